This is an optimization exercise on Yosys and OpenROAD, whose aim is small area and a short achievable clock period, not a production implementation.
At most, simulation tests tie the RTL to the original design; equivalence was not proved.
The runs stand in the order in which they began. Some may have run side by side, so a run need not build on the results above it, and the first need not be the original design.
Some runs may be left out. An edit can pass the tests and still lose a function that they never use.
Only the layout flow was run in runs 2, 3 and 13; the RTL was not checked for function there.
Power figures rest on the tool's default switching activity, not on a simulated workload.

### flow/config.mk
export PLATFORM = sky130hd
export DESIGN_NAME = fp_pipeline
export DESIGN_NICKNAME = fp_pipeline
export VERILOG_FILES = /design/flow/design.v
export SDC_FILE = /design/flow/constraint.sdc
export NUM_CORES = 4
export LEC_CHECK = 0
export CAP_MARGIN = 20
export CORE_MARGIN = 2
export CORE_UTILIZATION = 40
export SLEW_MARGIN = 20
### flow/constraint.sdc
create_clock -name core_clock -period 7.0 [get_ports {clk}]
set_input_delay 1.4000 -clock core_clock [delete_from_list [all_inputs] [get_ports {clk}]]
set_output_delay 1.4000 -clock core_clock [all_outputs]
set_load 0.01 [all_outputs]
### flow/run.sh
#!/bin/bash
# synth_recipe.tcl (not shown) runs the flow's synth.tcl, then flattens the netlist and writes it again
# the make line also repeats each setting of config.mk as NAME=value (left out here)
make -C /OpenROAD-flow-scripts/flow DESIGN_CONFIG=/design/flow/config.mk WORK_HOME=/design/flow/orfs CLKGATE_MAP_FILE= SYNTH_SCRIPT=/design/flow/synth_recipe.tcl finish
### flow/design.v
module b16fpmul_pipe (          
    input [15:0] oprA, oprB,
    input clk,
    input rst,
    input pipe_en,
    output reg [15:0] Result
);    
    reg SA, SB, SR;                  
    reg [5:0] ExpZ; 
    reg [4:0] ExpA, ExpB, ExpR;      
    reg [9:0] FracA, FracB, FracR;   
    reg [21:0] FracZ;                
    reg [21:0] FracZ_reg;
    reg [5:0] ExpR_reg;
    reg SRreg; 
    always @(*) begin
        SA = oprA[15];
        SB = oprB[15];
        ExpA = oprA[14:10];
        ExpB = oprB[14:10];
        FracA = oprA[9:0];
        FracB = oprB[9:0]; 
        SR = SA ^ SB;
        FracZ = {1'b1, FracA} * {1'b1, FracB};
        ExpZ = ExpA + ExpB;
        ExpZ = ExpZ - 15;
    end
    always @(posedge clk) begin
        if (rst) begin
            FracZ_reg <= 0;
            ExpR_reg <= 0;
            SRreg <= 0;
        end else if (pipe_en) begin
            FracZ_reg <= FracZ;
            ExpR_reg <= ExpZ[5:0];
            SRreg <= SR;
        end
    end
    reg [4:0] ExpR_out;
    always @(*) begin
        ExpR_out = FracZ_reg[21] ? ExpR_reg[4:0] + 1 : ExpR_reg[4:0];
        FracR = FracZ_reg[21] ? FracZ_reg[20:11] : FracZ_reg[19:10];
        if (ExpR_reg[5] == 1) begin
            Result = 16'b0;
        end else begin
            Result = {SRreg, ExpR_out[4:0], FracR};
        end
    end
endmodule
module b16fpadd_pipe (oprA, oprB, clk, reset, pipe_en, Result);         
    input [15:0] oprA, oprB;
    input clk, reset, pipe_en;
    output reg [15:0] Result;
    reg SA, SB, SR;                  
    reg [4:0] ExpA, ExpB, ExpR;      
    reg [9:0] FracA, FracB, FracR;   
    reg [11:0] FracA_ext, FracB_ext;  
    reg [12:0] FracZ;
    reg [4:0] ExpDiff;
    integer i;
    reg [3:0] shift_amt;
    always @(*) begin
        SA = oprA[15];
        SB = oprB[15];
        ExpA = oprA[14:10];
        ExpB = oprB[14:10];
        FracA = oprA[9:0];
        FracB = oprB[9:0];
        FracA_ext = (ExpA == 0) ? {1'b0, FracA, 1'b0} : {1'b1, FracA, 1'b0};   
        FracB_ext = (ExpB == 0) ? {1'b0, FracB, 1'b0} : {1'b1, FracB, 1'b0};   
        if (ExpA > ExpB) begin
            ExpDiff = ExpA - ExpB;
            FracB_ext = FracB_ext >> ExpDiff;
            ExpR = ExpA;
        end else begin
            ExpDiff = ExpB - ExpA;
            FracA_ext = FracA_ext >> ExpDiff;
            ExpR = ExpB;
        end
        if (SA == SB) begin
            FracZ = FracA_ext + FracB_ext;
            SR = SA;
        end else begin
            if (FracA_ext >= FracB_ext) begin
                FracZ = FracA_ext - FracB_ext;
                SR = SA;
            end else begin
                FracZ = FracB_ext - FracA_ext;
                SR = SB;
            end
        end
    end 
    reg [4:0] ExpR_reg;
    reg [12:0] FracZ_reg;
    reg SR_reg;
    always @(posedge clk) begin
        if (reset) begin
            ExpR_reg <= 0;
            FracZ_reg <= 0;
            SR_reg <= 0;
        end else if (pipe_en) begin
            ExpR_reg <= ExpR;
            FracZ_reg <= FracZ;
            SR_reg <= SR;
        end
    end
    reg [4:0] ExpR_norm;
    reg [9:0] FracR_norm;
    reg [12:0] FracZ_norm;
    reg SR_norm;
    always @(*) begin
        shift_amt = 0;
        FracZ_norm = 0;
        if (FracZ_reg == 0) begin
            ExpR_norm = 0;
            FracR_norm = 0;
            SR_norm = 0;
        end else begin
            casex (FracZ_reg)
                13'b1xxxxxxxxxxxx: shift_amt = 0;
                13'b01xxxxxxxxxxx: shift_amt = 1;
                13'b001xxxxxxxxxx: shift_amt = 2;
                13'b0001xxxxxxxxx: shift_amt = 3;
                13'b00001xxxxxxxx: shift_amt = 4;
                13'b000001xxxxxxx: shift_amt = 5;
                13'b0000001xxxxxx: shift_amt = 6;
                13'b00000001xxxxx: shift_amt = 7;
                13'b000000001xxxx: shift_amt = 8;
                13'b0000000001xxx: shift_amt = 9;
                13'b00000000001xx: shift_amt = 10;
                13'b000000000001x: shift_amt = 11;
                13'b0000000000001: shift_amt = 12;
                default: shift_amt = 13;
            endcase
            FracZ_norm = FracZ_reg << shift_amt;
            ExpR_norm = ExpR_reg - shift_amt + 1;
            FracR_norm = FracZ_norm[11:2];
            SR_norm = SR_reg;
        end
        Result = {SR_norm, ExpR_norm, FracR_norm};
    end
endmodule
module fp_pipeline (
    input wire clk,
    input wire reset,
    input wire pipe_en,
    input wire [15:0] in_scalar,
    input wire [15:0] in_batch,
    input wire [8:0] in_waddr,
    input wire in_wen,
    input wire in_valid,
    output wire out_we,
    output wire [8:0] out_waddr,
    output wire [15:0] out_data
);
reg [42:0] ID_MUL_reg;
reg [26:0] MUL_ACC_reg;
reg [26:0] ACC_MEM_reg;
reg proc_en;
always @(posedge clk) begin
    if (reset) begin
        proc_en <= 1'b0;
    end else begin
        proc_en <= pipe_en;
    end
end
always @(posedge clk) begin
    if (reset) begin
        ID_MUL_reg[41] <= 1'b0;
        ID_MUL_reg[42] <= 1'b0;
    end else if (proc_en) begin
        ID_MUL_reg[15:0] <= in_scalar;
        ID_MUL_reg[31:16] <= in_batch;
        ID_MUL_reg[40:32] <= in_waddr;
        ID_MUL_reg[41] <= in_wen;
        ID_MUL_reg[42] <= in_valid;
    end
end
wire [15:0] fp0data_MUL;
wire [15:0] fp1data_MUL;
wire [15:0] fpmul;
wire [8:0] waddr_MUL;
wire wEn_MUL;
wire valid_MUL;
assign fp0data_MUL = ID_MUL_reg[15:0];
assign fp1data_MUL = ID_MUL_reg[31:16];
assign waddr_MUL = ID_MUL_reg[40:32];
assign wEn_MUL = ID_MUL_reg[41];
assign valid_MUL = ID_MUL_reg[42];
b16fpmul_pipe fpmult_pipe (
    .clk(clk),
    .rst(reset),
    .pipe_en(proc_en),
    .oprA(fp0data_MUL),
    .oprB(fp1data_MUL),
    .Result(fpmul)
);
reg [8:0] waddr_MUL_reg;         
reg wEn_MUL_reg;
reg valid_MUL_reg;
always @(posedge clk) begin
    if (reset) begin
        waddr_MUL_reg <= 9'b0;
        wEn_MUL_reg <= 1'b0;
        valid_MUL_reg <= 1'b0;
    end else if (proc_en) begin
        waddr_MUL_reg <= waddr_MUL;
        wEn_MUL_reg <= wEn_MUL;
        valid_MUL_reg <= valid_MUL;
    end
end
always @(posedge clk) begin
    if (reset) begin
        MUL_ACC_reg <= 27'b0;
    end else if (proc_en) begin
        MUL_ACC_reg[15:0] <= fpmul;
        MUL_ACC_reg[24:16] <= waddr_MUL_reg;
        MUL_ACC_reg[25] <= wEn_MUL_reg;
        MUL_ACC_reg[26] <= valid_MUL_reg;
    end
end
wire [15:0] fp2data_ACC;
wire [15:0] fp3data_ACC;
wire [15:0] fpaccum;
wire [8:0] waddr_ACC;
wire wEn_ACC;
wire valid_ACC;
assign valid_ACC = MUL_ACC_reg[26];
assign fp2data_ACC = valid_ACC ? MUL_ACC_reg[15:0] : 16'b0;
assign waddr_ACC = MUL_ACC_reg[24:16];
assign wEn_ACC = MUL_ACC_reg[25];
b16fpadd_pipe fpacc(
    .oprA(fp2data_ACC),
    .oprB(fp3data_ACC),
    .clk(clk),
    .reset(reset),
    .pipe_en(proc_en),
    .Result(fpaccum)
);
reg [8:0] waddr_ACC_reg;         
reg wEn_ACC_reg;
reg valid_ACC_reg;
always @(posedge clk) begin
    if (reset) begin
        waddr_ACC_reg <= 9'b0;
        wEn_ACC_reg <= 1'b0;
        valid_ACC_reg <= 1'b0;
    end else if (proc_en) begin
        waddr_ACC_reg <= waddr_ACC;
        wEn_ACC_reg <= wEn_ACC;
        valid_ACC_reg <= valid_ACC;
    end
end
always @(posedge clk) begin
    if (reset) begin
        ACC_MEM_reg[25] <= 1'b0;
    end else if (proc_en) begin
        ACC_MEM_reg[15:0] <= fpaccum;
        ACC_MEM_reg[24:16] <= waddr_ACC_reg;
        ACC_MEM_reg[25] <= wEn_ACC_reg;
        ACC_MEM_reg[26] <= valid_ACC_reg;
    end
end
wire [15:0] fpmulacc;
wire [8:0] waddr_MEM;
wire wEn_MEM;
wire valid_MEM;
assign fpmulacc = ACC_MEM_reg[15:0];
assign valid_MEM = ACC_MEM_reg[26];
assign fp3data_ACC = (wEn_MEM||!valid_MEM) ? 16'b0 : fpmulacc;
assign waddr_MEM = ACC_MEM_reg[24:16];
assign wEn_MEM = ACC_MEM_reg[25];
assign out_we = wEn_MEM;
assign out_waddr = waddr_MEM;
assign out_data = fpmulacc;
endmodule
==> load_flow_metrics.sql, run 1 <==
INSERT INTO impl_metrics (metric_group, metric, value, unit) VALUES
('worst_hold_path', 'hold_path_depth', '0', ''),
('critical_path', 'worstRegToRegCells', '23', ''),
('power_and_ir_drop', 'combinationalPowerShare', '0.339', ''),
('floorplanning', 'fp.dieW', '187', 'µm'),
('global_routing', 'grt_start_max_net_pins', '72', ''),
('place', 'placement.cell_area', '14400', 'µm²'),
('power_and_ir_drop', 'internal_power', '0.00198', 'W'),
('floorplanning', 'floorplan.die_area', '35000', 'µm²'),
('critical_path', 'critPathSlowestCell', 'sky130_fd_sc_hd__or3_2', ''),
('timing', 'maxSlewViolCount', '0', ''),
('power_and_ir_drop', 'power_switching', '0.00108', 'W'),
('yosys', 'synth.top_cells.by_count', 'sky130_fd_sc_hd__inv_1 (179), sky130_fd_sc_hd__nor2_1 (162), sky130_fd_sc_hd__nand2_1 (124), sky130_fd_sc_hd__ha_1 (117), sky130_fd_sc_hd__dfxtp_1 (91)', ''),
('global_routing', 'grt_util_all_layers', '0.186', ''),
('power_and_ir_drop', 'power.density_cell_area', '204', 'nW/µm²'),
('critical_path', 'path_cells', 'and2b_2 > nand2_1 > inv_1 > ha_1 > inv_1 > fa_1 > a21o_1 > a211o_1 > a21oi_2 > o22ai_2 > nor2_1 > nand3_1 > a21boi_0 > ha_1 > or3_2 > nor3b_1 > a211oi_2 > nor4b_4 > buf_4 > or4_1 > o221ai_1 > mux2_1 > a21oi_1', ''),
('final_layout', 'design.final.nets', '1735', ''),
('final_layout', 'multi_input_comb_area', '8540', 'µm²'),
('place', 'port_buffers', '71', ''),
('yosys', 'synthDominantCellAreaShare', '0.150', ''),
('routing', 'dr_total_vias', '10247', ''),
('routing', 'wirelength', '31300', 'µm'),
('final_layout', 'final_layout_size_suffix_gt1_frac', '0.0707', ''),
('routing', 'drt_iter0_markers', '753', ''),
('worst_hold_path', 'worst_hold_startpoint', 'waddr_ACC_reg[4]$_SDFFE_PP0P_', ''),
('worst_hold_path', 'timing.hold.worst_endpoint', 'ACC_MEM_reg[20]$_DFFE_PP_', ''),
('yosys', 'yosysMostFrequentCell', 'sky130_fd_sc_hd__inv_1', ''),
('place', 'gp_congestion', '0.847', ''),
('yosys', 'yosys_register_bits', '158', ''),
('timing', 'max_freq', '155', 'MHz'),
('clock_tree', 'cts_htree_levels', '4', ''),
('floorplanning', 'initial_utilization', '0.403', ''),
('timing', 'timing.final.setup_violations', '0', ''),
('routing', 'wl_per_cell', '16.1', 'µm'),
('place', 'dp_hpwl', '23400', 'µm'),
('routing', 'drt_first_pass_iters', '7', ''),
('routing', 'ant_nets', '0', ''),
('floorplanning', 'die_y', '187', 'µm'),
('routing', 'viasPerCell', '5.26', ''),
('clock_tree', 'tritoncts_num_sinks', '158', ''),
('timing', 'slew_headroom', '0.344', ''),
('yosys', 'synth.cell_area', '13400', 'µm²'),
('routing', 'remaining_drc_errors', '0', ''),
('global_routing', 'first_global_vias', '10287', ''),
('clock_tree', 'cts_buffer_depth', '2', ''),
('critical_path', 'worst_ep_arrival_time', '6.84', 'ns'),
('status', 'status', 'finished clean', ''),
('timing', 'final.min_clock_period', '6.45', 'ns'),
('power_and_ir_drop', 'clockPowerShare', '0.305', ''),
('power_and_ir_drop', 'seqPwrFrac', '0.356', ''),
('yosys', 'synthesis.area_per_instance', '9.20', 'µm²'),
('final_layout', 'largest_register_ffs', '43', ''),
('yosys', 'async_flop_share', '0', ''),
('critical_path', 'r2r_start', 'ACC_MEM_reg[25]$_SDFFE_PP0P_', ''),
('global_routing', 'grt_overflow', '0', ''),
('place', 'dp_slack', '0.471', 'ns'),
('critical_path', 'timing.critical_path.max_delay_family', 'simple AND/OR/NAND/NOR gates', ''),
('timing', 'final_hold_violating_endpoints', '0', ''),
('yosys', 'synth.lib_cells_used.distinct', '83', ''),
('yosys', 'seq_area_frac_synth', '0.286', ''),
('critical_path', 'end_kind', 'flop', ''),
('floorplanning', 'core_area', '33300', 'µm²'),
('timing', 'grt_setup_unrepaired', 'false', ''),
('clock_tree', 'worst_setup_hold_path_clk_slew', '0.08', 'ns'),
('final_layout', 'n_fill_cell', '3238', ''),
('yosys', 'top_flip_flop_cell_by_instance_count_after_synthesis', 'sky130_fd_sc_hd__dfxtp_1', ''),
('critical_path', 'cp_num_cells', '23', ''),
('critical_path', 'critical_path.startpoint_type', 'flop', ''),
('clock_tree', 'cts_buffers', '17', ''),
('final_layout', 'area_growth', '11.8', '%'),
('final_layout', 'area.sequential', '3840', 'µm²'),
('yosys', 'synth_edf_count', '67', '');
how the worst max path moves through the flow:
| stage | from | to | slack [ns] |
|---|---|---|---|
| 4_1_cts | ACC_MEM_reg[25]$_SDFFE_PP0P_ | fpacc.FracZ_reg[4]$_SDFFE_PP0P_ | 0.45 |
| 6_report | ACC_MEM_reg[25]$_SDFFE_PP0P_ | fpacc.FracZ_reg[7]$_SDFFE_PP0P_ | 0.55 |
| 2_1_floorplan | ACC_MEM_reg[25]$_SDFFE_PP0P_ | fpacc.FracZ_reg[7]$_SDFFE_PP0P_ | 0.85 |
| 3_5_place_dp | ACC_MEM_reg[25]$_SDFFE_PP0P_ | fpacc.FracZ_reg[4]$_SDFFE_PP0P_ | 0.47 |
| 5_1_grt | ACC_MEM_reg[25]$_SDFFE_PP0P_ | fpacc.FracZ_reg[7]$_SDFFE_PP0P_ | 0.07 |
| 3_3_place_gp | ACC_MEM_reg[25]$_SDFFE_PP0P_ | fpacc.FracZ_reg[4]$_SDFFE_PP0P_ | 0.58 |
power groups by stage:
| stage | clock (W) | combinational, W | sequential [W] |
|---|---|---|---|
| 2_1_floorplan | 0 | 0.000837 | 0.00108 |
| 3_3_place_gp | 0 | 0.00103 | 0.00111 |
| 3_5_place_dp | 0 | 0.00104 | 0.00111 |
| 4_1_cts | 0.000956 | 0.00105 | 0.00109 |
| 5_1_grt | 0.000996 | 0.00121 | 0.00110 |
| 6_report | 0.000932 | 0.00104 | 0.00109 |
layer usage:
metal	up-vias	wire, µm	GRT usage
met2	232	14500	0.305
met1	4956	14800	0.251
met4	0	656	0.0672
met5	-	0	0
li1	5022	-	-
met3	37	1320	0.0268
placed cells by master, fill, tap and decap left out, drive strengths merged, types with 6 or more instances in the layout:
| master | instances |
|---|---|
| a211oi | 23 |
| a21o | 13 |
| a21oi | 71 |
| a22o | 13 |
| a22oi | 18 |
| a311oi | 6 |
| a31oi | 11 |
| and2 | 45 |
| buf | 10 |
| clkbuf | 17 |
| clkdlybuf4s50 | 70 |
| dfxtp | 91 |
| edfxtp | 67 |
| fa | 86 |
| ha | 117 |
| inv | 195 |
| mux2 | 25 |
| mux2i | 74 |
| nand2 | 126 |
| nand2b | 10 |
| nand3 | 23 |
| nor2 | 163 |
| nor2b | 10 |
| nor3 | 19 |
| o211ai | 12 |
| o21a | 9 |
| o21ai | 36 |
| o21bai | 12 |
| o22ai | 7 |
| o31ai | 9 |
| or3 | 8 |
| xnor2 | 24 |
| xor2 | 10 |
through the flow:
stage / util / std cells / power [W] / hold WS (ns)
global route: 0.450 / 1947 / 0.00331 / 0.436
detailed placement: 0.432 / 1914 / 0.00215 / 0.415
global placement: 0.432 / 1914 / 0.00214 / 0.418
finish: 0.450 / 1947 / 0.00306 / 0.427
CTS: 0.450 / 1946 / 0.00309 / 0.429
floorplan: - / 1457 / 0.00192 / 0.408
area by class of cell:
| class | instances | area share |
|---|---|---|
| Multi-Input combinational cell | 1045 | 0.570 |
| Tap cell | 448 | 0.0374 |
| Timing Repair Buffer | 80 | 0.0518 |
| Inverter | 184 | 0.0461 |
| Sequential cell | 158 | 0.256 |
| Clock inverter | 15 | 0.0107 |
| Clock buffer | 17 | 0.0284 |
what timing repair did:
action | in CTS | in global routing
resized for setup | 0 | 1
endpoints found under the setup margin | 0 | 4
hold buffers | 0 | 0
buffers inserted | 0 | 1
logic make-up (layout without fill, tap and decap cells):
logic type / after synthesis / after routing / share of synthesized area
simple gates: 430 / 430 / 0.150
xor+xnor: 34 / 34 / 0.0236
mux: 102 / 102 / 0.0822
buf+inv: 254 / 296 / 0.0789
compound gates: 276 / 276 / 0.142
flops: 158 / 158 / 0.286
fa+ha+maj: 203 / 203 / 0.238
==> inputs of run 2 (changes only) <==
==> flow/design.v (replaced) <==
module fpmul_exp (
    input  [4:0] ea, eb,
    input        valid,
    output [4:0] e5,
    output       z
);
    wire [5:0] ez = {1'b0, ea} + {1'b0, eb} - 6'd15;
    assign e5 = ez[4:0];
    assign z  = ez[5] | ~valid;
endmodule
module fpmul_frac (
    input  [9:0]  fa, fb,
    output [11:0] ph
);
    wire [21:0] p = {1'b1, fa} * {1'b1, fb};
    assign ph = p[21:10];
endmodule
module fpmul_norm (
    input  [11:0] ph,
    input  [4:0]  e5,
    input         z,
    input         s,
    output [15:0] r
);
    wire [4:0] e = e5 + {4'b0, ph[11]};
    wire [9:0] f = ph[11] ? ph[10:1] : ph[9:0];
    assign r = z ? 16'b0 : {s, e, f};
endmodule
module fpadd_align (
    input  [15:0] a, b,
    output reg [12:0] fz,
    output reg [4:0]  er,
    output reg        sr
);
    wire       sa = a[15], sb = b[15];
    wire [4:0] ea = a[14:10], eb = b[14:10];
    wire [11:0] xa = {|ea, a[9:0], 1'b0};
    wire [11:0] xb = {|eb, b[9:0], 1'b0};
    wire        agt = ea > eb;
    wire [4:0]  dab = ea - eb;
    wire [4:0]  dba = eb - ea;
    wire [11:0] big   = agt ? xa : xb;
    wire [11:0] sml = agt ? (xb >> dab) : (xa >> dba);
    wire        eq = (ea == eb);
    wire        alt = xa < xb;   
    always @(*) begin
        er = agt ? ea : eb;
        if (sa == sb) begin
            fz = {1'b0, big} + {1'b0, sml};
            sr = sa;
        end else if (eq) begin
            fz = alt ? {1'b0, xb} - {1'b0, xa} : {1'b0, xa} - {1'b0, xb};
            sr = alt ? sb : sa;
        end else begin
            fz = {1'b0, big} - {1'b0, sml};
            sr = agt ? sa : sb;
        end
    end
endmodule
module fpadd_norm (
    input  [12:0] fz,
    input  [4:0]  er,
    input         sr,
    output reg [15:0] r
);
    reg [3:0] lz;
    reg [12:0] n;
    integer i;
    always @(*) begin
        lz = 4'd12;
        for (i = 0; i <= 12; i = i + 1)
            if (fz[i]) lz = 12 - i;
        n = fz << lz;
        if (fz == 13'b0)
            r = 16'b0;
        else
            r = {sr, er - {1'b0, lz} + 5'd1, n[11:2]};
    end
endmodule
module fp_pipeline (
    input wire clk,
    input wire reset,
    input wire pipe_en,
    input wire [15:0] in_scalar,
    input wire [15:0] in_batch,
    input wire [8:0] in_waddr,
    input wire in_wen,
    input wire in_valid,
    output wire out_we,
    output wire [8:0] out_waddr,
    output wire [15:0] out_data
);
reg proc_en;
always @(posedge clk) begin
    if (reset) proc_en <= 1'b0;
    else       proc_en <= pipe_en;
end
wire [4:0] e5_in;
wire       z_in;
fpmul_exp u_exp (.ea(in_scalar[14:10]), .eb(in_batch[14:10]), .valid(in_valid),
                 .e5(e5_in), .z(z_in));
reg [9:0] s1_fa, s1_fb;
reg [4:0] s1_e5;
reg       s1_s;
reg [8:0] s1_waddr;
reg       s1_z, s1_wen, s1_vw;
always @(posedge clk) begin
    if (proc_en) begin
        s1_fa    <= in_scalar[9:0];
        s1_fb    <= in_batch[9:0];
        s1_e5    <= e5_in;
        s1_s     <= in_scalar[15] ^ in_batch[15];
        s1_waddr <= in_waddr;
    end
end
always @(posedge clk) begin
    if (reset) begin
        s1_z <= 1'b1; s1_wen <= 1'b0; s1_vw <= 1'b0;
    end else if (proc_en) begin
        s1_z <= z_in; s1_wen <= in_wen; s1_vw <= in_valid | in_wen;
    end
end
wire [11:0] ph;
fpmul_frac u_mul (.fa(s1_fa), .fb(s1_fb), .ph(ph));
reg [11:0] s2_ph;
reg [4:0]  s2_e5;
reg        s2_s;
reg [8:0]  s2_waddr;
reg        s2_z, s2_wen, s2_vw;
always @(posedge clk) begin
    if (proc_en) begin
        s2_ph    <= ph;
        s2_e5    <= s1_e5;
        s2_s     <= s1_s;
        s2_waddr <= s1_waddr;
    end
end
always @(posedge clk) begin
    if (reset) begin
        s2_z <= 1'b1; s2_wen <= 1'b0; s2_vw <= 1'b0;
    end else if (proc_en) begin
        s2_z <= s1_z; s2_wen <= s1_wen; s2_vw <= s1_vw;
    end
end
wire [15:0] prod;
fpmul_norm u_mnorm (.ph(s2_ph), .e5(s2_e5), .z(s2_z), .s(s2_s), .r(prod));
reg [15:0] s3_p;
reg [8:0]  s3_waddr;
reg        s3_wen, s3_vw;
always @(posedge clk) begin
    if (proc_en) begin
        s3_p     <= prod;
        s3_waddr <= s2_waddr;
        s3_vw    <= s2_vw;
    end
end
always @(posedge clk) begin
    if (reset)        s3_wen <= 1'b0;
    else if (proc_en) s3_wen <= s2_wen;
end
reg  [15:0] s5_sum;
reg         s5_wen;
wire        use_c = s3_vw & ~s5_wen;
wire [15:0] c = {s5_sum[15], use_c ? s5_sum[14:0] : 15'b0};
wire [12:0] fz;
wire [4:0]  er;
wire        sr;
fpadd_align u_align (.a(s3_p), .b(c), .fz(fz), .er(er), .sr(sr));
reg [12:0] s4_fz;
reg [4:0]  s4_er;
reg        s4_sr;
reg [8:0]  s4_waddr;
reg        s4_wen;
always @(posedge clk) begin
    if (proc_en) begin
        s4_fz    <= fz;
        s4_er    <= er;
        s4_sr    <= sr;
        s4_waddr <= s3_waddr;
    end
end
always @(posedge clk) begin
    if (reset)        s4_wen <= 1'b0;
    else if (proc_en) s4_wen <= s3_wen;
end
wire [15:0] sum;
fpadd_norm u_anorm (.fz(s4_fz), .er(s4_er), .sr(s4_sr), .r(sum));
reg [8:0] s5_waddr;
always @(posedge clk) begin
    if (proc_en) begin
        s5_sum   <= sum;
        s5_waddr <= s4_waddr;
    end
end
always @(posedge clk) begin
    if (reset)        s5_wen <= 1'b0;
    else if (proc_en) s5_wen <= s4_wen;
end
assign out_we    = s5_wen;
assign out_waddr = s5_waddr;
assign out_data  = s5_sum;
endmodule
--- a/flow/config.mk
+++ b/flow/config.mk
@@ -5,7 +5,9 @@
 export SDC_FILE = /design/flow/constraint.sdc
 export NUM_CORES = 4
 export LEC_CHECK = 0
+export ABC_CLOCK_PERIOD_IN_PS = 3000
 export CAP_MARGIN = 20
 export CORE_MARGIN = 2
 export CORE_UTILIZATION = 40
+export SETUP_SLACK_MARGIN = 3.5
 export SLEW_MARGIN = 20
==> run 2 against run 1 <==
Highest routed layer unchanged; via count is 3.2% lower; synthesized cell count shrank 9.5%; non-clock buffer count increased by 104; sequential cell count decreased by 7; critical endpoint is now s2_ph[10]$_DFFE_PP_; largest power group is now combinational cells; clock-buffer cell count unchanged.
==> load_flow_metrics.sql, run 2 <==
INSERT INTO impl_metrics (metric_group, metric, value, unit) VALUES
('global_routing', 'grt_pass1_wl', '50100', 'µm'),
('routing', 'drt_iter0_markers', '423', ''),
('final_layout', 'design.final.nets', '1731', ''),
('global_routing', 'antenna_found_initial', '0', ''),
('yosys', 'post_synthesis_cell_count', '1319', ''),
('timing', 'worstMarginPinSlew', '0.822', 'ns'),
('global_routing', 'grt_overflow', '0', ''),
('yosys', 'async_flop_share', '0', ''),
('floorplanning', 'fp.dieW', '185', 'µm'),
('global_routing', 'grtUsageMet1', '0.227', ''),
('timing', 'finalSetupTns', '0', 'ns'),
('floorplanning', 'core_area', '32500', 'µm²'),
('critical_path', 'end_kind', 'flop', ''),
('critical_path', 'critical_path.startpoint_type', 'flop', ''),
('final_layout', 'final_layout_size_suffix_gt1_frac', '0.205', ''),
('timing', 'timing.final.setup_violations', '0', ''),
('clock_tree', 'hold_buffers', '0', ''),
('critical_path', 'worstPathMaxFanout', '4', ''),
('clock_tree', 'cts_buffer_depth', '2', ''),
('clock_tree', 'cts_htree_levels', '4', ''),
('final_layout', 'antenna_cells_inserted', '0', ''),
('place', 'dp_hpwl', '22600', 'µm'),
('timing', 'maxSlewViolCount', '0', ''),
('timing', 'share_of_the_cycle_needed_by_the_critical_path_after_routing', '0.753', ''),
('yosys', 'synthesis.area_per_instance', '9.97', 'µm²'),
('routing', 'viasPerCell', '5.15', ''),
('yosys', 'yosysMostFrequentCell', 'sky130_fd_sc_hd__inv_1', ''),
('final_layout', 'n_fill_cell', '2923', ''),
('floorplanning', 'core.rowCount', '66', ''),
('timing', 'max_freq', '190', 'MHz'),
('yosys', 'synth_top_area_cell', 'sky130_fd_sc_hd__edfxtp_1', ''),
('global_routing', 'first_global_vias', '10079', ''),
('final_layout', 'layout.cells.most_common_list', 'sky130_fd_sc_hd__inv_1 (168), sky130_fd_sc_hd__edfxtp_1 (141), sky130_fd_sc_hd__nand2_1 (132), sky130_fd_sc_hd__ha_1 (105), sky130_fd_sc_hd__buf_4 (90)', ''),
('yosys', 'seq_area_frac_synth', '0.337', ''),
('power_and_ir_drop', 'power_switching', '0.00157', 'W'),
('routing', 'dr_total_vias', '9923', ''),
('critical_path', 'worstRegToRegCells', '20', ''),
('timing', 'final_hold_violating_endpoints', '0', ''),
('power_and_ir_drop', 'netSwitchingFraction', '0.374', ''),
('timing', 'grt_setup_unrepaired', 'true', ''),
('timing', 'slew_headroom', '0.452', ''),
('timing', 'final.min_clock_period', '5.27', 'ns'),
('power_and_ir_drop', 'clockPowerShare', '0.220', ''),
('global_routing', 'grt_util_met2', '0.324', ''),
('routing', 'remaining_drc_errors', '0', ''),
('yosys', 'yosys_register_bits', '151', ''),
('worst_hold_path', 'timing.hold.worst_endpoint', 's4_waddr[7]$_DFFE_PP_', ''),
('power_and_ir_drop', 'seqPwrFrac', '0.290', ''),
('timing', 'fin_skew', '0.0121', 'ns'),
('power_and_ir_drop', 'max-vdd-ir-drop', '0.000210', 'V'),
('yosys', 'top_flip_flop_cell_by_instance_count_after_synthesis', 'sky130_fd_sc_hd__edfxtp_1', ''),
('clock_tree', 'cts_tree', 'yes', ''),
('routing', 'ant_nets', '0', ''),
('global_routing', 'use_met3', '0.0319', ''),
('yosys', 'synth.lib_cells_used.distinct', '73', ''),
('place', 'dp_slack', '1.44', 'ns'),
('global_routing', 'global_route.peak_usage_layer', 'met2', ''),
('routing', 'drt_first_pass_iters', '5', ''),
('yosys', 'synthDominantCellAreaShare', '0.322', ''),
('power_and_ir_drop', 'internal_power', '0.00263', 'W'),
('yosys', 'postSynthNetCount', '1579', ''),
('clock_tree', 'tritoncts_num_sinks', '151', ''),
('power_and_ir_drop', 'power.density_cell_area', '255', 'nW/µm²'),
('yosys', 'synth_edf_count', '141', ''),
('clock_tree', 'cts_buffers', '17', ''),
('floorplanning', 'initial_utilization', '0.405', ''),
('critical_path', 'reg2reg_setup_slack', '1.73', 'ns'),
('power_and_ir_drop', 'combinationalPowerShare', '0.490', ''),
('status', 'status', 'finished clean', ''),
('worst_hold_path', 'worst_hold_startpoint', 's3_waddr[7]$_DFFE_PP_', ''),
('yosys', 'synth-warning-count', '3', ''),
('yosys', 'synth.cell_area', '13100', 'µm²'),
('place', 'port_buffers', '71', ''),
('clock_tree', 'root_buffer', 'sky130_fd_sc_hd__clkbuf_16', ''),
('power_and_ir_drop', 'cellLeakagePower', '7.01', 'nW'),
('critical_path', 'worst_ep_required_time', '7.18', 'ns'),
('yosys', 'synth.top_cells.by_count', 'sky130_fd_sc_hd__inv_1 (182), sky130_fd_sc_hd__nand2_1 (144), sky130_fd_sc_hd__edfxtp_1 (141), sky130_fd_sc_hd__ha_1 (127), sky130_fd_sc_hd__fa_1 (87)', ''),
('global_routing', 'grt_util_all_layers', '0.186', ''),
('routing', 'wirelength', '31000', 'µm'),
('floorplanning', 'floorplan.die_area', '34300', 'µm²'),
('clock_tree', 'worst_setup_hold_path_clk_slew', '0.08', 'ns'),
('final_layout', 'layout.cells.most_common', 'sky130_fd_sc_hd__inv_1', ''),
('clock_tree', 'clock_insertion_delay_worst_skew', '0.43', 'ns'),
('floorplanning', 'die_y', '185', 'µm'),
('final_layout', 'area_growth', '25.4', '%'),
('yosys', 'post_synth_main_area_contributors', 'sky130_fd_sc_hd__edfxtp_1 (32%), sky130_fd_sc_hd__fa_1 (13%), sky130_fd_sc_hd__ha_1 (12%)', ''),
('critical_path', 'timing.setup.critical_path_class', 'flop to flop', ''),
('worst_hold_path', 'hold_path_depth', '0', ''),
('worst_hold_path', 'min_path_type', 'flop to flop', ''),
('timing', 'finalWorstSetupSlack', '1.73', 'ns'),
('place', 'gp_congestion', '0.861', ''),
('critical_path', 'worst_ep_arrival_time', '5.45', 'ns'),
('flow_run', 'drv_cap', '0', ''),
('global_routing', 'grt_start_max_net_pins', '67', ''),
('critical_path', 'r2r_start', 's1_fb[4]$_DFFE_PP_', ''),
('routing', 'wl_per_cell', '16.1', 'µm'),
('floorplanning', 'pin_count', '72', ''),
('critical_path', 'critical_path.reg2reg.endpoint', 's2_ph[10]$_DFFE_PP_', '');
run 2: cell count changes in the layout (fill, tap and decap cells not counted), moves of 16 or more:
cell | previous run | this run
sky130_fd_sc_hd__mux2_2 | 23 | 7
sky130_fd_sc_hd__nor2_1 | 162 | 77
sky130_fd_sc_hd__a22oi_1 | 18 | 2
sky130_fd_sc_hd__a21oi_1 | 69 | 47
sky130_fd_sc_hd__ha_4 | 0 | 16
sky130_fd_sc_hd__dfxtp_1 | 90 | 8
sky130_fd_sc_hd__edfxtp_1 | 67 | 141
sky130_fd_sc_hd__mux2i_1 | 73 | 43
sky130_fd_sc_hd__buf_6 | 0 | 18
sky130_fd_sc_hd__buf_4 | 10 | 90
run 2: final cells by class:
type	instances	area, µm²	share of cell area
multi-input combinational	934	8510	0.516
tap	442	553	0.0336
timing repair buffer	184	1680	0.102
inverter	183	694	0.0421
clock buffer	17	425	0.0258
clock inverter	15	176	0.0107
sequential	151	4440	0.270
run 2: per-stage QoR:
| step | instance area [µm²] | std cells | hold slack (ns) | util | total power [W] |
|---|---|---|---|---|---|
| after floorplan | 13500 | 1319 | 0.400 | - | 0.00254 |
| after global placement | 14400 | 1786 | 0.401 | 0.445 | 0.00289 |
| after detailed placement | 14400 | 1786 | 0.405 | 0.445 | 0.00293 |
| after CTS | 15900 | 1896 | 0.420 | 0.491 | 0.00410 |
| after global routing | 16500 | 1926 | 0.426 | 0.508 | 0.00452 |
| final | 16500 | 1926 | 0.415 | 0.508 | 0.00420 |
run 2: cell families (layout without fill, tap and decap cells):
group           count (synthesis)  in the layout  synth area share
compound gates                254            254             0.127
xor+xnor                       37             37            0.0258
fa+ha+maj                     214            214             0.253
buf+inv                       235            399            0.0690
flops                         151            151             0.337
mux                            66             66            0.0586
simple gates                  362            363             0.129
run 2: power by group through the flow:
stage | logic [W] | clock network, W | registers (W)
after floorplan | 0.00133 | 0 | 0.00122
after global placement | 0.00165 | 0 | 0.00124
after detailed placement | 0.00168 | 0 | 0.00124
after CTS | 0.00194 | 0.000945 | 0.00122
after global routing | 0.00231 | 0.000986 | 0.00123
final | 0.00206 | 0.000924 | 0.00122
run 2: critical path: stages, from the launching register on:
cell and delay (ns):
sky130_fd_sc_hd__edfxtp_1 0.45, sky130_fd_sc_hd__buf_6 0.15, sky130_fd_sc_hd__buf_8 0.12, sky130_fd_sc_hd__nand2_4 0.06, sky130_fd_sc_hd__fa_1 0.43, sky130_fd_sc_hd__fa_2 0.54
sky130_fd_sc_hd__inv_2 0.04, sky130_fd_sc_hd__ha_4 0.23, sky130_fd_sc_hd__fa_1 0.46, sky130_fd_sc_hd__fa_1 0.61, sky130_fd_sc_hd__ha_4 0.23, sky130_fd_sc_hd__a211oi_2 0.24
sky130_fd_sc_hd__o211ai_1 0.18, sky130_fd_sc_hd__a211oi_2 0.27, sky130_fd_sc_hd__o211ai_1 0.17, sky130_fd_sc_hd__nand2_1 0.12, sky130_fd_sc_hd__a211o_1 0.12, sky130_fd_sc_hd__and4b_1 0.22
sky130_fd_sc_hd__o21bai_2 0.09, sky130_fd_sc_hd__buf_4 0.14, sky130_fd_sc_hd__xor2_2 0.13
run 2: routing by layer:
metal	vias up	routed length (µm)	part of all wire
li1	4842	-	-
met1	4768	13200	0.43
met2	249	15400	0.50
met3	64	1260	0.041
met4	0	1100	0.035
met5	-	0	0
run 2: worst max path at each step:
stage	from	endpoint	slack (ns)
2_1_floorplan	s1_fb[8]$_DFFE_PP_	s2_ph[11]$_DFFE_PP_	2.00
3_3_place_gp	s1_fb[2]$_DFFE_PP_	s2_ph[11]$_DFFE_PP_	1.52
3_5_place_dp	s1_fa[5]$_DFFE_PP_	s2_ph[11]$_DFFE_PP_	1.44
4_1_cts	s1_fb[3]$_DFFE_PP_	s2_ph[11]$_DFFE_PP_	1.75
5_1_grt	s1_fb[4]$_DFFE_PP_	s2_ph[10]$_DFFE_PP_	1.52
6_report	s1_fb[4]$_DFFE_PP_	s2_ph[10]$_DFFE_PP_	1.73
run 2: timing repair:
| item | 4_1_cts | 5_1_grt |
|---|---|---|
| gates resized for setup | 60 | 77 |
| pin swaps | 58 | 57 |
| setup endpoints to repair | 26 | 25 |
| setup buffers | 77 | 30 |
| gates cloned | 1 | 0 |
==> inputs of run 3 (changes only) <==
--- a/flow/config.mk
+++ b/flow/config.mk
@@ -5,9 +5,7 @@
 export SDC_FILE = /design/flow/constraint.sdc
 export NUM_CORES = 4
 export LEC_CHECK = 0
-export ABC_CLOCK_PERIOD_IN_PS = 3000
 export CAP_MARGIN = 20
 export CORE_MARGIN = 2
 export CORE_UTILIZATION = 40
-export SETUP_SLACK_MARGIN = 3.5
 export SLEW_MARGIN = 20
==> run 3 against run 2 <==
Area after synthesis stayed put; core utilization is 5.0 points lower; maximum frequency is 11% lower; setup slack worse by 0.63 ns; clock skew is 0.0010 ns higher; final area is 9.9% lower; via count is 4.6% lower; highest routed layer is now met5.
==> load_flow_metrics.sql, run 3 <==
INSERT INTO impl_metrics (metric_group, metric, value, unit) VALUES
('status', 'status', 'finished clean', ''),
('final_layout', 'final_layout_size_suffix_gt1_frac', '0.0494', ''),
('timing', 'max_freq', '169', 'MHz'),
('place', 'gp_congestion', '0.910', ''),
('clock_tree', 'cts_buffers', '17', ''),
('floorplanning', 'core.rowCount', '66', ''),
('clock_tree', 'cts_buffer_depth', '2', ''),
('yosys', 'async_flop_share', '0', ''),
('floorplanning', 'pin_count', '72', ''),
('yosys', 'seq_area_frac_synth', '0.337', ''),
('routing', 'wl_per_cell', '16.3', 'µm'),
('clock_tree', 'worst_setup_hold_path_clk_slew', '0.06', 'ns'),
('critical_path', 'worstSetupStartpoint', 's3_vw$_DFFE_PP_', ''),
('timing', 'worstMarginPinSlew', '1.08', 'ns'),
('yosys', 'synthDominantCellAreaShare', '0.322', ''),
('final_layout', 'layout.cells.most_common', 'sky130_fd_sc_hd__inv_1', ''),
('global_routing', 'first_global_vias', '9483', ''),
('clock_tree', 'clock_insertion_delay_worst_skew', '0.44', 'ns'),
('yosys', 'yosysMostFrequentCell', 'sky130_fd_sc_hd__inv_1', ''),
('power_and_ir_drop', 'seqPwrFrac', '0.325', ''),
('yosys', 'yosys_register_bits', '151', ''),
('floorplanning', 'core_area', '32500', 'µm²'),
('critical_path', 'worst_ep_arrival_time', '6.08', 'ns'),
('yosys', 'post_synthesis_cell_count', '1319', ''),
('clock_tree', 'cts-resized-gates', '0', ''),
('place', 'dp_slack', '1.18', 'ns'),
('routing', 'ant_nets', '0', ''),
('critical_path', 'critical_path.startpoint_type', 'flop', ''),
('final_layout', 'area_growth', '13.0', '%'),
('timing', 'finalWorstSetupSlack', '1.10', 'ns'),
('floorplanning', 'die_y', '185', 'µm'),
('yosys', 'synth-warning-count', '3', ''),
('critical_path', 'critPathSlowestCell', 'sky130_fd_sc_hd__fa_1', ''),
('final_layout', 'antenna_cells_inserted', '0', ''),
('routing', 'wirelength', '29700', 'µm'),
('yosys', 'top_flip_flop_cell_by_instance_count_after_synthesis', 'sky130_fd_sc_hd__edfxtp_1', ''),
('global_routing', 'grt_util_all_layers', '0.184', ''),
('critical_path', 'path_cells', 'nor2b_1 > buf_4 > nand2_1 > ha_1 > fa_1 > mux2i_1 > mux2i_1 > mux2i_1 > o22a_1 > o21ai_0 > ha_1 > fa_1 > a21o_1 > a21o_1 > a21o_1 > a21oi_1 > o21bai_1 > a21oi_1 > nor2_1 > a211oi_1 > o22ai_1 > o21bai_1', ''),
('timing', 'maxSlewViolCount', '0', ''),
('critical_path', 'r2r_start', 's3_vw$_DFFE_PP_', ''),
('critical_path', 'timing.setup.critical_path_class', 'flop to flop', ''),
('yosys', 'synth.top_cells.by_count', 'sky130_fd_sc_hd__inv_1 (182), sky130_fd_sc_hd__nand2_1 (144), sky130_fd_sc_hd__edfxtp_1 (141), sky130_fd_sc_hd__ha_1 (127), sky130_fd_sc_hd__fa_1 (87)', ''),
('yosys', 'synth.cell_area', '13100', 'µm²'),
('clock_tree', 'tritoncts_num_sinks', '151', ''),
('worst_hold_path', 'min_path_type', 'flop to flop', ''),
('routing', 'dr_total_vias', '9471', ''),
('timing', 'final.min_clock_period', '5.90', 'ns'),
('floorplanning', 'fp.dieW', '185', 'µm'),
('power_and_ir_drop', 'combinationalPowerShare', '0.420', ''),
('timing', 'finalSetupTns', '0', 'ns'),
('critical_path', 'end_kind', 'flop', ''),
('yosys', 'post_synth_main_area_contributors', 'sky130_fd_sc_hd__edfxtp_1 (32%), sky130_fd_sc_hd__fa_1 (13%), sky130_fd_sc_hd__ha_1 (12%)', ''),
('yosys', 'synth.lib_cells_used.distinct', '73', ''),
('power_and_ir_drop', 'netSwitchingFraction', '0.352', ''),
('timing', 'slew_headroom', '0.283', ''),
('flow_run', 'drv_cap', '0', ''),
('final_layout', 'area.sequential', '4440', 'µm²'),
('global_routing', 'grt_pass1_wl', '49100', 'µm'),
('critical_path', 'worstPathMaxFanout', '19', ''),
('global_routing', 'grt_overflow', '0', ''),
('clock_tree', 'hold_buffers', '0', ''),
('power_and_ir_drop', 'internal_power', '0.00246', 'W'),
('timing', 'fin_skew', '0.0132', 'ns'),
('routing', 'drt_first_pass_iters', '6', ''),
('yosys', 'synth_top_area_cell', 'sky130_fd_sc_hd__edfxtp_1', ''),
('floorplanning', 'initial_utilization', '0.405', ''),
('yosys', 'synthesis.area_per_instance', '9.97', 'µm²'),
('routing', 'viasPerCell', '5.21', ''),
('clock_tree', 'cts_tree', 'yes', ''),
('final_layout', 'design.final.nets', '1624', ''),
('power_and_ir_drop', 'clockPowerShare', '0.255', ''),
('yosys', 'postSynthNetCount', '1579', ''),
('clock_tree', 'cts_htree_levels', '4', ''),
('timing', 'share_of_the_cycle_needed_by_the_critical_path_after_routing', '0.843', ''),
('final_layout', 'n_fill_cell', '3083', ''),
('clock_tree', 'cts_setup_buffers', '0', ''),
('place', 'dp_hpwl', '23400', 'µm'),
('yosys', 'synth_edf_count', '141', ''),
('timing', 'final_hold_violating_endpoints', '0', ''),
('global_routing', 'antenna_found_initial', '1', ''),
('critical_path', 'worst_path_largest_cell_delay', '0.94', 'ns'),
('power_and_ir_drop', 'power_switching', '0.00134', 'W'),
('power_and_ir_drop', 'max-vdd-ir-drop', '0.000160', 'V'),
('global_routing', 'grt_start_max_net_pins', '85', ''),
('critical_path', 'worst_ep_required_time', '7.18', 'ns'),
('power_and_ir_drop', 'cellLeakagePower', '6.38', 'nW'),
('critical_path', 'timing.critical_path.max_delay_family', 'compound AO/OA/AOI/OAI gates', ''),
('floorplanning', 'floorplan.die_area', '34300', 'µm²'),
('worst_hold_path', 'worst_hold_startpoint', 's1_waddr[5]$_DFFE_PP_', ''),
('timing', 'timing.final.setup_violations', '0', ''),
('final_layout', 'multi_input_comb_area', '7800', 'µm²'),
('final_layout', 'layout.cells.most_common_list', 'sky130_fd_sc_hd__inv_1 (182), sky130_fd_sc_hd__nand2_1 (144), sky130_fd_sc_hd__edfxtp_1 (141), sky130_fd_sc_hd__ha_1 (127), sky130_fd_sc_hd__fa_1 (87)', ''),
('routing', 'drt_iter0_markers', '721', ''),
('power_and_ir_drop', 'power.density_cell_area', '256', 'nW/µm²'),
('place', 'port_buffers', '71', ''),
('routing', 'remaining_drc_errors', '0', ''),
('power_and_ir_drop', 'power.total', '0.00380', 'W'),
('clock_tree', 'root_buffer', 'sky130_fd_sc_hd__clkbuf_16', ''),
('critical_path', 'worst-path-buf-inv', '1', ''),
('timing', 'grt_setup_unrepaired', 'false', '');
-- run 3: cell counts after synthesis --
Identical to the previous run, type by type.
-- run 3: metal layers --
metal,wire length (µm),share of wire,up-vias,global-route usage
met2,14700,0.49,227,0.316
li1,-,-,4621,-
met5,13,0.00044,-,0
met4,763,0.026,2,0.0635
met1,13000,0.44,4575,0.234
met3,1210,0.041,46,0.0326
-- run 3: final timing paths --
kind | endpoint | slack, ns | cells after the start
worst max-delay path | s4_fz[9]$_DFFE_PP_ | 1.10 | 22
worst min-delay path | s2_waddr[5]$_DFFE_PP_ | 0.42 | 0
worst max register to register | s4_fz[9]$_DFFE_PP_ | 1.10 | 22
worst min register to register | s2_waddr[5]$_DFFE_PP_ | 0.42 | 0
-- run 3: cell families (layout without fill, tap and decap cells) --
family / count (synthesis) / in the layout / synth area share
xor+xnor: 37 / 37 / 0.0258
buf+inv: 235 / 293 / 0.0690
mux: 66 / 66 / 0.0586
simple gates: 362 / 362 / 0.129
compound gates: 254 / 254 / 0.127
flops: 151 / 151 / 0.337
fa+ha+maj: 214 / 214 / 0.253
-- run 3: per-stage QoR --
stage,instances,utilization,area [µm²],hold slack [ns]
floorplan,1319,-,13100,0.400
global placement,1787,0.439,14200,0.401
detailed placement,1787,0.439,14200,0.405
CTS,1819,0.458,14900,0.420
global route,1819,0.458,14900,0.424
finish,1819,0.458,14900,0.417
-- run 3: power by group through the flow --
stage / Sequential (W) / Clock [W] / Combinational (W)
floorplan: 0.00122 / 0 / 0.00125
global placement: 0.00125 / 0 / 0.00157
detailed placement: 0.00125 / 0 / 0.00159
CTS: 0.00124 / 0.000998 / 0.00160
global route: 0.00125 / 0.00104 / 0.00182
finish: 0.00123 / 0.000967 / 0.00159
-- run 3: cell type report --
type                    count  share of cell area
flip-flops and latches    151               0.299
inverters                 183              0.0462
clock inverters            13              0.0120
clock buffers              19              0.0291
repair buffers             78              0.0514
multi-input cells         933               0.525
well taps                 442              0.0372
-- run 3: worst reg2reg max path, cell delays in order, from the launching register on --
cell and delay, ns:
sky130_fd_sc_hd__edfxtp_1 0.33, sky130_fd_sc_hd__nor2b_1 0.29, sky130_fd_sc_hd__buf_4 0.29, sky130_fd_sc_hd__nand2_1 0.12, sky130_fd_sc_hd__ha_1 0.21, sky130_fd_sc_hd__fa_1 0.94
sky130_fd_sc_hd__mux2i_1 0.33, sky130_fd_sc_hd__mux2i_1 0.14, sky130_fd_sc_hd__mux2i_1 0.17, sky130_fd_sc_hd__o22a_1 0.20, sky130_fd_sc_hd__o21ai_0 0.18, sky130_fd_sc_hd__ha_1 0.29
sky130_fd_sc_hd__fa_1 0.42, sky130_fd_sc_hd__a21o_1 0.18, sky130_fd_sc_hd__a21o_1 0.20, sky130_fd_sc_hd__a21o_1 0.19, sky130_fd_sc_hd__a21oi_1 0.23, sky130_fd_sc_hd__o21bai_1 0.09
sky130_fd_sc_hd__a21oi_1 0.30, sky130_fd_sc_hd__nor2_1 0.07, sky130_fd_sc_hd__a211oi_1 0.22, sky130_fd_sc_hd__o22ai_1 0.09, sky130_fd_sc_hd__o21bai_1 0.17
==> inputs of run 4 (changes only) <==
==> flow/design.v (replaced) <==
module fpmul_exp (
    input  [4:0] ea, eb,
    input        valid,
    output [4:0] e5,
    output       z
);
    wire [5:0] ez = {1'b0, ea} + {1'b0, eb} - 6'd15;
    assign e5 = ez[4:0];
    assign z  = ez[5] | ~valid;
endmodule
module fpmul_norm (
    input  [21:0] r0, r1,
    input  [4:0]  e5,
    input         z,
    input         s,
    output [15:0] r,
    output        hidden     
);
    wire [21:0] p = r0 + r1;
    wire [4:0] e = p[21] ? e5 + 5'd1 : e5;
    wire [9:0] f = p[21] ? p[20:11] : p[19:10];
    assign r = z ? 16'b0 : {s, e, f};
    assign hidden = ~z & (|e);
endmodule
module fpmul_tree (
    input  [9:0]  fa, fb,
    output [21:0] r0, r1
);
    wire t1, t2;
    assign t1 = (fa[0]&fb[9]) ^ (fa[1]&fb[8]);
    assign t2 = (fa[0]&fb[9]) & (fa[1]&fb[8]);
    wire t3, t4;
    assign t3 = (fa[1]&fb[9]) ^ (fa[2]&fb[8]) ^ (fa[3]&fb[7]);
    assign t4 = ((fa[1]&fb[9]) & (fa[2]&fb[8])) | ((fa[1]&fb[9]) & (fa[3]&fb[7])) | ((fa[2]&fb[8]) & (fa[3]&fb[7]));
    wire t5, t6;
    assign t5 = (fa[4]&fb[6]) ^ (fa[5]&fb[5]);
    assign t6 = (fa[4]&fb[6]) & (fa[5]&fb[5]);
    wire t7, t8;
    assign t7 = (fa[2]&fb[9]) ^ (fa[3]&fb[8]) ^ (fa[4]&fb[7]);
    assign t8 = ((fa[2]&fb[9]) & (fa[3]&fb[8])) | ((fa[2]&fb[9]) & (fa[4]&fb[7])) | ((fa[3]&fb[8]) & (fa[4]&fb[7]));
    wire t9, t10;
    assign t9 = (fa[5]&fb[6]) ^ (fa[6]&fb[5]);
    assign t10 = (fa[5]&fb[6]) & (fa[6]&fb[5]);
    wire t11, t12;
    assign t11 = (fa[3]&fb[9]) ^ (fa[4]&fb[8]) ^ (fa[5]&fb[7]);
    assign t12 = ((fa[3]&fb[9]) & (fa[4]&fb[8])) | ((fa[3]&fb[9]) & (fa[5]&fb[7])) | ((fa[4]&fb[8]) & (fa[5]&fb[7]));
    wire t13, t14;
    assign t13 = (fa[0]&fb[6]) ^ (fa[1]&fb[5]);
    assign t14 = (fa[0]&fb[6]) & (fa[1]&fb[5]);
    wire t15, t16;
    assign t15 = (fa[0]&fb[7]) ^ (fa[1]&fb[6]) ^ (fa[2]&fb[5]);
    assign t16 = ((fa[0]&fb[7]) & (fa[1]&fb[6])) | ((fa[0]&fb[7]) & (fa[2]&fb[5])) | ((fa[1]&fb[6]) & (fa[2]&fb[5]));
    wire t17, t18;
    assign t17 = (fa[3]&fb[4]) ^ (fa[4]&fb[3]);
    assign t18 = (fa[3]&fb[4]) & (fa[4]&fb[3]);
    wire t19, t20;
    assign t19 = (fa[0]&fb[8]) ^ (fa[1]&fb[7]) ^ (fa[2]&fb[6]);
    assign t20 = ((fa[0]&fb[8]) & (fa[1]&fb[7])) | ((fa[0]&fb[8]) & (fa[2]&fb[6])) | ((fa[1]&fb[7]) & (fa[2]&fb[6]));
    wire t21, t22;
    assign t21 = (fa[3]&fb[5]) ^ (fa[4]&fb[4]) ^ (fa[5]&fb[3]);
    assign t22 = ((fa[3]&fb[5]) & (fa[4]&fb[4])) | ((fa[3]&fb[5]) & (fa[5]&fb[3])) | ((fa[4]&fb[4]) & (fa[5]&fb[3]));
    wire t23, t24;
    assign t23 = (fa[6]&fb[2]) ^ (fa[7]&fb[1]);
    assign t24 = (fa[6]&fb[2]) & (fa[7]&fb[1]);
    wire t25, t26;
    assign t25 = t1 ^ (fa[2]&fb[7]) ^ (fa[3]&fb[6]);
    assign t26 = (t1 & (fa[2]&fb[7])) | (t1 & (fa[3]&fb[6])) | ((fa[2]&fb[7]) & (fa[3]&fb[6]));
    wire t27, t28;
    assign t27 = (fa[4]&fb[5]) ^ (fa[5]&fb[4]) ^ (fa[6]&fb[3]);
    assign t28 = ((fa[4]&fb[5]) & (fa[5]&fb[4])) | ((fa[4]&fb[5]) & (fa[6]&fb[3])) | ((fa[5]&fb[4]) & (fa[6]&fb[3]));
    wire t29, t30;
    assign t29 = (fa[7]&fb[2]) ^ (fa[8]&fb[1]) ^ (fa[9]&fb[0]);
    assign t30 = ((fa[7]&fb[2]) & (fa[8]&fb[1])) | ((fa[7]&fb[2]) & (fa[9]&fb[0])) | ((fa[8]&fb[1]) & (fa[9]&fb[0]));
    wire t31, t32;
    assign t31 = t2 ^ t3 ^ t5;
    assign t32 = (t2 & t3) | (t2 & t5) | (t3 & t5);
    wire t33, t34;
    assign t33 = (fa[6]&fb[4]) ^ (fa[7]&fb[3]) ^ (fa[8]&fb[2]);
    assign t34 = ((fa[6]&fb[4]) & (fa[7]&fb[3])) | ((fa[6]&fb[4]) & (fa[8]&fb[2])) | ((fa[7]&fb[3]) & (fa[8]&fb[2]));
    wire t35, t36;
    assign t35 = (fa[9]&fb[1]) ^ fa[0] ^ fb[0];
    assign t36 = ((fa[9]&fb[1]) & fa[0]) | ((fa[9]&fb[1]) & fb[0]) | (fa[0] & fb[0]);
    wire t37, t38;
    assign t37 = t4 ^ t6 ^ t7;
    assign t38 = (t4 & t6) | (t4 & t7) | (t6 & t7);
    wire t39, t40;
    assign t39 = t9 ^ (fa[7]&fb[4]) ^ (fa[8]&fb[3]);
    assign t40 = (t9 & (fa[7]&fb[4])) | (t9 & (fa[8]&fb[3])) | ((fa[7]&fb[4]) & (fa[8]&fb[3]));
    wire t41, t42;
    assign t41 = (fa[9]&fb[2]) ^ fa[1] ^ fb[1];
    assign t42 = ((fa[9]&fb[2]) & fa[1]) | ((fa[9]&fb[2]) & fb[1]) | (fa[1] & fb[1]);
    wire t43, t44;
    assign t43 = t8 ^ t10 ^ t11;
    assign t44 = (t8 & t10) | (t8 & t11) | (t10 & t11);
    wire t45, t46;
    assign t45 = (fa[6]&fb[6]) ^ (fa[7]&fb[5]) ^ (fa[8]&fb[4]);
    assign t46 = ((fa[6]&fb[6]) & (fa[7]&fb[5])) | ((fa[6]&fb[6]) & (fa[8]&fb[4])) | ((fa[7]&fb[5]) & (fa[8]&fb[4]));
    wire t47, t48;
    assign t47 = (fa[9]&fb[3]) ^ fa[2] ^ fb[2];
    assign t48 = ((fa[9]&fb[3]) & fa[2]) | ((fa[9]&fb[3]) & fb[2]) | (fa[2] & fb[2]);
    wire t49, t50;
    assign t49 = t12 ^ (fa[4]&fb[9]) ^ (fa[5]&fb[8]);
    assign t50 = (t12 & (fa[4]&fb[9])) | (t12 & (fa[5]&fb[8])) | ((fa[4]&fb[9]) & (fa[5]&fb[8]));
    wire t51, t52;
    assign t51 = (fa[6]&fb[7]) ^ (fa[7]&fb[6]) ^ (fa[8]&fb[5]);
    assign t52 = ((fa[6]&fb[7]) & (fa[7]&fb[6])) | ((fa[6]&fb[7]) & (fa[8]&fb[5])) | ((fa[7]&fb[6]) & (fa[8]&fb[5]));
    wire t53, t54;
    assign t53 = (fa[9]&fb[4]) ^ fa[3] ^ fb[3];
    assign t54 = ((fa[9]&fb[4]) & fa[3]) | ((fa[9]&fb[4]) & fb[3]) | (fa[3] & fb[3]);
    wire t55, t56;
    assign t55 = (fa[5]&fb[9]) ^ (fa[6]&fb[8]) ^ (fa[7]&fb[7]);
    assign t56 = ((fa[5]&fb[9]) & (fa[6]&fb[8])) | ((fa[5]&fb[9]) & (fa[7]&fb[7])) | ((fa[6]&fb[8]) & (fa[7]&fb[7]));
    wire t57, t58;
    assign t57 = (fa[8]&fb[6]) ^ (fa[9]&fb[5]) ^ fa[4];
    assign t58 = ((fa[8]&fb[6]) & (fa[9]&fb[5])) | ((fa[8]&fb[6]) & fa[4]) | ((fa[9]&fb[5]) & fa[4]);
    wire t59, t60;
    assign t59 = (fa[6]&fb[9]) ^ (fa[7]&fb[8]) ^ (fa[8]&fb[7]);
    assign t60 = ((fa[6]&fb[9]) & (fa[7]&fb[8])) | ((fa[6]&fb[9]) & (fa[8]&fb[7])) | ((fa[7]&fb[8]) & (fa[8]&fb[7]));
    wire t61, t62;
    assign t61 = (fa[0]&fb[4]) ^ (fa[1]&fb[3]);
    assign t62 = (fa[0]&fb[4]) & (fa[1]&fb[3]);
    wire t63, t64;
    assign t63 = (fa[0]&fb[5]) ^ (fa[1]&fb[4]) ^ (fa[2]&fb[3]);
    assign t64 = ((fa[0]&fb[5]) & (fa[1]&fb[4])) | ((fa[0]&fb[5]) & (fa[2]&fb[3])) | ((fa[1]&fb[4]) & (fa[2]&fb[3]));
    wire t65, t66;
    assign t65 = (fa[3]&fb[2]) ^ (fa[4]&fb[1]);
    assign t66 = (fa[3]&fb[2]) & (fa[4]&fb[1]);
    wire t67, t68;
    assign t67 = t13 ^ (fa[2]&fb[4]) ^ (fa[3]&fb[3]);
    assign t68 = (t13 & (fa[2]&fb[4])) | (t13 & (fa[3]&fb[3])) | ((fa[2]&fb[4]) & (fa[3]&fb[3]));
    wire t69, t70;
    assign t69 = (fa[4]&fb[2]) ^ (fa[5]&fb[1]) ^ (fa[6]&fb[0]);
    assign t70 = ((fa[4]&fb[2]) & (fa[5]&fb[1])) | ((fa[4]&fb[2]) & (fa[6]&fb[0])) | ((fa[5]&fb[1]) & (fa[6]&fb[0]));
    wire t71, t72;
    assign t71 = t14 ^ t15 ^ t17;
    assign t72 = (t14 & t15) | (t14 & t17) | (t15 & t17);
    wire t73, t74;
    assign t73 = (fa[5]&fb[2]) ^ (fa[6]&fb[1]) ^ (fa[7]&fb[0]);
    assign t74 = ((fa[5]&fb[2]) & (fa[6]&fb[1])) | ((fa[5]&fb[2]) & (fa[7]&fb[0])) | ((fa[6]&fb[1]) & (fa[7]&fb[0]));
    wire t75, t76;
    assign t75 = t16 ^ t18 ^ t19;
    assign t76 = (t16 & t18) | (t16 & t19) | (t18 & t19);
    wire t77, t78;
    assign t77 = t21 ^ t23 ^ (fa[8]&fb[0]);
    assign t78 = (t21 & t23) | (t21 & (fa[8]&fb[0])) | (t23 & (fa[8]&fb[0]));
    wire t79, t80;
    assign t79 = t20 ^ t22 ^ t24;
    assign t80 = (t20 & t22) | (t20 & t24) | (t22 & t24);
    wire t81, t82;
    assign t81 = t25 ^ t27 ^ t29;
    assign t82 = (t25 & t27) | (t25 & t29) | (t27 & t29);
    wire t83, t84;
    assign t83 = t26 ^ t28 ^ t30;
    assign t84 = (t26 & t28) | (t26 & t30) | (t28 & t30);
    wire t85, t86;
    assign t85 = t31 ^ t33 ^ t35;
    assign t86 = (t31 & t33) | (t31 & t35) | (t33 & t35);
    wire t87, t88;
    assign t87 = t32 ^ t34 ^ t36;
    assign t88 = (t32 & t34) | (t32 & t36) | (t34 & t36);
    wire t89, t90;
    assign t89 = t37 ^ t39 ^ t41;
    assign t90 = (t37 & t39) | (t37 & t41) | (t39 & t41);
    wire t91, t92;
    assign t91 = t38 ^ t40 ^ t42;
    assign t92 = (t38 & t40) | (t38 & t42) | (t40 & t42);
    wire t93, t94;
    assign t93 = t43 ^ t45 ^ t47;
    assign t94 = (t43 & t45) | (t43 & t47) | (t45 & t47);
    wire t95, t96;
    assign t95 = t44 ^ t46 ^ t48;
    assign t96 = (t44 & t46) | (t44 & t48) | (t46 & t48);
    wire t97, t98;
    assign t97 = t49 ^ t51 ^ t53;
    assign t98 = (t49 & t51) | (t49 & t53) | (t51 & t53);
    wire t99, t100;
    assign t99 = t50 ^ t52 ^ t54;
    assign t100 = (t50 & t52) | (t50 & t54) | (t52 & t54);
    wire t101, t102;
    assign t101 = t55 ^ t57 ^ fb[4];
    assign t102 = (t55 & t57) | (t55 & fb[4]) | (t57 & fb[4]);
    wire t103, t104;
    assign t103 = t56 ^ t58 ^ t59;
    assign t104 = (t56 & t58) | (t56 & t59) | (t58 & t59);
    wire t105, t106;
    assign t105 = (fa[9]&fb[6]) ^ fa[5] ^ fb[5];
    assign t106 = ((fa[9]&fb[6]) & fa[5]) | ((fa[9]&fb[6]) & fb[5]) | (fa[5] & fb[5]);
    wire t107, t108;
    assign t107 = t60 ^ (fa[7]&fb[9]) ^ (fa[8]&fb[8]);
    assign t108 = (t60 & (fa[7]&fb[9])) | (t60 & (fa[8]&fb[8])) | ((fa[7]&fb[9]) & (fa[8]&fb[8]));
    wire t109, t110;
    assign t109 = (fa[9]&fb[7]) ^ fa[6] ^ fb[6];
    assign t110 = ((fa[9]&fb[7]) & fa[6]) | ((fa[9]&fb[7]) & fb[6]) | (fa[6] & fb[6]);
    wire t111, t112;
    assign t111 = (fa[8]&fb[9]) ^ (fa[9]&fb[8]) ^ fa[7];
    assign t112 = ((fa[8]&fb[9]) & (fa[9]&fb[8])) | ((fa[8]&fb[9]) & fa[7]) | ((fa[9]&fb[8]) & fa[7]);
    wire t113, t114;
    assign t113 = (fa[0]&fb[3]) ^ (fa[1]&fb[2]);
    assign t114 = (fa[0]&fb[3]) & (fa[1]&fb[2]);
    wire t115, t116;
    assign t115 = t61 ^ (fa[2]&fb[2]) ^ (fa[3]&fb[1]);
    assign t116 = (t61 & (fa[2]&fb[2])) | (t61 & (fa[3]&fb[1])) | ((fa[2]&fb[2]) & (fa[3]&fb[1]));
    wire t117, t118;
    assign t117 = t62 ^ t63 ^ t65;
    assign t118 = (t62 & t63) | (t62 & t65) | (t63 & t65);
    wire t119, t120;
    assign t119 = t64 ^ t66 ^ t67;
    assign t120 = (t64 & t66) | (t64 & t67) | (t66 & t67);
    wire t121, t122;
    assign t121 = t68 ^ t70 ^ t71;
    assign t122 = (t68 & t70) | (t68 & t71) | (t70 & t71);
    wire t123, t124;
    assign t123 = t72 ^ t74 ^ t75;
    assign t124 = (t72 & t74) | (t72 & t75) | (t74 & t75);
    wire t125, t126;
    assign t125 = t76 ^ t78 ^ t79;
    assign t126 = (t76 & t78) | (t76 & t79) | (t78 & t79);
    wire t127, t128;
    assign t127 = t80 ^ t82 ^ t83;
    assign t128 = (t80 & t82) | (t80 & t83) | (t82 & t83);
    wire t129, t130;
    assign t129 = t84 ^ t86 ^ t87;
    assign t130 = (t84 & t86) | (t84 & t87) | (t86 & t87);
    wire t131, t132;
    assign t131 = t88 ^ t90 ^ t91;
    assign t132 = (t88 & t90) | (t88 & t91) | (t90 & t91);
    wire t133, t134;
    assign t133 = t92 ^ t94 ^ t95;
    assign t134 = (t92 & t94) | (t92 & t95) | (t94 & t95);
    wire t135, t136;
    assign t135 = t96 ^ t98 ^ t99;
    assign t136 = (t96 & t98) | (t96 & t99) | (t98 & t99);
    wire t137, t138;
    assign t137 = t100 ^ t102 ^ t103;
    assign t138 = (t100 & t102) | (t100 & t103) | (t102 & t103);
    wire t139, t140;
    assign t139 = t104 ^ t106 ^ t107;
    assign t140 = (t104 & t106) | (t104 & t107) | (t106 & t107);
    wire t141, t142;
    assign t141 = t108 ^ t110 ^ t111;
    assign t142 = (t108 & t110) | (t108 & t111) | (t110 & t111);
    wire t143, t144;
    assign t143 = t112 ^ (fa[9]&fb[9]) ^ fa[8];
    assign t144 = (t112 & (fa[9]&fb[9])) | (t112 & fa[8]) | ((fa[9]&fb[9]) & fa[8]);
    wire t145, t146;
    assign t145 = (fa[0]&fb[2]) ^ (fa[1]&fb[1]);
    assign t146 = (fa[0]&fb[2]) & (fa[1]&fb[1]);
    wire t147, t148;
    assign t147 = t113 ^ (fa[2]&fb[1]) ^ (fa[3]&fb[0]);
    assign t148 = (t113 & (fa[2]&fb[1])) | (t113 & (fa[3]&fb[0])) | ((fa[2]&fb[1]) & (fa[3]&fb[0]));
    wire t149, t150;
    assign t149 = t114 ^ t115 ^ (fa[4]&fb[0]);
    assign t150 = (t114 & t115) | (t114 & (fa[4]&fb[0])) | (t115 & (fa[4]&fb[0]));
    wire t151, t152;
    assign t151 = t116 ^ t117 ^ (fa[5]&fb[0]);
    assign t152 = (t116 & t117) | (t116 & (fa[5]&fb[0])) | (t117 & (fa[5]&fb[0]));
    wire t153, t154;
    assign t153 = t118 ^ t119 ^ t69;
    assign t154 = (t118 & t119) | (t118 & t69) | (t119 & t69);
    wire t155, t156;
    assign t155 = t120 ^ t121 ^ t73;
    assign t156 = (t120 & t121) | (t120 & t73) | (t121 & t73);
    wire t157, t158;
    assign t157 = t122 ^ t123 ^ t77;
    assign t158 = (t122 & t123) | (t122 & t77) | (t123 & t77);
    wire t159, t160;
    assign t159 = t124 ^ t125 ^ t81;
    assign t160 = (t124 & t125) | (t124 & t81) | (t125 & t81);
    wire t161, t162;
    assign t161 = t126 ^ t127 ^ t85;
    assign t162 = (t126 & t127) | (t126 & t85) | (t127 & t85);
    wire t163, t164;
    assign t163 = t128 ^ t129 ^ t89;
    assign t164 = (t128 & t129) | (t128 & t89) | (t129 & t89);
    wire t165, t166;
    assign t165 = t130 ^ t131 ^ t93;
    assign t166 = (t130 & t131) | (t130 & t93) | (t131 & t93);
    wire t167, t168;
    assign t167 = t132 ^ t133 ^ t97;
    assign t168 = (t132 & t133) | (t132 & t97) | (t133 & t97);
    wire t169, t170;
    assign t169 = t134 ^ t135 ^ t101;
    assign t170 = (t134 & t135) | (t134 & t101) | (t135 & t101);
    wire t171, t172;
    assign t171 = t136 ^ t137 ^ t105;
    assign t172 = (t136 & t137) | (t136 & t105) | (t137 & t105);
    wire t173, t174;
    assign t173 = t138 ^ t139 ^ t109;
    assign t174 = (t138 & t139) | (t138 & t109) | (t139 & t109);
    wire t175, t176;
    assign t175 = t140 ^ t141 ^ fb[7];
    assign t176 = (t140 & t141) | (t140 & fb[7]) | (t141 & fb[7]);
    wire t177, t178;
    assign t177 = t142 ^ t143 ^ fb[8];
    assign t178 = (t142 & t143) | (t142 & fb[8]) | (t143 & fb[8]);
    wire t179, t180;
    assign t179 = t144 ^ fa[9] ^ fb[9];
    assign t180 = (t144 & fa[9]) | (t144 & fb[9]) | (fa[9] & fb[9]);
    assign r0 = {1'b0, t180, t178, t176, t174, t172, t170, t168, t166, t164, t162, t160, t158, t156, t154, t152, t150, t148, t146, t145, (fa[0]&fb[1]), (fa[0]&fb[0])};
    assign r1 = {1'b0, 1'b1, t179, t177, t175, t173, t171, t169, t167, t165, t163, t161, t159, t157, t155, t153, t151, t149, t147, (fa[2]&fb[0]), (fa[1]&fb[0]), 1'b0};
endmodule
module fpadd_norm (
    input  [12:0] fz,
    input  [4:0]  er,
    input         sr,
    output reg [15:0] r,
    output reg        hidden    
);
    reg [3:0] lz;
    reg [12:0] n;
    reg [4:0] e;
    integer i;
    always @(*) begin
        lz = 4'd12;
        for (i = 0; i <= 12; i = i + 1)
            if (fz[i]) lz = 12 - i;
        n = fz << lz;
        e = er - {1'b0, lz} + 5'd1;
        if (fz == 13'b0) begin
            r = 16'b0;
            hidden = 1'b0;
        end else begin
            r = {sr, e, n[11:2]};
            hidden = |e;
        end
    end
endmodule
module fpadd_order (
    input  [14:0] a, b,
    output        a_big,
    output [3:0]  d,
    output        dz
);
    wire [4:0] ea = a[14:10], eb = b[14:10];
    wire [5:0] dab = {1'b0, ea} - {1'b0, eb};
    wire [4:0] dba = eb - ea;
    wire       b_egt = dab[5];
    wire       eeq = (ea == eb);
    wire       fge = a[9:0] >= b[9:0];
    assign a_big = ~b_egt & (~eeq | fge);
    wire [4:0] dd = b_egt ? dba : dab[4:0];
    assign d  = dd[3:0];
    assign dz = dd[4] | (dd[3] & dd[2]);
endmodule
module fpadd_align (
    input  [15:0] a, b,        
    input         ha, hb,      
    input         a_big,
    input  [3:0]  d,
    input         dz,
    output [12:0] fz,
    output [4:0]  er,
    output        sr
);
    wire [11:0] xa = {ha, a[9:0], 1'b0};
    wire [11:0] xb = {hb, b[9:0], 1'b0};
    wire [11:0] big = a_big ? xa : xb;
    wire [11:0] sml = a_big ? xb : xa;
    wire [11:0] sh  = dz ? 12'b0 : sml >> d;
    wire        sub = a[15] ^ b[15];
    assign fz = {1'b0, big} + ({1'b0, sh} ^ {13{sub}}) + {12'b0, sub};
    assign er = a_big ? a[14:10] : b[14:10];
    assign sr = a_big ? a[15] : b[15];
endmodule
module fp_pipeline (
    input wire clk,
    input wire reset,
    input wire pipe_en,
    input wire [15:0] in_scalar,
    input wire [15:0] in_batch,
    input wire [8:0] in_waddr,
    input wire in_wen,
    input wire in_valid,
    output wire out_we,
    output wire [8:0] out_waddr,
    output wire [15:0] out_data
);
reg proc_en;
always @(posedge clk) begin
    if (reset) proc_en <= 1'b0;
    else       proc_en <= pipe_en;
end
wire [4:0] e5_in;
wire       z_in;
fpmul_exp u_exp (.ea(in_scalar[14:10]), .eb(in_batch[14:10]), .valid(in_valid),
                 .e5(e5_in), .z(z_in));
reg [9:0] s1_fa, s1_fb;
reg [4:0] s1_e5;
reg       s1_s;
reg [8:0] s1_waddr;
reg       s1_z, s1_wen, s1_vw;
always @(posedge clk) begin
    if (proc_en) begin
        s1_fa    <= in_scalar[9:0];
        s1_fb    <= in_batch[9:0];
        s1_e5    <= e5_in;
        s1_s     <= in_scalar[15] ^ in_batch[15];
        s1_waddr <= in_waddr;
    end
end
always @(posedge clk) begin
    if (reset) begin
        s1_z <= 1'b1; s1_wen <= 1'b0; s1_vw <= 1'b0;
    end else if (proc_en) begin
        s1_z <= z_in; s1_wen <= in_wen; s1_vw <= in_valid | in_wen;
    end
end
wire [21:0] r0, r1;
fpmul_tree u_tree (.fa(s1_fa), .fb(s1_fb), .r0(r0), .r1(r1));
reg [20:1] s2_r0;
reg [19:1] s2_r1;
reg [4:0]  s2_e5;
reg        s2_s;
reg [8:0]  s2_waddr;
reg        s2_z, s2_wen, s2_vw;
always @(posedge clk) begin
    if (proc_en) begin
        s2_r0    <= r0[20:1];
        s2_r1    <= r1[19:1];
        s2_e5    <= s1_e5;
        s2_s     <= s1_s;
        s2_waddr <= s1_waddr;
    end
end
always @(posedge clk) begin
    if (reset) begin
        s2_z <= 1'b1; s2_wen <= 1'b0; s2_vw <= 1'b0;
    end else if (proc_en) begin
        s2_z <= s1_z; s2_wen <= s1_wen; s2_vw <= s1_vw;
    end
end
reg  [12:0] s4_fz;
reg  [4:0]  s4_er;
reg         s4_sr;
reg         s4_wen;
wire [15:0] sum;
wire        sum_h;
fpadd_norm u_anorm (.fz(s4_fz), .er(s4_er), .sr(s4_sr), .r(sum), .hidden(sum_h));
wire [15:0] prod;
wire        prod_h;
fpmul_norm u_mnorm (.r0({1'b0, s2_r0, 1'b0}), .r1({2'b01, s2_r1, 1'b0}),
                    .e5(s2_e5), .z(s2_z), .s(s2_s), .r(prod), .hidden(prod_h));
wire        g_next = s2_vw & ~s4_wen;
wire [14:0] c_next = g_next ? sum[14:0] : 15'b0;
wire        a_big;
wire [3:0]  d;
wire        dz;
fpadd_order u_order (.a(prod[14:0]), .b(c_next), .a_big(a_big), .d(d), .dz(dz));
reg [15:0] s3_p;
reg        s3_h, s3_g, s3_abig, s3_dz;
reg [3:0]  s3_d;
reg [8:0]  s3_waddr;
reg        s3_wen;
always @(posedge clk) begin
    if (proc_en) begin
        s3_p     <= prod;
        s3_h     <= prod_h;
        s3_g     <= g_next;
        s3_abig  <= a_big;
        s3_d     <= d;
        s3_dz    <= dz;
        s3_waddr <= s2_waddr;
    end
end
always @(posedge clk) begin
    if (reset)        s3_wen <= 1'b0;
    else if (proc_en) s3_wen <= s2_wen;
end
reg  [15:0] s5_sum;
reg         s5_h;
wire [15:0] c = {s5_sum[15], s3_g ? s5_sum[14:0] : 15'b0};
wire        c_h = s3_g & s5_h;
wire [12:0] fz;
wire [4:0]  er;
wire        sr;
fpadd_align u_align (.a(s3_p), .b(c), .ha(s3_h), .hb(c_h), .a_big(s3_abig),
                     .d(s3_d), .dz(s3_dz), .fz(fz), .er(er), .sr(sr));
reg [8:0] s4_waddr;
always @(posedge clk) begin
    if (proc_en) begin
        s4_fz    <= fz;
        s4_er    <= er;
        s4_sr    <= sr;
        s4_waddr <= s3_waddr;
    end
end
always @(posedge clk) begin
    if (reset)        s4_wen <= 1'b0;
    else if (proc_en) s4_wen <= s3_wen;
end
reg [8:0] s5_waddr;
reg       s5_wen;
always @(posedge clk) begin
    if (proc_en) begin
        s5_sum   <= sum;
        s5_h     <= sum_h;
        s5_waddr <= s4_waddr;
    end
end
always @(posedge clk) begin
    if (reset)        s5_wen <= 1'b0;
    else if (proc_en) s5_wen <= s4_wen;
end
assign out_we    = s5_wen;
assign out_waddr = s5_waddr;
assign out_data  = s5_sum;
endmodule
--- a/flow/config.mk
+++ b/flow/config.mk
@@ -8,4 +8,5 @@
 export CAP_MARGIN = 20
 export CORE_MARGIN = 2
 export CORE_UTILIZATION = 40
+export SETUP_SLACK_MARGIN = 3.5
 export SLEW_MARGIN = 20
==> run 4 against run 3 <==
Final area grew 4.3%; clock power grew 4%; worst hold slack lost 0.0033 ns; first-iteration DRC count shrank 32%; critical path depth shrank 3.
==> load_flow_metrics.sql, run 4 <==
INSERT INTO impl_metrics (metric_group, metric, value, unit) VALUES
('critical_path', 'worstPathMaxFanout', '8', ''),
('timing', 'finalSetupTns', '0', 'ns'),
('final_layout', 'layout.cells.most_common_list', 'sky130_fd_sc_hd__edfxtp_1 (176), sky130_fd_sc_hd__inv_1 (128), sky130_fd_sc_hd__nand2_1 (94), sky130_fd_sc_hd__fa_1 (81), sky130_fd_sc_hd__buf_4 (78)', ''),
('final_layout', 'design.final.nets', '1456', ''),
('floorplanning', 'floorplan.die_area', '32500', 'µm²'),
('final_layout', 'area_growth', '24.4', '%'),
('timing', 'max_freq', '248', 'MHz'),
('floorplanning', 'die_y', '180', 'µm'),
('yosys', 'postSynthNetCount', '1315', ''),
('routing', 'wl_per_cell', '16.5', 'µm'),
('floorplanning', 'core_area', '30600', 'µm²'),
('yosys', 'synthesis.area_per_instance', '11.2', 'µm²'),
('final_layout', 'multi_input_comb_area', '6910', 'µm²'),
('final_layout', 'n_fill_cell', '2746', ''),
('timing', 'slew_headroom', '0.351', ''),
('yosys', 'async_flop_share', '0', ''),
('global_routing', 'antenna_found_initial', '0', ''),
('final_layout', 'finalCoreUtilization', '0.506', ''),
('critical_path', 'end_kind', 'flop', ''),
('power_and_ir_drop', 'power.total', '0.00365', 'W'),
('clock_tree', 'cts_htree_levels', '4', ''),
('timing', 'final.min_clock_period', '4.04', 'ns'),
('final_layout', 'final_layout_size_suffix_gt1_frac', '0.181', ''),
('yosys', 'synth.cell_area', '12400', 'µm²'),
('status', 'status', 'finished clean', ''),
('yosys', 'synth-warning-count', '2', ''),
('timing', 'holdWs', '0.414', 'ns'),
('global_routing', 'first_global_vias', '8532', ''),
('timing', 'final_hold_violating_endpoints', '0', ''),
('timing', 'worstMarginPinSlew', '0.973', 'ns'),
('clock_tree', 'cts_tree', 'yes', ''),
('yosys', 'seq_area_frac_synth', '0.441', ''),
('routing', 'remaining_drc_errors', '0', ''),
('global_routing', 'grt_pass1_wl', '44300', 'µm'),
('critical_path', 'timing.setup.critical_path_class', 'flop to flop', ''),
('yosys', 'synth.top_cells.by_count', 'sky130_fd_sc_hd__edfxtp_1 (176), sky130_fd_sc_hd__inv_1 (131), sky130_fd_sc_hd__nand2_1 (98), sky130_fd_sc_hd__fa_1 (85), sky130_fd_sc_hd__ha_1 (76)', ''),
('global_routing', 'grt_util_all_layers', '0.171', ''),
('yosys', 'post_synth_main_area_contributors', 'sky130_fd_sc_hd__edfxtp_1 (42%), sky130_fd_sc_hd__fa_1 (14%), sky130_fd_sc_hd__ha_1 (7.6%)', ''),
('clock_tree', 'hold_buffers', '0', ''),
('timing', 'maxSlewViolCount', '0', ''),
('timing', 'grt_setup_unrepaired', 'true', ''),
('routing', 'viasPerCell', '5.10', ''),
('timing', 'timing.final.setup_violations', '0', ''),
('timing', 'share_of_the_cycle_needed_by_the_critical_path_after_routing', '0.577', ''),
('place', 'port_buffers', '71', ''),
('timing', 'fin_skew', '0.0101', 'ns'),
('critical_path', 'worst_ep_required_time', '7.21', 'ns'),
('clock_tree', 'cts_buffer_depth', '2', ''),
('yosys', 'yosysMostFrequentCell', 'sky130_fd_sc_hd__edfxtp_1', ''),
('final_layout', 'area.sequential', '5490', 'µm²'),
('floorplanning', 'initial_utilization', '0.407', ''),
('floorplanning', 'core.rowCount', '64', ''),
('clock_tree', 'cts_buffers', '17', ''),
('power_and_ir_drop', 'power.density_cell_area', '235', 'nW/µm²'),
('power_and_ir_drop', 'max-vdd-ir-drop', '0.000191', 'V'),
('yosys', 'synthDominantCellAreaShare', '0.425', ''),
('routing', 'drt_iter0_markers', '491', ''),
('yosys', 'synth.lib_cells_used.distinct', '65', ''),
('flow_run', 'drv_cap', '0', ''),
('place', 'gp_congestion', '0.874', ''),
('final_layout', 'layout.cells.most_common', 'sky130_fd_sc_hd__edfxtp_1', ''),
('routing', 'wirelength', '27300', 'µm'),
('final_layout', 'largest_register_ffs', '20', ''),
('power_and_ir_drop', 'cellLeakagePower', '6.22', 'nW'),
('place', 'dp_hpwl', '18700', 'µm'),
('global_routing', 'grt_overflow', '0', ''),
('worst_hold_path', 'min_path_type', 'flop to flop', ''),
('global_routing', 'grt_start_max_net_pins', '77', ''),
('clock_tree', 'clock_insertion_delay_worst_skew', '0.45', 'ns'),
('routing', 'dr_total_vias', '8463', ''),
('clock_tree', 'root_buffer', 'sky130_fd_sc_hd__clkbuf_16', ''),
('floorplanning', 'pin_count', '72', ''),
('routing', 'ant_nets', '0', ''),
('floorplanning', 'fp.dieW', '180', 'µm'),
('critical_path', 'worst_ep_arrival_time', '4.25', 'ns'),
('final_layout', 'antenna_cells_inserted', '0', ''),
('yosys', 'yosys_register_bits', '186', ''),
('routing', 'drt_first_pass_iters', '7', ''),
('critical_path', 'critical_path.startpoint_type', 'flop', ''),
('clock_tree', 'tritoncts_num_sinks', '186', ''),
('clock_tree', 'worst_setup_hold_path_clk_slew', '0.08', 'ns'),
('yosys', 'synth_edf_count', '176', ''),
('yosys', 'synth_top_area_cell', 'sky130_fd_sc_hd__edfxtp_1', ''),
('yosys', 'post_synthesis_cell_count', '1108', ''),
('yosys', 'top_flip_flop_cell_by_instance_count_after_synthesis', 'sky130_fd_sc_hd__edfxtp_1', '');
==> run 4: stage by stage <==
step	cells	instance area, µm²	setup slack [ns]
floorplan	1108	12600	3.00
global placement	1545	13700	2.22
detailed placement	1545	13700	2.10
CTS	1643	15200	3.02
global route	1658	15500	2.78
finish	1658	15500	2.96
==> run 4: repair_timing <==
action                                  in CTS  in global routing
resized for setup                           66                 39
cloned                                       4                  0
setup buffers                               62                 15
endpoints found under the setup margin      20                 17
pin swaps                                   37                 36
hold endpoints to repair                     0                  0
==> run 4: final timing paths <==
| path | from | to | slack (ns) | cells after the start |
|---|---|---|---|---|
| setup reg to reg | s4_fz[1]$_DFFE_PP_ | s3_abig$_DFFE_PP_ | 2.96 | 19 |
| setup / recovery | s4_fz[1]$_DFFE_PP_ | s3_abig$_DFFE_PP_ | 2.96 | 19 |
| hold / removal | s1_s$_DFFE_PP_ | s2_s$_DFFE_PP_ | 0.41 | 0 |
| hold reg to reg | s1_s$_DFFE_PP_ | s2_s$_DFFE_PP_ | 0.41 | 0 |
==> run 4: cells by family (layout without fill, tap and decap cells) <==
family,after synthesis,after routing,synth area share
buf+inv,172,325,0.0531
xor+xnor,44,44,0.0310
simple gates,329,329,0.130
fa+ha+maj,161,161,0.213
flops,186,186,0.441
compound gates,177,178,0.0967
mux,39,39,0.0350
==> run 4: area by class of cell <==
cell class,count,area share
Clock inverter,15,0.0132
Multi-Input combinational cell,751,0.446
Tap cell,396,0.0320
Clock buffer,17,0.0275
Timing Repair Buffer,157,0.0935
Sequential cell,186,0.354
Inverter,136,0.0333
==> run 4: power by group <==
group	internal (W)	total, W	switching, W
Combinational	0.000571	0.00119	0.000620
Clock	0.000519	0.00101	0.000494
Sequential	0.00136	0.00144	0.0000814
==> run 4: worst max-delay path: stages (launching register included) <==
cell and delay (ns):
sky130_fd_sc_hd__edfxtp_1 0.43, sky130_fd_sc_hd__buf_4 0.18, sky130_fd_sc_hd__nand2b_4 0.05, sky130_fd_sc_hd__a21o_1 0.18, sky130_fd_sc_hd__a21oi_2 0.20, sky130_fd_sc_hd__o31ai_4 0.11, sky130_fd_sc_hd__a21oi_4 0.18, sky130_fd_sc_hd__inv_2 0.08
sky130_fd_sc_hd__ha_2 0.19, sky130_fd_sc_hd__ha_4 0.16, sky130_fd_sc_hd__fa_2 0.35, sky130_fd_sc_hd__xnor2_2 0.17, sky130_fd_sc_hd__or3_4 0.36, sky130_fd_sc_hd__inv_2 0.08, sky130_fd_sc_hd__ha_4 0.22, sky130_fd_sc_hd__a21o_1 0.18
sky130_fd_sc_hd__a21o_1 0.22, sky130_fd_sc_hd__buf_4 0.16, sky130_fd_sc_hd__a21boi_0 0.11, sky130_fd_sc_hd__a41o_1 0.21
==> run 4: metal layers <==
metal	vias up	global-route usage	routed length (µm)	share of wire
met4	0	0.0748	892	0.033
li1	4098	-	-	-
met1	4135	0.218	12200	0.44
met2	174	0.286	13400	0.49
met5	-	0	0	0
met3	56	0.0285	862	0.032
==> inputs of run 5 (changes only) <==
--- a/flow/design.v
+++ b/flow/design.v
@@ -9,16 +9,17 @@
     assign z  = ez[5] | ~valid;
 endmodule
 module fpmul_norm (
-    input  [21:0] r0, r1,
+    input  [11:0] r0, r1,
+    input         c10,
     input  [4:0]  e5,
     input         z,
     input         s,
     output [15:0] r,
     output        hidden     
 );
-    wire [21:0] p = r0 + r1;
-    wire [4:0] e = p[21] ? e5 + 5'd1 : e5;
-    wire [9:0] f = p[21] ? p[20:11] : p[19:10];
+    wire [11:0] p = r0 + r1 + {11'b0, c10};
+    wire [4:0] e = p[11] ? e5 + 5'd1 : e5;
+    wire [9:0] f = p[11] ? p[10:1] : p[9:0];
     assign r = z ? 16'b0 : {s, e, f};
     assign hidden = ~z & (|e);
 endmodule
@@ -407,16 +408,19 @@
 end
 wire [21:0] r0, r1;
 fpmul_tree u_tree (.fa(s1_fa), .fb(s1_fb), .r0(r0), .r1(r1));
-reg [20:1] s2_r0;
-reg [19:1] s2_r1;
-reg [4:0]  s2_e5;
-reg        s2_s;
-reg [8:0]  s2_waddr;
-reg        s2_z, s2_wen, s2_vw;
+wire [9:0]  lo = {1'b0, r0[9:1]} + {1'b0, r1[9:1]};
+reg [20:10] s2_r0;
+reg [19:10] s2_r1;
+reg         s2_c10;
+reg [4:0]   s2_e5;
+reg         s2_s;
+reg [8:0]   s2_waddr;
+reg         s2_z, s2_wen, s2_vw;
 always @(posedge clk) begin
     if (proc_en) begin
-        s2_r0    <= r0[20:1];
-        s2_r1    <= r1[19:1];
+        s2_r0    <= r0[20:10];
+        s2_r1    <= r1[19:10];
+        s2_c10   <= lo[9];
         s2_e5    <= s1_e5;
         s2_s     <= s1_s;
         s2_waddr <= s1_waddr;
@@ -438,7 +442,7 @@
 fpadd_norm u_anorm (.fz(s4_fz), .er(s4_er), .sr(s4_sr), .r(sum), .hidden(sum_h));
 wire [15:0] prod;
 wire        prod_h;
-fpmul_norm u_mnorm (.r0({1'b0, s2_r0, 1'b0}), .r1({2'b01, s2_r1, 1'b0}),
+fpmul_norm u_mnorm (.r0({1'b0, s2_r0}), .r1({2'b01, s2_r1}), .c10(s2_c10),
                     .e5(s2_e5), .z(s2_z), .s(s2_s), .r(prod), .hidden(prod_h));
 wire        g_next = s2_vw & ~s4_wen;
 wire [14:0] c_next = g_next ? sum[14:0] : 15'b0;
--- a/flow/config.mk
+++ b/flow/config.mk
@@ -8,5 +8,5 @@
 export CAP_MARGIN = 20
 export CORE_MARGIN = 2
 export CORE_UTILIZATION = 40
-export SETUP_SLACK_MARGIN = 3.5
+export SETUP_SLACK_MARGIN = 3.0
 export SLEW_MARGIN = 20
==> run 5 against run 4 <==
Clock-buffer cell count stayed put; critical endpoint is now s3_dz$_DFFE_PP_; clock power is 7% lower; global-route usage is 0.74 points lower; routed wire length is 8.0% lower; worst hold slack better by 0.0058 ns; register-to-register slack better by 0.05 ns; critical path depth is 2 lower; sequential power is 9% lower; still clean; largest cell class unchanged; final area is 6.9% lower.
==> load_flow_metrics.sql, run 5 <==
INSERT INTO impl_metrics (metric_group, metric, value, unit) VALUES
('floorplanning', 'initial_utilization', '0.404', ''),
('place', 'gp_congestion', '0.838', ''),
('critical_path', 'worst-path-buf-inv', '3', ''),
('routing', 'wirelength', '25200', 'µm'),
('final_layout', 'layout.cells.most_common', 'sky130_fd_sc_hd__edfxtp_1', ''),
('critical_path', 'end_kind', 'flop', ''),
('power_and_ir_drop', 'seqPwrFrac', '0.394', ''),
('yosys', 'yosys_register_bits', '169', ''),
('floorplanning', 'pin_count', '72', ''),
('timing', 'share_of_the_cycle_needed_by_the_critical_path_after_routing', '0.570', ''),
('clock_tree', 'worst_setup_hold_path_clk_slew', '0.07', 'ns'),
('power_and_ir_drop', 'clockPowerShare', '0.282', ''),
('yosys', 'synth.cell_area', '11900', 'µm²'),
('timing', 'grt_setup_unrepaired', 'true', ''),
('critical_path', 'timing.setup.critical_path_class', 'flop to flop', ''),
('yosys', 'postSynthNetCount', '1263', ''),
('timing', 'maxSlewViolCount', '0', ''),
('timing', 'final_hold_violating_endpoints', '0', ''),
('floorplanning', 'fp.dieW', '177', 'µm'),
('timing', 'max_freq', '251', 'MHz'),
('yosys', 'synth_edf_count', '159', ''),
('timing', 'timing.final.setup_violations', '0', ''),
('yosys', 'post_synth_main_area_contributors', 'sky130_fd_sc_hd__edfxtp_1 (40%), sky130_fd_sc_hd__fa_1 (15%), sky130_fd_sc_hd__ha_1 (7.9%)', ''),
('final_layout', 'final_layout_size_suffix_gt1_frac', '0.146', ''),
('clock_tree', 'cts_buffer_depth', '2', ''),
('routing', 'drt_first_pass_iters', '4', ''),
('yosys', 'synthesis.area_per_instance', '11.3', 'µm²'),
('routing', 'viasPerCell', '4.98', ''),
('power_and_ir_drop', 'netSwitchingFraction', '0.331', ''),
('yosys', 'post_synthesis_cell_count', '1055', ''),
('global_routing', 'antenna_found_initial', '0', ''),
('yosys', 'synth.lib_cells_used.distinct', '67', ''),
('floorplanning', 'core_area', '29500', 'µm²'),
('critical_path', 'critPathSlowestCell', 'sky130_fd_sc_hd__edfxtp_1', ''),
('yosys', 'synthDominantCellAreaShare', '0.401', ''),
('routing', 'wl_per_cell', '15.7', 'µm'),
('flow_run', 'drv_cap', '0', ''),
('status', 'status', 'finished clean', ''),
('routing', 'ant_nets', '0', ''),
('floorplanning', 'floorplan.die_area', '31200', 'µm²'),
('yosys', 'synth_top_area_cell', 'sky130_fd_sc_hd__edfxtp_1', ''),
('power_and_ir_drop', 'internal_power', '0.00223', 'W'),
('yosys', 'seq_area_frac_synth', '0.418', ''),
('routing', 'dr_total_vias', '7972', ''),
('floorplanning', 'core.rowCount', '63', ''),
('power_and_ir_drop', 'power_switching', '0.00110', 'W'),
('yosys', 'synth-warning-count', '2', ''),
('worst_hold_path', 'min_path_type', 'flop to flop', ''),
('yosys', 'top_flip_flop_cell_by_instance_count_after_synthesis', 'sky130_fd_sc_hd__edfxtp_1', ''),
('timing', 'final.min_clock_period', '3.99', 'ns'),
('timing', 'fin_skew', '0.0134', 'ns'),
('yosys', 'yosysMostFrequentCell', 'sky130_fd_sc_hd__edfxtp_1', ''),
('yosys', 'async_flop_share', '0', ''),
('timing', 'worstMarginPinSlew', '1.11', 'ns'),
('clock_tree', 'cts_buffers', '17', ''),
('timing', 'slew_headroom', '0.263', ''),
('critical_path', 'worstPathMaxFanout', '5', ''),
('yosys', 'synth.top_cells.by_count', 'sky130_fd_sc_hd__edfxtp_1 (159), sky130_fd_sc_hd__inv_1 (136), sky130_fd_sc_hd__fa_1 (87), sky130_fd_sc_hd__nand2_1 (81), sky130_fd_sc_hd__ha_1 (75)', ''),
('clock_tree', 'cts_htree_levels', '4', ''),
('clock_tree', 'cts_tree', 'yes', ''),
('critical_path', 'worst_ep_arrival_time', '4.18', 'ns'),
('critical_path', 'path_cells', 'buf_6 > buf_6 > nor3_4 > buf_12 > nand2_4 > ha_4 > ha_4 > a21o_1 > a21oi_2 > xnor2_2 > or3_4 > ha_4 > a21o_1 > a31oi_4 > mux2i_1 > xnor2_1 > a21o_1', ''),
('global_routing', 'first_global_vias', '7910', ''),
('global_routing', 'grt_overflow', '0', ''),
('clock_tree', 'clock_insertion_delay_worst_skew', '0.43', 'ns'),
('global_routing', 'grt_pass1_wl', '40000', 'µm'),
('global_routing', 'grt_util_all_layers', '0.163', ''),
('final_layout', 'n_fill_cell', '2739', ''),
('power_and_ir_drop', 'power.total', '0.00333', 'W'),
('global_routing', 'grt_start_max_net_pins', '66', ''),
('critical_path', 'critical_path.startpoint_type', 'flop', ''),
('final_layout', 'layout.cells.most_common_list', 'sky130_fd_sc_hd__edfxtp_1 (159), sky130_fd_sc_hd__inv_1 (136), sky130_fd_sc_hd__fa_1 (85), sky130_fd_sc_hd__nand2_1 (78)', ''),
('routing', 'drt_iter0_markers', '419', ''),
('place', 'dp_hpwl', '18500', 'µm'),
('timing', 'finalSetupTns', '0', 'ns'),
('clock_tree', 'tritoncts_num_sinks', '169', ''),
('floorplanning', 'die_y', '177', 'µm'),
('critical_path', 'worst_path_largest_cell_delay', '0.47', 'ns'),
('final_layout', 'antenna_cells_inserted', '0', ''),
('power_and_ir_drop', 'cellLeakagePower', '5.96', 'nW'),
('clock_tree', 'root_buffer', 'sky130_fd_sc_hd__clkbuf_16', ''),
('power_and_ir_drop', 'power.density_cell_area', '231', 'nW/µm²'),
('critical_path', 'timing.critical_path.max_delay_family', 'compound AO/OA/AOI/OAI gates', ''),
('routing', 'remaining_drc_errors', '0', ''),
('final_layout', 'area_growth', '21.1', '%'),
('place', 'port_buffers', '71', ''),
('power_and_ir_drop', 'max-vdd-ir-drop', '0.000154', 'V'),
('final_layout', 'design.final.nets', '1405', ''),
('critical_path', 'worst_ep_required_time', '7.19', 'ns'),
('power_and_ir_drop', 'combinationalPowerShare', '0.324', '');
==> run 5: cell count changes in the layout (fill, tap and decap cells not counted), sizes merged, moves of 5 or more <==
cell	change
a21oi	-9
buf	-6
edfxtp	-17
inv	+7
mux2	+9
mux2i	+12
nand2	-17
nand3	-5
o21ai	-6
xnor2	-8
xor2	+8
==> run 5: per-layer routing <==
| metal | vias up | routed length, µm | track usage |
|---|---|---|---|
| met1 | 3905 | 11000 | 0.212 |
| met5 | - | 0 | 0 |
| met2 | 152 | 12700 | 0.282 |
| li1 | 3884 | - | - |
| met3 | 31 | 884 | 0.0241 |
| met4 | 0 | 506 | 0.0496 |
==> run 5: cells by family after synthesis <==
family                   count (synthesis)  synth area share
XOR/XNOR                                44            0.0324
multiplexers                            59            0.0546
AND/OR/NAND/NOR                        306             0.130
flip-flops                             169             0.418
AO/OA/AOI/OAI                          150            0.0847
adder cells (fa/ha/maj)                162             0.225
buffers and inverters                  165            0.0552
==> run 5: metrics by stage <==
stage / area, µm² / util / worst slack [ns] / cells / hold slack [ns]
after CTS: 13900 / 0.470 / 2.93 / 1542 / 0.421
after global routing: 14400 / 0.489 / 2.87 / 1600 / 0.429
final: 14400 / 0.489 / 3.01 / 1600 / 0.419
after detailed placement: 13100 / 0.443 / 2.49 / 1491 / 0.405
after floorplan: 12000 / - / 2.99 / 1055 / 0.400
after global placement: 13100 / 0.443 / 2.57 / 1491 / 0.401
==> run 5: cell type report <==
| type | instances | area (µm²) | area share |
|---|---|---|---|
| Tap cell | 390 | 488 | 0.0339 |
| Sequential cell | 169 | 4980 | 0.345 |
| Inverter | 137 | 514 | 0.0357 |
| Timing Repair Buffer | 151 | 1350 | 0.0933 |
| Clock buffer | 17 | 425 | 0.0295 |
| Clock inverter | 15 | 171 | 0.0119 |
| Multi-Input combinational cell | 721 | 6490 | 0.450 |
==> run 5: worst paths after layout <==
check / from / to / slack, ns / cells after the start
max: s4_fz[9]$_DFFE_PP_ / s3_dz$_DFFE_PP_ / 3.01 / 17
min: s1_e5[3]$_DFFE_PP_ / s2_e5[3]$_DFFE_PP_ / 0.42 / 0
max reg2reg: s4_fz[9]$_DFFE_PP_ / s3_dz$_DFFE_PP_ / 3.01 / 17
min reg2reg: s1_e5[3]$_DFFE_PP_ / s2_e5[3]$_DFFE_PP_ / 0.42 / 0
==> run 5: worst reg2reg max path, delay by kind of cell (launching register included) <==
family | cells | cell delay, ns
XOR/XNOR | 2 | 0.22
flip-flops | 1 | 0.47
adder cells (fa/ha/maj) | 3 | 0.68
buffers and inverters | 3 | 0.44
AND/OR/NAND/NOR | 3 | 0.74
AO/OA/AOI/OAI | 5 | 0.95
multiplexers | 1 | 0.25
==> run 5: power groups by stage <==
stage	Sequential, W	Combinational, W	Clock (W)
detailed placement	0.00135	0.000967	0
floorplan	0.00132	0.000735	0
global placement	0.00135	0.000955	0
finish	0.00131	0.00108	0.000941
CTS	0.00132	0.00102	0.000969
global route	0.00132	0.00122	0.00101
==> run 5: what timing repair did <==
| action | in CTS | in global routing |
|---|---|---|
| buffers inserted | 19 | 58 |
| hold buffers | 0 | 0 |
| setup endpoints to repair | 8 | 10 |
| gates resized for setup | 10 | 28 |
| pin swaps | 4 | 25 |
==> inputs of run 6 (changes only) <==
==> flow/flow/run.sh (new file) <==
#!/bin/bash
# The standard layout (standard.sh, unchanged synthesis and steps),
# except that the buffers it puts on every input and output port are
# sky130_fd_sc_hd__buf_1 cells instead of the flow's default choice.
set -e
cd "$(dirname "$0")/.."
export BUFFER_PORTS_ARGS="-buffer_cell sky130_fd_sc_hd__buf_1"
bash standard.sh > standard.log 2>&1
==> flow/standard.sh (new file) <==
#!/bin/bash
# synth_recipe.tcl (not shown) runs the flow's synth.tcl, then flattens the netlist and writes it again
# the make line also repeats each setting of config.mk as NAME=value (left out here)
make -C /OpenROAD-flow-scripts/flow DESIGN_CONFIG=/design/flow/config.mk WORK_HOME=/design/flow/orfs CLKGATE_MAP_FILE= SYNTH_SCRIPT=/design/flow/synth_recipe.tcl "${@:-finish}"
removed: flow/run.sh
==> run 6 against run 5 <==
Worst hold slack got worse by 0.0017 ns; sequential power about the same; via count decreased by 0.54%; maximum frequency increased by 0.38%; final area decreased by 3.2%; core utilization decreased by 1.6 points; first-iteration DRC count decreased by 1.2%; critical path depth decreased by 2; clock skew about the same; largest power group unchanged; highest routed layer unchanged.
==> load_flow_metrics.sql, run 6 <==
INSERT INTO impl_metrics (metric_group, metric, value, unit) VALUES
('yosys', 'synth_edf_count', '159', ''),
('clock_tree', 'root_buffer', 'sky130_fd_sc_hd__clkbuf_16', ''),
('final_layout', 'finalCoreUtilization', '0.473', ''),
('global_routing', 'antenna_found_initial', '0', ''),
('critical_path', 'reg2reg_setup_slack', '3.03', 'ns'),
('global_routing', 'grt_overflow', '0', ''),
('final_layout', 'layout.cells.most_common_list', 'sky130_fd_sc_hd__edfxtp_1 (159), sky130_fd_sc_hd__inv_1 (136), sky130_fd_sc_hd__fa_1 (85), sky130_fd_sc_hd__nand2_1 (78), sky130_fd_sc_hd__and2_1 (74)', ''),
('routing', 'viasPerCell', '4.99', ''),
('yosys', 'synthDominantCellAreaShare', '0.401', ''),
('critical_path', 'worst_ep_arrival_time', '4.16', 'ns'),
('place', 'placement.cell_area', '12600', 'µm²'),
('floorplanning', 'floorplan.die_area', '31200', 'µm²'),
('critical_path', 'critical_path.startpoint_type', 'flop', ''),
('power_and_ir_drop', 'max-vdd-ir-drop', '0.000128', 'V'),
('routing', 'routedLengthMet1', '11100', 'µm'),
('floorplanning', 'core.rowCount', '63', ''),
('global_routing', 'grt_util_all_layers', '0.160', ''),
('clock_tree', 'cts_htree_levels', '4', ''),
('power_and_ir_drop', 'cellLeakagePower', '5.71', 'nW'),
('worst_hold_path', 'worst_hold_startpoint', 's1_e5[3]$_DFFE_PP_', ''),
('global_routing', 'grt_start_max_net_pins', '63', ''),
('final_layout', 'design.final.nets', '1393', ''),
('critical_path', 'worst_path_largest_cell_delay', '0.46', 'ns'),
('routing', 'wirelength', '24600', 'µm'),
('floorplanning', 'die_y', '177', 'µm'),
('routing', 'wl_per_cell', '15.5', 'µm'),
('clock_tree', 'clock_insertion_delay_worst_skew', '0.43', 'ns'),
('timing', 'holdWs', '0.418', 'ns'),
('clock_tree', 'cts_buffer_depth', '2', ''),
('critical_path', 'path_cells', 'nor4_4 > o31ai_2 > and2_4 > ha_1 > inv_1 > ha_2 > fa_2 > xnor2_2 > or3_4 > inv_1 > ha_2 > a31oi_4 > mux2i_1 > xnor2_1 > a21o_1', ''),
('timing', 'final_hold_violating_endpoints', '0', ''),
('timing', 'maxSlewViolCount', '0', ''),
('place', 'port_buffers', '71', ''),
('floorplanning', 'fp.dieW', '177', 'µm'),
('critical_path', 'r2r_start', 's4_fz[5]$_DFFE_PP_', ''),
('timing', 'max_freq', '252', 'MHz'),
('routing', 'dr_total_vias', '7929', ''),
('critical_path', 'worst-path-buf-inv', '2', ''),
('worst_hold_path', 'timing.hold.worst_endpoint', 's2_e5[3]$_DFFE_PP_', ''),
('critical_path', 'critical_path.reg2reg.endpoint', 's3_dz$_DFFE_PP_', ''),
('routing', 'remaining_drc_errors', '0', ''),
('critical_path', 'worstPathMaxFanout', '5', ''),
('yosys', 'synth.top_cells.by_count', 'sky130_fd_sc_hd__edfxtp_1 (159), sky130_fd_sc_hd__inv_1 (136), sky130_fd_sc_hd__fa_1 (87), sky130_fd_sc_hd__nand2_1 (81), sky130_fd_sc_hd__ha_1 (75)', ''),
('power_and_ir_drop', 'power.density_cell_area', '239', 'nW/µm²'),
('timing', 'worstMarginPinSlew', '0.799', 'ns'),
('critical_path', 'timing.setup.critical_path_class', 'flop to flop', ''),
('final_layout', 'final_layout_size_suffix_gt1_frac', '0.146', ''),
('timing', 'final.min_clock_period', '3.97', 'ns'),
('yosys', 'post_synth_main_area_contributors', 'sky130_fd_sc_hd__edfxtp_1 (40%), sky130_fd_sc_hd__fa_1 (15%), sky130_fd_sc_hd__ha_1 (7.9%)', ''),
('routing', 'routed-wl-met3', '787', 'µm'),
('critical_path', 'timing.critical_path.max_delay_family', 'adder cells', ''),
('floorplanning', 'initial_utilization', '0.404', ''),
('final_layout', 'layout.cells.most_common', 'sky130_fd_sc_hd__edfxtp_1', ''),
('timing', 'share_of_the_cycle_needed_by_the_critical_path_after_routing', '0.568', ''),
('timing', 'timing.final.setup_violations', '0', ''),
('timing', 'grt_setup_unrepaired', 'true', ''),
('yosys', 'synthesis.area_per_instance', '11.3', 'µm²'),
('final_layout', 'area_growth', '17.1', '%'),
('global_routing', 'first_global_vias', '7829', ''),
('yosys', 'synth-warning-count', '2', ''),
('place', 'dp_hpwl', '18100', 'µm'),
('clock_tree', 'cts_buffers', '17', ''),
('yosys', 'seq_area_frac_synth', '0.418', ''),
('place', 'gp_congestion', '0.854', ''),
('global_routing', 'grt_pass1_wl', '39400', 'µm'),
('floorplanning', 'pin_count', '72', ''),
('yosys', 'postSynthNetCount', '1263', ''),
('routing', 'ant_nets', '0', ''),
('status', 'status', 'finished clean', ''),
('final_layout', 'antenna_cells_inserted', '0', ''),
('final_layout', 'n_fill_cell', '2753', ''),
('yosys', 'yosys_register_bits', '169', ''),
('timing', 'finalSetupTns', '0', 'ns'),
('routing', 'drt_first_pass_iters', '7', ''),
('worst_hold_path', 'hold_path_depth', '0', ''),
('timing', 'slew_headroom', '0.467', ''),
('yosys', 'yosysMostFrequentCell', 'sky130_fd_sc_hd__edfxtp_1', ''),
('yosys', 'synth.cell_area', '11900', 'µm²'),
('clock_tree', 'tritoncts_num_sinks', '169', ''),
('critical_path', 'cp_num_cells', '15', ''),
('clock_tree', 'cts_tree', 'yes', ''),
('yosys', 'async_flop_share', '0', ''),
('clock_tree', 'worst_setup_hold_path_clk_slew', '0.07', 'ns'),
('floorplanning', 'core_area', '29500', 'µm²'),
('critical_path', 'worst_ep_required_time', '7.19', 'ns'),
('critical_path', 'critPathSlowestCell', 'sky130_fd_sc_hd__edfxtp_1', ''),
('yosys', 'synth.lib_cells_used.distinct', '67', ''),
('yosys', 'synth_top_area_cell', 'sky130_fd_sc_hd__edfxtp_1', ''),
('routing', 'route.met2.wl', '12300', 'µm'),
('critical_path', 'worstRegToRegCells', '15', ''),
('worst_hold_path', 'min_path_type', 'flop to flop', ''),
('clock_tree', 'hold_buffers', '0', ''),
('timing', 'fin_skew', '0.0129', 'ns'),
('routing', 'drt_iter0_markers', '414', ''),
('critical_path', 'end_kind', 'flop', ''),
('final_layout', 'finished_layout_cell_area', '13900', 'µm²'),
('routing', 'maxUsedRoutingLayer', 'met4', ''),
('yosys', 'top_flip_flop_cell_by_instance_count_after_synthesis', 'sky130_fd_sc_hd__edfxtp_1', ''),
('flow_run', 'drv_cap', '0', ''),
('yosys', 'post_synthesis_cell_count', '1055', '');
==> run 6: changes by cell type in the layout (fill, tap and decap cells not counted), sizes merged <==
cell,change
clkinv,-2
clkinvlp,+1
clkdlybuf4s50,-71
buf,+59
bufinv,+1
==> run 6: worst max path at each step <==
| stage | from | endpoint | slack [ns] |
|---|---|---|---|
| floorplan | s4_fz[11]$_DFFE_PP_ | s3_dz$_DFFE_PP_ | 2.99 |
| global placement | s4_fz[11]$_DFFE_PP_ | s3_dz$_DFFE_PP_ | 2.55 |
| detailed placement | s4_fz[11]$_DFFE_PP_ | s3_dz$_DFFE_PP_ | 2.48 |
| CTS | s2_r0[10]$_DFFE_PP_ | s3_dz$_DFFE_PP_ | 2.97 |
| global route | s4_fz[5]$_DFFE_PP_ | s3_dz$_DFFE_PP_ | 2.89 |
| finish | s4_fz[5]$_DFFE_PP_ | s3_dz$_DFFE_PP_ | 3.03 |
==> run 6: per-layer routing <==
| layer | GRT usage | up-vias |
|---|---|---|
| met5 | 0 | - |
| li1 | - | 3872 |
| met2 | 0.278 | 149 |
| met1 | 0.209 | 3881 |
| met4 | 0.0434 | 0 |
| met3 | 0.0237 | 27 |
==> run 6: logic make-up after synthesis <==
group | synth area share
XOR/XNOR | 0.0324
multiplexers | 0.0546
AND/OR/NAND/NOR | 0.130
adder cells (fa/ha/maj) | 0.225
AO/OA/AOI/OAI | 0.0847
buffers and inverters | 0.0552
flip-flops | 0.418
==> run 6: stage by stage <==
step           total power [W]  cells  setup WS [ns]
2_1_floorplan          0.00205   1055           2.99
3_3_place_gp           0.00227   1491           2.55
3_5_place_dp           0.00230   1491           2.48
4_1_cts                0.00329   1541           2.97
5_1_grt                0.00354   1588           2.89
6_report               0.00333   1588           3.03
==> run 6: area by class of cell <==
class,count,area [µm²],area share
inverter,137,514,0.0369
clock buffer,17,425,0.0305
timing repair buffer,139,811,0.0581
tap,390,488,0.0350
sequential,169,4980,0.357
multi-input combinational,721,6560,0.470
clock inverter,15,171,0.0123
==> run 6: power by group <==
group / internal, W / switching [W] / total [W] / leakage, nW
registers: 0.00124 / 0.0000739 / 0.00131 / 1.59
clock network: 0.000512 / 0.000436 / 0.000948 / 0.292
logic: 0.000487 / 0.000584 / 0.00107 / 3.83
==> run 6: what timing repair did <==
item / 4_1_cts / 5_1_grt
resized for setup: 12 / 39
setup buffers: 18 / 46
gates cloned: 0 / 1
pin swaps: 5 / 25
endpoints found under the setup margin: 6 / 10
==> inputs of run 7 (changes only) <==
--- a/flow/config.mk
+++ b/flow/config.mk
@@ -8,5 +8,6 @@
 export CAP_MARGIN = 20
 export CORE_MARGIN = 2
 export CORE_UTILIZATION = 40
+export CTS_BUF_LIST = sky130_fd_sc_hd__clkbuf_8
 export SETUP_SLACK_MARGIN = 3.0
 export SLEW_MARGIN = 20
==> run 7 against run 6 <==
Sequential share of layout area rose by 0.43 points; largest cell class unchanged; core utilization shrank 0.56 points; via count is 0.21% lower; setup slack worse by 0.075 ns; sequential cell count unchanged; area after synthesis unchanged; routed wire length is essentially flat; register-to-register slack worse by 0.08 ns; largest power group unchanged; combinational power about the same.
==> load_flow_metrics.sql, run 7 <==
INSERT INTO impl_metrics (metric_group, metric, value, unit) VALUES
('global_routing', 'grt_pass1_wl', '39400', 'µm'),
('floorplanning', 'floorplan.die_area', '31200', 'µm²'),
('yosys', 'post_synth_xor_area_fraction', '0.0324', ''),
('timing', 'max_freq', '247', 'MHz'),
('yosys', 'synth.top_cells.by_count', 'sky130_fd_sc_hd__edfxtp_1 (159), sky130_fd_sc_hd__inv_1 (136), sky130_fd_sc_hd__fa_1 (87), sky130_fd_sc_hd__nand2_1 (81), sky130_fd_sc_hd__ha_1 (75)', ''),
('critical_path', 'worst_ep_arrival_time', '4.28', 'ns'),
('timing', 'finalSetupTns', '0', 'ns'),
('power_and_ir_drop', 'power.density_cell_area', '224', 'nW/µm²'),
('clock_tree', 'tritoncts_num_sinks', '169', ''),
('yosys', 'async_flop_share', '0', ''),
('clock_tree', 'cts_buffer_depth', '2', ''),
('yosys', 'top_flip_flop_cell_by_instance_count_after_synthesis', 'sky130_fd_sc_hd__edfxtp_1', ''),
('clock_tree', 'worst_setup_hold_path_clk_slew', '0.10', 'ns'),
('power_and_ir_drop', 'max-vdd-ir-drop', '0.000100', 'V'),
('floorplanning', 'fp.dieW', '177', 'µm'),
('global_routing', 'antenna_found_initial', '0', ''),
('yosys', 'seq_area_frac_synth', '0.418', ''),
('timing', 'grt_setup_unrepaired', 'true', ''),
('timing', 'maxSlewViolCount', '0', ''),
('yosys', 'yosysMostFrequentCell', 'sky130_fd_sc_hd__edfxtp_1', ''),
('clock_tree', 'clock_insertion_delay_worst_skew', '0.47', 'ns'),
('status', 'status', 'finished clean', ''),
('critical_path', 'timing.setup.critical_path_class', 'flop to flop', ''),
('yosys', 'synthDominantCellAreaShare', '0.401', ''),
('routing', 'ant_nets', '0', ''),
('worst_hold_path', 'min_path_type', 'flop to flop', ''),
('yosys', 'post_synth_main_area_contributors', 'sky130_fd_sc_hd__edfxtp_1 (40%), sky130_fd_sc_hd__fa_1 (15%), sky130_fd_sc_hd__ha_1 (7.9%)', ''),
('routing', 'wl_per_cell', '15.5', 'µm'),
('clock_tree', 'cts_tree', 'yes', ''),
('timing', 'holdWs', '0.419', 'ns'),
('floorplanning', 'core.rowCount', '63', ''),
('global_routing', 'grt_start_max_net_pins', '63', ''),
('timing', 'worstMarginPinSlew', '0.800', 'ns'),
('yosys', 'synth_mux_area_frac', '0.0546', ''),
('global_routing', 'grt_util_met2', '0.280', ''),
('floorplanning', 'core_area', '29500', 'µm²'),
('critical_path', 'critical_path.reg2reg.endpoint', 's3_dz$_DFFE_PP_', ''),
('global_routing', 'use_met3', '0.0263', ''),
('floorplanning', 'initial_utilization', '0.404', ''),
('yosys', 'synth-warning-count', '2', ''),
('final_layout', 'antenna_cells_inserted', '0', ''),
('yosys', 'synth_top_area_cell', 'sky130_fd_sc_hd__edfxtp_1', ''),
('timing', 'final_hold_violating_endpoints', '0', ''),
('yosys', 'synthAdderAreaFrac', '0.225', ''),
('power_and_ir_drop', 'cellLeakagePower', '5.63', 'nW'),
('yosys', 'synth_compound_area_frac', '0.0847', ''),
('worst_hold_path', 'hold_path_depth', '0', ''),
('routing', 'dr_total_vias', '7912', ''),
('final_layout', 'layout.cells.most_common', 'sky130_fd_sc_hd__edfxtp_1', ''),
('place', 'dp_hpwl', '18100', 'µm'),
('global_routing', 'global_route.peak_usage_layer', 'met2', ''),
('routing', 'wirelength', '24600', 'µm'),
('timing', 'slew_headroom', '0.466', ''),
('place', 'dp_slack', '2.48', 'ns'),
('timing', 'fin_skew', '0.0216', 'ns'),
('final_layout', 'area.sequential', '4980', 'µm²'),
('yosys', 'synth_simple_gate_area_share', '0.130', ''),
('critical_path', 'r2r_start', 's4_fz[9]$_DFFE_PP_', ''),
('routing', 'drt_iter0_markers', '373', ''),
('floorplanning', 'pin_count', '72', ''),
('yosys', 'post_synthesis_cell_count', '1055', ''),
('yosys', 'yosys_register_bits', '169', ''),
('flow_run', 'drv_cap', '0', ''),
('timing', 'finalWorstSetupSlack', '2.95', 'ns'),
('global_routing', 'first_global_vias', '7864', ''),
('timing', 'share_of_the_cycle_needed_by_the_critical_path_after_routing', '0.578', ''),
('final_layout', 'area_growth', '15.8', '%'),
('routing', 'drt_first_pass_iters', '5', ''),
('critical_path', 'worstSetupStartpoint', 's4_fz[9]$_DFFE_PP_', ''),
('clock_tree', 'cts_buffers', '17', ''),
('timing', 'final.min_clock_period', '4.05', 'ns'),
('yosys', 'synth_edf_count', '159', ''),
('critical_path', 'end_kind', 'flop', ''),
('yosys', 'postSynthNetCount', '1263', ''),
('critical_path', 'worstPathMaxFanout', '5', ''),
('yosys', 'synth.lib_cells_used.distinct', '67', ''),
('global_routing', 'grt_util_all_layers', '0.161', ''),
('final_layout', 'multi_input_comb_area', '6580', 'µm²'),
('yosys', 'synth.cell_area', '11900', 'µm²'),
('critical_path', 'worstRegToRegCells', '16', ''),
('global_routing', 'grt_overflow', '0', ''),
('critical_path', 'critical_path.startpoint_type', 'flop', ''),
('clock_tree', 'root_buffer', 'sky130_fd_sc_hd__clkbuf_8', ''),
('critical_path', 'reg2reg_setup_slack', '2.95', 'ns'),
('yosys', 'synth_top_family_by_area', 'adder cells', ''),
('final_layout', 'layout.cells.most_common_list', 'sky130_fd_sc_hd__edfxtp_1 (159), sky130_fd_sc_hd__inv_1 (134), sky130_fd_sc_hd__fa_1 (85), sky130_fd_sc_hd__nand2_1 (79), sky130_fd_sc_hd__and2_1 (74)', ''),
('yosys', 'synthesis.area_per_instance', '11.3', 'µm²'),
('clock_tree', 'cts_htree_levels', '4', ''),
('timing', 'timing.final.setup_violations', '0', ''),
('place', 'port_buffers', '71', ''),
('critical_path', 'worst_ep_required_time', '7.23', 'ns'),
('routing', 'viasPerCell', '4.99', ''),
('place', 'gp_congestion', '0.854', ''),
('final_layout', 'design.final.nets', '1392', ''),
('final_layout', 'finalCoreUtilization', '0.468', ''),
('worst_hold_path', 'timing.hold.worst_endpoint', 's2_e5[3]$_DFFE_PP_', ''),
('final_layout', 'final_layout_size_suffix_gt1_frac', '0.145', ''),
('worst_hold_path', 'worst_hold_startpoint', 's1_e5[3]$_DFFE_PP_', ''),
('final_layout', 'n_fill_cell', '2786', ''),
('routing', 'remaining_drc_errors', '0', ''),
('floorplanning', 'die_y', '177', 'µm'),
('global_routing', 'grtUsageMet1', '0.206', '');
==> run 7: changes by cell type in the layout (fill, tap and decap cells not counted), sizes merged <==
cell	change
buf	-1
==> run 7: critical path, cell delays in order, from the launching register on <==
cell and delay [ns]:
sky130_fd_sc_hd__edfxtp_1 0.45, sky130_fd_sc_hd__buf_6 0.15, sky130_fd_sc_hd__nor4_4 0.31, sky130_fd_sc_hd__o31ai_2 0.13
sky130_fd_sc_hd__and2_4 0.21, sky130_fd_sc_hd__ha_4 0.26, sky130_fd_sc_hd__inv_2 0.04, sky130_fd_sc_hd__ha_4 0.16
sky130_fd_sc_hd__fa_2 0.40, sky130_fd_sc_hd__xnor2_2 0.15, sky130_fd_sc_hd__or3_4 0.41, sky130_fd_sc_hd__ha_4 0.17
sky130_fd_sc_hd__a21o_1 0.20, sky130_fd_sc_hd__a31oi_4 0.24, sky130_fd_sc_hd__mux2i_1 0.25, sky130_fd_sc_hd__xnor2_1 0.10
sky130_fd_sc_hd__a21o_1 0.19
==> run 7: layout make-up <==
type,instances,share of cell area
inverter,137,0.0373
timing repair buffer,138,0.0592
sequential,169,0.361
clock inverter,15,0.0124
multi-input combinational,721,0.477
clock buffer,17,0.0170
tap,390,0.0354
==> run 7: stage by stage <==
step	area [µm²]	std cells	power [W]
3_5_place_dp	12600	1491	0.00230
5_1_grt	13800	1587	0.00331
3_3_place_gp	12600	1491	0.00227
2_1_floorplan	12000	1055	0.00205
4_1_cts	13200	1542	0.00305
6_report	13800	1587	0.00309
==> run 7: worst max-delay path by stage <==
stage	to	slack [ns]	depth (start not counted)
final	s3_dz$_DFFE_PP_	2.95	16
after global routing	s3_dz$_DFFE_PP_	2.82	16
after CTS	s3_dz$_DFFE_PP_	2.93	16
after detailed placement	s3_dz$_DFFE_PP_	2.48	14
after global placement	s3_dz$_DFFE_PP_	2.55	14
after floorplan	s3_dz$_DFFE_PP_	2.99	17
==> run 7: where the power goes <==
| part | total [W] | internal, W | switching [W] |
|---|---|---|---|
| Combinational | 0.00107 | 0.000487 | 0.000585 |
| Sequential | 0.00131 | 0.00124 | 0.0000729 |
| Clock | 0.000712 | 0.000303 | 0.000409 |
==> run 7: cell families (layout without fill, tap and decap cells) <==
| logic type | after synthesis | in the layout |
|---|---|---|
| compound gates | 150 | 150 |
| fa+ha+maj | 162 | 162 |
| flops | 169 | 169 |
| buf+inv | 165 | 307 |
| xor+xnor | 44 | 44 |
| simple gates | 306 | 306 |
| mux | 59 | 59 |
==> run 7: layer usage <==
layer  routed length (µm)  part of all wire  up-vias
met3                  845             0.034       31
met2                12200              0.50      162
met4                  491             0.020        0
met1                11100              0.45     3859
li1                     -                 -     3860
met5                    0                 0        -
==> run 7: repair_timing <==
item	4_1_cts	5_1_grt
hold buffers	0	0
setup endpoints to repair	6	11
gates cloned	0	1
pin swaps	6	20
resized for setup	12	41
setup buffers	19	44
==> inputs of run 8 (changes only) <==
--- a/flow/config.mk
+++ b/flow/config.mk
@@ -7,7 +7,7 @@
 export LEC_CHECK = 0
 export CAP_MARGIN = 20
 export CORE_MARGIN = 2
-export CORE_UTILIZATION = 40
-export CTS_BUF_LIST = sky130_fd_sc_hd__clkbuf_8
-export SETUP_SLACK_MARGIN = 3.0
+export CORE_UTILIZATION = 60
+export PLACE_DENSITY = 0.8
+export SETUP_SLACK_MARGIN = 3.1
 export SLEW_MARGIN = 20
==> run 8 against run 7 <==
Highest routed layer unchanged; worst hold slack worse by 0.0027 ns; sequential cell count unchanged; largest cell class unchanged; non-clock buffer count down 1; maximum frequency up 3.3%; die area down 33%; critical path depth unchanged; final cell count down 7.9%; register-to-register slack better by 0.13 ns; routed wire length up 1.3%; synthesized cell count unchanged; sequential power about the same; via count up 2.9%.
==> load_flow_metrics.sql, run 8 <==
INSERT INTO impl_metrics (metric_group, metric, value, unit) VALUES
('power_and_ir_drop', 'power_switching', '0.00111', 'W'),
('clock_tree', 'clock_insertion_delay_worst_skew', '0.43', 'ns'),
('critical_path', 'timing.setup.critical_path_class', 'flop to flop', ''),
('clock_tree', 'cts_buffers', '17', ''),
('power_and_ir_drop', 'cellLeakagePower', '5.72', 'nW'),
('clock_tree', 'cts_tree', 'yes', ''),
('status', 'status', 'finished clean', ''),
('global_routing', 'grt_util_all_layers', '0.238', ''),
('power_and_ir_drop', 'max-vdd-ir-drop', '0.000197', 'V'),
('routing', 'remaining_drc_errors', '0', ''),
('power_and_ir_drop', 'netSwitchingFraction', '0.335', ''),
('critical_path', 'cp_num_cells', '16', ''),
('place', 'dp_hpwl', '17100', 'µm'),
('final_layout', 'antenna_cells_inserted', '0', ''),
('critical_path', 'r2r_start', 's4_fz[8]$_DFFE_PP_', ''),
('routing', 'ant_nets', '0', ''),
('critical_path', 'critPathSlowestCell', 'sky130_fd_sc_hd__edfxtp_1', ''),
('routing', 'dr_total_vias', '8144', ''),
('power_and_ir_drop', 'combinationalPowerShare', '0.328', ''),
('timing', 'share_of_the_cycle_needed_by_the_critical_path_after_routing', '0.560', ''),
('timing', 'grt_setup_unrepaired', 'true', ''),
('yosys', 'async_flop_share', '0', ''),
('flow_run', 'drv_cap', '0', ''),
('critical_path', 'end_kind', 'flop', ''),
('yosys', 'synthesis.area_per_instance', '11.3', 'µm²'),
('place', 'port_buffers', '71', ''),
('final_layout', 'n_fill_cell', '1326', ''),
('final_layout', 'layout.cells.most_common_list', 'sky130_fd_sc_hd__edfxtp_1 (159), sky130_fd_sc_hd__inv_1 (134), sky130_fd_sc_hd__fa_1 (84), sky130_fd_sc_hd__nand2_1 (78), sky130_fd_sc_hd__and2_1 (74)', ''),
('yosys', 'post_synthesis_cell_count', '1055', ''),
('critical_path', 'timing.critical_path.max_delay_family', 'simple AND/OR/NAND/NOR gates', ''),
('routing', 'drt_first_pass_iters', '5', ''),
('clock_tree', 'root_buffer', 'sky130_fd_sc_hd__clkbuf_16', ''),
('final_layout', 'finished_layout_cell_area', '13900', 'µm²'),
('final_layout', 'design.final.nets', '1391', ''),
('final_layout', 'final_layout_size_suffix_gt1_frac', '0.152', ''),
('yosys', 'post_synth_main_area_contributors', 'sky130_fd_sc_hd__edfxtp_1 (40%), sky130_fd_sc_hd__fa_1 (15%), sky130_fd_sc_hd__ha_1 (7.9%)', ''),
('place', 'placement.cell_area', '12500', 'µm²'),
('clock_tree', 'hold_buffers', '0', ''),
('floorplanning', 'initial_utilization', '0.612', ''),
('critical_path', 'path_cells', 'or2_4 > nor3_4 > nand2_2 > nand2_4 > ha_4 > ha_4 > a21o_1 > a21oi_2 > xnor2_2 > or3_4 > ha_4 > a21o_1 > a31oi_4 > mux2i_1 > xnor2_1 > a21o_1', ''),
('yosys', 'seq_area_frac_synth', '0.418', ''),
('routing', 'viasPerCell', '5.57', ''),
('timing', 'worstMarginPinSlew', '0.955', 'ns'),
('final_layout', 'area_growth', '16.4', '%'),
('timing', 'finalSetupTns', '0', 'ns'),
('timing', 'timing.final.setup_violations', '0', ''),
('critical_path', 'worstSetupStartpoint', 's4_fz[8]$_DFFE_PP_', ''),
('yosys', 'top_flip_flop_cell_by_instance_count_after_synthesis', 'sky130_fd_sc_hd__edfxtp_1', ''),
('yosys', 'synth.top_cells.by_count', 'sky130_fd_sc_hd__edfxtp_1 (159), sky130_fd_sc_hd__inv_1 (136), sky130_fd_sc_hd__fa_1 (87), sky130_fd_sc_hd__nand2_1 (81), sky130_fd_sc_hd__ha_1 (75)', ''),
('critical_path', 'worstPathMaxFanout', '4', ''),
('critical_path', 'worst_ep_required_time', '7.19', 'ns'),
('critical_path', 'critPathCapture', 's3_dz$_DFFE_PP_', ''),
('floorplanning', 'pin_count', '72', ''),
('floorplanning', 'floorplan.die_area', '21000', 'µm²'),
('yosys', 'synth_edf_count', '159', ''),
('clock_tree', 'worst_setup_hold_path_clk_slew', '0.07', 'ns'),
('critical_path', 'worst-path-buf-inv', '0', ''),
('timing', 'final_hold_violating_endpoints', '0', ''),
('yosys', 'synth.cell_area', '11900', 'µm²'),
('timing', 'fin_skew', '0.0105', 'ns'),
('clock_tree', 'tritoncts_num_sinks', '169', ''),
('worst_hold_path', 'min_path_type', 'flop to flop', ''),
('yosys', 'synth.lib_cells_used.distinct', '67', ''),
('clock_tree', 'cts_buffer_depth', '2', ''),
('global_routing', 'grt_pass1_wl', '38200', 'µm'),
('critical_path', 'reg2reg_setup_slack', '3.08', 'ns'),
('floorplanning', 'core.rowCount', '51', ''),
('critical_path', 'worst_path_largest_cell_delay', '0.42', 'ns'),
('critical_path', 'critical_path.startpoint_type', 'flop', ''),
('floorplanning', 'core_area', '19500', 'µm²'),
('global_routing', 'antenna_found_initial', '0', ''),
('timing', 'max_freq', '255', 'MHz'),
('power_and_ir_drop', 'power.density_cell_area', '240', 'nW/µm²'),
('power_and_ir_drop', 'power.total', '0.00333', 'W'),
('timing', 'final.min_clock_period', '3.92', 'ns'),
('routing', 'drt_iter0_markers', '538', ''),
('place', 'gp_congestion', '0.923', ''),
('yosys', 'synth_top_area_cell', 'sky130_fd_sc_hd__edfxtp_1', ''),
('power_and_ir_drop', 'internal_power', '0.00221', 'W'),
('floorplanning', 'die_y', '145', 'µm'),
('global_routing', 'first_global_vias', '7944', ''),
('floorplanning', 'fp.dieW', '145', 'µm'),
('critical_path', 'worst_ep_arrival_time', '4.11', 'ns'),
('routing', 'wl_per_cell', '17.0', 'µm'),
('yosys', 'synth-warning-count', '2', ''),
('timing', 'maxSlewViolCount', '0', ''),
('critical_path', 'critical_path.reg2reg.endpoint', 's3_dz$_DFFE_PP_', ''),
('global_routing', 'grt_overflow', '0', ''),
('final_layout', 'layout.cells.most_common', 'sky130_fd_sc_hd__edfxtp_1', ''),
('timing', 'slew_headroom', '0.364', ''),
('yosys', 'postSynthNetCount', '1263', ''),
('clock_tree', 'cts_htree_levels', '4', ''),
('critical_path', 'worstRegToRegCells', '16', ''),
('yosys', 'yosysMostFrequentCell', 'sky130_fd_sc_hd__edfxtp_1', ''),
('power_and_ir_drop', 'seqPwrFrac', '0.394', ''),
('timing', 'holdWs', '0.416', 'ns'),
('power_and_ir_drop', 'clockPowerShare', '0.278', ''),
('yosys', 'synthDominantCellAreaShare', '0.401', ''),
('routing', 'wirelength', '24900', 'µm'),
('yosys', 'yosys_register_bits', '169', ''),
('global_routing', 'grt_start_max_net_pins', '87', '');
-- run 8: cell count changes in the layout (fill, tap and decap cells not counted), sizes merged --
cell	before	now
buf	137	136
bufinv	1	0
clkinv	4	6
inv	146	145
-- run 8: cell type report --
cell class	count	area, µm²	area share
well taps	265	332	0.0239
flip-flops and latches	169	4980	0.359
repair buffers	137	837	0.0604
clock inverters	15	173	0.0125
multi-input cells	721	6610	0.476
clock buffers	17	425	0.0307
inverters	137	514	0.0371
-- run 8: cell families (layout without fill, tap and decap cells) --
family                     count (synthesis)  after routing  share of synthesized area
and+or+nand+nor                          306            306                      0.130
muxes                                     59             59                     0.0546
xor gates and xnor gates                  44             44                     0.0324
buffers and inverters                    165            306                     0.0552
DFF                                      169            169                      0.418
AOI/OAI and AO/OA                        150            150                     0.0847
adders and majority gates                162            162                      0.225
-- run 8: metal layers --
layer | vias up | GRT usage | wire [µm]
met5 | - | 0 | 0
met4 | 0 | 0.104 | 877
met3 | 60 | 0.0451 | 1210
met2 | 243 | 0.414 | 12800
met1 | 3974 | 0.291 | 10000
li1 | 3867 | - | -
-- run 8: per-stage QoR --
step / instances / setup slack (ns) / utilization
floorplan: 1055 / 2.99 / -
global placement: 1366 / 2.55 / 0.640
detailed placement: 1366 / 2.46 / 0.640
CTS: 1418 / 3.05 / 0.684
global route: 1461 / 2.96 / 0.712
finish: 1461 / 3.08 / 0.712
-- run 8: power groups by stage --
stage	clock network, W	logic [W]	registers (W)
2_1_floorplan	0	0.000735	0.00132
5_1_grt	0.000978	0.00123	0.00132
6_report	0.000925	0.00109	0.00131
3_5_place_dp	0	0.000935	0.00135
4_1_cts	0.000938	0.000998	0.00132
3_3_place_gp	0	0.000903	0.00134
-- run 8: worst min-delay path by stage --
| stage | start | endpoint | slack [ns] | depth (start not counted) |
|---|---|---|---|---|
| 2_1_floorplan | s1_e5[0]$_DFFE_PP_ | s2_e5[0]$_DFFE_PP_ | 0.40 | 0 |
| 3_3_place_gp | s1_waddr[2]$_DFFE_PP_ | s2_waddr[2]$_DFFE_PP_ | 0.40 | 0 |
| 3_5_place_dp | s2_waddr[8]$_DFFE_PP_ | s3_waddr[8]$_DFFE_PP_ | 0.40 | 0 |
| 4_1_cts | s1_s$_DFFE_PP_ | s2_s$_DFFE_PP_ | 0.42 | 0 |
| 5_1_grt | s1_e5[1]$_DFFE_PP_ | s2_e5[1]$_DFFE_PP_ | 0.43 | 0 |
| 6_report | s4_waddr[1]$_DFFE_PP_ | s5_waddr[1]$_DFFE_PP_ | 0.42 | 0 |
-- run 8: what timing repair did --
item	4_1_cts	5_1_grt
cloned	0	1
pin swaps	8	37
buffers inserted	20	41
endpoints found under the setup margin	8	9
gates resized for setup	18	51
-- run 8: worst reg2reg max path, cell delays in order (launching register included) --
cell	delay [ns]
sky130_fd_sc_hd__edfxtp_1	0.42
sky130_fd_sc_hd__or2_4	0.30
sky130_fd_sc_hd__nor3_4	0.27
sky130_fd_sc_hd__nand2_2	0.13
sky130_fd_sc_hd__nand2_4	0.08
sky130_fd_sc_hd__ha_4	0.20
sky130_fd_sc_hd__ha_4	0.21
sky130_fd_sc_hd__a21o_1	0.19
sky130_fd_sc_hd__a21oi_2	0.19
sky130_fd_sc_hd__xnor2_2	0.11
sky130_fd_sc_hd__or3_4	0.41
sky130_fd_sc_hd__ha_4	0.23
sky130_fd_sc_hd__a21o_1	0.18
sky130_fd_sc_hd__a31oi_4	0.23
sky130_fd_sc_hd__mux2i_1	0.25
sky130_fd_sc_hd__xnor2_1	0.11
sky130_fd_sc_hd__a21o_1	0.18
==> inputs of run 9 (changes only) <==
--- a/flow/design.v
+++ b/flow/design.v
@@ -329,26 +329,24 @@
 module fpadd_order (
     input  [14:0] a, b,
     output        a_big,
-    output [3:0]  d,
-    output        dz
+    output [4:0]  dab, dba,
+    output        b_egt
 );
     wire [4:0] ea = a[14:10], eb = b[14:10];
-    wire [5:0] dab = {1'b0, ea} - {1'b0, eb};
-    wire [4:0] dba = eb - ea;
-    wire       b_egt = dab[5];
+    wire [5:0] d6 = {1'b0, ea} - {1'b0, eb};
+    assign dab   = d6[4:0];
+    assign dba   = eb - ea;
+    assign b_egt = d6[5];
     wire       eeq = (ea == eb);
     wire       fge = a[9:0] >= b[9:0];
     assign a_big = ~b_egt & (~eeq | fge);
-    wire [4:0] dd = b_egt ? dba : dab[4:0];
-    assign d  = dd[3:0];
-    assign dz = dd[4] | (dd[3] & dd[2]);
 endmodule
 module fpadd_align (
     input  [15:0] a, b,        
     input         ha, hb,      
     input         a_big,
-    input  [3:0]  d,
-    input         dz,
+    input  [4:0]  dab, dba,    
+    input         b_egt,       
     output [12:0] fz,
     output [4:0]  er,
     output        sr
@@ -357,7 +355,9 @@
     wire [11:0] xb = {hb, b[9:0], 1'b0};
     wire [11:0] big = a_big ? xa : xb;
     wire [11:0] sml = a_big ? xb : xa;
-    wire [11:0] sh  = dz ? 12'b0 : sml >> d;
+    wire [4:0]  dd  = b_egt ? dba : dab;
+    wire        dz  = dd[4] | (dd[3] & dd[2]);
+    wire [11:0] sh  = dz ? 12'b0 : sml >> dd[3:0];
     wire        sub = a[15] ^ b[15];
     assign fz = {1'b0, big} + ({1'b0, sh} ^ {13{sub}}) + {12'b0, sub};
     assign er = a_big ? a[14:10] : b[14:10];
@@ -446,13 +446,13 @@
                     .e5(s2_e5), .z(s2_z), .s(s2_s), .r(prod), .hidden(prod_h));
 wire        g_next = s2_vw & ~s4_wen;
 wire [14:0] c_next = g_next ? sum[14:0] : 15'b0;
-wire        a_big;
-wire [3:0]  d;
-wire        dz;
-fpadd_order u_order (.a(prod[14:0]), .b(c_next), .a_big(a_big), .d(d), .dz(dz));
+wire        a_big, b_egt;
+wire [4:0]  dab, dba;
+fpadd_order u_order (.a(prod[14:0]), .b(c_next), .a_big(a_big), .dab(dab), .dba(dba),
+                     .b_egt(b_egt));
 reg [15:0] s3_p;
-reg        s3_h, s3_g, s3_abig, s3_dz;
-reg [3:0]  s3_d;
+reg        s3_h, s3_g, s3_abig, s3_begt;
+reg [4:0]  s3_dab, s3_dba;
 reg [8:0]  s3_waddr;
 reg        s3_wen;
 always @(posedge clk) begin
@@ -461,8 +461,9 @@
         s3_h     <= prod_h;
         s3_g     <= g_next;
         s3_abig  <= a_big;
-        s3_d     <= d;
-        s3_dz    <= dz;
+        s3_dab   <= dab;
+        s3_dba   <= dba;
+        s3_begt  <= b_egt;
         s3_waddr <= s2_waddr;
     end
 end
@@ -478,7 +479,7 @@
 wire [4:0]  er;
 wire        sr;
 fpadd_align u_align (.a(s3_p), .b(c), .ha(s3_h), .hb(c_h), .a_big(s3_abig),
-                     .d(s3_d), .dz(s3_dz), .fz(fz), .er(er), .sr(sr));
+                     .dab(s3_dab), .dba(s3_dba), .b_egt(s3_begt), .fz(fz), .er(er), .sr(sr));
 reg [8:0] s4_waddr;
 always @(posedge clk) begin
     if (proc_en) begin
--- a/flow/config.mk
+++ b/flow/config.mk
@@ -9,5 +9,5 @@
 export CORE_MARGIN = 2
 export CORE_UTILIZATION = 60
 export PLACE_DENSITY = 0.8
-export SETUP_SLACK_MARGIN = 3.1
+export SETUP_SLACK_MARGIN = 3.4
 export SLEW_MARGIN = 20
==> run 9 against run 8 <==
Highest routed layer unchanged; sequential share of layout area fell by 0.47 points; via count rose by 6.9%; first-iteration DRC count rose by 2.6%; combinational power barely moved; maximum frequency rose by 2.4%; clock-buffer cell count did not move; largest power group unchanged; die area rose by 3.0%; global-route usage rose by 2.1 points; worst hold slack improved by 0.0025 ns.
==> load_flow_metrics.sql, run 9 <==
INSERT INTO impl_metrics (metric_group, metric, value, unit) VALUES
('floorplanning', 'fp.dieW', '147', 'µm'),
('place', 'port_buffers', '71', ''),
('timing', 'worstMarginPinSlew', '0.936', 'ns'),
('timing', 'finalSetupTns', '0', 'ns'),
('timing', 'grt_setup_unrepaired', 'true', ''),
('yosys', 'top_flip_flop_cell_by_instance_count_after_synthesis', 'sky130_fd_sc_hd__edfxtp_1', ''),
('global_routing', 'antenna_found_initial', '0', ''),
('global_routing', 'grt_start_max_net_pins', '77', ''),
('clock_tree', 'cts_tree', 'yes', ''),
('critical_path', 'worst_ep_arrival_time', '4.00', 'ns'),
('critical_path', 'critPathSlowestCell', 'sky130_fd_sc_hd__or4_4', ''),
('power_and_ir_drop', 'internal_power', '0.00230', 'W'),
('power_and_ir_drop', 'combinationalPowerShare', '0.324', ''),
('global_routing', 'first_global_vias', '8831', ''),
('floorplanning', 'die_y', '147', 'µm'),
('final_layout', 'area_growth', '17.9', '%'),
('critical_path', 'end_kind', 'flop', ''),
('routing', 'wirelength', '27900', 'µm'),
('yosys', 'synth_edf_count', '164', ''),
('clock_tree', 'worst_setup_hold_path_clk_slew', '0.08', 'ns'),
('floorplanning', 'core.rowCount', '52', ''),
('critical_path', 'worst_path_largest_cell_delay', '0.59', 'ns'),
('floorplanning', 'pin_count', '72', ''),
('power_and_ir_drop', 'clockPowerShare', '0.286', ''),
('yosys', 'post_synthesis_cell_count', '1096', ''),
('final_layout', 'multi_input_comb_area', '6870', 'µm²'),
('global_routing', 'grt_overflow', '0', ''),
('power_and_ir_drop', 'power_switching', '0.00116', 'W'),
('final_layout', 'layout.cells.most_common_list', 'sky130_fd_sc_hd__edfxtp_1 (164), sky130_fd_sc_hd__inv_1 (138), sky130_fd_sc_hd__fa_1 (83), sky130_fd_sc_hd__and2_1 (82), sky130_fd_sc_hd__buf_1 (71)', ''),
('timing', 'maxSlewViolCount', '0', ''),
('yosys', 'yosys_register_bits', '174', ''),
('clock_tree', 'cts_buffers', '17', ''),
('yosys', 'seq_area_frac_synth', '0.417', ''),
('global_routing', 'grt_pass1_wl', '43600', 'µm'),
('routing', 'remaining_drc_errors', '0', ''),
('place', 'placed_cells', '1412', ''),
('routing', 'drt_first_pass_iters', '5', ''),
('yosys', 'postSynthNetCount', '1304', ''),
('final_layout', 'final_cell_count_no_fill', '1521', ''),
('yosys', 'synth_top_area_cell', 'sky130_fd_sc_hd__edfxtp_1', ''),
('worst_hold_path', 'min_path_type', 'flop to flop', ''),
('critical_path', 'critical_path.startpoint_type', 'flop', ''),
('yosys', 'async_flop_share', '0', ''),
('clock_tree', 'clock_insertion_delay_worst_skew', '0.44', 'ns'),
('final_layout', 'n_fill_cell', '1395', ''),
('final_layout', 'design.final.nets', '1446', ''),
('place', 'gp_congestion', '0.907', ''),
('routing', 'wl_per_cell', '18.3', 'µm'),
('clock_tree', 'tritoncts_num_sinks', '174', ''),
('yosys', 'synth.lib_cells_used.distinct', '68', ''),
('power_and_ir_drop', 'cellLeakagePower', '5.94', 'nW'),
('final_layout', 'area.sequential', '5130', 'µm²'),
('final_layout', 'antenna_cells_inserted', '0', ''),
('timing', 'final_hold_violating_endpoints', '0', ''),
('timing', 'slew_headroom', '0.376', ''),
('critical_path', 'worst_ep_required_time', '7.17', 'ns'),
('routing', 'ant_nets', '0', ''),
('final_layout', 'layout.cells.most_common', 'sky130_fd_sc_hd__edfxtp_1', ''),
('yosys', 'synth-warning-count', '2', ''),
('routing', 'viasPerCell', '5.73', ''),
('routing', 'drt_iter0_markers', '552', ''),
('power_and_ir_drop', 'netSwitchingFraction', '0.335', ''),
('clock_tree', 'cts_buffer_depth', '2', ''),
('timing', 'share_of_the_cycle_needed_by_the_critical_path_after_routing', '0.547', ''),
('yosys', 'synth.cell_area', '12300', 'µm²'),
('yosys', 'yosysMostFrequentCell', 'sky130_fd_sc_hd__edfxtp_1', ''),
('power_and_ir_drop', 'seqPwrFrac', '0.389', ''),
('critical_path', 'timing.setup.critical_path_class', 'flop to flop', ''),
('yosys', 'synthesis.area_per_instance', '11.2', 'µm²'),
('final_layout', 'final_layout_size_suffix_gt1_frac', '0.182', ''),
('critical_path', 'worstPathMaxFanout', '4', ''),
('yosys', 'synth.top_cells.by_count', 'sky130_fd_sc_hd__edfxtp_1 (164), sky130_fd_sc_hd__inv_1 (144), sky130_fd_sc_hd__fa_1 (87), sky130_fd_sc_hd__and2_1 (84), sky130_fd_sc_hd__ha_1 (75)', ''),
('power_and_ir_drop', 'max-vdd-ir-drop', '0.000244', 'V'),
('global_routing', 'grt_util_all_layers', '0.259', ''),
('yosys', 'post_synth_main_area_contributors', 'sky130_fd_sc_hd__edfxtp_1 (40%), sky130_fd_sc_hd__fa_1 (14%), sky130_fd_sc_hd__ha_1 (7.6%)', ''),
('clock_tree', 'cts_htree_levels', '4', ''),
('yosys', 'synthDominantCellAreaShare', '0.401', ''),
('routing', 'dr_total_vias', '8708', ''),
('floorplanning', 'initial_utilization', '0.609', ''),
('status', 'status', 'finished clean', ''),
('timing', 'final.min_clock_period', '3.83', 'ns'),
('power_and_ir_drop', 'power.density_cell_area', '239', 'nW/µm²'),
('timing', 'fin_skew', '0.0125', 'ns'),
('timing', 'max_freq', '261', 'MHz'),
('critical_path', 'path_cells', 'buf_6 > or4_4 > a21oi_4 > inv_4 > ha_4 > inv_1 > fa_1 > or3_4 > inv_4 > ha_4 > o21ai_4 > a21boi_2 > o21a_1 > nor2_4 > a211oi_2', ''),
('floorplanning', 'core_area', '20200', 'µm²'),
('timing', 'timing.final.setup_violations', '0', ''),
('place', 'dp_hpwl', '19000', 'µm'),
('flow_run', 'drv_cap', '0', ''),
('floorplanning', 'floorplan.die_area', '21600', 'µm²'),
('clock_tree', 'root_buffer', 'sky130_fd_sc_hd__clkbuf_16', '');
run 9: cell types whose count changed after synthesis, sizes merged, moves of 6 or more:
| cell | change |
|---|---|
| clkbuf | +7 |
| xor2 | -6 |
| a21oi | +10 |
| nand2 | -11 |
| nor3 | -7 |
| mux2i | -19 |
| or4 | +6 |
| a211oi | +14 |
| and2 | +9 |
| inv | +12 |
| o21ai | +6 |
run 9: stage by stage:
stage	setup WS [ns]	instance area (µm²)	hold WS [ns]	total power (W)	utilization
6_report	3.17	14500	0.419	0.00346	0.718
5_1_grt	3.07	14500	0.419	0.00365	0.718
4_1_cts	3.28	14200	0.418	0.00342	0.705
3_5_place_dp	2.64	12900	0.405	0.00232	0.637
3_3_place_gp	2.76	12900	0.401	0.00229	0.637
2_1_floorplan	3.27	12400	0.400	0.00208	-
run 9: metal layers:
layer | GRT usage | wire [µm]
met1 | 0.318 | 11000
met2 | 0.452 | 14500
met3 | 0.0422 | 1410
met4 | 0.119 | 944
met5 | 0 | 0
run 9: power by group through the flow:
stage	Sequential (W)	Clock [W]	Combinational, W
finish	0.00135	0.000989	0.00112
CTS	0.00134	0.00101	0.00107
floorplan	0.00135	0	0.000728
global placement	0.00137	0	0.000914
detailed placement	0.00138	0	0.000939
global route	0.00135	0.00103	0.00126
run 9: cell type report:
type,count,area share
repair buffers,153,0.0643
flip-flops and latches,174,0.354
clock inverters,15,0.0145
well taps,270,0.0233
clock buffers,17,0.0294
inverters,148,0.0393
multi-input cells,744,0.475
run 9: timing repair:
action / in CTS / in global routing
endpoints found under the setup margin: 20 / 17
pin swaps: 32 / 15
buffers inserted: 65 / 12
hold buffers: 0 / 0
resized for setup: 62 / 45
hold endpoints to repair: 0 / 0
run 9: path summary, 6_finish.rpt:
| path | start | end | slack, ns | cells past startpoint |
|---|---|---|---|---|
| setup / recovery | s4_fz[9]$_DFFE_PP_ | s3_abig$_DFFE_PP_ | 3.17 | 15 |
| hold / removal | s2_waddr[8]$_DFFE_PP_ | s3_waddr[8]$_DFFE_PP_ | 0.42 | 0 |
| setup reg to reg | s4_fz[9]$_DFFE_PP_ | s3_abig$_DFFE_PP_ | 3.17 | 15 |
| hold reg to reg | s2_waddr[8]$_DFFE_PP_ | s3_waddr[8]$_DFFE_PP_ | 0.42 | 0 |
run 9: worst max-delay path: cells and delay by family, from the launching register on:
kind	cells	cell delay (ns)
AND/OR/NAND/NOR	3	1.17
adder cells (fa/ha/maj)	3	0.98
AO/OA/AOI/OAI	5	0.62
flip-flops	1	0.44
buffers and inverters	4	0.34
run 9: logic make-up after synthesis:
kind of cell,synth area share
adders and majority gates,0.218
buffers and inverters,0.0562
and+or+nand+nor,0.128
DFF,0.417
AOI/OAI and AO/OA,0.105
xor gates and xnor gates,0.0271
muxes,0.0479
==> inputs of run 10 (changes only) <==
==> flow/design.v: back to that of run 5 <==
--- a/flow/config.mk
+++ b/flow/config.mk
@@ -8,6 +8,7 @@
 export CAP_MARGIN = 20
 export CORE_MARGIN = 2
 export CORE_UTILIZATION = 60
+export CTS_BUF_LIST = sky130_fd_sc_hd__clkbuf_8
 export PLACE_DENSITY = 0.8
-export SETUP_SLACK_MARGIN = 3.4
+export SETUP_SLACK_MARGIN = 3.1
 export SLEW_MARGIN = 20
==> run 10 against run 9 <==
First-iteration DRC count decreased by 15%; still clean on timing, DRC and antenna; non-clock buffer count decreased by 20; sequential share of layout area increased by 1.0 points; die area decreased by 2.9%; routed wire length decreased by 13%; sequential cell count decreased by 5; sequential power decreased by 3%.
==> load_flow_metrics.sql, run 10 <==
INSERT INTO impl_metrics (metric_group, metric, value, unit) VALUES
('yosys', 'synth-warning-count', '2', ''),
('routing', 'viasPerCell', '5.55', ''),
('flow_run', 'drv_cap', '0', ''),
('clock_tree', 'hold_buffers', '0', ''),
('yosys', 'yosysMostFrequentCell', 'sky130_fd_sc_hd__edfxtp_1', ''),
('final_layout', 'multi_input_comb_area', '6610', 'µm²'),
('power_and_ir_drop', 'cellLeakagePower', '5.62', 'nW'),
('floorplanning', 'core.rowCount', '51', ''),
('timing', 'maxSlewViolCount', '0', ''),
('floorplanning', 'initial_utilization', '0.612', ''),
('critical_path', 'worst_ep_required_time', '7.23', 'ns'),
('final_layout', 'design.final.nets', '1387', ''),
('timing', 'grt_setup_unrepaired', 'true', ''),
('yosys', 'synth.top_cells.by_count', 'sky130_fd_sc_hd__edfxtp_1 (159), sky130_fd_sc_hd__inv_1 (136), sky130_fd_sc_hd__fa_1 (87), sky130_fd_sc_hd__nand2_1 (81), sky130_fd_sc_hd__ha_1 (75)', ''),
('critical_path', 'worstPathMaxFanout', '4', ''),
('clock_tree', 'cts_tree', 'yes', ''),
('timing', 'timing.final.setup_violations', '0', ''),
('global_routing', 'grt_overflow', '0', ''),
('place', 'port_buffers', '71', ''),
('clock_tree', 'clock_insertion_delay_worst_skew', '0.47', 'ns'),
('routing', 'ant_nets', '0', ''),
('clock_tree', 'cts_htree_levels', '4', ''),
('global_routing', 'antenna_found_initial', '0', ''),
('critical_path', 'worst_ep_arrival_time', '4.19', 'ns'),
('timing', 'final.min_clock_period', '3.96', 'ns'),
('yosys', 'seq_area_frac_synth', '0.418', ''),
('clock_tree', 'cts_buffers', '17', ''),
('routing', 'wirelength', '24100', 'µm'),
('timing', 'finalSetupTns', '0', 'ns'),
('final_layout', 'antenna_cells_inserted', '0', ''),
('place', 'placement.cell_area', '12500', 'µm²'),
('yosys', 'async_flop_share', '0', ''),
('critical_path', 'critical_path.startpoint_type', 'flop', ''),
('yosys', 'synth_edf_count', '159', ''),
('routing', 'wl_per_cell', '16.6', 'µm'),
('final_layout', 'final_layout_size_suffix_gt1_frac', '0.148', ''),
('yosys', 'synth.cell_area', '11900', 'µm²'),
('floorplanning', 'floorplan.die_area', '21000', 'µm²'),
('yosys', 'synth.lib_cells_used.distinct', '67', ''),
('critical_path', 'worst-path-buf-inv', '2', ''),
('place', 'dp_hpwl', '17100', 'µm'),
('worst_hold_path', 'hold_path_depth', '0', ''),
('critical_path', 'r2r_start', 's4_fz[10]$_DFFE_PP_', ''),
('yosys', 'synth_top_area_cell', 'sky130_fd_sc_hd__edfxtp_1', ''),
('critical_path', 'worstRegToRegCells', '16', ''),
('yosys', 'synthDominantCellAreaShare', '0.401', ''),
('routing', 'remaining_drc_errors', '0', ''),
('critical_path', 'critPathSlowestCell', 'sky130_fd_sc_hd__edfxtp_1', ''),
('worst_hold_path', 'timing.hold.worst_endpoint', 's2_s$_DFFE_PP_', ''),
('worst_hold_path', 'worst_hold_startpoint', 's1_s$_DFFE_PP_', ''),
('yosys', 'yosys_register_bits', '169', ''),
('yosys', 'top_flip_flop_cell_by_instance_count_after_synthesis', 'sky130_fd_sc_hd__edfxtp_1', ''),
('yosys', 'post_synth_main_area_contributors', 'sky130_fd_sc_hd__edfxtp_1 (40%), sky130_fd_sc_hd__fa_1 (15%), sky130_fd_sc_hd__ha_1 (7.9%)', ''),
('clock_tree', 'worst_setup_hold_path_clk_slew', '0.11', 'ns'),
('floorplanning', 'fp.dieW', '145', 'µm'),
('final_layout', 'area_growth', '14.6', '%'),
('yosys', 'post_synthesis_cell_count', '1055', ''),
('clock_tree', 'tritoncts_num_sinks', '169', ''),
('critical_path', 'end_kind', 'flop', ''),
('timing', 'worstMarginPinSlew', '0.957', 'ns'),
('final_layout', 'layout.cells.most_common_list', 'sky130_fd_sc_hd__edfxtp_1 (159), sky130_fd_sc_hd__inv_1 (135), sky130_fd_sc_hd__fa_1 (85), sky130_fd_sc_hd__nand2_1 (78), sky130_fd_sc_hd__and2_1 (74)', ''),
('critical_path', 'worst_path_largest_cell_delay', '0.51', 'ns'),
('floorplanning', 'pin_count', '72', ''),
('floorplanning', 'core_area', '19500', 'µm²'),
('critical_path', 'timing.setup.critical_path_class', 'flop to flop', ''),
('final_layout', 'n_fill_cell', '1380', ''),
('global_routing', 'first_global_vias', '7932', ''),
('floorplanning', 'die_y', '145', 'µm'),
('timing', 'max_freq', '252', 'MHz'),
('final_layout', 'finished_layout_cell_area', '13600', 'µm²'),
('timing', 'share_of_the_cycle_needed_by_the_critical_path_after_routing', '0.566', ''),
('clock_tree', 'cts_buffer_depth', '2', ''),
('critical_path', 'timing.critical_path.max_delay_family', 'compound AO/OA/AOI/OAI gates', ''),
('global_routing', 'grt_util_all_layers', '0.232', ''),
('final_layout', 'layout.cells.most_common', 'sky130_fd_sc_hd__edfxtp_1', ''),
('global_routing', 'grt_start_max_net_pins', '87', ''),
('yosys', 'postSynthNetCount', '1263', ''),
('place', 'gp_congestion', '0.923', ''),
('power_and_ir_drop', 'power.density_cell_area', '226', 'nW/µm²'),
('critical_path', 'critical_path.reg2reg.endpoint', 's3_dz$_DFFE_PP_', ''),
('routing', 'drt_first_pass_iters', '5', ''),
('critical_path', 'reg2reg_setup_slack', '3.04', 'ns'),
('status', 'status', 'finished clean', ''),
('timing', 'fin_skew', '0.0198', 'ns'),
('routing', 'dr_total_vias', '8088', ''),
('worst_hold_path', 'min_path_type', 'flop to flop', ''),
('routing', 'drt_iter0_markers', '468', ''),
('final_layout', 'area.sequential', '4980', 'µm²'),
('power_and_ir_drop', 'max-vdd-ir-drop', '0.000143', 'V'),
('clock_tree', 'root_buffer', 'sky130_fd_sc_hd__clkbuf_8', ''),
('timing', 'slew_headroom', '0.362', ''),
('timing', 'final_hold_violating_endpoints', '0', ''),
('yosys', 'synthesis.area_per_instance', '11.3', 'µm²'),
('critical_path', 'path_cells', 'buf_6 > buf_4 > nor3_4 > nand2_4 > ha_4 > ha_4 > a21o_1 > a21oi_2 > xnor2_2 > or3_4 > ha_4 > a21o_1 > a31oi_4 > mux2i_1 > xnor2_1 > a21o_1', ''),
('global_routing', 'grt_pass1_wl', '37600', 'µm');
==> run 10: logic make-up after synthesis <==
logic type / Yosys count / share of synthesized area
xor+xnor: 44 / 0.0324
compound gates: 150 / 0.0847
buf+inv: 165 / 0.0552
fa+ha+maj: 162 / 0.225
mux: 59 / 0.0546
flops: 169 / 0.418
simple gates: 306 / 0.130
==> run 10: layer usage <==
metal,up-vias,wire length (µm),GRT usage
met1,3929,9860,0.287
met3,44,1200,0.0398
met4,0,678,0.0925
met5,-,0,0
met2,254,12400,0.407
li1,3861,-,-
==> run 10: what timing repair did <==
action	CTS	global route
cloned	0	1
endpoints found under the setup margin	8	9
pin swaps	8	28
resized for setup	21	46
setup buffers	22	35
==> run 10: stage by stage <==
stage	cells	hold slack [ns]	worst slack, ns	util	total power, W
3_5_place_dp	1366	0.405	2.46	0.640	0.00228
4_1_cts	1420	0.417	3.06	0.675	0.00301
3_3_place_gp	1366	0.401	2.55	0.640	0.00225
6_report	1457	0.416	3.04	0.701	0.00308
5_1_grt	1457	0.425	2.92	0.701	0.00328
2_1_floorplan	1055	0.400	2.99	-	0.00205
==> run 10: area by class of cell <==
class | instances | share of cell area
Sequential cell | 169 | 0.365
Multi-Input combinational cell | 721 | 0.484
Tap cell | 265 | 0.0243
Timing Repair Buffer | 133 | 0.0591
Clock inverter | 15 | 0.0127
Clock buffer | 17 | 0.0171
Inverter | 137 | 0.0377
==> run 10: worst max path at each step <==
stage                                    from  depth (start not counted)         endpoint
final                     s4_fz[10]$_DFFE_PP_                         16  s3_dz$_DFFE_PP_
after global routing      s4_fz[10]$_DFFE_PP_                         16  s3_dz$_DFFE_PP_
after CTS                 s4_fz[10]$_DFFE_PP_                         16  s3_dz$_DFFE_PP_
after detailed placement  s4_fz[11]$_DFFE_PP_                         14  s3_dz$_DFFE_PP_
after global placement    s4_fz[11]$_DFFE_PP_                         14  s3_dz$_DFFE_PP_
after floorplan           s4_fz[11]$_DFFE_PP_                         17  s3_dz$_DFFE_PP_
==> run 10: report_power, final <==
| group | leakage (nW) | total [W] | switching, W | internal [W] |
|---|---|---|---|---|
| registers | 1.59 | 0.00131 | 0.0000722 | 0.00124 |
| clock network | 0.202 | 0.000687 | 0.000413 | 0.000273 |
| logic | 3.83 | 0.00108 | 0.000595 | 0.000489 |
==> inputs of run 11 (changes only) <==
--- a/flow/config.mk
+++ b/flow/config.mk
@@ -8,7 +8,7 @@
 export CAP_MARGIN = 20
 export CORE_MARGIN = 2
 export CORE_UTILIZATION = 60
-export CTS_BUF_LIST = sky130_fd_sc_hd__clkbuf_8
 export PLACE_DENSITY = 0.8
 export SETUP_SLACK_MARGIN = 3.1
 export SLEW_MARGIN = 20
+export TNS_END_PERCENT = 10
==> run 11 against run 10 <==
Routed wire length fell by 0.73%; via count decreased by 1.3%; worst hold slack improved by 0.00083 ns; final cell count fell by 1.0%; register-to-register slack improved by 0.03 ns; die area unchanged; sequential cell count is the same; sequential power barely moved; maximum frequency increased by 0.81%; sequential share of layout area fell by 0.057 points; final area up 0.16%; clock-buffer cell count did not move; critical endpoint unchanged.
==> load_flow_metrics.sql, run 11 <==
INSERT INTO impl_metrics (metric_group, metric, value, unit) VALUES
('final_layout', 'finished_layout_cell_area', '13700', 'µm²'),
('flow_run', 'drv_cap', '0', ''),
('place', 'port_buffers', '71', ''),
('yosys', 'synth_edf_count', '159', ''),
('clock_tree', 'clock_insertion_delay_worst_skew', '0.44', 'ns'),
('floorplanning', 'core_area', '19500', 'µm²'),
('timing', 'finalSetupTns', '0', 'ns'),
('yosys', 'yosysMostFrequentCell', 'sky130_fd_sc_hd__edfxtp_1', ''),
('routing', 'drt_iter0_markers', '484', ''),
('floorplanning', 'core.rowCount', '51', ''),
('critical_path', 'worstPathMaxFanout', '4', ''),
('power_and_ir_drop', 'max-vdd-ir-drop', '0.000197', 'V'),
('power_and_ir_drop', 'power.density_cell_area', '241', 'nW/µm²'),
('routing', 'dr_total_vias', '7979', ''),
('timing', 'slew_headroom', '0.364', ''),
('yosys', 'synth-warning-count', '2', ''),
('global_routing', 'grt_overflow', '0', ''),
('clock_tree', 'cts_htree_levels', '4', ''),
('critical_path', 'timing.setup.critical_path_class', 'flop to flop', ''),
('yosys', 'async_flop_share', '0', ''),
('global_routing', 'first_global_vias', '7950', ''),
('clock_tree', 'cts_buffers', '17', ''),
('yosys', 'postSynthNetCount', '1263', ''),
('routing', 'wirelength', '24000', 'µm'),
('critical_path', 'reg2reg_setup_slack', '3.07', 'ns'),
('critical_path', 'critPathSlowestCell', 'sky130_fd_sc_hd__edfxtp_1', ''),
('floorplanning', 'floorplan.die_area', '21000', 'µm²'),
('place', 'placed_cells', '1366', ''),
('status', 'status', 'finished clean', ''),
('critical_path', 'critical_path.startpoint_type', 'flop', ''),
('yosys', 'synth.top_cells.by_count', 'sky130_fd_sc_hd__edfxtp_1 (159), sky130_fd_sc_hd__inv_1 (136), sky130_fd_sc_hd__fa_1 (87), sky130_fd_sc_hd__nand2_1 (81), sky130_fd_sc_hd__ha_1 (75)', ''),
('worst_hold_path', 'min_path_type', 'flop to flop', ''),
('clock_tree', 'root_buffer', 'sky130_fd_sc_hd__clkbuf_16', ''),
('clock_tree', 'cts_buffer_depth', '2', ''),
('global_routing', 'grt_start_max_net_pins', '87', ''),
('final_layout', 'layout.cells.most_common', 'sky130_fd_sc_hd__edfxtp_1', ''),
('timing', 'max_freq', '254', 'MHz'),
('floorplanning', 'initial_utilization', '0.612', ''),
('critical_path', 'end_kind', 'flop', ''),
('yosys', 'top_flip_flop_cell_by_instance_count_after_synthesis', 'sky130_fd_sc_hd__edfxtp_1', ''),
('power_and_ir_drop', 'seqPwrFrac', '0.398', ''),
('timing', 'maxSlewViolCount', '0', ''),
('clock_tree', 'tritoncts_num_sinks', '169', ''),
('critical_path', 'worst-path-buf-inv', '0', ''),
('yosys', 'seq_area_frac_synth', '0.418', ''),
('timing', 'share_of_the_cycle_needed_by_the_critical_path_after_routing', '0.562', ''),
('final_layout', 'area_growth', '14.8', '%'),
('yosys', 'synth.lib_cells_used.distinct', '67', ''),
('place', 'placement.cell_area', '12500', 'µm²'),
('timing', 'final.min_clock_period', '3.93', 'ns'),
('global_routing', 'antenna_found_initial', '0', ''),
('timing', 'fin_skew', '0.00957', 'ns'),
('final_layout', 'antenna_cells_inserted', '0', ''),
('routing', 'drt_first_pass_iters', '4', ''),
('critical_path', 'path_cells', 'or2_4 > nor3_4 > nand2_2 > nand2_4 > ha_4 > ha_4 > a21o_1 > a21oi_2 > xnor2_2 > or3_4 > ha_4 > a21o_1 > a31oi_4 > mux2i_1 > xnor2_1 > a21o_1', ''),
('critical_path', 'worst_ep_required_time', '7.19', 'ns'),
('yosys', 'post_synthesis_cell_count', '1055', ''),
('power_and_ir_drop', 'combinationalPowerShare', '0.321', ''),
('critical_path', 'timing.critical_path.max_delay_family', 'simple AND/OR/NAND/NOR gates', ''),
('timing', 'final_hold_violating_endpoints', '0', ''),
('routing', 'viasPerCell', '5.53', ''),
('power_and_ir_drop', 'netSwitchingFraction', '0.334', ''),
('floorplanning', 'pin_count', '72', ''),
('clock_tree', 'cts_tree', 'yes', ''),
('yosys', 'synth.cell_area', '11900', 'µm²'),
('yosys', 'synthesis.area_per_instance', '11.3', 'µm²'),
('global_routing', 'grt_util_all_layers', '0.238', ''),
('final_layout', 'design.final.nets', '1372', ''),
('timing', 'worstMarginPinSlew', '0.954', 'ns'),
('final_layout', 'final_cell_count_no_fill', '1442', ''),
('yosys', 'synthDominantCellAreaShare', '0.401', ''),
('yosys', 'yosys_register_bits', '169', ''),
('timing', 'timing.final.setup_violations', '0', ''),
('floorplanning', 'die_y', '145', 'µm'),
('final_layout', 'final_layout_size_suffix_gt1_frac', '0.137', ''),
('routing', 'wl_per_cell', '16.6', 'µm'),
('clock_tree', 'hold_buffers', '0', ''),
('power_and_ir_drop', 'cellLeakagePower', '5.61', 'nW'),
('critical_path', 'worst_ep_arrival_time', '4.12', 'ns'),
('power_and_ir_drop', 'power_switching', '0.00110', 'W'),
('final_layout', 'layout.cells.most_common_list', 'sky130_fd_sc_hd__edfxtp_1 (159), sky130_fd_sc_hd__inv_1 (134), sky130_fd_sc_hd__fa_1 (84), sky130_fd_sc_hd__nand2_1 (78), sky130_fd_sc_hd__and2_1 (74)', ''),
('timing', 'grt_setup_unrepaired', 'true', ''),
('yosys', 'synth_top_area_cell', 'sky130_fd_sc_hd__edfxtp_1', ''),
('clock_tree', 'worst_setup_hold_path_clk_slew', '0.07', 'ns'),
('routing', 'ant_nets', '0', ''),
('global_routing', 'grt_pass1_wl', '38200', 'µm'),
('place', 'gp_congestion', '0.923', ''),
('place', 'dp_hpwl', '17100', 'µm'),
('routing', 'remaining_drc_errors', '0', ''),
('yosys', 'post_synth_main_area_contributors', 'sky130_fd_sc_hd__edfxtp_1 (40%), sky130_fd_sc_hd__fa_1 (15%), sky130_fd_sc_hd__ha_1 (7.9%)', ''),
('power_and_ir_drop', 'clockPowerShare', '0.280', ''),
('floorplanning', 'fp.dieW', '145', 'µm'),
('critical_path', 'worst_path_largest_cell_delay', '0.42', 'ns'),
('power_and_ir_drop', 'internal_power', '0.00220', 'W');
[run 11: final cells by class]
type,instances,area (µm²)
Tap cell,265,332
Fill cell,1371,5790
Timing Repair Buffer,118,668
Clock inverter,15,173
Clock buffer,17,425
Inverter,137,514
Sequential cell,169,4980
Multi-Input combinational cell,721,6580
[run 11: what timing repair did]
action,in CTS,in global routing
pin swaps,8,30
setup buffers,20,23
resized for setup,17,45
setup endpoints to repair,8,9
gates cloned,0,0
[run 11: path summary, 6_finish.rpt]
path	startpoint	end	cells after the start
hold / removal	s4_waddr[1]$_DFFE_PP_	s5_waddr[1]$_DFFE_PP_	0
setup reg to reg	s4_fz[8]$_DFFE_PP_	s3_dz$_DFFE_PP_	16
hold reg to reg	s4_waddr[1]$_DFFE_PP_	s5_waddr[1]$_DFFE_PP_	0
setup / recovery	s4_fz[8]$_DFFE_PP_	s3_dz$_DFFE_PP_	16
[run 11: logic make-up after synthesis]
kind of cell	count (synthesis)	synth area share
xor+xnor	44	0.0324
mux	59	0.0546
flops	169	0.418
simple gates	306	0.130
compound gates	150	0.0847
buf+inv	165	0.0552
fa+ha+maj	162	0.225
[run 11: worst register-to-register path, delay by kind of cell, from the launching register on]
kind | cells | cell delay [ns]
AO/OA/AOI/OAI | 5 | 0.94
AND/OR/NAND/NOR | 5 | 1.19
flip-flops | 1 | 0.42
adder cells (fa/ha/maj) | 3 | 0.64
XOR/XNOR | 2 | 0.22
multiplexers | 1 | 0.27
[run 11: stage by stage]
stage                     hold WS (ns)  power [W]  worst slack, ns  utilization
after floorplan                  0.400    0.00205             2.99            -
after global placement           0.401    0.00225             2.55        0.640
after detailed placement         0.405    0.00228             2.46        0.640
after CTS                        0.416    0.00325             3.05        0.683
after global routing             0.425    0.00350             2.95        0.702
final                            0.417    0.00330             3.07        0.702
[run 11: per-layer routing]
layer	global-route usage	part of all wire
met4	0.106	0.036
met2	0.413	0.51
met1	0.291	0.41
met5	0	0
met3	0.0451	0.042
[run 11: power groups by stage]
stage               Clock [W]  Sequential, W  Combinational (W)
finish               0.000924        0.00131            0.00106
floorplan                   0        0.00132           0.000735
global route         0.000976        0.00132            0.00120
detailed placement          0        0.00135           0.000935
global placement            0        0.00134           0.000903
CTS                  0.000938        0.00132           0.000997
==> inputs of run 12 (changes only) <==
--- a/flow/config.mk
+++ b/flow/config.mk
@@ -9,6 +9,6 @@
 export CORE_MARGIN = 2
 export CORE_UTILIZATION = 60
 export PLACE_DENSITY = 0.8
-export SETUP_SLACK_MARGIN = 3.1
+export SETUP_SLACK_MARGIN = 3.0
 export SLEW_MARGIN = 20
 export TNS_END_PERCENT = 10
==> run 12 against run 11 <==
Sequential cell count unchanged; largest power group unchanged; critical path depth unchanged; global-route usage down 0.33 points; highest routed layer unchanged; non-clock buffer count down 5; final area down 0.60%; clock power about the same; core utilization down 0.42 points.
==> load_flow_metrics.sql, run 12 <==
INSERT INTO impl_metrics (metric_group, metric, value, unit) VALUES
('status', 'status', 'finished clean', ''),
('worst_hold_path', 'min_path_type', 'flop to flop', ''),
('critical_path', 'worst_path_largest_cell_delay', '0.40', 'ns'),
('timing', 'slew_headroom', '0.351', ''),
('global_routing', 'grt_util_all_layers', '0.235', ''),
('yosys', 'post_synthesis_cell_count', '1055', ''),
('clock_tree', 'cts_tree', 'yes', ''),
('floorplanning', 'core.rowCount', '51', ''),
('clock_tree', 'root_buffer', 'sky130_fd_sc_hd__clkbuf_16', ''),
('final_layout', 'finalCoreUtilization', '0.698', ''),
('clock_tree', 'clock_insertion_delay_worst_skew', '0.43', 'ns'),
('final_layout', 'final_layout_size_suffix_gt1_frac', '0.122', ''),
('floorplanning', 'fp.dieW', '145', 'µm'),
('routing', 'dr_total_vias', '8016', ''),
('floorplanning', 'initial_utilization', '0.612', ''),
('timing', 'max_freq', '250', 'MHz'),
('power_and_ir_drop', 'max-vdd-ir-drop', '0.000196', 'V'),
('power_and_ir_drop', 'clockPowerShare', '0.281', ''),
('timing', 'worstMarginPinSlew', '0.973', 'ns'),
('timing', 'finalSetupTns', '0', 'ns'),
('floorplanning', 'die_y', '145', 'µm'),
('place', 'placed_cells', '1366', ''),
('power_and_ir_drop', 'netSwitchingFraction', '0.333', ''),
('global_routing', 'first_global_vias', '7841', ''),
('flow_run', 'drv_cap', '0', ''),
('routing', 'remaining_drc_errors', '0', ''),
('clock_tree', 'cts_htree_levels', '4', ''),
('critical_path', 'worst_ep_required_time', '7.19', 'ns'),
('floorplanning', 'floorplan.die_area', '21000', 'µm²'),
('yosys', 'postSynthNetCount', '1263', ''),
('global_routing', 'grt_pass1_wl', '37700', 'µm'),
('floorplanning', 'pin_count', '72', ''),
('power_and_ir_drop', 'power.density_cell_area', '242', 'nW/µm²'),
('clock_tree', 'cts_buffers', '17', ''),
('power_and_ir_drop', 'cellLeakagePower', '5.59', 'nW'),
('timing', 'grt_setup_unrepaired', 'true', ''),
('timing', 'final_hold_violating_endpoints', '0', ''),
('yosys', 'synth-warning-count', '2', ''),
('timing', 'fin_skew', '0.00929', 'ns'),
('routing', 'ant_nets', '0', ''),
('critical_path', 'worst-path-buf-inv', '2', ''),
('yosys', 'seq_area_frac_synth', '0.418', ''),
('yosys', 'yosysMostFrequentCell', 'sky130_fd_sc_hd__edfxtp_1', ''),
('clock_tree', 'hold_buffers', '0', ''),
('place', 'dp_hpwl', '17100', 'µm'),
('yosys', 'synth.lib_cells_used.distinct', '67', ''),
('floorplanning', 'core_area', '19500', 'µm²'),
('timing', 'maxSlewViolCount', '0', ''),
('global_routing', 'grt_start_max_net_pins', '87', ''),
('power_and_ir_drop', 'power.total', '0.00328', 'W'),
('routing', 'wl_per_cell', '16.6', 'µm'),
('final_layout', 'layout.cells.most_common_list', 'sky130_fd_sc_hd__edfxtp_1 (159), sky130_fd_sc_hd__inv_1 (135), sky130_fd_sc_hd__fa_1 (85), sky130_fd_sc_hd__nand2_1 (78), sky130_fd_sc_hd__and2_1 (74)', ''),
('final_layout', 'layout.cells.most_common', 'sky130_fd_sc_hd__edfxtp_1', ''),
('timing', 'timing.final.setup_violations', '0', ''),
('critical_path', 'worstPathMaxFanout', '8', ''),
('yosys', 'synthDominantCellAreaShare', '0.401', ''),
('yosys', 'synthesis.area_per_instance', '11.3', 'µm²'),
('clock_tree', 'worst_setup_hold_path_clk_slew', '0.07', 'ns'),
('clock_tree', 'tritoncts_num_sinks', '169', ''),
('critical_path', 'path_cells', 'buf_6 > nor4_4 > o31ai_2 > and2_4 > ha_1 > inv_1 > ha_1 > fa_2 > xnor2_2 > or3_4 > ha_2 > a21o_1 > a31oi_4 > mux2i_1 > xnor2_1 > a21o_1', ''),
('power_and_ir_drop', 'power_switching', '0.00109', 'W'),
('critical_path', 'timing.critical_path.max_delay_family', 'adder cells', ''),
('yosys', 'top_flip_flop_cell_by_instance_count_after_synthesis', 'sky130_fd_sc_hd__edfxtp_1', ''),
('yosys', 'async_flop_share', '0', ''),
('routing', 'wirelength', '23900', 'µm'),
('yosys', 'post_synth_main_area_contributors', 'sky130_fd_sc_hd__edfxtp_1 (40%), sky130_fd_sc_hd__fa_1 (15%), sky130_fd_sc_hd__ha_1 (7.9%)', ''),
('timing', 'final.min_clock_period', '4.01', 'ns'),
('clock_tree', 'cts_buffer_depth', '2', ''),
('final_layout', 'n_fill_cell', '1383', ''),
('final_layout', 'multi_input_comb_area', '6540', 'µm²'),
('place', 'port_buffers', '71', ''),
('routing', 'drt_first_pass_iters', '5', ''),
('yosys', 'synth_edf_count', '159', ''),
('final_layout', 'area_growth', '14.1', '%'),
('final_layout', 'design.final.nets', '1367', ''),
('critical_path', 'worst_ep_arrival_time', '4.20', 'ns'),
('final_layout', 'area.sequential', '4980', 'µm²'),
('critical_path', 'critPathSlowestCell', 'sky130_fd_sc_hd__or3_4', ''),
('critical_path', 'end_kind', 'flop', ''),
('yosys', 'synth_top_area_cell', 'sky130_fd_sc_hd__edfxtp_1', ''),
('global_routing', 'grt_overflow', '0', ''),
('yosys', 'yosys_register_bits', '169', ''),
('yosys', 'synth.top_cells.by_count', 'sky130_fd_sc_hd__edfxtp_1 (159), sky130_fd_sc_hd__inv_1 (136), sky130_fd_sc_hd__fa_1 (87), sky130_fd_sc_hd__nand2_1 (81), sky130_fd_sc_hd__ha_1 (75)', ''),
('routing', 'viasPerCell', '5.58', ''),
('power_and_ir_drop', 'internal_power', '0.00219', 'W'),
('final_layout', 'final_cell_count_no_fill', '1437', ''),
('routing', 'drt_iter0_markers', '498', ''),
('critical_path', 'critical_path.startpoint_type', 'flop', ''),
('critical_path', 'timing.setup.critical_path_class', 'flop to flop', ''),
('global_routing', 'antenna_found_initial', '0', ''),
('timing', 'share_of_the_cycle_needed_by_the_critical_path_after_routing', '0.573', ''),
('power_and_ir_drop', 'combinationalPowerShare', '0.320', ''),
('power_and_ir_drop', 'seqPwrFrac', '0.400', ''),
('final_layout', 'antenna_cells_inserted', '0', ''),
('yosys', 'synth.cell_area', '11900', 'µm²'),
('place', 'gp_congestion', '0.923', '');
==> run 12: power groups by stage <==
stage | combinational [W] | sequential (W) | clock (W)
after floorplan | 0.000735 | 0.00132 | 0
after global placement | 0.000903 | 0.00134 | 0
after detailed placement | 0.000935 | 0.00135 | 0
after CTS | 0.000979 | 0.00132 | 0.000938
after global routing | 0.00119 | 0.00132 | 0.000976
final | 0.00105 | 0.00131 | 0.000922
==> run 12: cell type report <==
cell class,instances,share of cell area
Clock buffer,17,0.0313
Clock inverter,15,0.0127
Inverter,137,0.0378
Multi-Input combinational cell,721,0.481
Sequential cell,169,0.366
Tap cell,265,0.0244
Timing Repair Buffer,113,0.0464
==> run 12: worst register-to-register path, stage by stage, from the launching register on <==
cell and delay, ns:
sky130_fd_sc_hd__edfxtp_1 0.38, sky130_fd_sc_hd__buf_6 0.15, sky130_fd_sc_hd__nor4_4 0.29, sky130_fd_sc_hd__o31ai_2 0.14
sky130_fd_sc_hd__and2_4 0.19, sky130_fd_sc_hd__ha_1 0.26, sky130_fd_sc_hd__inv_1 0.04, sky130_fd_sc_hd__ha_1 0.22
sky130_fd_sc_hd__fa_2 0.37, sky130_fd_sc_hd__xnor2_2 0.17, sky130_fd_sc_hd__or3_4 0.40, sky130_fd_sc_hd__ha_2 0.19
sky130_fd_sc_hd__a21o_1 0.20, sky130_fd_sc_hd__a31oi_4 0.22, sky130_fd_sc_hd__mux2i_1 0.25, sky130_fd_sc_hd__xnor2_1 0.11
sky130_fd_sc_hd__a21o_1 0.19
==> run 12: routing by layer <==
metal,global-route usage,vias to the layer above,share of wire
met1,0.293,3867,0.41
met5,0,-,0
met3,0.0421,61,0.049
li1,-,3829,-
met2,0.404,259,0.51
met4,0.100,0,0.035
==> run 12: timing repair <==
item                       4_1_cts  5_1_grt
setup endpoints to repair        6       10
pin swaps                        4       21
gates cloned                     0        0
resized for setup               11       36
setup buffers                   13       25
==> run 12: per-stage QoR <==
step                instance area [µm²]  hold WS, ns  setup slack [ns]
global route                      13600        0.425              2.92
finish                            13600        0.416              2.99
floorplan                         12000        0.400              2.99
detailed placement                12500        0.405              2.46
global placement                  12500        0.401              2.55
CTS                               13200        0.416              2.95
==> run 12: path summary, 6_finish.rpt <==
path,from,to,slack (ns),cells past startpoint
hold reg to reg,s4_waddr[1]$_DFFE_PP_,s5_waddr[1]$_DFFE_PP_,0.42,0
hold / removal,s4_waddr[1]$_DFFE_PP_,s5_waddr[1]$_DFFE_PP_,0.42,0
setup reg to reg,s4_fz[10]$_DFFE_PP_,s3_dz$_DFFE_PP_,2.99,16
setup / recovery,s4_fz[10]$_DFFE_PP_,s3_dz$_DFFE_PP_,2.99,16
==> run 12: cells by family (layout without fill, tap and decap cells) <==
logic type | Yosys count | after routing | share of synthesized area
buf+inv | 165 | 282 | 0.0552
xor+xnor | 44 | 44 | 0.0324
flops | 169 | 169 | 0.418
compound gates | 150 | 150 | 0.0847
fa+ha+maj | 162 | 162 | 0.225
simple gates | 306 | 306 | 0.130
mux | 59 | 59 | 0.0546
==> inputs of run 13 (changes only) <==
--- a/flow/design.v
+++ b/flow/design.v
@@ -14,14 +14,12 @@
     input  [4:0]  e5,
     input         z,
     input         s,
-    output [15:0] r,
-    output        hidden     
+    output [15:0] r
 );
     wire [11:0] p = r0 + r1 + {11'b0, c10};
     wire [4:0] e = p[11] ? e5 + 5'd1 : e5;
     wire [9:0] f = p[11] ? p[10:1] : p[9:0];
     assign r = z ? 16'b0 : {s, e, f};
-    assign hidden = ~z & (|e);
 endmodule
 module fpmul_tree (
     input  [9:0]  fa, fb,
@@ -304,8 +302,7 @@
     input  [12:0] fz,
     input  [4:0]  er,
     input         sr,
-    output reg [15:0] r,
-    output reg        hidden    
+    output reg [15:0] r
 );
     reg [3:0] lz;
     reg [12:0] n;
@@ -317,13 +314,10 @@
             if (fz[i]) lz = 12 - i;
         n = fz << lz;
         e = er - {1'b0, lz} + 5'd1;
-        if (fz == 13'b0) begin
+        if (fz == 13'b0)
             r = 16'b0;
-            hidden = 1'b0;
-        end else begin
+        else
             r = {sr, e, n[11:2]};
-            hidden = |e;
-        end
     end
 endmodule
 module fpadd_order (
@@ -438,12 +432,10 @@
 reg         s4_sr;
 reg         s4_wen;
 wire [15:0] sum;
-wire        sum_h;
-fpadd_norm u_anorm (.fz(s4_fz), .er(s4_er), .sr(s4_sr), .r(sum), .hidden(sum_h));
+fpadd_norm u_anorm (.fz(s4_fz), .er(s4_er), .sr(s4_sr), .r(sum));
 wire [15:0] prod;
-wire        prod_h;
 fpmul_norm u_mnorm (.r0({1'b0, s2_r0}), .r1({2'b01, s2_r1}), .c10(s2_c10),
-                    .e5(s2_e5), .z(s2_z), .s(s2_s), .r(prod), .hidden(prod_h));
+                    .e5(s2_e5), .z(s2_z), .s(s2_s), .r(prod));
 wire        g_next = s2_vw & ~s4_wen;
 wire [14:0] c_next = g_next ? sum[14:0] : 15'b0;
 wire        a_big;
@@ -451,14 +443,13 @@
 wire        dz;
 fpadd_order u_order (.a(prod[14:0]), .b(c_next), .a_big(a_big), .d(d), .dz(dz));
 reg [15:0] s3_p;
-reg        s3_h, s3_g, s3_abig, s3_dz;
+reg        s3_g, s3_abig, s3_dz;
 reg [3:0]  s3_d;
 reg [8:0]  s3_waddr;
 reg        s3_wen;
 always @(posedge clk) begin
     if (proc_en) begin
         s3_p     <= prod;
-        s3_h     <= prod_h;
         s3_g     <= g_next;
         s3_abig  <= a_big;
         s3_d     <= d;
@@ -471,13 +462,12 @@
     else if (proc_en) s3_wen <= s2_wen;
 end
 reg  [15:0] s5_sum;
-reg         s5_h;
 wire [15:0] c = {s5_sum[15], s3_g ? s5_sum[14:0] : 15'b0};
-wire        c_h = s3_g & s5_h;
+wire        c_h = s3_g & (|s5_sum[14:10]);
 wire [12:0] fz;
 wire [4:0]  er;
 wire        sr;
-fpadd_align u_align (.a(s3_p), .b(c), .ha(s3_h), .hb(c_h), .a_big(s3_abig),
+fpadd_align u_align (.a(s3_p), .b(c), .ha(|s3_p[14:10]), .hb(c_h), .a_big(s3_abig),
                      .d(s3_d), .dz(s3_dz), .fz(fz), .er(er), .sr(sr));
 reg [8:0] s4_waddr;
 always @(posedge clk) begin
@@ -497,7 +487,6 @@
 always @(posedge clk) begin
     if (proc_en) begin
         s5_sum   <= sum;
-        s5_h     <= sum_h;
         s5_waddr <= s4_waddr;
     end
 end
==> run 13 against run 12 <==
Largest power group unchanged; non-clock buffer count fell by 1; maximum frequency is 3.1% lower; worst hold slack better by 0.0040 ns; area after synthesis rose by 2.1%; synthesized cell count grew 2.7%; via count up 6.0%; sequential power about the same; core utilization fell by 0.92 points.
==> load_flow_metrics.sql, run 13 <==
INSERT INTO impl_metrics (metric_group, metric, value, unit) VALUES
('global_routing', 'global_route.peak_usage_layer', 'met2', ''),
('global_routing', 'grtUsageMet1', '0.320', ''),
('place', 'placement.cell_area', '12600', 'µm²'),
('power_and_ir_drop', 'max-vdd-ir-drop', '0.000160', 'V'),
('yosys', 'post_synth_xor_area_fraction', '0.0288', ''),
('routing', 'wirelength', '25800', 'µm'),
('global_routing', 'grt_start_max_net_pins', '88', ''),
('yosys', 'synthAdderAreaFrac', '0.220', ''),
('yosys', 'synthDominantCellAreaShare', '0.388', ''),
('timing', 'finalSetupTns', '0', 'ns'),
('floorplanning', 'die_y', '146', 'µm'),
('clock_tree', 'clock_insertion_delay_worst_skew', '0.43', 'ns'),
('floorplanning', 'pin_count', '72', ''),
('critical_path', 'end_kind', 'flop', ''),
('floorplanning', 'core_area', '20000', 'µm²'),
('routing', 'remaining_drc_errors', '0', ''),
('yosys', 'synth.lib_cells_used.distinct', '74', ''),
('routing', 'viasPerCell', '5.79', ''),
('yosys', 'synth_mux_area_frac', '0.0524', ''),
('critical_path', 'timing.setup.critical_path_class', 'flop to flop', ''),
('global_routing', 'first_global_vias', '8538', ''),
('final_layout', 'antenna_cells_inserted', '0', ''),
('global_routing', 'grt_overflow', '0', ''),
('yosys', 'post_synth_main_area_contributors', 'sky130_fd_sc_hd__edfxtp_1 (39%), sky130_fd_sc_hd__fa_1 (14%), sky130_fd_sc_hd__ha_1 (7.7%)', ''),
('yosys', 'synth.top_cells.by_count', 'sky130_fd_sc_hd__edfxtp_1 (157), sky130_fd_sc_hd__inv_1 (135), sky130_fd_sc_hd__fa_1 (87), sky130_fd_sc_hd__and2_1 (76), sky130_fd_sc_hd__ha_1 (75)', ''),
('routing', 'wl_per_cell', '17.6', 'µm'),
('power_and_ir_drop', 'power.density_cell_area', '244', 'nW/µm²'),
('yosys', 'synth_top_family_by_area', 'adder cells', ''),
('yosys', 'synth_edf_count', '157', ''),
('global_routing', 'grt_pass1_wl', '42200', 'µm'),
('critical_path', 'worst_ep_arrival_time', '4.32', 'ns'),
('routing', 'drt_first_pass_iters', '5', ''),
('floorplanning', 'initial_utilization', '0.607', ''),
('critical_path', 'critPathSlowestCell', 'sky130_fd_sc_hd__edfxtp_1', ''),
('final_layout', 'design.final.nets', '1393', ''),
('final_layout', 'final_cell_count_no_fill', '1468', ''),
('clock_tree', 'root_buffer', 'sky130_fd_sc_hd__clkbuf_16', ''),
('final_layout', 'finished_layout_cell_area', '13800', 'µm²'),
('yosys', 'synth_simple_gate_area_share', '0.139', ''),
('timing', 'final.min_clock_period', '4.14', 'ns'),
('yosys', 'synth.cell_area', '12200', 'µm²'),
('clock_tree', 'cts_tree', 'yes', ''),
('timing', 'final_hold_violating_endpoints', '0', ''),
('clock_tree', 'hold_buffers', '0', ''),
('timing', 'slew_headroom', '0.302', ''),
('yosys', 'synth_compound_area_frac', '0.100', ''),
('global_routing', 'grt_util_met2', '0.426', ''),
('clock_tree', 'cts_buffer_depth', '2', ''),
('clock_tree', 'cts_buffers', '17', ''),
('final_layout', 'layout.cells.most_common_list', 'sky130_fd_sc_hd__edfxtp_1 (157), sky130_fd_sc_hd__inv_1 (131), sky130_fd_sc_hd__fa_1 (85), sky130_fd_sc_hd__and2_1 (76), sky130_fd_sc_hd__buf_1 (71)', ''),
('timing', 'timing.final.setup_violations', '0', ''),
('critical_path', 'path_cells', 'buf_6 > nor4_4 > o31a_1 > nor2_4 > ha_4 > inv_1 > ha_2 > fa_2 > xnor2_1 > or3_4 > inv_2 > ha_4 > o211ai_1 > buf_4 > a211oi_4 > or3_1 > a22o_1', ''),
('timing', 'grt_setup_unrepaired', 'true', ''),
('floorplanning', 'floorplan.die_area', '21400', 'µm²'),
('clock_tree', 'tritoncts_num_sinks', '167', ''),
('yosys', 'seq_area_frac_synth', '0.404', ''),
('routing', 'drt_iter0_markers', '688', ''),
('place', 'dp_hpwl', '18500', 'µm'),
('critical_path', 'critPathMostFrequentCell', 'sky130_fd_sc_hd__ha_4', ''),
('yosys', 'yosysMostFrequentCell', 'sky130_fd_sc_hd__edfxtp_1', ''),
('yosys', 'async_flop_share', '0', ''),
('timing', 'max_freq', '242', 'MHz'),
('yosys', 'top_flip_flop_cell_by_instance_count_after_synthesis', 'sky130_fd_sc_hd__edfxtp_1', ''),
('timing', 'fin_skew', '0.0141', 'ns'),
('place', 'gp_congestion', '0.902', ''),
('floorplanning', 'fp.dieW', '146', 'µm'),
('global_routing', 'antenna_found_initial', '0', ''),
('yosys', 'post_synthesis_cell_count', '1084', ''),
('timing', 'worstMarginPinSlew', '1.05', 'ns'),
('final_layout', 'final_layout_size_suffix_gt1_frac', '0.134', ''),
('yosys', 'synthesis.area_per_instance', '11.2', 'µm²'),
('yosys', 'synth_top_area_cell', 'sky130_fd_sc_hd__edfxtp_1', ''),
('final_layout', 'n_fill_cell', '1491', ''),
('routing', 'dr_total_vias', '8500', ''),
('clock_tree', 'worst_setup_hold_path_clk_slew', '0.07', 'ns'),
('critical_path', 'critical_path.startpoint_type', 'flop', ''),
('yosys', 'yosys_register_bits', '167', ''),
('place', 'port_buffers', '71', ''),
('power_and_ir_drop', 'cellLeakagePower', '5.56', 'nW'),
('global_routing', 'grt_util_all_layers', '0.248', ''),
('status', 'status', 'finished clean', ''),
('place', 'placed_cells', '1398', ''),
('clock_tree', 'cts_htree_levels', '4', ''),
('worst_hold_path', 'min_path_type', 'flop to flop', ''),
('flow_run', 'drv_cap', '0', ''),
('floorplanning', 'core.rowCount', '52', ''),
('critical_path', 'worst_ep_required_time', '7.19', 'ns'),
('timing', 'share_of_the_cycle_needed_by_the_critical_path_after_routing', '0.591', ''),
('routing', 'ant_nets', '0', ''),
('yosys', 'postSynthNetCount', '1292', ''),
('global_routing', 'use_met3', '0.0484', ''),
('critical_path', 'worstPathMaxFanout', '6', ''),
('timing', 'maxSlewViolCount', '0', ''),
('final_layout', 'layout.cells.most_common', 'sky130_fd_sc_hd__edfxtp_1', ''),
('yosys', 'synth-warning-count', '2', ''),
('final_layout', 'area_growth', '13.5', '%'),
('critical_path', 'worst_path_largest_cell_delay', '0.51', 'ns');
-- run 13: cell types whose count changed after synthesis, sizes merged, moves of 9 or more --
cell	before	now
a31oi	13	2
mux2i	42	19
mux4	2	11
and2	75	84
xor2	20	10
nand2	81	66
-- run 13: logic make-up after synthesis --
family	Yosys count
DFF	167
muxes	47
xor gates and xnor gates	40
and+or+nand+nor	321
AOI/OAI and AO/OA	179
adders and majority gates	162
buffers and inverters	168
-- run 13: layout make-up --
class	instances	area [µm²]	area share
Multi-Input combinational cell	749	6830	0.495
Sequential cell	167	4920	0.356
Timing Repair Buffer	112	594	0.0430
Inverter	138	522	0.0378
Clock buffer	17	425	0.0308
Tap cell	270	338	0.0245
Clock inverter	15	179	0.0130
-- run 13: through the flow --
stage	hold slack, ns	power [W]	worst slack [ns]	util
final	0.420	0.00337	2.86	0.689
after global routing	0.418	0.00357	2.73	0.689
after CTS	0.421	0.00331	2.75	0.669
after detailed placement	0.405	0.00235	2.24	0.631
after global placement	0.400	0.00232	2.49	0.631
after floorplan	0.400	0.00210	2.98	-
-- run 13: timing repair --
item / CTS / global route
pin swaps: 3 / 17
setup endpoints to repair: 10 / 13
setup buffers: 11 / 27
resized for setup: 15 / 35
-- run 13: report_power, final --
part | switching, W | total, W | internal, W
sequential | 0.0000954 | 0.00133 | 0.00123
combinational | 0.000611 | 0.00112 | 0.000509
clock | 0.000444 | 0.000925 | 0.000481
-- run 13: path summary, 6_finish.rpt --
kind	from	to	slack (ns)	cells after the start
worst min register to register	s4_waddr[3]$_DFFE_PP_	s5_waddr[3]$_DFFE_PP_	0.42	0
worst min-delay path	s4_waddr[3]$_DFFE_PP_	s5_waddr[3]$_DFFE_PP_	0.42	0
worst max register to register	s4_fz[6]$_DFFE_PP_	s3_dz$_DFFE_PP_	2.86	17
worst max-delay path	s4_fz[6]$_DFFE_PP_	s3_dz$_DFFE_PP_	2.86	17
-- run 13: routing by layer --
metal  vias to the layer above  routed length [µm]
met4                         0                 682
met1                      4132               10800
met3                        67                1350
met5                         -                   0
met2                       304               13000
li1                       3997                   -
-- run 13: worst max-delay path: cells and delay by family (launching register included) --
kind / cells / cell delay (ns)
AO/OA/AOI/OAI: 4 / 0.61
adder cells (fa/ha/maj): 4 / 1.01
AND/OR/NAND/NOR: 4 / 1.12
buffers and inverters: 4 / 0.46
XOR/XNOR: 1 / 0.17
flip-flops: 1 / 0.51
==> inputs of run 14 (changes only) <==
==> flow/design.v: back to that of run 5 <==
--- a/flow/config.mk
+++ b/flow/config.mk
@@ -9,6 +9,6 @@
 export CORE_MARGIN = 2
 export CORE_UTILIZATION = 60
 export PLACE_DENSITY = 0.8
-export SETUP_SLACK_MARGIN = 3.0
+export SETUP_SLACK_MARGIN = 3.2
 export SLEW_MARGIN = 20
 export TNS_END_PERCENT = 10
==> run 14 against run 13 <==
Still clean; sequential cell count up 2; core utilization is 1.3 points higher; first-iteration DRC count decreased by 33%; maximum frequency increased by 5.7%; clock-buffer cell count stayed put; non-clock buffer count grew 9; clock skew down 0.0036 ns; critical path type unchanged; largest cell class unchanged.
==> load_flow_metrics.sql, run 14 <==
INSERT INTO impl_metrics (metric_group, metric, value, unit) VALUES
('yosys', 'seq_area_frac_synth', '0.418', ''),
('clock_tree', 'worst_setup_hold_path_clk_slew', '0.08', 'ns'),
('critical_path', 'critical_path.reg2reg.endpoint', 's3_dz$_DFFE_PP_', ''),
('critical_path', 'r2r_start', 's4_fz[7]$_DFFE_PP_', ''),
('global_routing', 'antenna_found_initial', '0', ''),
('timing', 'fin_skew', '0.0105', 'ns'),
('power_and_ir_drop', 'max-vdd-ir-drop', '0.000196', 'V'),
('routing', 'wirelength', '24200', 'µm'),
('routing', 'dr_total_vias', '8027', ''),
('place', 'gp_congestion', '0.923', ''),
('floorplanning', 'floorplan.die_area', '21000', 'µm²'),
('timing', 'grt_setup_unrepaired', 'true', ''),
('yosys', 'yosysMostFrequentCell', 'sky130_fd_sc_hd__edfxtp_1', ''),
('critical_path', 'worst_ep_arrival_time', '4.10', 'ns'),
('worst_hold_path', 'hold_path_depth', '0', ''),
('timing', 'slew_headroom', '0.361', ''),
('timing', 'max_freq', '255', 'MHz'),
('final_layout', 'final_layout_size_suffix_gt1_frac', '0.134', ''),
('global_routing', 'grt_start_max_net_pins', '87', ''),
('yosys', 'synth.top_cells.by_count', 'sky130_fd_sc_hd__edfxtp_1 (159), sky130_fd_sc_hd__inv_1 (136), sky130_fd_sc_hd__fa_1 (87), sky130_fd_sc_hd__nand2_1 (81), sky130_fd_sc_hd__ha_1 (75)', ''),
('final_layout', 'layout.cells.most_common_list', 'sky130_fd_sc_hd__edfxtp_1 (159), sky130_fd_sc_hd__inv_1 (134), sky130_fd_sc_hd__fa_1 (84), sky130_fd_sc_hd__nand2_1 (78), sky130_fd_sc_hd__and2_1 (74)', ''),
('timing', 'finalSetupTns', '0', 'ns'),
('timing', 'maxSlewViolCount', '0', ''),
('yosys', 'top_flip_flop_cell_by_instance_count_after_synthesis', 'sky130_fd_sc_hd__edfxtp_1', ''),
('clock_tree', 'cts_tree', 'yes', ''),
('yosys', 'yosys_register_bits', '169', ''),
('timing', 'share_of_the_cycle_needed_by_the_critical_path_after_routing', '0.559', ''),
('timing', 'final.min_clock_period', '3.91', 'ns'),
('floorplanning', 'pin_count', '72', ''),
('floorplanning', 'fp.dieW', '145', 'µm'),
('yosys', 'synth_edf_count', '159', ''),
('power_and_ir_drop', 'power.density_cell_area', '241', 'nW/µm²'),
('yosys', 'post_synthesis_cell_count', '1055', ''),
('worst_hold_path', 'worst_hold_startpoint', 's1_s$_DFFE_PP_', ''),
('clock_tree', 'root_buffer', 'sky130_fd_sc_hd__clkbuf_16', ''),
('yosys', 'async_flop_share', '0', ''),
('timing', 'timing.final.setup_violations', '0', ''),
('final_layout', 'final_cell_count_no_fill', '1445', ''),
('critical_path', 'worst_path_largest_cell_delay', '0.42', 'ns'),
('worst_hold_path', 'min_path_type', 'flop to flop', ''),
('routing', 'drt_first_pass_iters', '5', ''),
('critical_path', 'worstSetupStartpoint', 's4_fz[7]$_DFFE_PP_', ''),
('worst_hold_path', 'timing.hold.worst_endpoint', 's2_s$_DFFE_PP_', ''),
('global_routing', 'grt_pass1_wl', '38900', 'µm'),
('critical_path', 'path_cells', 'or2_4 > nor3_4 > buf_4 > nand2_2 > ha_1 > ha_4 > a21oi_2 > xnor2_2 > or3_4 > ha_4 > a21o_1 > a31oi_4 > mux2i_1 > xnor2_1 > a21o_1', ''),
('yosys', 'post_synth_main_area_contributors', 'sky130_fd_sc_hd__edfxtp_1 (40%), sky130_fd_sc_hd__fa_1 (15%), sky130_fd_sc_hd__ha_1 (7.9%)', ''),
('yosys', 'postSynthNetCount', '1263', ''),
('final_layout', 'design.final.nets', '1375', ''),
('critical_path', 'critPathSlowestCell', 'sky130_fd_sc_hd__edfxtp_1', ''),
('floorplanning', 'core.rowCount', '51', ''),
('critical_path', 'worst-path-buf-inv', '1', ''),
('floorplanning', 'core_area', '19500', 'µm²'),
('floorplanning', 'initial_utilization', '0.612', ''),
('critical_path', 'worstPathMaxFanout', '4', ''),
('clock_tree', 'cts_htree_levels', '4', ''),
('final_layout', 'finalCoreUtilization', '0.702', ''),
('place', 'port_buffers', '71', ''),
('yosys', 'synthDominantCellAreaShare', '0.401', ''),
('place', 'placed_cells', '1366', ''),
('timing', 'worstMarginPinSlew', '0.959', 'ns'),
('final_layout', 'layout.cells.most_common', 'sky130_fd_sc_hd__edfxtp_1', ''),
('place', 'dp_hpwl', '17100', 'µm'),
('routing', 'remaining_drc_errors', '0', ''),
('critical_path', 'worst_ep_required_time', '7.19', 'ns'),
('routing', 'ant_nets', '0', ''),
('clock_tree', 'cts_buffer_depth', '2', ''),
('floorplanning', 'die_y', '145', 'µm'),
('critical_path', 'timing.setup.critical_path_class', 'flop to flop', ''),
('routing', 'drt_iter0_markers', '462', ''),
('yosys', 'synth-warning-count', '2', ''),
('power_and_ir_drop', 'cellLeakagePower', '5.62', 'nW'),
('global_routing', 'grt_util_all_layers', '0.243', ''),
('critical_path', 'worstRegToRegCells', '15', ''),
('power_and_ir_drop', 'power.total', '0.00330', 'W'),
('flow_run', 'drv_cap', '0', ''),
('final_layout', 'antenna_cells_inserted', '0', ''),
('yosys', 'synth_top_area_cell', 'sky130_fd_sc_hd__edfxtp_1', ''),
('global_routing', 'grt_overflow', '0', ''),
('status', 'status', 'finished clean', ''),
('critical_path', 'critical_path.startpoint_type', 'flop', ''),
('clock_tree', 'clock_insertion_delay_worst_skew', '0.43', 'ns'),
('routing', 'viasPerCell', '5.56', ''),
('yosys', 'synth.lib_cells_used.distinct', '67', ''),
('timing', 'final_hold_violating_endpoints', '0', ''),
('critical_path', 'timing.critical_path.max_delay_family', 'simple AND/OR/NAND/NOR gates', ''),
('routing', 'wl_per_cell', '16.8', 'µm'),
('yosys', 'synth.cell_area', '11900', 'µm²'),
('clock_tree', 'tritoncts_num_sinks', '169', ''),
('yosys', 'synthesis.area_per_instance', '11.3', 'µm²'),
('global_routing', 'first_global_vias', '8026', ''),
('clock_tree', 'cts_buffers', '17', ''),
('critical_path', 'end_kind', 'flop', ''),
('final_layout', 'area_growth', '14.7', '%'),
('critical_path', 'reg2reg_setup_slack', '3.09', 'ns');
[run 14: cell types whose count changed in the layout (fill, tap and decap cells not counted), moves of 8 or more]
cell	delta
sky130_fd_sc_hd__buf_4	+8
sky130_fd_sc_hd__nand2_1	+13
sky130_fd_sc_hd__o21ai_0	-9
sky130_fd_sc_hd__mux2i_1	+20
sky130_fd_sc_hd__a31oi_1	+8
sky130_fd_sc_hd__xor2_1	+10
[run 14: timing repair]
action,4_1_cts,5_1_grt
gates resized for setup,36,19
pin swaps,21,14
endpoints found under the setup margin,10,11
hold buffers,0,0
setup buffers,29,17
hold endpoints to repair,0,0
[run 14: cells by family after synthesis]
family / synth area share
mux: 0.0546
simple gates: 0.130
fa+ha+maj: 0.225
flops: 0.418
xor+xnor: 0.0324
buf+inv: 0.0552
compound gates: 0.0847
[run 14: cell type report]
class,count,area (µm²)
inverter,137,514
timing repair buffer,121,683
clock inverter,15,173
sequential,169,4980
fill,1374,5810
clock buffer,17,425
multi-input combinational,721,6550
tap,265,332
[run 14: how the worst max path moves through the flow]
stage	endpoint	cells after the start
6_report	s3_dz$_DFFE_PP_	15
5_1_grt	s3_dz$_DFFE_PP_	16
4_1_cts	s3_dz$_DFFE_PP_	14
3_5_place_dp	s3_dz$_DFFE_PP_	14
3_3_place_gp	s3_dz$_DFFE_PP_	14
2_1_floorplan	s3_dz$_DFFE_PP_	17
[run 14: layer usage]
| layer | vias up | routed length, µm | global-route usage |
|---|---|---|---|
| met5 | - | 0 | 0 |
| met4 | 0 | 856 | 0.107 |
| met3 | 53 | 1140 | 0.0448 |
| met2 | 244 | 12400 | 0.424 |
| met1 | 3883 | 9830 | 0.295 |
| li1 | 3847 | - | - |
[run 14: stage by stage]
step	cell area, µm²	hold slack [ns]	worst slack, ns
6_report	13700	0.416	3.09
5_1_grt	13700	0.425	2.95
4_1_cts	13500	0.416	3.18
3_5_place_dp	12500	0.405	2.46
3_3_place_gp	12500	0.401	2.55
2_1_floorplan	12000	0.400	2.99
[run 14: where the power goes]
part           internal (W)  total [W]  switching (W)
clock network      0.000482   0.000924       0.000442
registers           0.00124    0.00131      0.0000729
logic              0.000478    0.00106       0.000585
==> inputs of run 15 (changes only) <==
==> flow/run.sh (new file) <==
#!/bin/bash
# synth_recipe.tcl (not shown) runs the flow's synth.tcl, then flattens the netlist and writes it again
# the make line also repeats each setting of config.mk as NAME=value (left out here)
make -C /OpenROAD-flow-scripts/flow DESIGN_CONFIG=/design/flow/config.mk WORK_HOME=/design/flow/orfs CLKGATE_MAP_FILE= SYNTH_SCRIPT=/design/flow/synth_recipe.tcl finish
removed: flow/flow/run.sh
removed: flow/standard.sh
==> run 15 against run 14 <==
Sequential share of layout area is 2.0 points lower; highest routed layer unchanged; setup slack better by 0.0031 ns; sequential power hardly changed; worst hold slack better by 0.0040 ns.
==> load_flow_metrics.sql, run 15 <==
INSERT INTO impl_metrics (metric_group, metric, value, unit) VALUES
('worst_hold_path', 'timing.hold.worst_endpoint', 's4_waddr[8]$_DFFE_PP_', ''),
('worst_hold_path', 'min_path_type', 'flop to flop', ''),
('yosys', 'synth.lib_cells_used.distinct', '67', ''),
('final_layout', 'antenna_cells_inserted', '0', ''),
('timing', 'max_freq', '256', 'MHz'),
('routing', 'drt_iter0_markers', '509', ''),
('final_layout', 'area_growth', '21.2', '%'),
('clock_tree', 'hold_buffers', '0', ''),
('critical_path', 'critical_path.reg2reg.endpoint', 's3_dz$_DFFE_PP_', ''),
('routing', 'remaining_drc_errors', '0', ''),
('yosys', 'synth-warning-count', '2', ''),
('power_and_ir_drop', 'max-vdd-ir-drop', '0.000204', 'V'),
('global_routing', 'first_global_vias', '7968', ''),
('floorplanning', 'initial_utilization', '0.612', ''),
('timing', 'share_of_the_cycle_needed_by_the_critical_path_after_routing', '0.559', ''),
('yosys', 'synthesis.area_per_instance', '11.3', 'µm²'),
('routing', 'wirelength', '24500', 'µm'),
('routing', 'drt_first_pass_iters', '5', ''),
('timing', 'finalSetupTns', '0', 'ns'),
('status', 'status', 'finished clean', ''),
('yosys', 'synth.cell_area', '11900', 'µm²'),
('routing', 'wl_per_cell', '16.6', 'µm'),
('place', 'dp_slack', '2.45', 'ns'),
('floorplanning', 'core.rowCount', '51', ''),
('timing', 'worstMarginPinSlew', '1.04', 'ns'),
('critical_path', 'critical_path.startpoint_type', 'flop', ''),
('final_layout', 'design.final.nets', '1412', ''),
('final_layout', 'final_cell_count_no_fill', '1482', ''),
('critical_path', 'worst_ep_required_time', '7.18', 'ns'),
('yosys', 'postSynthNetCount', '1263', ''),
('clock_tree', 'cts_tree', 'yes', ''),
('critical_path', 'reg2reg_setup_slack', '3.09', 'ns'),
('timing', 'grt_setup_unrepaired', 'true', ''),
('global_routing', 'grt_overflow', '0', ''),
('critical_path', 'worstRegToRegCells', '17', ''),
('floorplanning', 'die_y', '145', 'µm'),
('yosys', 'synth_edf_count', '159', ''),
('routing', 'ant_nets', '0', ''),
('final_layout', 'layout.cells.most_common', 'sky130_fd_sc_hd__edfxtp_1', ''),
('yosys', 'synth_top_area_cell', 'sky130_fd_sc_hd__edfxtp_1', ''),
('yosys', 'seq_area_frac_synth', '0.418', ''),
('critical_path', 'end_kind', 'flop', ''),
('floorplanning', 'floorplan.die_area', '21000', 'µm²'),
('global_routing', 'grt_start_max_net_pins', '92', ''),
('timing', 'fin_skew', '0.0135', 'ns'),
('routing', 'dr_total_vias', '8195', ''),
('timing', 'holdWs', '0.420', 'ns'),
('global_routing', 'grt_pass1_wl', '38400', 'µm'),
('place', 'port_buffers', '71', ''),
('power_and_ir_drop', 'cellLeakagePower', '6.01', 'nW'),
('critical_path', 'r2r_start', 's4_fz[10]$_DFFE_PP_', ''),
('clock_tree', 'worst_setup_hold_path_clk_slew', '0.07', 'ns'),
('clock_tree', 'root_buffer', 'sky130_fd_sc_hd__clkbuf_16', ''),
('place', 'dp_hpwl', '17600', 'µm'),
('timing', 'slew_headroom', '0.308', ''),
('yosys', 'yosys_register_bits', '169', ''),
('yosys', 'post_synthesis_cell_count', '1055', ''),
('floorplanning', 'core_area', '19500', 'µm²'),
('worst_hold_path', 'hold_path_depth', '0', ''),
('yosys', 'async_flop_share', '0', ''),
('timing', 'timing.final.setup_violations', '0', ''),
('yosys', 'yosysMostFrequentCell', 'sky130_fd_sc_hd__edfxtp_1', ''),
('critical_path', 'path_cells', 'buf_4 > nor4_4 > o31ai_2 > and2_4 > ha_4 > inv_2 > ha_4 > a21o_1 > a21oi_2 > xnor2_2 > or3_4 > ha_4 > a21o_1 > a31oi_4 > mux2i_1 > xnor2_1 > a21o_1', ''),
('floorplanning', 'fp.dieW', '145', 'µm'),
('critical_path', 'critPathSlowestCell', 'sky130_fd_sc_hd__edfxtp_1', ''),
('timing', 'final_hold_violating_endpoints', '0', ''),
('timing', 'final.min_clock_period', '3.91', 'ns'),
('clock_tree', 'cts_htree_levels', '4', ''),
('flow_run', 'drv_cap', '0', ''),
('yosys', 'post_synth_main_area_contributors', 'sky130_fd_sc_hd__edfxtp_1 (40%), sky130_fd_sc_hd__fa_1 (15%), sky130_fd_sc_hd__ha_1 (7.9%)', ''),
('global_routing', 'grt_util_all_layers', '0.240', ''),
('yosys', 'synthDominantCellAreaShare', '0.401', ''),
('clock_tree', 'cts_buffer_depth', '2', ''),
('critical_path', 'worst_path_largest_cell_delay', '0.49', 'ns'),
('yosys', 'synth.top_cells.by_count', 'sky130_fd_sc_hd__edfxtp_1 (159), sky130_fd_sc_hd__inv_1 (136), sky130_fd_sc_hd__fa_1 (87), sky130_fd_sc_hd__nand2_1 (81), sky130_fd_sc_hd__ha_1 (75)', ''),
('critical_path', 'worst_ep_arrival_time', '4.10', 'ns'),
('place', 'placed_cells', '1366', ''),
('clock_tree', 'tritoncts_num_sinks', '169', ''),
('critical_path', 'worstPathMaxFanout', '5', ''),
('timing', 'maxSlewViolCount', '0', ''),
('final_layout', 'final_layout_size_suffix_gt1_frac', '0.163', ''),
('clock_tree', 'clock_insertion_delay_worst_skew', '0.43', 'ns'),
('critical_path', 'timing.setup.critical_path_class', 'flop to flop', ''),
('yosys', 'top_flip_flop_cell_by_instance_count_after_synthesis', 'sky130_fd_sc_hd__edfxtp_1', ''),
('power_and_ir_drop', 'power.density_cell_area', '236', 'nW/µm²'),
('routing', 'viasPerCell', '5.53', ''),
('worst_hold_path', 'worst_hold_startpoint', 's3_waddr[8]$_DFFE_PP_', ''),
('global_routing', 'antenna_found_initial', '0', ''),
('floorplanning', 'pin_count', '72', ''),
('clock_tree', 'cts_buffers', '17', ''),
('timing', 'finalWorstSetupSlack', '3.09', 'ns'),
('place', 'gp_congestion', '0.903', ''),
('final_layout', 'layout.cells.most_common_list', 'sky130_fd_sc_hd__edfxtp_1 (159), sky130_fd_sc_hd__inv_1 (134), sky130_fd_sc_hd__fa_1 (85), sky130_fd_sc_hd__buf_4 (82), sky130_fd_sc_hd__nand2_1 (78)', '');
[run 15: worst max path at each step]
stage                        start               to  slack [ns]  depth (start not counted)
6_report       s4_fz[10]$_DFFE_PP_  s3_dz$_DFFE_PP_        3.09                         17
5_1_grt        s4_fz[10]$_DFFE_PP_  s3_dz$_DFFE_PP_        2.99                         17
4_1_cts         s4_fz[9]$_DFFE_PP_  s3_dz$_DFFE_PP_        3.12                         16
3_5_place_dp   s4_fz[11]$_DFFE_PP_  s3_dz$_DFFE_PP_        2.45                         14
3_3_place_gp   s4_fz[11]$_DFFE_PP_  s3_dz$_DFFE_PP_        2.52                         14
2_1_floorplan  s4_fz[11]$_DFFE_PP_  s3_dz$_DFFE_PP_        2.99                         17
[run 15: worst max-delay path, delay by kind of cell, from the launching register on]
kind | cells | cell delay [ns]
compound gates | 6 | 1.06
simple gates | 3 | 0.74
fa+ha+maj | 3 | 0.66
flops | 1 | 0.49
mux | 1 | 0.26
buf+inv | 2 | 0.23
xor+xnor | 2 | 0.20
[run 15: logic make-up after synthesis]
| kind of cell | synth area share |
|---|---|
| simple gates | 0.130 |
| flops | 0.418 |
| buf+inv | 0.0552 |
| fa+ha+maj | 0.225 |
| compound gates | 0.0847 |
| mux | 0.0546 |
| xor+xnor | 0.0324 |
[run 15: final cells by class]
type / count / area [µm²]
Inverter: 137 / 514
Fill cell: 1300 / 5030
Tap cell: 265 / 332
Timing Repair Buffer: 158 / 1390
Clock inverter: 15 / 200
Clock buffer: 17 / 425
Sequential cell: 169 / 4980
Multi-Input combinational cell: 721 / 6600
[run 15: layer usage]
layer / GRT usage / vias to the layer above / part of all wire
met4: 0.0935 / 0 / 0.038
li1: - / 3908 / -
met1: 0.300 / 3955 / 0.41
met5: 0 / - / 0
met3: 0.0395 / 65 / 0.043
met2: 0.418 / 267 / 0.51
[run 15: per-stage QoR]
| step | power [W] | instance area [µm²] | util |
|---|---|---|---|
| after floorplan | 0.00205 | 12000 | - |
| after CTS | 0.00336 | 14000 | 0.717 |
| after global placement | 0.00228 | 12900 | 0.663 |
| after detailed placement | 0.00231 | 12900 | 0.663 |
| after global routing | 0.00361 | 14400 | 0.741 |
| final | 0.00341 | 14400 | 0.741 |
[run 15: repair_timing]
action / 4_1_cts / 5_1_grt
pin swaps: 23 / 20
resized for setup: 33 / 26
buffers inserted: 37 / 47
setup endpoints to repair: 12 / 9
[run 15: report_power, final]
part           leakage (nW)  switching, W  internal (W)
Combinational          4.12      0.000595      0.000540
Clock                 0.307      0.000445      0.000521
Sequential             1.59     0.0000736       0.00124
==> inputs of run 16 (changes only) <==
==> flow/flow/run.sh (new file) <==
#!/bin/bash
# The standard layout (standard.sh, unchanged synthesis and steps),
# except that the buffers it puts on every input and output port are
# sky130_fd_sc_hd__buf_1 cells instead of the flow's default choice.
set -e
cd "$(dirname "$0")/.."
export BUFFER_PORTS_ARGS="-buffer_cell sky130_fd_sc_hd__buf_1"
bash standard.sh > standard.log 2>&1
==> flow/standard.sh (new file) <==
#!/bin/bash
# synth_recipe.tcl (not shown) runs the flow's synth.tcl, then flattens the netlist and writes it again
# the make line also repeats each setting of config.mk as NAME=value (left out here)
make -C /OpenROAD-flow-scripts/flow DESIGN_CONFIG=/design/flow/config.mk WORK_HOME=/design/flow/orfs CLKGATE_MAP_FILE= SYNTH_SCRIPT=/design/flow/synth_recipe.tcl "${@:-finish}"
--- a/flow/config.mk
+++ b/flow/config.mk
@@ -7,8 +7,8 @@
 export LEC_CHECK = 0
 export CAP_MARGIN = 20
 export CORE_MARGIN = 2
-export CORE_UTILIZATION = 60
-export PLACE_DENSITY = 0.8
+export CORE_UTILIZATION = 65
+export PLACE_DENSITY = 0.85
 export SETUP_SLACK_MARGIN = 3.2
 export SLEW_MARGIN = 20
 export TNS_END_PERCENT = 10
removed: flow/run.sh
==> run 16 against run 15 <==
Clock skew is 0.00058 ns higher; maximum frequency is 3.5% lower; setup slack worse by 0.14 ns; synthesized cell count stayed put; core utilization is 1.5 points higher; routed wire length is 2.6% higher; clock-buffer cell count stayed put.
==> load_flow_metrics.sql, run 16 <==
INSERT INTO impl_metrics (metric_group, metric, value, unit) VALUES
('timing', 'final.min_clock_period', '4.05', 'ns'),
('yosys', 'seq_area_frac_synth', '0.418', ''),
('worst_hold_path', 'min_path_type', 'flop to flop', ''),
('final_layout', 'n_fill_cell', '1121', ''),
('routing', 'viasPerCell', '5.84', ''),
('yosys', 'synth_simple_gate_area_share', '0.130', ''),
('global_routing', 'grt_util_all_layers', '0.266', ''),
('clock_tree', 'cts_tree', 'yes', ''),
('global_routing', 'antenna_found_initial', '0', ''),
('global_routing', 'grt_start_max_net_pins', '92', ''),
('power_and_ir_drop', 'power.density_cell_area', '244', 'nW/µm²'),
('yosys', 'synth_edf_count', '159', ''),
('global_routing', 'grt_pass1_wl', '40300', 'µm'),
('power_and_ir_drop', 'internal_power', '0.00220', 'W'),
('yosys', 'synth_top_family_by_area', 'adder cells', ''),
('clock_tree', 'worst_setup_hold_path_clk_slew', '0.08', 'ns'),
('final_layout', 'layout.cells.most_common_list', 'sky130_fd_sc_hd__edfxtp_1 (159), sky130_fd_sc_hd__inv_1 (132), sky130_fd_sc_hd__fa_1 (85), sky130_fd_sc_hd__nand2_1 (78), sky130_fd_sc_hd__and2_1 (74)', ''),
('final_layout', 'area.sequential', '4980', 'µm²'),
('routing', 'drt_iter0_markers', '596', ''),
('floorplanning', 'core.rowCount', '49', ''),
('place', 'port_buffers', '71', ''),
('yosys', 'yosys_register_bits', '169', ''),
('routing', 'routedLengthMet1', '9710', 'µm'),
('power_and_ir_drop', 'power_switching', '0.00111', 'W'),
('yosys', 'post_synthesis_cell_count', '1055', ''),
('clock_tree', 'root_buffer', 'sky130_fd_sc_hd__clkbuf_16', ''),
('power_and_ir_drop', 'seqPwrFrac', '0.397', ''),
('routing', 'maxUsedRoutingLayer', 'met4', ''),
('yosys', 'synth_top_area_cell', 'sky130_fd_sc_hd__edfxtp_1', ''),
('routing', 'wirelength', '25200', 'µm'),
('floorplanning', 'core_area', '18000', 'µm²'),
('routing', 'wl_per_cell', '17.9', 'µm'),
('yosys', 'top_flip_flop_cell_by_instance_count_after_synthesis', 'sky130_fd_sc_hd__edfxtp_1', ''),
('timing', 'share_of_the_cycle_needed_by_the_critical_path_after_routing', '0.579', ''),
('floorplanning', 'floorplan.die_area', '19400', 'µm²'),
('routing', 'remaining_drc_errors', '0', ''),
('critical_path', 'r2r_start', 's4_fz[9]$_DFFE_PP_', ''),
('clock_tree', 'clock_insertion_delay_worst_skew', '0.44', 'ns'),
('yosys', 'yosysMostFrequentCell', 'sky130_fd_sc_hd__edfxtp_1', ''),
('final_layout', 'area_growth', '14.1', '%'),
('routing', 'ant_nets', '0', ''),
('place', 'gp_congestion', '0.920', ''),
('routing', 'dr_total_vias', '8223', ''),
('critical_path', 'reg2reg_setup_slack', '2.95', 'ns'),
('critical_path', 'timing.setup.critical_path_class', 'flop to flop', ''),
('yosys', 'post_synth_xor_area_fraction', '0.0324', ''),
('yosys', 'synthAdderAreaFrac', '0.225', ''),
('timing', 'fin_skew', '0.0141', 'ns'),
('critical_path', 'critical_path.reg2reg.endpoint', 's3_dz$_DFFE_PP_', ''),
('final_layout', 'finalCoreUtilization', '0.757', ''),
('power_and_ir_drop', 'max-vdd-ir-drop', '0.000203', 'V'),
('timing', 'final_hold_violating_endpoints', '0', ''),
('critical_path', 'worst_ep_required_time', '7.19', 'ns'),
('yosys', 'synth.top_cells.by_count', 'sky130_fd_sc_hd__edfxtp_1 (159), sky130_fd_sc_hd__inv_1 (136), sky130_fd_sc_hd__fa_1 (87), sky130_fd_sc_hd__nand2_1 (81), sky130_fd_sc_hd__ha_1 (75)', ''),
('floorplanning', 'pin_count', '72', ''),
('yosys', 'post_synth_main_area_contributors', 'sky130_fd_sc_hd__edfxtp_1 (40%), sky130_fd_sc_hd__fa_1 (15%), sky130_fd_sc_hd__ha_1 (7.9%)', ''),
('final_layout', 'layout.cells.most_common', 'sky130_fd_sc_hd__edfxtp_1', ''),
('yosys', 'synth_compound_area_frac', '0.0847', ''),
('final_layout', 'multi_input_comb_area', '6570', 'µm²'),
('power_and_ir_drop', 'netSwitchingFraction', '0.336', ''),
('worst_hold_path', 'hold_path_depth', '0', ''),
('global_routing', 'first_global_vias', '8268', ''),
('worst_hold_path', 'timing.hold.worst_endpoint', 's2_waddr[4]$_DFFE_PP_', ''),
('yosys', 'synth.cell_area', '11900', 'µm²'),
('clock_tree', 'cts_buffer_depth', '2', ''),
('timing', 'finalWorstSetupSlack', '2.95', 'ns'),
('floorplanning', 'fp.dieW', '139', 'µm'),
('power_and_ir_drop', 'clockPowerShare', '0.279', ''),
('place', 'dp_slack', '2.43', 'ns'),
('floorplanning', 'die_y', '139', 'µm'),
('yosys', 'async_flop_share', '0', ''),
('critical_path', 'end_kind', 'flop', ''),
('yosys', 'synth-warning-count', '2', ''),
('timing', 'timing.final.setup_violations', '0', ''),
('global_routing', 'grt_overflow', '0', ''),
('place', 'dp_hpwl', '17600', 'µm'),
('timing', 'finalSetupTns', '0', 'ns'),
('floorplanning', 'initial_utilization', '0.663', ''),
('critical_path', 'worstPathMaxFanout', '5', ''),
('final_layout', 'antenna_cells_inserted', '0', ''),
('yosys', 'synthesis.area_per_instance', '11.3', 'µm²'),
('power_and_ir_drop', 'cellLeakagePower', '5.61', 'nW'),
('clock_tree', 'cts_htree_levels', '4', ''),
('routing', 'routed-wl-met3', '1260', 'µm'),
('clock_tree', 'tritoncts_num_sinks', '169', ''),
('critical_path', 'critical_path.startpoint_type', 'flop', ''),
('timing', 'worstMarginPinSlew', '1.04', 'ns'),
('status', 'status', 'finished clean', ''),
('timing', 'grt_setup_unrepaired', 'true', ''),
('critical_path', 'worst_ep_arrival_time', '4.24', 'ns'),
('timing', 'slew_headroom', '0.309', ''),
('timing', 'max_freq', '247', 'MHz'),
('flow_run', 'drv_cap', '0', ''),
('power_and_ir_drop', 'combinationalPowerShare', '0.324', ''),
('clock_tree', 'cts_buffers', '17', ''),
('routing', 'route.met2.wl', '13200', 'µm'),
('critical_path', 'worstRegToRegCells', '17', ''),
('yosys', 'postSynthNetCount', '1263', ''),
('worst_hold_path', 'worst_hold_startpoint', 's1_waddr[4]$_DFFE_PP_', ''),
('yosys', 'synthDominantCellAreaShare', '0.401', ''),
('clock_tree', 'hold_buffers', '0', ''),
('timing', 'maxSlewViolCount', '0', ''),
('routing', 'drt_first_pass_iters', '5', ''),
('yosys', 'synth.lib_cells_used.distinct', '67', ''),
('final_layout', 'design.final.nets', '1373', ''),
('final_layout', 'final_layout_size_suffix_gt1_frac', '0.133', ''),
('yosys', 'synth_mux_area_frac', '0.0546', '');
[run 16: cell counts after synthesis]
No cell type changed its count.
[run 16: final cells by class]
| type | count | share of cell area |
|---|---|---|
| repair buffers | 119 | 0.0474 |
| clock buffers | 17 | 0.0313 |
| inverters | 137 | 0.0378 |
| multi-input cells | 721 | 0.483 |
| well taps | 229 | 0.0211 |
| clock inverters | 15 | 0.0128 |
| flip-flops and latches | 169 | 0.366 |
[run 16: worst max-delay path by stage]
| stage | from | endpoint | slack (ns) |
|---|---|---|---|
| 6_report | s4_fz[9]$_DFFE_PP_ | s3_dz$_DFFE_PP_ | 2.95 |
| 3_5_place_dp | s4_fz[11]$_DFFE_PP_ | s3_dz$_DFFE_PP_ | 2.43 |
| 2_1_floorplan | s4_fz[11]$_DFFE_PP_ | s3_dz$_DFFE_PP_ | 2.99 |
| 4_1_cts | s4_fz[9]$_DFFE_PP_ | s3_dz$_DFFE_PP_ | 3.09 |
| 3_3_place_gp | s4_fz[11]$_DFFE_PP_ | s3_dz$_DFFE_PP_ | 2.52 |
| 5_1_grt | s4_fz[1]$_DFFE_PP_ | s3_dz$_DFFE_PP_ | 2.85 |
[run 16: worst max-delay path, stage by stage, from the launching register on]
cell,delay (ns)
sky130_fd_sc_hd__edfxtp_1,0.45
sky130_fd_sc_hd__buf_4,0.18
sky130_fd_sc_hd__buf_4,0.14
sky130_fd_sc_hd__nor3_4,0.24
sky130_fd_sc_hd__buf_6,0.15
sky130_fd_sc_hd__nand2_4,0.05
sky130_fd_sc_hd__ha_4,0.29
sky130_fd_sc_hd__ha_4,0.19
sky130_fd_sc_hd__a21o_1,0.16
sky130_fd_sc_hd__a21oi_2,0.16
sky130_fd_sc_hd__xnor2_2,0.11
sky130_fd_sc_hd__or3_4,0.40
sky130_fd_sc_hd__ha_4,0.22
sky130_fd_sc_hd__a21o_1,0.20
sky130_fd_sc_hd__a31oi_4,0.25
sky130_fd_sc_hd__mux2i_1,0.27
sky130_fd_sc_hd__xnor2_1,0.14
sky130_fd_sc_hd__a21o_1,0.20
[run 16: routing by layer]
| layer | vias to the layer above | GRT usage |
|---|---|---|
| met5 | - | 0 |
| met4 | 0 | 0.123 |
| met3 | 80 | 0.0413 |
| met2 | 310 | 0.475 |
| met1 | 4009 | 0.318 |
| li1 | 3824 | - |
[run 16: power by group through the flow]
stage	clock, W	combinational [W]	sequential, W
2_1_floorplan	0	0.000735	0.00132
3_3_place_gp	0	0.000894	0.00135
3_5_place_dp	0	0.000935	0.00135
4_1_cts	0.000937	0.00102	0.00131
5_1_grt	0.000978	0.00120	0.00132
6_report	0.000924	0.00107	0.00132
[run 16: cells by family (layout without fill, tap and decap cells)]
family | after synthesis | after routing
buffers and inverters | 165 | 288
flip-flops | 169 | 169
XOR/XNOR | 44 | 44
multiplexers | 59 | 59
adder cells (fa/ha/maj) | 162 | 162
AND/OR/NAND/NOR | 306 | 306
AO/OA/AOI/OAI | 150 | 150
[run 16: per-stage QoR]
stage | power, W | hold slack [ns] | area, µm² | std cells
after floorplan | 0.00205 | 0.400 | 12000 | 1055
after global placement | 0.00224 | 0.400 | 12400 | 1330
after detailed placement | 0.00228 | 0.405 | 12400 | 1330
after CTS | 0.00328 | 0.418 | 13400 | 1393
after global routing | 0.00350 | 0.423 | 13600 | 1407
final | 0.00331 | 0.417 | 13600 | 1407
[run 16: repair_timing]
action | CTS | global route
endpoints found under the setup margin | 12 | 10
buffers inserted | 31 | 14
gates cloned | 0 | 0
pin swaps | 14 | 13
resized for setup | 27 | 26
==> inputs of run 17 (changes only) <==
--- a/flow/design.v
+++ b/flow/design.v
@@ -305,7 +305,9 @@
     input  [4:0]  er,
     input         sr,
     output reg [15:0] r,
-    output reg        hidden    
+    output reg        hidden,   
+    output reg [14:0] m,        
+    output reg        nz        
 );
     reg [3:0] lz;
     reg [12:0] n;
@@ -317,6 +319,8 @@
             if (fz[i]) lz = 12 - i;
         n = fz << lz;
         e = er - {1'b0, lz} + 5'd1;
+        m = {e, n[11:2]};
+        nz = |fz;
         if (fz == 13'b0) begin
             r = 16'b0;
             hidden = 1'b0;
@@ -328,6 +332,7 @@
 endmodule
 module fpadd_order (
     input  [14:0] a, b,
+    input         bu,
     output        a_big,
     output [3:0]  d,
     output        dz
@@ -338,10 +343,10 @@
     wire       b_egt = dab[5];
     wire       eeq = (ea == eb);
     wire       fge = a[9:0] >= b[9:0];
-    assign a_big = ~b_egt & (~eeq | fge);
+    assign a_big = ~bu | (~b_egt & (~eeq | fge));
     wire [4:0] dd = b_egt ? dba : dab[4:0];
     assign d  = dd[3:0];
-    assign dz = dd[4] | (dd[3] & dd[2]);
+    assign dz = ~bu | dd[4] | (dd[3] & dd[2]);
 endmodule
 module fpadd_align (
     input  [15:0] a, b,        
@@ -439,19 +444,22 @@
 reg         s4_wen;
 wire [15:0] sum;
 wire        sum_h;
-fpadd_norm u_anorm (.fz(s4_fz), .er(s4_er), .sr(s4_sr), .r(sum), .hidden(sum_h));
+wire [14:0] sum_m;
+wire        sum_nz;
+fpadd_norm u_anorm (.fz(s4_fz), .er(s4_er), .sr(s4_sr), .r(sum), .hidden(sum_h),
+                    .m(sum_m), .nz(sum_nz));
 wire [15:0] prod;
 wire        prod_h;
 fpmul_norm u_mnorm (.r0({1'b0, s2_r0}), .r1({2'b01, s2_r1}), .c10(s2_c10),
                     .e5(s2_e5), .z(s2_z), .s(s2_s), .r(prod), .hidden(prod_h));
-wire        g_next = s2_vw & ~s4_wen;
-wire [14:0] c_next = g_next ? sum[14:0] : 15'b0;
+wire        bu_next = s2_vw & ~s4_wen & sum_nz;
 wire        a_big;
 wire [3:0]  d;
 wire        dz;
-fpadd_order u_order (.a(prod[14:0]), .b(c_next), .a_big(a_big), .d(d), .dz(dz));
+fpadd_order u_order (.a(prod[14:0]), .b(sum_m), .bu(bu_next), .a_big(a_big), .d(d),
+                     .dz(dz));
 reg [15:0] s3_p;
-reg        s3_h, s3_g, s3_abig, s3_dz;
+reg        s3_h, s3_abig, s3_dz;
 reg [3:0]  s3_d;
 reg [8:0]  s3_waddr;
 reg        s3_wen;
@@ -459,7 +467,6 @@
     if (proc_en) begin
         s3_p     <= prod;
         s3_h     <= prod_h;
-        s3_g     <= g_next;
         s3_abig  <= a_big;
         s3_d     <= d;
         s3_dz    <= dz;
@@ -472,12 +479,10 @@
 end
 reg  [15:0] s5_sum;
 reg         s5_h;
-wire [15:0] c = {s5_sum[15], s3_g ? s5_sum[14:0] : 15'b0};
-wire        c_h = s3_g & s5_h;
 wire [12:0] fz;
 wire [4:0]  er;
 wire        sr;
-fpadd_align u_align (.a(s3_p), .b(c), .ha(s3_h), .hb(c_h), .a_big(s3_abig),
+fpadd_align u_align (.a(s3_p), .b(s5_sum), .ha(s3_h), .hb(s5_h), .a_big(s3_abig),
                      .d(s3_d), .dz(s3_dz), .fz(fz), .er(er), .sr(sr));
 reg [8:0] s4_waddr;
 always @(posedge clk) begin
--- a/flow/config.mk
+++ b/flow/config.mk
@@ -7,8 +7,8 @@
 export LEC_CHECK = 0
 export CAP_MARGIN = 20
 export CORE_MARGIN = 2
-export CORE_UTILIZATION = 65
-export PLACE_DENSITY = 0.85
+export CORE_UTILIZATION = 60
+export PLACE_DENSITY = 0.8
 export SETUP_SLACK_MARGIN = 3.2
 export SLEW_MARGIN = 20
 export TNS_END_PERCENT = 10
==> run 17 against run 16 <==
Clock-buffer cell count unchanged; maximum frequency decreased by 2.9%; synthesized cell count decreased by 4.7%; area after synthesis decreased by 1.8%; sequential share of layout area decreased by 0.090 points; power decreased by 1.9%; setup slack got worse by 0.12 ns; final cell count decreased by 1.1%; final area decreased by 0.36%; via count decreased by 4.1%.
==> load_flow_metrics.sql, run 17 <==
INSERT INTO impl_metrics (metric_group, metric, value, unit) VALUES
('yosys', 'yosys_register_bits', '168', ''),
('critical_path', 'timing.critical_path.max_delay_family', 'adder cells', ''),
('yosys', 'synthDominantCellAreaShare', '0.406', ''),
('yosys', 'synth_top_area_cell', 'sky130_fd_sc_hd__edfxtp_1', ''),
('yosys', 'top_flip_flop_cell_by_instance_count_after_synthesis', 'sky130_fd_sc_hd__edfxtp_1', ''),
('yosys', 'synth.cell_area', '11700', 'µm²'),
('yosys', 'post_synth_main_area_contributors', 'sky130_fd_sc_hd__edfxtp_1 (41%), sky130_fd_sc_hd__fa_1 (15%), sky130_fd_sc_hd__ha_1 (8.0%)', ''),
('yosys', 'postSynthNetCount', '1213', ''),
('global_routing', 'antenna_found_initial', '0', ''),
('routing', 'remaining_drc_errors', '0', ''),
('critical_path', 'worstPathMaxFanout', '7', ''),
('yosys', 'synthesis.area_per_instance', '11.6', 'µm²'),
('final_layout', 'final_layout_size_suffix_gt1_frac', '0.149', ''),
('final_layout', 'area.sequential', '4950', 'µm²'),
('place', 'placement.cell_area', '12300', 'µm²'),
('routing', 'viasPerCell', '5.67', ''),
('timing', 'finalSetupTns', '0', 'ns'),
('routing', 'ant_nets', '0', ''),
('final_layout', 'finished_layout_cell_area', '13500', 'µm²'),
('power_and_ir_drop', 'cellLeakagePower', '5.64', 'nW'),
('timing', 'timing.final.setup_violations', '0', ''),
('global_routing', 'first_global_vias', '8044', ''),
('critical_path', 'critical_path.startpoint_type', 'flop', ''),
('timing', 'slew_headroom', '0.416', ''),
('routing', 'drt_iter0_markers', '547', ''),
('power_and_ir_drop', 'seqPwrFrac', '0.397', ''),
('floorplanning', 'pin_count', '72', ''),
('floorplanning', 'initial_utilization', '0.607', ''),
('power_and_ir_drop', 'internal_power', '0.00216', 'W'),
('power_and_ir_drop', 'power.density_cell_area', '240', 'nW/µm²'),
('worst_hold_path', 'min_path_type', 'flop to flop', ''),
('clock_tree', 'clock_insertion_delay_worst_skew', '0.44', 'ns'),
('final_layout', 'layout.cells.most_common', 'sky130_fd_sc_hd__edfxtp_1', ''),
('yosys', 'synth_simple_gate_area_share', '0.115', ''),
('global_routing', 'grt_pass1_wl', '39200', 'µm'),
('final_layout', 'layout.cells.most_common_list', 'sky130_fd_sc_hd__edfxtp_1 (158), sky130_fd_sc_hd__inv_1 (129), sky130_fd_sc_hd__fa_1 (84), sky130_fd_sc_hd__and2_1 (72), sky130_fd_sc_hd__buf_1 (71)', ''),
('status', 'status', 'finished clean', ''),
('power_and_ir_drop', 'power_switching', '0.00109', 'W'),
('timing', 'final.min_clock_period', '4.17', 'ns'),
('yosys', 'synth.lib_cells_used.distinct', '67', ''),
('yosys', 'synthAdderAreaFrac', '0.229', ''),
('timing', 'holdWs', '0.419', 'ns'),
('timing', 'maxSlewViolCount', '0', ''),
('floorplanning', 'die_y', '144', 'µm'),
('global_routing', 'grt_overflow', '0', ''),
('clock_tree', 'cts_buffers', '17', ''),
('critical_path', 'worst_path_largest_cell_delay', '0.62', 'ns'),
('timing', 'fin_skew', '0.00832', 'ns'),
('critical_path', 'timing.setup.critical_path_class', 'flop to flop', ''),
('critical_path', 'critPathSlowestCell', 'sky130_fd_sc_hd__fa_2', ''),
('yosys', 'synth_edf_count', '158', ''),
('yosys', 'seq_area_frac_synth', '0.423', ''),
('yosys', 'async_flop_share', '0', ''),
('floorplanning', 'fp.dieW', '144', 'µm'),
('power_and_ir_drop', 'netSwitchingFraction', '0.335', ''),
('critical_path', 'end_kind', 'flop', ''),
('routing', 'drt_first_pass_iters', '6', ''),
('place', 'dp_hpwl', '16600', 'µm'),
('timing', 'worstMarginPinSlew', '0.875', 'ns'),
('floorplanning', 'core.rowCount', '51', ''),
('power_and_ir_drop', 'clockPowerShare', '0.300', ''),
('power_and_ir_drop', 'max-vdd-ir-drop', '0.000228', 'V'),
('floorplanning', 'floorplan.die_area', '20600', 'µm²'),
('yosys', 'post_synthesis_cell_count', '1005', ''),
('yosys', 'post_synth_xor_area_fraction', '0.0307', ''),
('floorplanning', 'core_area', '19300', 'µm²'),
('clock_tree', 'cts_tree', 'yes', ''),
('yosys', 'synth.top_cells.by_count', 'sky130_fd_sc_hd__edfxtp_1 (158), sky130_fd_sc_hd__inv_1 (133), sky130_fd_sc_hd__fa_1 (87), sky130_fd_sc_hd__ha_1 (75), sky130_fd_sc_hd__and2_1 (72)', ''),
('yosys', 'synth_top_family_by_area', 'adder cells', ''),
('clock_tree', 'root_buffer', 'sky130_fd_sc_hd__clkbuf_16', ''),
('power_and_ir_drop', 'power.total', '0.00325', 'W'),
('critical_path', 'critPathMostFrequentCell', 'sky130_fd_sc_hd__ha_4', ''),
('global_routing', 'grt_start_max_net_pins', '67', ''),
('final_layout', 'multi_input_comb_area', '6450', 'µm²'),
('yosys', 'synth_compound_area_frac', '0.0832', ''),
('clock_tree', 'tritoncts_num_sinks', '168', ''),
('critical_path', 'worst_ep_arrival_time', '4.34', 'ns'),
('routing', 'wirelength', '24400', 'µm'),
('yosys', 'yosysMostFrequentCell', 'sky130_fd_sc_hd__edfxtp_1', ''),
('routing', 'wl_per_cell', '17.5', 'µm'),
('global_routing', 'grt_util_all_layers', '0.247', ''),
('yosys', 'synth-warning-count', '2', ''),
('timing', 'final_hold_violating_endpoints', '0', ''),
('final_layout', 'area_growth', '15.8', '%'),
('place', 'port_buffers', '71', ''),
('clock_tree', 'worst_setup_hold_path_clk_slew', '0.08', 'ns'),
('clock_tree', 'hold_buffers', '0', ''),
('routing', 'dr_total_vias', '7888', ''),
('critical_path', 'worst-path-buf-inv', '2', ''),
('clock_tree', 'cts_buffer_depth', '2', ''),
('final_layout', 'n_fill_cell', '1359', ''),
('place', 'gp_congestion', '0.924', ''),
('final_layout', 'design.final.nets', '1321', ''),
('yosys', 'synth_mux_area_frac', '0.0649', ''),
('timing', 'grt_setup_unrepaired', 'true', ''),
('critical_path', 'worst_ep_required_time', '7.17', 'ns'),
('clock_tree', 'cts_htree_levels', '4', ''),
('final_layout', 'antenna_cells_inserted', '0', ''),
('timing', 'max_freq', '240', 'MHz'),
('critical_path', 'path_cells', 'or3_4 > o31ai_4 > inv_4 > ha_2 > ha_4 > fa_2 > inv_2 > ha_4 > or2_4 > o221ai_4 > a21oi_4 > mux2i_2 > o211a_1 > xor2_1 > nand3_1', ''),
('power_and_ir_drop', 'combinationalPowerShare', '0.303', ''),
('timing', 'share_of_the_cycle_needed_by_the_critical_path_after_routing', '0.596', ''),
('flow_run', 'drv_cap', '0', '');
-- run 17: cell count changes after synthesis, moves of 5 or more --
cell                       previous run  this run
sky130_fd_sc_hd__nor2b_1             24        12
sky130_fd_sc_hd__o211ai_1             7         1
sky130_fd_sc_hd__a31oi_1             13         4
sky130_fd_sc_hd__xnor2_1             24        17
sky130_fd_sc_hd__clkbuf_1            15        20
sky130_fd_sc_hd__o21ai_0             32        25
sky130_fd_sc_hd__nand2_1             81        56
sky130_fd_sc_hd__mux2_2              14        21
-- run 17: routing by layer --
metal	vias to the layer above	GRT usage	part of all wire
met1	3865	0.314	0.41
met4	0	0.0893	0.023
met2	274	0.422	0.52
met5	-	0	0
li1	3679	-	-
met3	70	0.0506	0.053
-- run 17: repair_timing --
| action | 4_1_cts | 5_1_grt |
|---|---|---|
| setup buffers | 31 | 9 |
| endpoints found under the setup margin | 11 | 14 |
| pin swaps | 23 | 10 |
| cloned | 1 | 0 |
| gates resized for setup | 49 | 12 |
-- run 17: layout make-up --
| type | instances | share of cell area |
|---|---|---|
| clock buffers | 17 | 0.0314 |
| well taps | 265 | 0.0245 |
| inverters | 136 | 0.0381 |
| repair buffers | 117 | 0.0489 |
| flip-flops and latches | 168 | 0.365 |
| clock inverters | 15 | 0.0152 |
| multi-input cells | 673 | 0.477 |
-- run 17: final timing paths --
path / start / to / slack (ns) / cells past startpoint
worst max-delay path: s4_fz[12]$_DFFE_PP_ / s3_dz$_DFFE_PP_ / 2.83 / 15
worst min-delay path: s3_waddr[8]$_DFFE_PP_ / s4_waddr[8]$_DFFE_PP_ / 0.42 / 0
worst max register to register: s4_fz[12]$_DFFE_PP_ / s3_dz$_DFFE_PP_ / 2.83 / 15
worst min register to register: s3_waddr[8]$_DFFE_PP_ / s4_waddr[8]$_DFFE_PP_ / 0.42 / 0
-- run 17: logic make-up after synthesis --
family	count (synthesis)
and+or+nand+nor	263
DFF	168
buffers and inverters	164
adders and majority gates	162
AOI/OAI and AO/OA	140
muxes	67
xor gates and xnor gates	41
-- run 17: through the flow --
stage | cells | setup slack [ns] | util
2_1_floorplan | 1005 | 2.95 | -
3_3_place_gp | 1318 | 2.55 | 0.636
6_report | 1391 | 2.83 | 0.703
5_1_grt | 1391 | 2.70 | 0.703
3_5_place_dp | 1318 | 2.46 | 0.636
4_1_cts | 1382 | 3.12 | 0.696
-- run 17: power by group through the flow --
stage	registers, W	clock network (W)	logic (W)
3_3_place_gp	0.00131	0	0.000807
5_1_grt	0.00130	0.00102	0.00111
4_1_cts	0.00129	0.000987	0.000936
6_report	0.00129	0.000974	0.000986
3_5_place_dp	0.00131	0	0.000840
2_1_floorplan	0.00129	0	0.000660
==> inputs of run 18 (changes only) <==
==> flow/design.v: back to that of run 5 <==
--- a/flow/config.mk
+++ b/flow/config.mk
@@ -8,6 +8,7 @@
 export CAP_MARGIN = 20
 export CORE_MARGIN = 2
 export CORE_UTILIZATION = 60
+export CTS_BUF_LIST = sky130_fd_sc_hd__clkbuf_8
 export PLACE_DENSITY = 0.8
 export SETUP_SLACK_MARGIN = 3.2
 export SLEW_MARGIN = 20
==> run 18 against run 17 <==
Sequential cell count rose by 1; global-route usage is 1.0 points lower; maximum frequency grew 5.3%; final area is 0.38% lower; first-iteration DRC count shrank 6.4%; die area is 1.8% higher; critical path depth up 1.
==> load_flow_metrics.sql, run 18 <==
INSERT INTO impl_metrics (metric_group, metric, value, unit) VALUES
('place', 'dp_hpwl', '17100', 'µm'),
('timing', 'max_freq', '252', 'MHz'),
('final_layout', 'area.sequential', '4980', 'µm²'),
('global_routing', 'antenna_found_initial', '0', ''),
('global_routing', 'grt_overflow', '0', ''),
('place', 'gp_congestion', '0.923', ''),
('final_layout', 'final_layout_size_suffix_gt1_frac', '0.133', ''),
('final_layout', 'n_fill_cell', '1410', ''),
('yosys', 'yosysMostFrequentCell', 'sky130_fd_sc_hd__edfxtp_1', ''),
('final_layout', 'area_growth', '13.3', '%'),
('clock_tree', 'cts_tree', 'yes', ''),
('place', 'placed_cells', '1366', ''),
('yosys', 'synth.cell_area', '11900', 'µm²'),
('status', 'status', 'finished clean', ''),
('floorplanning', 'core_area', '19500', 'µm²'),
('yosys', 'postSynthNetCount', '1263', ''),
('timing', 'grt_setup_unrepaired', 'true', ''),
('place', 'placement.cell_area', '12500', 'µm²'),
('routing', 'dr_total_vias', '8017', ''),
('timing', 'timing.final.setup_violations', '0', ''),
('critical_path', 'worst_path_largest_cell_delay', '0.52', 'ns'),
('routing', 'ant_nets', '0', ''),
('timing', 'finalSetupTns', '0', 'ns'),
('worst_hold_path', 'min_path_type', 'flop to flop', ''),
('global_routing', 'first_global_vias', '8090', ''),
('floorplanning', 'initial_utilization', '0.612', ''),
('power_and_ir_drop', 'power.density_cell_area', '227', 'nW/µm²'),
('global_routing', 'grt_pass1_wl', '38400', 'µm'),
('yosys', 'async_flop_share', '0', ''),
('global_routing', 'grt_util_all_layers', '0.237', ''),
('yosys', 'seq_area_frac_synth', '0.418', ''),
('critical_path', 'path_cells', 'buf_6 > buf_4 > nor3_4 > nand2_4 > ha_4 > ha_4 > a21o_1 > a21oi_4 > xnor2_2 > or3_4 > ha_4 > a21o_1 > a31oi_4 > mux2i_1 > xnor2_1 > a21o_1', ''),
('yosys', 'synth.top_cells.by_count', 'sky130_fd_sc_hd__edfxtp_1 (159), sky130_fd_sc_hd__inv_1 (136), sky130_fd_sc_hd__fa_1 (87), sky130_fd_sc_hd__nand2_1 (81), sky130_fd_sc_hd__ha_1 (75)', ''),
('yosys', 'post_synth_main_area_contributors', 'sky130_fd_sc_hd__edfxtp_1 (40%), sky130_fd_sc_hd__fa_1 (15%), sky130_fd_sc_hd__ha_1 (7.9%)', ''),
('critical_path', 'critPathSlowestCell', 'sky130_fd_sc_hd__edfxtp_1', ''),
('yosys', 'synthDominantCellAreaShare', '0.401', ''),
('routing', 'drt_iter0_markers', '512', ''),
('critical_path', 'worst_ep_arrival_time', '4.19', 'ns'),
('routing', 'viasPerCell', '5.56', ''),
('final_layout', 'antenna_cells_inserted', '0', ''),
('clock_tree', 'worst_setup_hold_path_clk_slew', '0.11', 'ns'),
('routing', 'wl_per_cell', '16.6', 'µm'),
('final_layout', 'final_cell_count_no_fill', '1442', ''),
('timing', 'worstMarginPinSlew', '0.970', 'ns'),
('yosys', 'synthesis.area_per_instance', '11.3', 'µm²'),
('final_layout', 'layout.cells.most_common', 'sky130_fd_sc_hd__edfxtp_1', ''),
('critical_path', 'end_kind', 'flop', ''),
('timing', 'final_hold_violating_endpoints', '0', ''),
('clock_tree', 'cts_htree_levels', '4', ''),
('timing', 'final.min_clock_period', '3.96', 'ns'),
('clock_tree', 'clock_insertion_delay_worst_skew', '0.46', 'ns'),
('routing', 'drt_first_pass_iters', '5', ''),
('clock_tree', 'cts_buffer_depth', '2', ''),
('timing', 'slew_headroom', '0.353', ''),
('final_layout', 'multi_input_comb_area', '6580', 'µm²'),
('yosys', 'synth-warning-count', '2', ''),
('critical_path', 'worstPathMaxFanout', '4', ''),
('floorplanning', 'pin_count', '72', ''),
('routing', 'wirelength', '24000', 'µm'),
('timing', 'maxSlewViolCount', '0', ''),
('yosys', 'yosys_register_bits', '169', ''),
('yosys', 'synth_top_area_cell', 'sky130_fd_sc_hd__edfxtp_1', ''),
('floorplanning', 'floorplan.die_area', '21000', 'µm²'),
('critical_path', 'critical_path.startpoint_type', 'flop', ''),
('yosys', 'post_synthesis_cell_count', '1055', ''),
('clock_tree', 'root_buffer', 'sky130_fd_sc_hd__clkbuf_8', ''),
('clock_tree', 'cts_buffers', '17', ''),
('floorplanning', 'die_y', '145', 'µm'),
('place', 'port_buffers', '71', ''),
('routing', 'remaining_drc_errors', '0', ''),
('power_and_ir_drop', 'cellLeakagePower', '5.53', 'nW'),
('yosys', 'synth.lib_cells_used.distinct', '67', ''),
('floorplanning', 'core.rowCount', '51', ''),
('power_and_ir_drop', 'max-vdd-ir-drop', '0.000133', 'V'),
('yosys', 'top_flip_flop_cell_by_instance_count_after_synthesis', 'sky130_fd_sc_hd__edfxtp_1', ''),
('critical_path', 'timing.setup.critical_path_class', 'flop to flop', ''),
('floorplanning', 'fp.dieW', '145', 'µm'),
('timing', 'share_of_the_cycle_needed_by_the_critical_path_after_routing', '0.566', ''),
('clock_tree', 'tritoncts_num_sinks', '169', ''),
('flow_run', 'drv_cap', '0', ''),
('yosys', 'synth_edf_count', '159', ''),
('global_routing', 'grt_start_max_net_pins', '87', ''),
('final_layout', 'finished_layout_cell_area', '13500', 'µm²'),
('final_layout', 'design.final.nets', '1372', ''),
('critical_path', 'worst_ep_required_time', '7.23', 'ns'),
('timing', 'fin_skew', '0.0162', 'ns'),
('final_layout', 'layout.cells.most_common_list', 'sky130_fd_sc_hd__edfxtp_1 (159), sky130_fd_sc_hd__inv_1 (135), sky130_fd_sc_hd__fa_1 (85), sky130_fd_sc_hd__nand2_1 (78), sky130_fd_sc_hd__and2_1 (74)', '');
==> run 18: kinds of logic after synthesis <==
group,Yosys count,synth area share
XOR/XNOR,44,0.0324
AND/OR/NAND/NOR,306,0.130
buffers and inverters,165,0.0552
AO/OA/AOI/OAI,150,0.0847
multiplexers,59,0.0546
adder cells (fa/ha/maj),162,0.225
flip-flops,169,0.418
==> run 18: power by group <==
group / leakage (nW) / switching (W) / internal, W
clock: 0.202 / 0.000411 / 0.000273
sequential: 1.59 / 0.0000739 / 0.00124
combinational: 3.74 / 0.000586 / 0.000483
==> run 18: through the flow <==
stage	hold slack, ns	setup slack (ns)	power [W]	utilization
final	0.419	3.04	0.00306	0.693
after global routing	0.432	2.89	0.00326	0.693
after global placement	0.401	2.55	0.00225	0.640
after floorplan	0.400	2.99	0.00205	-
after detailed placement	0.405	2.46	0.00228	0.640
after CTS	0.417	3.15	0.00303	0.681
==> run 18: area by class of cell <==
type | count | share of cell area
inverters | 137 | 0.0381
clock buffers | 17 | 0.0173
multi-input cells | 721 | 0.488
repair buffers | 118 | 0.0503
clock inverters | 15 | 0.0128
well taps | 265 | 0.0246
flip-flops and latches | 169 | 0.369
==> run 18: timing repair <==
item / CTS / global route
gates resized for setup: 33 / 22
pin swaps: 17 / 16
gates cloned: 0 / 1
hold endpoints to repair: 0 / 0
setup buffers: 29 / 13
setup endpoints to repair: 10 / 11
hold buffers: 0 / 0
==> run 18: final timing paths <==
check	from	endpoint	slack, ns	cells after the start
worst max-delay path	s4_fz[10]$_DFFE_PP_	s3_dz$_DFFE_PP_	3.04	16
worst min-delay path	s1_s$_DFFE_PP_	s2_s$_DFFE_PP_	0.42	0
worst max register to register	s4_fz[10]$_DFFE_PP_	s3_dz$_DFFE_PP_	3.04	16
worst min register to register	s1_s$_DFFE_PP_	s2_s$_DFFE_PP_	0.42	0
==> run 18: critical path: cells and delay by family, from the launching register on <==
family | cells | cell delay, ns
multiplexers | 1 | 0.29
adder cells (fa/ha/maj) | 3 | 0.72
buffers and inverters | 2 | 0.30
AO/OA/AOI/OAI | 5 | 0.89
flip-flops | 1 | 0.52
AND/OR/NAND/NOR | 3 | 0.79
XOR/XNOR | 2 | 0.20
==> run 18: routing by layer <==
| layer | vias up | part of all wire | global-route usage |
|---|---|---|---|
| met4 | 0 | 0.032 | 0.0966 |
| met5 | - | 0 | 0 |
| li1 | 3826 | - | - |
| met2 | 248 | 0.51 | 0.418 |
| met1 | 3892 | 0.41 | 0.289 |
| met3 | 51 | 0.047 | 0.0411 |

## afterwards: timing with drivers on the ports
How much do the figures lean on ideal ports? The routed layouts below were timed once more, with nothing changed but the port constraints. Step 1: set_driving_cell puts a clkbuf_16 on clk and a buf_2 on each other input, an assumption about the parent block. Step 2 moves the port delays by t, midway between the first and last clock arrival at a register: inputs arrive t later, outputs are due t later. That takes back most of the time a late clock gives input paths. Three values: no drivers, after step 1, after step 2; two values: the first two.
run | t, ns | setup slack, ns | cell pins on the clock port's net
run 1 | 0.495 | 0.546 / 0.546 / 0.546 | 1
run 2 | 0.479 | 1.732 / 1.732 / 1.732 | 1
run 3 | 0.487 | 1.100 / 1.100 / 1.100 | 1
run 4 | 0.495 | 2.960 / 2.960 / 2.960 | 1
run 5 | 0.468 | 3.012 / 3.012 / 3.012 | 1
run 6 | 0.465 | 3.027 / 3.027 / 3.027 | 1
run 7 | 0.496 | 2.952 / 2.952 / 2.952 | 1
run 8 | 0.474 | 3.080 / 3.080 / 3.080 | 1
run 9 | 0.476 | 3.171 / 3.171 / 3.171 | 1
run 10 | 0.499 | 3.037 / 3.037 / 3.037 | 1
run 11 | 0.475 | 3.069 / 3.069 / 3.069 | 1
run 12 | 0.475 | 2.992 / 2.992 / 2.992 | 1
run 13 | 0.473 | 2.863 / 2.863 / 2.863 | 1
run 14 | 0.475 | 3.086 / 3.086 / 3.086 | 1
run 15 | 0.471 | 3.089 / 3.089 / 3.089 | 1
run 16 | 0.477 | 2.947 / 2.947 / 2.947 | 1
run 17 | 0.478 | 2.827 / 2.827 / 2.827 | 1
run 18 | 0.495 | 3.037 / 3.037 / 3.037 | 1
After both steps every run listed still meets setup and hold.
